What follows belongs to an exercise in optimizing a design on an open flow for small area, a short achievable clock period and few clock cycles per item; a production flow would make more cautious choices.
At most, simulation tests tie the RTL to the original design; equivalence was not proved.
The runs stand in the order in which they began. Some may have run side by side, so a run need not build on the results above it, and the first need not be the original design.
Not every run is shown, and edits may drop behaviour that the tests do not exercise.
No functional check of the RTL was part of runs 2 to 8, 15 and 22.
Power and IR drop assume default switching activity.

### design/flow/constraint.sdc
create_clock -name core_clock -period 10.0 [get_ports {clk}]
set_input_delay 2.0000 -clock core_clock [delete_from_list [all_inputs] [get_ports {clk}]]
set_output_delay 2.0000 -clock core_clock [all_outputs]
set_load 0.01 [all_outputs]
### design/flow/design.v
module gost89_sbox(
  input      [63:0] sbox,
  input      [3:0]  in,
  output reg [3:0]  out
);
  always @(in or sbox)
    case (in)
      4'h0: out <= sbox[63:60];
      4'h1: out <= sbox[59:56];
      4'h2: out <= sbox[55:52];
      4'h3: out <= sbox[51:48];
      4'h4: out <= sbox[47:44];
      4'h5: out <= sbox[43:40];
      4'h6: out <= sbox[39:36];
      4'h7: out <= sbox[35:32];
      4'h8: out <= sbox[31:28];
      4'h9: out <= sbox[27:24];
      4'ha: out <= sbox[23:20];
      4'hb: out <= sbox[19:16];
      4'hc: out <= sbox[15:12];
      4'hd: out <= sbox[11:8];
      4'he: out <= sbox[7:4];
      4'hf: out <= sbox[3:0];
    endcase
endmodule
module gost89_round(
  input          clk,
  input  [511:0] sbox,
  input  [31:0]  key,
  input  [31:0]  n1,
  input  [31:0]  n2,
  output [31:0]  out1,
  output [31:0]  out2
);
  wire [31:0] tmp1, tmp2;
  assign tmp1 = n1 + key;
  gost89_sbox
    sbox1(sbox[511:448], tmp1[3:0],   tmp2[3:0]),
    sbox2(sbox[447:384], tmp1[7:4],   tmp2[7:4]),
    sbox3(sbox[383:320], tmp1[11:8],  tmp2[11:8]),
    sbox4(sbox[319:256], tmp1[15:12], tmp2[15:12]),
    sbox5(sbox[255:192], tmp1[19:16], tmp2[19:16]),
    sbox6(sbox[191:128], tmp1[23:20], tmp2[23:20]),
    sbox7(sbox[127:64],  tmp1[27:24], tmp2[27:24]),
    sbox8(sbox[63 :0],   tmp1[31:28], tmp2[31:28]);
  assign out1[10:0]  = tmp2[31:21] ^ n2[10:0];
  assign out1[31:11] = tmp2[20:0]  ^ n2[31:11];
  assign out2 = n1;
endmodule
module gost89_ofb_encrypt(
  input              clk,
  input              reset,
  input              load_data,
  input              load_IV,
  input      [255:0] key,
  input      [63:0]  in,
  input      [63:0]  IV,
  output     [63:0]  out,
  output reg         busy
);
  reg  [5:0]  round_num;
  reg  [31:0] n1, n2, round_key;
  reg  [63:0] fb;
  wire [31:0] out1, out2;
  wire  [511:0] sbox;
  assign sbox = 512'h4a92d80e6b1c7f53eb4c6dfa23810759581da342efc7609b7da1089fe46cb2536c715fd84a9e03b24ba0721d36859cfedb413f590ae7682c1fd057a4923e6b8c;
  gost89_round
    rnd(clk, sbox, round_key, n1, n2, out1, out2);
  always @(posedge clk) begin
    if (load_data) begin
      busy <= 1;
      round_num <= 0;
      if (load_IV) begin
        n1 <= IV[63:32];
        n2 <= IV[31:0];
      end
      else begin
        n1 <= fb[63:32];
        n2 <= fb[31:0];
      end
    end
    if (reset && !load_data) begin
      busy <= 0;
      round_num <= 32;
    end
    if (!reset && !load_data) begin
      if (round_num < 32)
        round_num <= round_num + 1;
      if (round_num > 0 && round_num < 32) begin
        n1 <= out1;
        n2 <= out2;
      end
      if (round_num == 32) begin
        fb[63:32] <= out2;
        fb[31:0]  <= out1;
        busy <= 0;
      end
    end
  end
  assign out = fb ^ in;
  always @(posedge clk)
    case (round_num)
      0:  round_key <= key[255:224];
      1:  round_key <= key[223:192];
      2:  round_key <= key[191:160];
      3:  round_key <= key[159:128];
      4:  round_key <= key[127:96];
      5:  round_key <= key[95:64];
      6:  round_key <= key[63:32];
      7:  round_key <= key[31:0];
      8:  round_key <= key[255:224];
      9:  round_key <= key[223:192];
      10: round_key <= key[191:160];
      11: round_key <= key[159:128];
      12: round_key <= key[127:96];
      13: round_key <= key[95:64];
      14: round_key <= key[63:32];
      15: round_key <= key[31:0];
      16: round_key <= key[255:224];
      17: round_key <= key[223:192];
      18: round_key <= key[191:160];
      19: round_key <= key[159:128];
      20: round_key <= key[127:96];
      21: round_key <= key[95:64];
      22: round_key <= key[63:32];
      23: round_key <= key[31:0];
      24: round_key <= key[31:0];
      25: round_key <= key[63:32];
      26: round_key <= key[95:64];
      27: round_key <= key[127:96];
      28: round_key <= key[159:128];
      29: round_key <= key[191:160];
      30: round_key <= key[223:192];
      31: round_key <= key[255:224];
    endcase
endmodule
### design/flow/config.mk
export PLATFORM = sky130hd
export DESIGN_NAME = gost89_ofb_encrypt
export DESIGN_NICKNAME = gost89_ofb_encrypt
export VERILOG_FILES = /design/flow/design.v
export SDC_FILE = /design/flow/constraint.sdc
export NUM_CORES = 4
export LEC_CHECK = 0
export CAP_MARGIN = 20
export CORE_AREA = 10 10 370 370
export DIE_AREA = 0 0 380 380
export SLEW_MARGIN = 20
### design/flow/run.sh
#!/bin/bash
# synth_recipe.tcl (not shown) runs the flow's synth.tcl, then flattens the netlist and writes it again
# the make line also repeats each setting of config.mk as NAME=value (left out here)
make -C /OpenROAD-flow-scripts/flow DESIGN_CONFIG=/design/flow/config.mk WORK_HOME=/design/flow/orfs CLKGATE_MAP_FILE= SYNTH_SCRIPT=/design/flow/synth_recipe.tcl finish
==> results of run 1 <==
## final cells by class
class	instances	area (um^2)	area share
Antenna cell	4	10.0	0.000521
Clock buffer	20	478	0.0249
Clock inverter	12	145	0.00756
Inverter	23	86.3	0.00450
Multi-Input combinational cell	1041	7350	0.383
Sequential cell	167	4300	0.224
Tap cell	1742	2180	0.114
Timing Repair Buffer	467	4640	0.242
## per-stage QoR
step	std cells	hold WS [ps]
3_5_place_dp	3440	485
3_3_place_gp	3439	481
5_1_grt	3475	530
4_1_cts	3472	504
2_1_floorplan	1316	453
6_report	3476	510
## placed cells by master (no fill, tap or decap), types with 8 or more instances in the layout
cell type | Yosys | final
xor2_1 | 89 | 89
nor3_1 | 15 | 14
nor2_1 | 94 | 86
a21oi_1 | 53 | 53
and3_1 | 10 | 10
mux2i_1 | 73 | 73
a31oi_1 | 41 | 41
dfxtp_1 | 71 | 71
o22ai_1 | 8 | 8
a22oi_1 | 10 | 10
nand2_1 | 128 | 127
buf_4 | 0 | 16
inv_1 | 23 | 23
a211oi_1 | 34 | 34
a21o_1 | 39 | 39
xnor2_1 | 45 | 45
nor2_4 | 0 | 8
nand4_1 | 11 | 11
ha_1 | 35 | 35
a22o_1 | 33 | 33
clkbuf_16 | 0 | 18
a222oi_1 | 32 | 32
nand3_1 | 19 | 19
a221oi_1 | 33 | 33
o21ai_0 | 102 | 102
clkdlybuf4s50_1 | 0 | 450
edfxtp_1 | 96 | 96
## final timing paths
kind | from | cells after the start | end
worst max-delay path | in[33] | 3 | out[33]
worst min-delay path | busy | 1 | busy
worst max register to register | n1[0] | 13 | n1[28]
worst min register to register | busy | 1 | busy
## cells by family (layout without fill, tap and decap cells)
group / after synthesis / in the layout / synth area share
multiplexers: 74 / 74 / 0.0617
XOR/XNOR: 136 / 136 / 0.100
flip-flops: 167 / 167 / 0.358
adder cells (fa/ha/maj): 36 / 36 / 0.0381
other: 0 / 4 / 0
buffers and inverters: 108 / 522 / 0.0366
AO/OA/AOI/OAI: 464 / 464 / 0.278
AND/OR/NAND/NOR: 331 / 331 / 0.127
## power by group through the flow
| stage | registers [mW] | logic (mW) | clock network, mW |
|---|---|---|---|
| floorplan | 0.951 | 1.28 | 0 |
| global placement | 1.02 | 1.98 | 0 |
| detailed placement | 1.02 | 2.00 | 0 |
| CTS | 1.01 | 2.01 | 0.716 |
| global route | 1.01 | 2.19 | 0.743 |
| finish | 1.00 | 1.99 | 0.698 |
## worst register-to-register path: cells and delay by family, from the launching register on
| kind | cells | cell delay (ps) |
|---|---|---|
| AND/OR/NAND/NOR | 3 | 340 |
| adder cells (fa/ha/maj) | 2 | 670 |
| flip-flops | 1 | 540 |
| buffers and inverters | 1 | 70 |
| XOR/XNOR | 1 | 200 |
| AO/OA/AOI/OAI | 6 | 2200 |
## state kept, by name (all words and copies together) (netlist names)
| name | cells |
|---|---|
| round_num | 6 |
| round_key | 32 |
| n2 | 32 |
| n1 | 32 |
| fb | 64 |
| busy | 1 |
## layer usage
metal  part of all wire  GRT usage  up-vias
li1                   -          -     5865
met1               0.44      0.109     5828
met2               0.47      0.140      485
met3              0.066     0.0208       49
met4              0.018     0.0205       12
met5             0.0011          0        -
==> metrics.md, run 1 <==
| Metric | Value |
|---|---|
| Effective utilization at floorplan | 0.0931 |
| Ys Warns | 2 |
| Clock Latency Late Sink | 470 ps |
| GPL Wtd Cong | 0.895 |
| Int Power | 2.08 mW |
| Relative slew slack | 0.260 |
| Total power | 3.69 mW |
| Family with the most delay on the worst path | buffers and inverters |
| IO Pins | 453 |
| P_sw | 1.60 mW |
| Fill cells | 14.6k |
| Final Hold Viols | 0 |
| Slew Limit Fails | 0 |
| Endpoint class of the critical path | primary output |
| RSZ-0062 raised after global routing | false |
| Grt ovf | 0 |
| FMAX | 180 MHz |
| Min Tclk post-route | 5570 ps |
| DRC violations left | 0 |
| Synth Area per Inst | 9.14 um^2 |
| Min-delay worst type | register to register |
| Antenna-violating nets left | 0 |
| Max clock buf depth | 2 |
| Drt wl/cell | 18.5 um |
| Initial DRC count | 931 |
| Post-synth top cells | nand2_1 (128), o21ai_0 (102), edfxtp_1 (96) |
| Crit-path cells | clkdlybuf4s50_1 > xor2_1 > clkdlybuf4s50_1 |
| Height of the die | 380 um |
| Antenna violations before repair | 20 |
| First-pass DRT Iterations | 8 |
| CTS root buf | clkbuf_16 |
| Util after Layout | 0.149 |
| Clock slew at reported path FFs | 80 ps |
| Vias | 12.2k |
| Setup TNS | 0 ps |
| TritonCTS clock tree | yes |
| GRT Overall Usage | 0.0845 |
| # H-tree levels | 4 |
| Post-DP HPWL | 53.6 mm |
| Max-cap viol count | 0 |
| Post-synth top flop | edfxtp_1 |
| Post-Syn Instances | 1316 |
| Num rows | 132 |
| Total core area | 129000 um^2 |
| P per Cell Area | 192 nW/um^2 |
| PnR worst setup slack | 4430 ps |
| Vias in the first global route | 11.9k |
| Post-cts resize count | 0 |
| #FFs+latches synth | 167 |
| Port-buffer cells | 452 |
| Clock Power Share | 0.189 |
| Place WS | 4200 ps |
| Cell taking the most area after synthesis | edfxtp_1 |
| Maximum vdd ir drop | 0.0926 mV |
| Critical-path top delay cell | clkdlybuf4s50_1 |
| Most frequent CP cell | clkdlybuf4s50_1 |
| Crit path max fanout | 1 |
| Fin crit share | 0.557 |
| Reg2reg setup slack | 5910 ps |
| Area growth from synthesis to layout | 59.7% |
| Final #Nets | 2141 |
| Post-DP Area | 18600 um^2 |
| Global-route wire length before repair | 88.5 mm |
| Static leakage | 6.53 nW |
| Crit Path Class | input pin to primary output |
| Final WL | 64.3 mm |
| EDFF count, synth | 96 |
| Main area contributors after synthesis | edfxtp_1 (24%), dfxtp_1 (12%), xor2_1 (6.5%) |
| Sequential area share after synthesis | 0.358 |
| Sequential Power Share | 0.271 |
| Final setup vio count | 0 |
| Critical path's largest stage delay | 620 ps |
| CP bufs+invs | 2 |
| Required time of the critical path | 8000 ps |
| Slew @ Worst Pin | 1110 ps |
| Comb power frac | 0.539 |
| Post-CTS Setup Bufs | 0 |
| CTS Sinks | 167 |
| Die ar. | 144000 um^2 |
| Critical path startpoint category | input pin |
| Distinct cells, synth | 83 |
| Asr flop ratio synth | 0 |
| Pin count of the biggest net entering global routing | 89 |
| Arrival time worst endpoint | 3570 ps |
| Clock Skew | 18.1 ps |
| Post-synth top area share | 0.240 |
| Most common cell in the netlist | nand2_1 |
| TritonCTS Buffers | 17 |
| Switching share of power | 0.435 |
| Status | timing/DRC/antenna clean |
| Mapped Area | 12000 um^2 |
| Share of layout cells above drive strength 1 | 0.0514 |
| Hold Buf Count CTS | 0 |
| Via-per-instance ratio | 3.52 |
| Die W | 380 um |
| Design Area, Final | 19200 um^2 |
| Mapped Nets | 1740 |
Testbench counts, summed over its fixed seeds: cycles 34,816, items 1,024.
==> run 2, diff against run 1 <==
==> design/flow/design.v (replaced) <==
module gost89_sbox #(parameter integer I = 0) (
  input      [3:0] in,
  output     [3:0] out
);
  localparam [511:0] SBOX = 512'h4a92d80e6b1c7f53eb4c6dfa23810759581da342efc7609b7da1089fe46cb2536c715fd84a9e03b24ba0721d36859cfedb413f590ae7682c1fd057a4923e6b8c;
  localparam [63:0]  ROW  = SBOX[511-64*I -: 64];
  assign out = ROW[63 - 4*in -: 4];
endmodule
module gost89_round(
  input  [31:0] key,
  input  [31:0] n1,
  input  [31:0] n2,
  output [31:0] out1,
  output [31:0] out2
);
  wire [31:0] sum = n1 + key;
  wire [31:0] s;
  genvar i;
  generate
    for (i = 0; i < 8; i = i + 1) begin : g_sb
      gost89_sbox #(.I(i)) sb(.in(sum[4*i +: 4]), .out(s[4*i +: 4]));
    end
  endgenerate
  assign out1 = {s[20:0], s[31:21]} ^ n2;
  assign out2 = n1;
endmodule
module gost89_ofb_encrypt(
  input              clk,
  input              reset,
  input              load_data,
  input              load_IV,
  input      [255:0] key,
  input      [63:0]  in,
  input      [63:0]  IV,
  output     [63:0]  out,
  output reg         busy
);
  localparam integer K  = 2;             
  localparam integer NC = 32 / K;        
  localparam integer CW = (NC > 1) ? $clog2(NC) : 1;
  reg  [31:0]   a, b;
  reg  [CW-1:0] cnt;
  localparam integer RK = (K > 1) ? 1 : 1;  
  reg  [32*RK-1:0] rk;             
  function [2:0] kidx(input [4:0] r);
    kidx = r[2:0] ^ {3{r[4] & r[3]}};
  endfunction
  function [31:0] ksel(input [255:0] k, input [2:0] i);
    ksel = k[255 - 32*i -: 32];
  endfunction
  wire [31:0] n1 [0:K];
  wire [31:0] n2 [0:K];
  assign n1[0] = a;
  assign n2[0] = b;
  genvar j;
  generate
    for (j = 0; j < K; j = j + 1) begin : g_rnd
      wire [4:0]  r  = cnt * K + j;
      wire [31:0] kj = (j < RK) ? rk[32*j +: 32] : ksel(key, kidx(r));
      gost89_round rnd(.key(kj), .n1(n1[j]), .n2(n2[j]),
                       .out1(n1[j+1]), .out2(n2[j+1]));
    end
  endgenerate
  wire [CW-1:0] cnt_n = load_data ? {CW{1'b0}} : cnt + 1'b1;
  wire [4:0]    r_n   = cnt_n * K;
  integer i;
  always @(posedge clk) begin
    if (load_data) begin
      busy <= 1'b1;
      if (load_IV) begin
        a <= IV[63:32];
        b <= IV[31:0];
      end else begin
        a <= b;
        b <= a;
      end
    end else if (reset) begin
      busy <= 1'b0;
    end else if (busy) begin
      a <= n1[K];
      b <= n2[K];
      if (cnt == NC - 1)
        busy <= 1'b0;
    end
    if (load_data || busy) begin
      cnt <= cnt_n;
      for (i = 0; i < RK; i = i + 1)
        rk[32*i +: 32] <= ksel(key, kidx(r_n + i));
    end
  end
  assign out = {b, a} ^ in;
endmodule
--- a/design/flow/config.mk
+++ b/design/flow/config.mk
@@ -7,5 +7,6 @@
 export LEC_CHECK = 0
 export CAP_MARGIN = 20
-export CORE_AREA = 10 10 370 370
-export DIE_AREA = 0 0 380 380
+export CORE_MARGIN = 2
+export CORE_UTILIZATION = 50
+export SETUP_SLACK_MARGIN = 4
 export SLEW_MARGIN = 20
==> run 2 against run 1 <==
Compared with the run above: critical endpoint is now a[8]; fmax down 25%; core utilization up 63 points; wire length up 28%; sequential share of layout area down 12 points; critical path depth up 31; largest cell class unchanged.
==> metrics.md, run 2 <==
| Metric | Value |
|---|---|
| Status | timing/DRC/antenna clean (unchanged) |
| Pin count of the biggest net entering global routing | 82 (was 89) |
| Port-buffer cells | 452 (unchanged) |
| CTS root buf | clkbuf_16 (unchanged) |
| Die W | 195 um (was 380 um) |
| Multi-input gate area | 17000 um^2 (was 7350 um^2) |
| Place WS | 1590 ps (was 4200 ps) |
| Grt ovf | 0 (unchanged) |
| Most frequent CP cell | buf_6 (was clkdlybuf4s50_1) |
| Clock Latency Late Sink | 390 ps (was 470 ps) |
| R2r startpoint | a[0] (was n1[0]) |
| Reg2reg setup slack | 2600 ps (was 5910 ps) |
| Vias in the first global route | 21.2k (was 11.9k) |
| Worst Setup EP | a[8] (was out[33]) |
| Antenna violations before repair | 15 (was 20) |
| Max clock buf depth | 2 (unchanged) |
| Effective utilization at floorplan | 0.510 (was 0.0931) |
| Cell taking the most area after synthesis | edfxtp_1 (unchanged) |
| CTS Sinks | 101 (was 167) |
| Crit path max fanout | 5 (was 1) |
| Commonest non-fill, non-tap cells in the layout | nand2_1 (554), clkdlybuf4s50_1 (450), buf_4 (203) (was clkdlybuf4s50_1 (450), nand2_1 (127), o21ai_0 (102)) |
| Final Hold Viols | 0 (unchanged) |
| Relative slew slack | 0.224 (was 0.260) |
| Distinct cells, synth | 95 (was 83) |
| Fill cells | 2511 (was 14.6k) |
| Num rows | 69 (was 132) |
| Die ar. | 37900 um^2 (was 144000 um^2) |
| Global-route wire length before repair | 121 mm (was 88.5 mm) |
| Share of layout cells above drive strength 1 | 0.214 (was 0.0514) |
| TritonCTS Buffers | 9 (was 17) |
| Crit path launch | a[0] (was in[33]) |
| Most common cell in the netlist | nand2_1 (unchanged) |
| Clock slew at reported path FFs | 100 ps (was 80 ps) |
| Arrival time worst endpoint | 7500 ps (was 3570 ps) |
| Synth Area per Inst | 7.24 um^2 (was 9.14 um^2) |
| Number of instances in the placed design | 3303 (was 3440) |
| Slew @ Worst Pin | 1150 ps (was 1110 ps) |
| Vias | 22.5k (was 12.2k) |
| Area growth from synthesis to layout | 52.6% (was 59.7%) |
| Main combinational cell family by area after synthesis | compound AO/OA/AOI/OAI gates (unchanged) |
| Family with the most delay on the worst path | compound AO/OA/AOI/OAI gates (was buffers and inverters) |
| PnR worst setup slack | 2600 ps (was 4430 ps) |
| XOR/XNOR Fraction of Synth Area | 0.114 (was 0.100) |
| Max-cap viol count | 0 (unchanged) |
| Required time of the critical path | 10100 ps (was 8000 ps) |
| Antenna-violating nets left | 0 (unchanged) |
| GRT Overall Usage | 0.407 (was 0.0845) |
| Post-synth top area share | 0.165 (was 0.240) |
| Mapped Area | 18200 um^2 (was 12000 um^2) |
| Total core area | 35700 um^2 (was 129000 um^2) |
| Mux share of post-synthesis cell area | 0.0908 (was 0.0617) |
| EDFF count, synth | 100 (was 96) |
| Critical-path top delay cell | edfxtp_1 (was clkdlybuf4s50_1) |
| RSZ-0062 raised after global routing | true (was false) |
| Clock Skew | 24.7 ps (was 18.1 ps) |
| Ys Warns | 1 (was 2) |
| IO Pins | 453 (unchanged) |
| TritonCTS clock tree | yes (unchanged) |
| Post-DP HPWL | 59.9 mm (was 53.6 mm) |
| Sequential area share after synthesis | 0.166 (was 0.358) |
| Commonest non-fill, non-tap cell in the layout | nand2_1 (was clkdlybuf4s50_1) |
| Post-Syn Instances | 2511 (was 1316) |
| DRC violations left | 0 (unchanged) |
| Height of the die | 195 um (was 380 um) |
| Endpoint class of the critical path | register (was primary output) |
| Slew Limit Fails | 0 (unchanged) |
| Final #Nets | 3605 (was 2141) |
| Asr flop ratio synth | 0 (unchanged) |
| CP bufs+invs | 5 (was 2) |
| Initial DRC count | 2365 (was 931) |
| Levels on crit path | 34 (was 3) |
| Mapped Nets | 3045 (was 1740) |
| Via-per-instance ratio | 6.34 (was 3.52) |
| Simple-gate share of the synthesized area | 0.222 (was 0.127) |
| Post-synth top cells | nand2_1 (566), a21oi_1 (225), o21ai_0 (219) (was nand2_1 (128), o21ai_0 (102), edfxtp_1 (96)) |
| Crit Path Class | register to register (was input pin to primary output) |
| Fin crit share | 0.740 (was 0.557) |
| Biggest regs | a x32, b x32, rk x32 |
| Final setup vio count | 0 (unchanged) |
| Critical path startpoint category | register (was input pin) |
| Drt wl/cell | 23.3 um (was 18.5 um) |
| # H-tree levels | 3 (was 4) |
| First-pass DRT Iterations | 8 (unchanged) |
| Min Tclk post-route | 7400 ps (was 5570 ps) |
| FMAX | 135 MHz (was 180 MHz) |
| FF/Latch Area | 3020 um^2 (was 4300 um^2) |
| #FFs+latches synth | 101 (was 167) |
| Synthesized-area fraction occupied by adder cells | 0.104 (was 0.0381) |
| Final WL | 82.6 mm (was 64.3 mm) |
| Main area contributors after synthesis | edfxtp_1 (17%), nand2_1 (12%), ha_1 (9.9%) (was edfxtp_1 (24%), dfxtp_1 (12%), xor2_1 (6.5%)) |
| Critical path's largest stage delay | 470 ps (was 620 ps) |
| Compound-Gate Fraction of Synth Area | 0.256 (was 0.278) |
| Final non-filler cell total | 3550 (was 3476) |
| Min-delay worst type | register to register (unchanged) |
| R2r endpoint | a[8] (was n1[28]) |
| Post-synth top flop | edfxtp_1 (unchanged) |
| Length in cells of the worst reg-to-reg path | 34 (was 13) |
| Setup TNS | 0 ps (unchanged) |
| GPL Wtd Cong | 0.993 (was 0.895) |
[run 2: cells by family (layout without fill, tap and decap cells)]
group,Yosys count,in the layout
xor+xnor,228,228
buf+inv,218,783
compound gates,759,759
mux,122,122
other cells,0,13
fa+ha+maj,150,150
flops,101,101
simple gates,933,933
[run 2: how the worst min path moves through the flow]
stage                     startpoint      to  slack [ps]  cells after the start
final                          b[11]   a[11]         770                      2
after floorplan               cnt[3]  cnt[3]         590                      2
after global routing           b[11]   a[11]         780                      2
after CTS                      b[11]   a[11]         760                      2
after detailed placement      cnt[3]  cnt[3]         690                      2
after global placement        cnt[3]  cnt[3]         670                      2
[run 2: layout make-up]
class	count	share of cell area
Tap cell	461	0.0208
Sequential cell	101	0.109
Multi-Input combinational cell	2192	0.611
Antenna cell	13	0.00117
Inverter	74	0.0109
Clock inverter	6	0.00185
Timing Repair Buffer	693	0.237
Clock buffer	10	0.00825
[run 2: timing repair]
item                       4_1_cts  5_1_grt
pin swaps                      127       90
resized for setup              314      101
setup endpoints to repair       32       32
setup buffers                  170       48
hold buffers                     0        0
[run 2: worst register-to-register path: cells and delay by family, from the launching register on]
family	cells	cell delay, ps
multiplexers	1	80
flip-flops	1	470
AND/OR/NAND/NOR	3	290
adder cells (fa/ha/maj)	4	1040
AO/OA/AOI/OAI	15	3280
XOR/XNOR	6	1300
buffers and inverters	5	660
[run 2: through the flow]
step	area [um^2]	utilization	hold slack, ps
6_report	27700	0.778	769
5_1_grt	27700	0.778	785
4_1_cts	26800	0.752	762
3_5_place_dp	23400	0.657	687
2_1_floorplan	18700	-	588
3_3_place_gp	23400	0.657	670
[run 2: per-layer routing]
layer,track usage,vias to the layer above,part of all wire
met4,0.221,2,0.058
li1,-,10200,-
met5,0,-,0.00012
met1,0.485,10500,0.36
met2,0.692,1517,0.48
met3,0.0786,322,0.10
Power of run 2 is not shown: default switching activity piles up to over one toggle a cycle in this logic, so the estimate is an artifact.
==> run 3, diff against run 2 <==
--- a/design/flow/design.v
+++ b/design/flow/design.v
@@ -36,5 +36,5 @@
   output reg         busy
 );
-  localparam integer K  = 2;             
+  localparam integer K  = 1;             
   localparam integer NC = 32 / K;        
   localparam integer CW = (NC > 1) ? $clog2(NC) : 1;
--- a/design/flow/config.mk
+++ b/design/flow/config.mk
@@ -9,4 +9,4 @@
 export CORE_MARGIN = 2
 export CORE_UTILIZATION = 50
-export SETUP_SLACK_MARGIN = 4
+export SETUP_SLACK_MARGIN = 5
 export SLEW_MARGIN = 20
==> run 3 against run 2 <==
Compared with the run above: still clean on timing, DRC and antenna; synthesized cell count decreased by 44%; flip-flop and latch count rose by 1; critical path depth shrank 31; wire length shrank 39%; fmax rose by 48%; clock skew shrank 5.6 ps; worst hold slack lost 170 ps; first-iteration DRC count fell by 37%; synthesized area fell by 31%; critical path type is now input pin to primary output.
==> metrics.md, run 3 <==
| Metric | Value |
|---|---|
| FMAX | 200 MHz (was 135 MHz) |
| Main area contributors after synthesis | edfxtp_1 (24%), mux2_2 (7.1%), ha_1 (7.1%) (was edfxtp_1 (17%), nand2_1 (12%), ha_1 (9.9%)) |
| DRC violations left | 0 (unchanged) |
| Post-Syn Instances | 1405 (was 2511) |
| Mapped Area | 12500 um^2 (was 18200 um^2) |
| Post-synth top flop | edfxtp_1 (unchanged) |
| Antenna-violating nets left | 0 (unchanged) |
| Final WL | 50.4 mm (was 82.6 mm) |
| Critical-path top delay cell | clkdlybuf4s50_1 (was edfxtp_1) |
| Final #Nets | 2249 (was 3605) |
| Sequential area share after synthesis | 0.245 (was 0.166) |
| Fin crit share | 0.500 (was 0.740) |
| Status | timing/DRC/antenna clean (unchanged) |
| Endpoint class of the critical path | primary output (was register) |
| EDFF count, synth | 101 (was 100) |
| #FFs+latches synth | 102 (was 101) |
| Area growth from synthesis to layout | 40.4% (was 52.6%) |
| CP bufs+invs | 2 (was 5) |
| Post-synth top area share | 0.243 (was 0.165) |
| Effective utilization at floorplan | 0.511 (was 0.510) |
| Vias | 13.2k (was 22.5k) |
| Clock Latency Late Sink | 380 ps (was 390 ps) |
| Ys Warns | 1 (unchanged) |
| Cell taking the most area after synthesis | edfxtp_1 (unchanged) |
| Hold Buf Count CTS | 0 (unchanged) |
| Grt ovf | 0 (unchanged) |
| Commonest non-fill, non-tap cell in the layout | clkdlybuf4s50_1 (was nand2_1) |
| Slew @ Worst Pin | 996 ps (was 1150 ps) |
| Setup TNS | 0 ps (unchanged) |
| # H-tree levels | 3 (unchanged) |
| Slew Limit Fails | 0 (unchanged) |
| Min-delay worst type | register to register (unchanged) |
| Family with the most delay on the worst path | buffers and inverters (was compound AO/OA/AOI/OAI gates) |
| Crit-path cells | clkdlybuf4s50_1 > xor2_2 > clkbuf_2 |
| CTS Sinks | 102 (was 101) |
| CTS root buf | clkbuf_16 (unchanged) |
| Final non-filler cell total | 2133 (was 3550) |
| Pin count of the biggest net entering global routing | 65 (was 82) |
| Min Tclk post-route | 5000 ps (was 7400 ps) |
| Final Hold Viols | 0 (unchanged) |
| First-pass DRT Iterations | 6 (was 8) |
| Relative slew slack | 0.332 (was 0.224) |
| TritonCTS clock tree | yes (unchanged) |
| GRT Overall Usage | 0.368 (was 0.407) |
| Total core area | 24400 um^2 (was 35700 um^2) |
| Initial DRC count | 1484 (was 2365) |
| Commonest non-fill, non-tap cells in the layout | clkdlybuf4s50_1 (386), nand2_1 (137), o21ai_0 (128) (was nand2_1 (554), clkdlybuf4s50_1 (450), buf_4 (203)) |
| Synth Area per Inst | 8.87 um^2 (was 7.24 um^2) |
| Asr flop ratio synth | 0 (unchanged) |
| Drt wl/cell | 23.6 um (was 23.3 um) |
| Distinct cells, synth | 99 (was 95) |
| Required time of the critical path | 8000 ps (was 10100 ps) |
| Num rows | 57 (was 69) |
| Max clock buf depth | 2 (unchanged) |
| Fill cells | 1933 (was 2511) |
| Critical path's largest stage delay | 590 ps (was 470 ps) |
| Vias in the first global route | 12.4k (was 21.2k) |
| Die ar. | 26200 um^2 (was 37900 um^2) |
| TritonCTS Buffers | 9 (unchanged) |
| Mapped Nets | 1865 (was 3045) |
| Most common cell in the netlist | nand2_1 (unchanged) |
| Number of instances in the placed design | 2100 (was 3303) |
| RSZ-0062 raised after global routing | true (unchanged) |
| Crit path max fanout | 1 (was 5) |
| Clock slew at reported path FFs | 90 ps (was 100 ps) |
| Final setup vio count | 0 (unchanged) |
| Critical path startpoint category | input pin (was register) |
| GPL Wtd Cong | 0.959 (was 0.993) |
| Max-cap viol count | 0 (unchanged) |
| Post-DP HPWL | 39.8 mm (was 59.9 mm) |
| Share of layout cells above drive strength 1 | 0.118 (was 0.214) |
| Arrival time worst endpoint | 3000 ps (was 7500 ps) |
| Global-route wire length before repair | 73.3 mm (was 121 mm) |
| Post-synth top cells | nand2_1 (140), o21ai_0 (128), a21oi_1 (106) (was nand2_1 (566), a21oi_1 (225), o21ai_0 (219)) |
| Biggest regs | a x32, b x32, rk x32 (unchanged) |
| Crit Path Class | input pin to primary output (was register to register) |
| Antenna violations before repair | 13 (was 15) |
| Via-per-instance ratio | 6.20 (was 6.34) |
| IO Pins | 453 (unchanged) |
| Height of the die | 162 um (was 195 um) |
| Clock Skew | 19.1 ps (was 24.7 ps) |
| Port-buffer cells | 452 (unchanged) |
| Die W | 162 um (was 195 um) |
run 3: changes by cell type after synthesis, moves of 27 or more:
cell	delta
o211ai_1	-27
a31oi_1	-33
nand2_1	-426
xnor2_1	-57
nor2_1	-84
ha_1	-73
and3_1	-36
xor2_1	-41
a21oi_1	-119
o21ai_0	-91
mux2i_1	-49
clkbuf_1	-71
mux2_2	+66
run 3: kinds of logic after synthesis:
family	synth area share
compound gates	0.230
xor+xnor	0.0946
fa+ha+maj	0.0737
buf+inv	0.0476
flops	0.245
mux	0.153
simple gates	0.156
run 3: path summary, 6_finish.rpt:
| check | start | endpoint | slack [ps] | depth (start not counted) |
|---|---|---|---|---|
| worst max-delay path | in[38] | out[38] | 5000 | 3 |
| worst min-delay path | busy | busy | 600 | 2 |
| worst max register to register | a[0] | a[5] | 5250 | 17 |
| worst min register to register | busy | busy | 600 | 2 |
run 3: final cells by class:
type	count	area [um^2]	area share
sequential	102	3050	0.175
inverter	52	195	0.0112
clock inverter	7	75.1	0.00429
timing repair buffer	464	4550	0.260
tap	324	405	0.0232
clock buffer	9	225	0.0129
multi-input combinational	1160	8950	0.512
antenna	15	37.5	0.00215
run 3: worst reg2reg max path, cell delays in order, from the launching register on:
cell and delay (ps):
edfxtp_1 490, ha_1 290, fa_1 470, a211oi_2 360, o21ai_2 180, a21oi_4 270
o22ai_2 140, o211a_1 330, inv_2 180, ha_2 320, clkinv_1 270, nand2_1 200
o21ai_0 110, o22ai_1 130, mux2i_1 110, a211oi_1 370, and3_1 210, o31ai_1 60
run 3: through the flow:
| step | utilization | setup WS [ps] | cell area [um^2] | hold WS [ps] |
|---|---|---|---|---|
| 6_report | 0.717 | 5000 | 17500 | 600 |
| 5_1_grt | 0.717 | 4950 | 17500 | 643 |
| 4_1_cts | 0.713 | 4830 | 17400 | 598 |
| 3_5_place_dp | 0.701 | 4190 | 17100 | 585 |
| 3_3_place_gp | 0.701 | 4340 | 17100 | 570 |
| 2_1_floorplan | - | 5100 | 12500 | 524 |
run 3: timing repair:
item / in CTS / in global routing
resized for setup: 81 / 25
setup endpoints to repair: 98 / 45
buffers inserted: 1 / 1
pin swaps: 1 / 1
run 3: routing by layer:
layer  global-route usage  up-vias  part of all wire
li1                     -     6097                 -
met1                0.478     6342              0.39
met2                0.610      711              0.48
met3               0.0654       79             0.091
met4                0.146        0             0.031
met5                    0        -                 0
Power of run 3 is not shown: the default activity estimate is doubtful for this run.
==> run 4, diff against run 3 <==
--- a/design/flow/design.v
+++ b/design/flow/design.v
@@ -36,11 +36,7 @@
   output reg         busy
 );
-  localparam integer K  = 1;             
-  localparam integer NC = 32 / K;        
-  localparam integer CW = (NC > 1) ? $clog2(NC) : 1;
-  reg  [31:0]   a, b;
-  reg  [CW-1:0] cnt;
-  localparam integer RK = (K > 1) ? 1 : 1;  
-  reg  [32*RK-1:0] rk;             
+  reg  [31:0] a, b;      
+  reg  [31:0] rk;        
+  reg  [4:0]  cnt;       
   function [2:0] kidx(input [4:0] r);
     kidx = r[2:0] ^ {3{r[4] & r[3]}};
@@ -49,20 +45,7 @@
     ksel = k[255 - 32*i -: 32];
   endfunction
-  wire [31:0] n1 [0:K];
-  wire [31:0] n2 [0:K];
-  assign n1[0] = a;
-  assign n2[0] = b;
-  genvar j;
-  generate
-    for (j = 0; j < K; j = j + 1) begin : g_rnd
-      wire [4:0]  r  = cnt * K + j;
-      wire [31:0] kj = (j < RK) ? rk[32*j +: 32] : ksel(key, kidx(r));
-      gost89_round rnd(.key(kj), .n1(n1[j]), .n2(n2[j]),
-                       .out1(n1[j+1]), .out2(n2[j+1]));
-    end
-  endgenerate
-  wire [CW-1:0] cnt_n = load_data ? {CW{1'b0}} : cnt + 1'b1;
-  wire [4:0]    r_n   = cnt_n * K;
-  integer i;
+  wire [31:0] ra, rb;
+  gost89_round rnd(.key(rk), .n1(a), .n2(b), .out1(ra), .out2(rb));
+  wire [4:0] cnt_inc = cnt + 5'd1;
   always @(posedge clk) begin
     if (load_data) begin
@@ -78,14 +61,11 @@
       busy <= 1'b0;
     end else if (busy) begin
-      a <= n1[K];
-      b <= n2[K];
-      if (cnt == NC - 1)
+      a <= ra;
+      b <= rb;
+      if (cnt == 5'd31)
         busy <= 1'b0;
     end
-    if (load_data || busy) begin
-      cnt <= cnt_n;
-      for (i = 0; i < RK; i = i + 1)
-        rk[32*i +: 32] <= ksel(key, kidx(r_n + i));
-    end
+    cnt <= load_data ? 5'd0 : cnt_inc;
+    rk  <= load_data ? key[255:224] : ksel(key, kidx(cnt_inc));
   end
   assign out = {b, a} ^ in;
==> run 4 against run 3 <==
Compared with the run above: clock skew is 6.5 ps lower; critical endpoint is now out[50]; still clean; first-iteration DRC count is 36% lower; wire length is 11% lower; fmax is 0.12% lower; synthesized cell count is 0.64% higher; core utilization is 0.18 points higher; clock-buffer cell count is 2 higher; setup slack worse by 6.1 ps; worst hold slack worse by 26 ps; via count is 2.5% lower; non-clock buffer count stayed put; flip-flop and latch count stayed put.
==> metrics.md, run 4 <==
| Metric | Value |
|---|---|
| Required time of the critical path | 8000 ps (about the same) |
| Hold Buf Count CTS | 0 (unchanged) |
| Asr flop ratio synth | 0 (unchanged) |
| #FFs+latches synth | 102 (unchanged) |
| Fill cells | 1867 (was 1933) |
| Length in cells of the worst reg-to-reg path | 16 (was 17) |
| # H-tree levels | 3 (unchanged) |
| Commonest non-fill, non-tap cells in the layout | clkdlybuf4s50_1 (386), nand2_1 (169), a21oi_1 (117) (was clkdlybuf4s50_1 (386), nand2_1 (137), o21ai_0 (128)) |
| FF/Latch Area | 2680 um^2 (was 3050 um^2) |
| Drt wl/cell | 21.2 um (was 23.6 um) |
| GRT Overall Usage | 0.347 (was 0.368) |
| Distinct cells, synth | 92 (was 99) |
| Biggest regs | a x32, b x32, rk x32 (unchanged) |
| Beginning of the worst hold path | busy (unchanged) |
| Die W | 158 um (was 162 um) |
| Final setup vio count | 0 (unchanged) |
| DRC violations left | 0 (unchanged) |
| Most common cell in the netlist | nand2_1 (unchanged) |
| Area growth from synthesis to layout | 41.8% (was 40.4%) |
| Min-delay worst type | register to register (unchanged) |
| WHS Endpoint | busy (unchanged) |
| Sequential area share after synthesis | 0.227 (was 0.245) |
| Max-cap viol count | 0 (unchanged) |
| IO Pins | 453 (unchanged) |
| Reg2reg setup slack | 5250 ps (about the same) |
| FMAX | 200 MHz (about the same) |
| Commonest non-fill, non-tap cell in the layout | clkdlybuf4s50_1 (unchanged) |
| EDFF count, synth | 64 (was 101) |
| Slew Limit Fails | 0 (unchanged) |
| Share of layout cells above drive strength 1 | 0.0889 (was 0.118) |
| Global-route wire length before repair | 66.2 mm (was 73.3 mm) |
| Clock Latency Late Sink | 370 ps (was 380 ps) |
| Multi-input gate area | 8710 um^2 (was 8950 um^2) |
| Via-per-instance ratio | 6.06 (was 6.20) |
| Mapped Nets | 1873 (was 1865) |
| R2r endpoint | a[6] (was a[5]) |
| Initial DRC count | 953 (was 1484) |
| Endpoint class of the critical path | primary output (unchanged) |
| Vias in the first global route | 12.0k (was 12.4k) |
| Crit path max fanout | 1 (unchanged) |
| Status | timing/DRC/antenna clean (unchanged) |
| Post-synth top cells | nand2_1 (172), a21oi_1 (117), nor2_1 (103) (was nand2_1 (140), o21ai_0 (128), a21oi_1 (106)) |
| Effective utilization at floorplan | 0.507 (was 0.511) |
| Post-Syn Instances | 1414 (was 1405) |
| Post-synth top area share | 0.162 (was 0.243) |
| TritonCTS clock tree | yes (unchanged) |
| Relative slew slack | 0.270 (was 0.332) |
| Main area contributors after synthesis | edfxtp_1 (16%), ha_1 (7.4%), xor2_1 (6.7%) (was edfxtp_1 (24%), mux2_2 (7.1%), ha_1 (7.1%)) |
| Final Hold Viols | 0 (unchanged) |
| Hold Path Stages | 2 (unchanged) |
| Crit Path Class | input pin to primary output (unchanged) |
| CTS root buf | clkbuf_16 (unchanged) |
| Pin count of the biggest net entering global routing | 66 (was 65) |
| Total core area | 23300 um^2 (was 24400 um^2) |
| Vias | 12.9k (was 13.2k) |
| Slew @ Worst Pin | 1090 ps (was 996 ps) |
| Post-DP HPWL | 36.2 mm (was 39.8 mm) |
| Height of the die | 158 um (was 162 um) |
| Final #Nets | 2254 (was 2249) |
| Num rows | 56 (was 57) |
| RSZ-0062 raised after global routing | false (was true) |
| Arrival time worst endpoint | 3000 ps (about the same) |
| Port-buffer cells | 452 (unchanged) |
| Design Area, Final | 16800 um^2 (was 17500 um^2) |
| Grt ovf | 0 (unchanged) |
| Clock Skew | 12.6 ps (was 19.1 ps) |
| GPL Wtd Cong | 0.969 (was 0.959) |
| Cell taking the most area after synthesis | edfxtp_1 (unchanged) |
| Post-synth top flop | edfxtp_1 (unchanged) |
| Die ar. | 24900 um^2 (was 26200 um^2) |
| Crit path launch | in[50] (was in[38]) |
| Antenna violations before repair | 8 (was 13) |
| Max clock buf depth | 2 (unchanged) |
| Fin crit share | 0.500 (about the same) |
| Clock slew at reported path FFs | 80 ps (was 90 ps) |
| Setup TNS | 0 ps (unchanged) |
| TritonCTS Buffers | 9 (unchanged) |
| Final WL | 45.1 mm (was 50.4 mm) |
| Synth Area per Inst | 8.36 um^2 (was 8.87 um^2) |
| Mapped Area | 11800 um^2 (was 12500 um^2) |
| Post-DP Area | 16500 um^2 (was 17100 um^2) |
| CTS Sinks | 102 (unchanged) |
| Antenna-violating nets left | 0 (unchanged) |
| First-pass DRT Iterations | 5 (was 6) |
| Ys Warns | 1 (unchanged) |
| Min Tclk post-route | 5000 ps (about the same) |
| Critical path startpoint category | input pin (unchanged) |
| R2r startpoint | a[0] (unchanged) |
==> run 4: cell count changes after synthesis, moves of 10 or more <==
cell and change:
nor2_1 +48, inv_1 -17, o21ai_0 -37, a221oi_1 +33
nand3_1 -16, a21oi_1 +11, edfxtp_1 -37, nand2_1 +32
xnor2_1 +10, a31oi_1 +34, nor3b_1 -31, mux2_2 -34
dfxtp_1 +37
==> run 4: worst max-delay path, stage by stage <==
cell,delay [ps]
clkdlybuf4s50_1,510
xor2_1,150
dlygate4sd2_1,340
==> run 4: final cells by class <==
cell class                 count  area share
multi-input combinational   1184       0.519
antenna                        8     0.00119
tap                          319      0.0238
clock inverter                 5     0.00380
timing repair buffer         464       0.269
sequential                   102       0.160
clock buffer                  11      0.0151
inverter                      34     0.00761
==> run 4: logic make-up after synthesis <==
family / count (synthesis) / share of synthesized area
compound gates: 458 / 0.260
xor+xnor: 142 / 0.109
fa+ha+maj: 72 / 0.0766
buf+inv: 128 / 0.0447
flops: 102 / 0.227
mux: 98 / 0.122
simple gates: 414 / 0.161
==> run 4: what timing repair did <==
item / 4_1_cts / 5_1_grt
endpoints found under the setup margin: 64 / 15
setup buffers: 0 / 0
resized for setup: 66 / 14
gates cloned: 0 / 0
==> run 4: layer usage <==
layer | vias to the layer above | wire length, um | global-route usage
met1 | 6091 | 17200 | 0.430
met2 | 641 | 22000 | 0.593
li1 | 6070 | - | -
met3 | 88 | 4600 | 0.0884
met4 | 4 | 1280 | 0.106
met5 | - | 33 | 0
==> run 4: worst max-delay path by stage <==
stage                         end  slack, ps  cells after the start
after floorplan              a[6]       5610                     17
after detailed placement  out[16]       4620                      3
final                     out[50]       5000                      3
after CTS                 out[16]       4960                      3
after global routing      out[54]       5000                      3
after global placement    out[16]       4550                      3
==> run 4: per-stage QoR <==
stage	setup WS [ps]	instances	util	hold WS, ps
2_1_floorplan	5610	1414	-	521
3_3_place_gp	4550	2103	0.707	532
3_5_place_dp	4620	2103	0.707	564
4_1_cts	4960	2119	0.717	575
5_1_grt	5000	2121	0.718	582
6_report	5000	2127	0.719	574
Power of run 4 is not shown: the default activity estimate is doubtful for this run.
==> run 5, diff against run 4 <==
==> design/flow/flow/run.sh (new file) <==
#!/bin/bash
# Standard ORFS layout (standard.sh), with the port buffers that
# buffer_ports inserts on every input and output made the smallest buffer
# (sky130_fd_sc_hd__buf_1) instead of ORFS's default choice; the resizer
# may still upsize any of them where timing needs it.
cp standard.sh standard.sh.log
export BUFFER_PORTS_ARGS="-buffer_cell sky130_fd_sc_hd__buf_1"
bash standard.sh > standard.log 2>&1
rc=$?
exit $rc
==> design/flow/standard.sh (new file) <==
#!/bin/bash
# synth_recipe.tcl (not shown) runs the flow's synth.tcl, then flattens the netlist and writes it again
# the make line also repeats each setting of config.mk as NAME=value (left out here)
make -C /OpenROAD-flow-scripts/flow DESIGN_CONFIG=/design/flow/config.mk WORK_HOME=/design/flow/orfs CLKGATE_MAP_FILE= SYNTH_SCRIPT=/design/flow/synth_recipe.tcl "${@:-finish}"
removed: design/flow/run.sh
==> run 5 against run 4 <==
Compared with the run above: sequential share of layout area is 3.2 points higher; non-clock buffer count stayed put; die area stayed put; flip-flop and latch count stayed put; worst hold slack worse by 20 ps; clock skew is 4.1 ps higher; fmax is 5.8% higher.
==> metrics.md, run 5 <==
| Metric | Value |
|---|---|
| Commonest non-fill, non-tap cells in the layout | buf_1 (450), nand2_1 (169), a21oi_1 (117) (was clkdlybuf4s50_1 (386), nand2_1 (169), a21oi_1 (117)) |
| Final non-filler cell total | 2123 (was 2127) |
| Asr flop ratio synth | 0 (unchanged) |
| Relative slew slack | 0.262 (was 0.270) |
| Clock Latency Late Sink | 370 ps (about the same) |
| Min Tclk post-route | 4730 ps (was 5000 ps) |
| Setup TNS | 0 ps (unchanged) |
| TritonCTS Buffers | 9 (unchanged) |
| Crit path max fanout | 12 (was 1) |
| IO Pins | 453 (unchanged) |
| Pin count of the biggest net entering global routing | 66 (unchanged) |
| Post-synth top cells | nand2_1 (172), a21oi_1 (117), nor2_1 (103) (unchanged) |
| Clock slew at reported path FFs | 80 ps (about the same) |
| Mapped Area | 11800 um^2 (unchanged) |
| Endpoint class of the critical path | register (was primary output) |
| Synth Area per Inst | 8.36 um^2 (unchanged) |
| Final #Nets | 2254 (unchanged) |
| Post-cts resize count | 0 (was 66) |
| Final Hold Viols | 0 (unchanged) |
| Height of the die | 158 um (unchanged) |
| Number of instances in the placed design | 2103 (unchanged) |
| Final setup vio count | 0 (unchanged) |
| Mapped Nets | 1873 (unchanged) |
| Share of layout cells above drive strength 1 | 0.0850 (was 0.0889) |
| Crit Path Class | register to register (was input pin to primary output) |
| Hold WS | 555 ps (was 574 ps) |
| Num rows | 56 (unchanged) |
| Hold Path Stages | 2 (unchanged) |
| Reg2reg setup slack | 5270 ps (was 5250 ps) |
| Final WL | 43.1 mm (was 45.1 mm) |
| Initial DRC count | 1036 (was 953) |
| Area growth from synthesis to layout | 18.2% (was 41.8%) |
| Grt ovf | 0 (unchanged) |
| Vias in the first global route | 11.1k (was 12.0k) |
| Port-buffer cells | 452 (unchanged) |
| EDFF count, synth | 64 (unchanged) |
| Fin crit share | 0.473 (was 0.500) |
| Distinct cells, synth | 92 (unchanged) |
| DRC violations left | 0 (unchanged) |
| Min-delay worst type | register to register (unchanged) |
| Die W | 158 um (unchanged) |
| Post-synth top area share | 0.162 (unchanged) |
| Sequential area share after synthesis | 0.227 (unchanged) |
| Main area contributors after synthesis | edfxtp_1 (16%), ha_1 (7.4%), xor2_1 (6.7%) (unchanged) |
| GPL Wtd Cong | 0.960 (was 0.969) |
| FMAX | 211 MHz (was 200 MHz) |
| Post-Syn Instances | 1414 (unchanged) |
| Total core area | 23300 um^2 (unchanged) |
| Hold Buf Count CTS | 0 (unchanged) |
| # H-tree levels | 3 (unchanged) |
| WHS Endpoint | busy (unchanged) |
| Vias | 12.7k (was 12.9k) |
| Beginning of the worst hold path | busy (unchanged) |
| R2r startpoint | a[0] (unchanged) |
| Antenna violations before repair | 10 (was 8) |
| Max clock buf depth | 2 (unchanged) |
| RSZ-0062 raised after global routing | false (unchanged) |
| First-pass DRT Iterations | 5 (unchanged) |
| Arrival time worst endpoint | 4830 ps (was 3000 ps) |
| Length in cells of the worst reg-to-reg path | 17 (was 16) |
| TritonCTS clock tree | yes (unchanged) |
| Clock Skew | 16.7 ps (was 12.6 ps) |
| Via-per-instance ratio | 5.97 (was 6.06) |
| Post-CTS Setup Bufs | 0 (unchanged) |
| Critical path startpoint category | register (was input pin) |
| Cell taking the most area after synthesis | edfxtp_1 (unchanged) |
| #FFs+latches synth | 102 (unchanged) |
| Ys Warns | 1 (unchanged) |
| CTS root buf | clkbuf_16 (unchanged) |
| CTS Sinks | 102 (unchanged) |
| Post-synth top flop | edfxtp_1 (unchanged) |
| Effective utilization at floorplan | 0.507 (unchanged) |
| Drt wl/cell | 20.3 um (was 21.2 um) |
| Max-cap viol count | 0 (unchanged) |
| Antenna-violating nets left | 0 (unchanged) |
| Commonest non-fill, non-tap cell in the layout | buf_1 (was clkdlybuf4s50_1) |
| R2r endpoint | a[6] (unchanged) |
| Die ar. | 24900 um^2 (unchanged) |
| Most common cell in the netlist | nand2_1 (unchanged) |
| Biggest regs | a x32, b x32, rk x32 (unchanged) |
| Global-route wire length before repair | 62.0 mm (was 66.2 mm) |
| Slew @ Worst Pin | 1100 ps (was 1090 ps) |
| Status | timing/DRC/antenna clean (unchanged) |
| Slew Limit Fails | 0 (unchanged) |
| Post-DP HPWL | 34.8 mm (was 36.2 mm) |
| Required time of the critical path | 10100 ps (was 8000 ps) |
| GRT Overall Usage | 0.329 (was 0.347) |
[run 5: cell types whose count changed in the layout (fill, tap and decap cells not counted), moves of 2 or more]
cell,before,now
buf_1,0,450
clkbuf_2,3,1
clkdlybuf4s15_1,2,0
clkdlybuf4s50_1,386,0
diode_2,8,4
dlygate4sd2_1,59,0
ha_1,67,69
ha_2,3,1
inv_6,0,3
inv_8,2,0
xor2_1,87,89
xor2_2,5,3
[run 5: stage by stage]
step            util  instance area, um^2  worst slack [ps]
2_1_floorplan      -                11800              5610
3_3_place_gp   0.586                13700              5350
3_5_place_dp   0.586                13700              5230
4_1_cts        0.598                14000              5220
5_1_grt        0.599                14000              5010
6_report       0.599                14000              5270
[run 5: worst max path at each step]
stage               startpoint    to  slack (ps)  depth (start not counted)
CTS                       a[0]  a[6]        5220                         17
global route              a[0]  a[6]        5010                         17
global placement          a[0]  a[6]        5350                         17
finish                    a[0]  a[6]        5270                         17
floorplan                 a[0]  a[6]        5610                         17
detailed placement        a[0]  a[6]        5230                         17
[run 5: cell families (layout without fill, tap and decap cells)]
| kind of cell | count (synthesis) | in the layout | synth area share |
|---|---|---|---|
| muxes | 98 | 98 | 0.122 |
| AOI/OAI and AO/OA | 458 | 458 | 0.260 |
| xor gates and xnor gates | 142 | 142 | 0.109 |
| and+or+nand+nor | 414 | 414 | 0.161 |
| other | 0 | 4 | 0 |
| buffers and inverters | 128 | 514 | 0.0447 |
| DFF | 102 | 102 | 0.227 |
| adders and majority gates | 72 | 72 | 0.0766 |
[run 5: metal layers]
metal	up-vias	wire (um)	global-route usage
li1	6071	-	-
met1	5830	18200	0.447
met2	666	19800	0.521
met3	91	3680	0.0665
met4	10	1320	0.112
met5	-	61	0
[run 5: critical path, stage by stage, from the launching register on]
cell and delay, ps:
edfxtp_1 460, ha_1 280, fa_1 440, a21o_1 230, a311o_1 450, nand4_2 160
a211oi_1 120, o21ba_1 240, o21ai_2 250, and2_1 370, inv_1 130, ha_2 280
inv_1 170, a21oi_1 90, mux2i_1 140, nand4_1 130, a2111oi_1 440, nor3b_2 90
[run 5: final cells by class]
class                      instances  area (um^2)
sequential                       102         2680
tap                              319          399
clock inverter                     5         37.5
inverter                          34          128
timing repair buffer             464         1790
multi-input combinational       1184         8690
antenna                            4         10.0
fill                            2208         9350
clock buffer                      11          246
Power of run 5 is not shown: the default activity estimate is doubtful for this run.
==> run 6, diff against run 5 <==
==> design/flow/flow/run.sh (replaced) <==
#!/bin/bash
# The standard ORFS layout (standard.sh) with two changes:
#  - the port buffers that buffer_ports puts on every input and output are the
#    smallest buffer (sky130_fd_sc_hd__buf_1) instead of ORFS's default choice;
#    the resizer may still upsize any of them where timing needs it;
#  - synthesis skips the extraction of full/half adder cells (extract_fa), so
#    ABC maps all of the combinational logic itself.
# Each tool's full output goes to standard.log (ORFS keeps per-step logs too).
export BUFFER_PORTS_ARGS="-buffer_cell sky130_fd_sc_hd__buf_1"
export ADDER_MAP_FILE=
bash standard.sh SETUP_SLACK_MARGIN=5.6 finish > standard.log 2>&1
==> run 6 against run 5 <==
Compared with the run above: still clean; flip-flop and latch count stayed put; first-iteration DRC count fell by 20%; clock skew is 3.6 ps lower; via count fell by 18%; synthesized cell count down 20%; design area decreased by 11%; worst hold slack got worse by 52 ps; cell count decreased by 15%.
==> metrics.md, run 6 <==
| Metric | Value |
|---|---|
| GRT Overall Usage | 0.333 (was 0.329) |
| Maximum vdd ir drop | 0.150 mV |
| Arrival time worst endpoint | 2470 ps (was 4830 ps) |
| Die W | 145 um (was 158 um) |
| Vias | 10.3k (was 12.7k) |
| Max-cap viol count | 0 (unchanged) |
| Mapped Area | 9970 um^2 (was 11800 um^2) |
| Post-DP Area | 11800 um^2 (was 13700 um^2) |
| Ys Warns | 1 (unchanged) |
| Crit Path Class | input pin to primary output (was register to register) |
| Mapped Nets | 1522 (was 1873) |
| Crit path max fanout | 1 (was 12) |
| Distinct cells, synth | 70 (was 92) |
| Compound-Gate Fraction of Synth Area | 0.188 (was 0.260) |
| Hold WS | 503 ps (was 555 ps) |
| Height of the die | 145 um (was 158 um) |
| EDFF count, synth | 64 (unchanged) |
| Crit-path cells | buf_8 > xor2_4 > buf_6 (was ha_1 > fa_1 > a21o_1 > a311o_1 > nand4_2 > a211oi_1 > o21ba_1 > o21ai_2 > and2_1 > inv_1 > ha_2 > inv_1 > a21oi_1 > mux2i_1 > nand4_1 > a2111oi_1 > nor3b_2) |
| Synthesized-area fraction occupied by adder cells | 0.0122 (was 0.0766) |
| Final #Nets | 1910 (was 2254) |
| # H-tree levels | 3 (unchanged) |
| TritonCTS clock tree | yes (unchanged) |
| DRC violations left | 0 (unchanged) |
| Clock slew at reported path FFs | 70 ps (was 80 ps) |
| Num rows | 51 (was 56) |
| Post-CTS Setup Bufs | 0 (unchanged) |
| Critical path startpoint category | input pin (was register) |
| Hold Buf Count CTS | 0 (unchanged) |
| Post-synth top area share | 0.193 (was 0.162) |
| Antenna-violating nets left | 0 (unchanged) |
| TritonCTS Buffers | 9 (unchanged) |
| Slew Limit Fails | 0 (unchanged) |
| Total power | 4.03 mW |
| Cell taking the most area after synthesis | edfxtp_1 (unchanged) |
| Main area contributors after synthesis | edfxtp_1 (19%), xor2_1 (8.6%), mux2i_1 (8.5%) (was edfxtp_1 (16%), ha_1 (7.4%), xor2_1 (6.7%)) |
| Setup TNS | 0 ps (unchanged) |
| Commonest non-fill, non-tap cell in the layout | buf_1 (unchanged) |
| Crit path launch | in[50] (was a[0]) |
| GPL Wtd Cong | 1.00 (was 0.960) |
| Critical-path top delay cell | xor2_4 (was edfxtp_1) |
| Grt ovf | 0 (unchanged) |
| FMAX | 224 MHz (was 211 MHz) |
| Slew @ Worst Pin | 1010 ps (was 1100 ps) |
| Post-synth top cells | nand2_1 (115), o21ai_0 (106), xor2_1 (98) (was nand2_1 (172), a21oi_1 (117), nor2_1 (103)) |
| Min Tclk post-route | 4470 ps (was 4730 ps) |
| Die ar. | 21100 um^2 (was 24900 um^2) |
| Commonest non-fill, non-tap cells in the layout | buf_1 (374), nand2_1 (114), o21ai_0 (105) (was buf_1 (450), nand2_1 (169), a21oi_1 (117)) |
| Levels on crit path | 3 (was 17) |
| Biggest regs | a x32, b x32, rk x32 (unchanged) |
| CP bufs+invs | 2 (unchanged) |
| R2r endpoint | a[10] (was a[6]) |
| Initial DRC count | 827 (was 1036) |
| XOR/XNOR Fraction of Synth Area | 0.155 (was 0.109) |
| Main combinational cell family by area after synthesis | multiplexers (was compound AO/OA/AOI/OAI gates) |
| Simple-gate share of the synthesized area | 0.131 (was 0.161) |
| Effective utilization at floorplan | 0.511 (was 0.507) |
| Static leakage | 4.65 nW |
| First-pass DRT Iterations | 6 (was 5) |
| Final setup vio count | 0 (unchanged) |
| Asr flop ratio synth | 0 (unchanged) |
| Area growth from synthesis to layout | 24.2% (was 18.2%) |
| Global-route wire length before repair | 54.6 mm (was 62.0 mm) |
| Relative slew slack | 0.328 (was 0.262) |
| Pin count of the biggest net entering global routing | 84 (was 66) |
| Post-Syn Instances | 1134 (was 1414) |
| Max clock buf depth | 2 (unchanged) |
| Clock Latency Late Sink | 360 ps (was 370 ps) |
| Required time of the critical path | 8000 ps (was 10100 ps) |
| Most common cell in the netlist | nand2_1 (unchanged) |
| Family with the most delay on the worst path | buffers and inverters (was compound AO/OA/AOI/OAI gates) |
| Drt wl/cell | 20.4 um (was 20.3 um) |
| Final WL | 36.6 mm (was 43.1 mm) |
| #FFs+latches synth | 102 (unchanged) |
| Synth Area per Inst | 8.79 um^2 (was 8.36 um^2) |
| Mux share of post-synthesis cell area | 0.206 (was 0.122) |
| Fill cells | 1803 (was 2208) |
| Reg2reg setup slack | 5950 ps (was 5270 ps) |
| IO Pins | 453 (unchanged) |
| Length in cells of the worst reg-to-reg path | 12 (was 17) |
| Sequential area share after synthesis | 0.269 (was 0.227) |
| CTS Sinks | 102 (unchanged) |
| P per Cell Area | 325 nW/um^2 |
| Critical path's largest stage delay | 220 ps (was 460 ps) |
| Design Area, Final | 12400 um^2 (was 14000 um^2) |
| Vias in the first global route | 9361 (was 11.1k) |
| Min-delay worst type | register to register (unchanged) |
| RSZ-0062 raised after global routing | true (was false) |
| Fin crit share | 0.447 (was 0.473) |
| Status | timing/DRC/antenna clean (unchanged) |
| Endpoint class of the critical path | primary output (was register) |
| CTS root buf | clkbuf_16 (unchanged) |
| Post-synth top flop | edfxtp_1 (unchanged) |
| Post-DP HPWL | 29.6 mm (was 34.8 mm) |
| Total core area | 19500 um^2 (was 23300 um^2) |
| Clock Skew | 13.1 ps (was 16.7 ps) |
| Worst Setup EP | out[50] (was a[6]) |
| Port-buffer cells | 452 (unchanged) |
| Antenna violations before repair | 4 (was 10) |
| Share of layout cells above drive strength 1 | 0.140 (was 0.0850) |
| Via-per-instance ratio | 5.75 (was 5.97) |
| Final Hold Viols | 0 (unchanged) |
| R2r startpoint | a[17] (was a[0]) |
==> run 6: timing repair <==
item                                    in CTS  in global routing
cloned                                       0                  0
resized for setup                           50                 88
endpoints found under the hold margin        0                  0
pin swaps                                    1                  0
endpoints found under the setup margin      26                 56
==> run 6: per-stage QoR <==
step           worst slack (ps)  instances   util
3_3_place_gp               5300       1776  0.603
4_1_cts                    5520       1792  0.625
2_1_floorplan              5780       1134      -
6_report                   5530       1797  0.634
5_1_grt                    5530       1792  0.634
3_5_place_dp               5310       1776  0.603
==> run 6: final cells by class <==
class / instances / area, um^2 / area share
Multi-Input combinational cell: 935 / 7060 / 0.570
Clock buffer: 12 / 250 / 0.0202
Inverter: 13 / 48.8 / 0.00394
Clock inverter: 4 / 31.3 / 0.00253
Antenna cell: 5 / 12.5 / 0.00101
Sequential cell: 102 / 2680 / 0.217
Timing Repair Buffer: 461 / 1970 / 0.159
Tap cell: 265 / 332 / 0.0268
==> run 6: per-layer routing <==
layer | routed length, um | track usage
met4 | 452 | 0.0598
met2 | 16900 | 0.530
met3 | 2950 | 0.0531
met1 | 16300 | 0.483
met5 | 13 | 0
==> run 6: how the worst min path moves through the flow <==
| stage | from | endpoint | slack [ps] | cells after the start |
|---|---|---|---|---|
| final | cnt[0] | cnt[0] | 500 | 1 |
| after global routing | cnt[0] | cnt[0] | 570 | 1 |
| after CTS | cnt[0] | cnt[0] | 500 | 1 |
| after detailed placement | cnt[0] | cnt[0] | 480 | 1 |
| after global placement | cnt[0] | cnt[0] | 480 | 1 |
| after floorplan | cnt[0] | cnt[0] | 450 | 1 |
==> run 6: kinds of logic after synthesis <==
logic type	count (synthesis)
mux	160
compound gates	301
fa+ha+maj	12
flops	102
simple gates	288
xor+xnor	174
buf+inv	97
==> run 6: where the power goes <==
group          leakage (nW)  total, mW  switching (mW)  internal [mW]
registers             0.962      0.956           0.304          0.652
logic                  3.56       2.73            1.53           1.20
clock network         0.137      0.347           0.167          0.180
total                  4.65       4.03            2.00           2.03
==> run 7, diff against run 6 <==
--- a/design/flow/flow/run.sh
+++ b/design/flow/flow/run.sh
@@ -9,3 +9,3 @@
 export BUFFER_PORTS_ARGS="-buffer_cell sky130_fd_sc_hd__buf_1"
 export ADDER_MAP_FILE=
-bash standard.sh SETUP_SLACK_MARGIN=5.6 finish > standard.log 2>&1
+bash standard.sh "$@" > standard.log 2>&1
==> run 7 against run 6 <==
Compared with the run above: first-iteration DRC count is 5.9% lower; non-clock buffer count stayed put; critical path type unchanged; clock-buffer cell count stayed put; highest routed layer unchanged; synthesized cell count stayed put; largest cell class unchanged; still clean.
==> metrics.md, run 7 <==
| Metric | Value |
|---|---|
| Final Hold Viols | 0 (unchanged) |
| Fin crit share | 0.470 (was 0.447) |
| Switching share of power | 0.501 (was 0.496) |
| Final WL | 36.3 mm (was 36.6 mm) |
| Effective utilization at floorplan | 0.511 (unchanged) |
| PnR worst setup slack | 5300 ps (was 5530 ps) |
| Cell taking the most area after synthesis | edfxtp_1 (unchanged) |
| First-pass DRT Iterations | 6 (unchanged) |
| Area growth from synthesis to layout | 21.0% (was 24.2%) |
| Min Tclk post-route | 4700 ps (was 4470 ps) |
| Arrival time worst endpoint | 2700 ps (was 2470 ps) |
| IO Pins | 453 (unchanged) |
| Max clock buf depth | 2 (unchanged) |
| CTS Sinks | 102 (unchanged) |
| Crit path max fanout | 1 (unchanged) |
| Antenna-violating nets left | 0 (unchanged) |
| Mapped Area | 9970 um^2 (unchanged) |
| GPL Wtd Cong | 1.00 (unchanged) |
| Slew Limit Fails | 0 (unchanged) |
| Fill cells | 1847 (was 1803) |
| Endpoint class of the critical path | primary output (unchanged) |
| GR peak layer | met2 (unchanged) |
| Distinct cells, synth | 70 (unchanged) |
| Sequential Power Share | 0.240 (was 0.237) |
| Post-DP HPWL | 29.6 mm (unchanged) |
| GRT Overall Usage | 0.331 (was 0.333) |
| Pin count of the biggest net entering global routing | 84 (unchanged) |
| Clock Skew | 12.7 ps (was 13.1 ps) |
| Biggest regs | a x32, b x32, rk x32 (unchanged) |
| Maximum vdd ir drop | 0.152 mV (was 0.150 mV) |
| Antenna violations before repair | 4 (unchanged) |
| Design Area, Final | 12100 um^2 (was 12400 um^2) |
| Post-synth top cells | nand2_1 (115), o21ai_0 (106), xor2_1 (98) (unchanged) |
| #FFs+latches synth | 102 (unchanged) |
| Final #Nets | 1910 (unchanged) |
| Commonest non-fill, non-tap cell in the layout | buf_1 (unchanged) |
| Main area contributors after synthesis | edfxtp_1 (19%), xor2_1 (8.6%), mux2i_1 (8.5%) (unchanged) |
| Relative slew slack | 0.336 (was 0.328) |
| Asr flop ratio synth | 0 (unchanged) |
| Die ar. | 21100 um^2 (unchanged) |
| Commonest non-fill, non-tap cells in the layout | buf_1 (450), nand2_1 (114), o21ai_0 (105) (was buf_1 (374), nand2_1 (114), o21ai_0 (105)) |
| M3 GR Usage | 0.0541 (was 0.0531) |
| Post-CTS Setup Bufs | 0 (unchanged) |
| Required time of the critical path | 8000 ps (about the same) |
| Mapped Nets | 1522 (unchanged) |
| Final setup vio count | 0 (unchanged) |
| Int Power | 1.97 mW (was 2.03 mW) |
| Min-delay worst type | register to register (unchanged) |
| Vias | 10.3k (about the same) |
| P per Cell Area | 327 nW/um^2 (was 325 nW/um^2) |
| Clock Latency Late Sink | 360 ps (about the same) |
| Critical path startpoint category | input pin (unchanged) |
| Crit Path Class | input pin to primary output (unchanged) |
| FMAX | 213 MHz (was 224 MHz) |
| Die W | 145 um (unchanged) |
| Via-per-instance ratio | 5.74 (was 5.75) |
| Num rows | 51 (unchanged) |
| Met2 Use GR | 0.525 (was 0.530) |
| Met1 GRT Util | 0.481 (was 0.483) |
| Initial DRC count | 778 (was 827) |
| Clock slew at reported path FFs | 70 ps (about the same) |
| Ys Warns | 1 (unchanged) |
| Max-cap viol count | 0 (unchanged) |
| TritonCTS clock tree | yes (unchanged) |
| Grt ovf | 0 (unchanged) |
| Clock Power Share | 0.088 (was 0.086) |
| Post-Syn Instances | 1134 (unchanged) |
| RSZ-0062 raised after global routing | false (was true) |
| Drt wl/cell | 20.2 um (was 20.4 um) |
| CTS root buf | clkbuf_16 (unchanged) |
| Post-synth top area share | 0.193 (unchanged) |
| Sequential area share after synthesis | 0.269 (unchanged) |
| P_sw | 1.98 mW (was 2.00 mW) |
| Place WS | 5310 ps (unchanged) |
| Slew @ Worst Pin | 989 ps (was 1010 ps) |
| Hold Buf Count CTS | 0 (unchanged) |
| Status | timing/DRC/antenna clean (unchanged) |
| Vias in the first global route | 9334 (was 9361) |
| EDFF count, synth | 64 (unchanged) |
| Port-buffer cells | 452 (unchanged) |
| Static leakage | 4.38 nW (was 4.65 nW) |
| Post-cts resize count | 0 (was 50) |
| Global-route wire length before repair | 54.4 mm (was 54.6 mm) |
| Util after Layout | 0.618 (was 0.634) |
| Synth Area per Inst | 8.79 um^2 (unchanged) |
| Height of the die | 145 um (unchanged) |
| DRC violations left | 0 (unchanged) |
| Hold WS | 494 ps (was 503 ps) |
| Setup TNS | 0 ps (unchanged) |
| # H-tree levels | 3 (unchanged) |
| Post-DP Area | 11800 um^2 (unchanged) |
| Comb power frac | 0.672 (was 0.677) |
| Share of layout cells above drive strength 1 | 0.0845 (was 0.140) |
| Post-synth top flop | edfxtp_1 (unchanged) |
| Most common cell in the netlist | nand2_1 (unchanged) |
| Total core area | 19500 um^2 (unchanged) |
| TritonCTS Buffers | 9 (unchanged) |
## run 7: cell types whose count changed in the layout (fill, tap and decap cells not counted), moves of 6 or more
cell | before | now
buf_1 | 374 | 450
buf_2 | 50 | 1
buf_6 | 11 | 0
clkbuf_2 | 13 | 1
xor2_1 | 92 | 98
## run 7: stage by stage
step	power (mW)	std cells
finish	3.95	1796
global route	4.27	1792
CTS	3.93	1792
detailed placement	3.57	1776
global placement	3.53	1776
floorplan	2.95	1134
## run 7: power by group through the flow
stage               Sequential [mW]  Combinational, mW  Clock [mW]
finish                        0.948               2.66       0.347
global route                  0.973               2.93       0.361
CTS                           0.942               2.64       0.348
detailed placement            0.950               2.62           0
global placement              0.948               2.58           0
floorplan                     0.724               2.23           0
## run 7: routing by layer
metal  up-vias  wire, um
li1       4938         -
met1      4851     16100
met2       478     16700
met3        36      3000
met4         2       484
met5         -        13
## run 7: logic make-up (layout without fill, tap and decap cells)
group / after synthesis / count (layout) / synth area share
muxes: 160 / 160 / 0.206
adders and majority gates: 12 / 12 / 0.0122
and+or+nand+nor: 288 / 288 / 0.131
AOI/OAI and AO/OA: 301 / 301 / 0.188
buffers and inverters: 97 / 490 / 0.0390
other: 0 / 4 / 0
xor gates and xnor gates: 174 / 174 / 0.155
DFF: 102 / 102 / 0.269
## run 7: final timing paths
path | startpoint | slack (ps) | to | depth (start not counted)
worst max-delay path | in[17] | 5300 | out[17] | 3
worst min-delay path | cnt[0] | 490 | cnt[0] | 1
worst max register to register | a[0] | 5780 | a[5] | 12
worst min register to register | cnt[0] | 490 | cnt[0] | 1
## run 7: final cells by class
cell class / count / area [um^2] / area share
multi-input combinational: 935 / 6950 / 0.576
clock inverter: 4 / 31.3 / 0.00259
inverter: 13 / 48.8 / 0.00404
sequential: 102 / 2680 / 0.222
timing repair buffer: 461 / 1770 / 0.146
antenna: 4 / 10.0 / 0.000829
tap: 265 / 332 / 0.0275
clock buffer: 12 / 250 / 0.0207
## run 7: worst max-delay path, stage by stage
cell and delay (ps):
buf_1 120, xor2_1 380, buf_1 200
==> run 8, diff against run 7 <==
--- a/design/flow/design.v
+++ b/design/flow/design.v
@@ -48,22 +48,15 @@
   gost89_round rnd(.key(rk), .n1(a), .n2(b), .out1(ra), .out2(rb));
   wire [4:0] cnt_inc = cnt + 5'd1;
+  wire        ld_iv = load_data & load_IV;
+  wire [31:0] fm    = load_data ? 32'd0 : (ra ^ b);
   always @(posedge clk) begin
-    if (load_data) begin
+    if (load_data || busy) begin
+      a <= ld_iv ? IV[63:32] : (b ^ fm);
+      b <= ld_iv ? IV[31:0]  : a;
+    end
+    if (load_data)
       busy <= 1'b1;
-      if (load_IV) begin
-        a <= IV[63:32];
-        b <= IV[31:0];
-      end else begin
-        a <= b;
-        b <= a;
-      end
-    end else if (reset) begin
+    else if (reset || cnt == 5'd31)
       busy <= 1'b0;
-    end else if (busy) begin
-      a <= ra;
-      b <= rb;
-      if (cnt == 5'd31)
-        busy <= 1'b0;
-    end
     cnt <= load_data ? 5'd0 : cnt_inc;
     rk  <= load_data ? key[255:224] : ksel(key, kidx(cnt_inc));
--- a/design/flow/flow/run.sh
+++ b/design/flow/flow/run.sh
@@ -9,3 +9,3 @@
 export BUFFER_PORTS_ARGS="-buffer_cell sky130_fd_sc_hd__buf_1"
 export ADDER_MAP_FILE=
-bash standard.sh "$@" > standard.log 2>&1
+bash standard.sh SETUP_SLACK_MARGIN=5.6 finish > standard.log 2>&1
==> run 8 against run 7 <==
Compared with the run above: first-iteration DRC count shrank 1.9%; core utilization grew 1.9 points; setup slack gained 240 ps; still clean; largest cell class unchanged; sequential share of layout area grew 0.074 points.
==> metrics.md, run 8 <==
| Metric | Value |
|---|---|
| Area growth from synthesis to layout | 24.0% (was 21.0%) |
| Slew @ Worst Pin | 1030 ps (was 989 ps) |
| Antenna violations before repair | 3 (was 4) |
| Comb power frac | 0.656 (was 0.672) |
| RSZ-0062 raised after global routing | true (was false) |
| Int Power | 1.92 mW (was 1.97 mW) |
| GRT Overall Usage | 0.331 (about the same) |
| Commonest non-fill, non-tap cells in the layout | buf_1 (380), nand2_1 (273), o21ai_0 (111) (was buf_1 (450), nand2_1 (114), o21ai_0 (105)) |
| Vias in the first global route | 9564 (was 9334) |
| Sequential Power Share | 0.242 (was 0.240) |
| Cell taking the most area after synthesis | edfxtp_1 (unchanged) |
| Post-CTS Setup Bufs | 0 (unchanged) |
| Most common cell in the netlist | nand2_1 (unchanged) |
| Total core area | 18900 um^2 (was 19500 um^2) |
| Ys Warns | 1 (unchanged) |
| Crit Path Class | input pin to primary output (unchanged) |
| TritonCTS Buffers | 9 (unchanged) |
| Min-delay worst type | register to register (unchanged) |
| Min Tclk post-route | 4460 ps (was 4700 ps) |
| Required time of the critical path | 8000 ps (about the same) |
| Total power | 3.85 mW (was 3.95 mW) |
| #FFs+latches synth | 102 (unchanged) |
| GPL Wtd Cong | 0.927 (was 1.00) |
| Asr flop ratio synth | 0 (unchanged) |
| Critical path's largest stage delay | 190 ps (was 380 ps) |
| Final Hold Viols | 0 (unchanged) |
| Grt ovf | 0 (unchanged) |
| Clock slew at reported path FFs | 70 ps (about the same) |
| Biggest regs | a x32, b x32, rk x32 (unchanged) |
| Static leakage | 4.61 nW (was 4.38 nW) |
| Max clock buf depth | 2 (unchanged) |
| Share of layout cells above drive strength 1 | 0.0871 (was 0.0845) |
| Family with the most delay on the worst path | buffers and inverters (was XOR/XNOR gates) |
| Clock Latency Late Sink | 370 ps (was 360 ps) |
| Die W | 143 um (was 145 um) |
| Via-per-instance ratio | 5.62 (was 5.74) |
| Mapped Area | 9700 um^2 (was 9970 um^2) |
| Port-buffer cells | 452 (unchanged) |
| Status | timing/DRC/antenna clean (unchanged) |
| Sequential area share after synthesis | 0.277 (was 0.269) |
| Arrival time worst endpoint | 2460 ps (was 2700 ps) |
| Crit path max fanout | 1 (unchanged) |
| FMAX | 224 MHz (was 213 MHz) |
| Post-DP HPWL | 28.2 mm (was 29.6 mm) |
| Drt wl/cell | 18.5 um (was 20.2 um) |
| P per Cell Area | 320 nW/um^2 (was 327 nW/um^2) |
| CP bufs+invs | 2 (unchanged) |
| Switching share of power | 0.502 (was 0.501) |
| IO Pins | 453 (unchanged) |
| Initial DRC count | 763 (was 778) |
| Place WS | 5280 ps (was 5310 ps) |
| Die ar. | 20500 um^2 (was 21100 um^2) |
| Crit-path cells | buf_8 > xor2_2 > buf_2 (was buf_1 > xor2_1 > buf_1) |
| Effective utilization at floorplan | 0.514 (was 0.511) |
| Setup TNS | 0 ps (unchanged) |
| Fin crit share | 0.446 (was 0.470) |
| Post-synth top cells | nand2_1 (274), o21ai_0 (112), xor2_1 (103) (was nand2_1 (115), o21ai_0 (106), xor2_1 (98)) |
| Relative slew slack | 0.311 (was 0.336) |
| Mapped Nets | 1679 (was 1522) |
| Critical path startpoint category | input pin (unchanged) |
| CTS root buf | clkbuf_16 (unchanged) |
| Global-route wire length before repair | 52.3 mm (was 54.4 mm) |
| Final setup vio count | 0 (unchanged) |
| Maximum vdd ir drop | 0.152 mV (about the same) |
| First-pass DRT Iterations | 6 (unchanged) |
| TritonCTS clock tree | yes (unchanged) |
| Vias | 10.8k (was 10.3k) |
| Final #Nets | 2047 (was 1910) |
| Multi-input gate area | 6670 um^2 (was 6950 um^2) |
| Num rows | 50 (was 51) |
| CTS Sinks | 102 (unchanged) |
| Height of the die | 143 um (was 145 um) |
| Max-cap viol count | 0 (unchanged) |
| Slew Limit Fails | 0 (unchanged) |
| FF/Latch Area | 2680 um^2 (unchanged) |
| Endpoint class of the critical path | primary output (unchanged) |
| EDFF count, synth | 64 (unchanged) |
| Main area contributors after synthesis | edfxtp_1 (20%), nand2_1 (11%), xor2_1 (9.3%) (was edfxtp_1 (19%), xor2_1 (8.6%), mux2i_1 (8.5%)) |
| Antenna-violating nets left | 0 (unchanged) |
| Commonest non-fill, non-tap cell in the layout | buf_1 (unchanged) |
| Pin count of the biggest net entering global routing | 99 (was 84) |
| Critical-path top delay cell | xor2_2 (was xor2_1) |
| Clock Power Share | 0.102 (was 0.088) |
| Post-Syn Instances | 1291 (was 1134) |
| Final WL | 35.7 mm (was 36.3 mm) |
| Post-synth top flop | edfxtp_1 (unchanged) |
| Clock Skew | 8.70 ps (was 12.7 ps) |
| # H-tree levels | 3 (unchanged) |
| Post-synth top area share | 0.198 (was 0.193) |
| Synth Area per Inst | 7.51 um^2 (was 8.79 um^2) |
| PnR worst setup slack | 5540 ps (was 5300 ps) |
| P_sw | 1.93 mW (was 1.98 mW) |
| DRC violations left | 0 (unchanged) |
| Distinct cells, synth | 76 (was 70) |
| Fill cells | 1830 (was 1847) |
## run 8: final timing paths
path | startpoint | to | slack (ps) | cells after the start
setup / recovery | in[13] | out[13] | 5540 | 3
hold / removal | busy | busy | 490 | 2
setup reg to reg | a[13] | a[2] | 5790 | 11
hold reg to reg | busy | busy | 490 | 2
## run 8: area by class of cell
class	count	share of cell area
flip-flops and latches	102	0.223
clock inverters	7	0.00801
multi-input cells	1072	0.555
clock buffers	9	0.0187
repair buffers	460	0.163
well taps	260	0.0270
diodes	2	0.000416
inverters	14	0.00468
## run 8: layer usage
layer	GRT usage	part of all wire	vias up
met3	0.0427	0.075	46
li1	-	-	5311
met2	0.548	0.47	505
met4	0.101	0.021	2
met1	0.454	0.43	4959
met5	0	0.00031	-
## run 8: timing repair
action	in CTS	in global routing
endpoints found under the setup margin	13	71
gates cloned	0	0
resized for setup	39	94
endpoints found under the hold margin	0	0
hold buffers	0	0
pin swaps	0	0
## run 8: metrics by stage
stage / hold slack (ps) / util / area [um^2] / cells
3_5_place_dp: 489 / 0.604 / 11400 / 1907
3_3_place_gp: 489 / 0.604 / 11400 / 1907
5_1_grt: 514 / 0.637 / 12000 / 1926
6_report: 493 / 0.637 / 12000 / 1926
4_1_cts: 497 / 0.627 / 11800 / 1923
2_1_floorplan: 453 / - / 9700 / 1291
## run 8: worst reg2reg max path, cell delays in order (launching register included)
cell,delay (ps)
edfxtp_1,590
a31oi_1,350
nor2_1,110
maj3_2,320
maj3_2,320
a22o_1,250
or3_4,390
maj3_2,360
xnor2_2,170
o311ai_1,600
o21ai_1,130
a221o_1,370
## run 8: power by group through the flow
| stage | Clock, mW | Sequential (mW) | Combinational [mW] |
|---|---|---|---|
| 2_1_floorplan | 0 | 0.723 | 1.99 |
| 3_3_place_gp | 0 | 0.929 | 2.38 |
| 3_5_place_dp | 0 | 0.929 | 2.42 |
| 4_1_cts | 0.389 | 0.924 | 2.45 |
| 5_1_grt | 0.406 | 0.952 | 2.78 |
| 6_report | 0.391 | 0.931 | 2.53 |
## run 8: cells by family after synthesis
group           share of synthesized area
buf+inv                            0.0476
fa+ha+maj                          0.0213
mux                                0.0427
xor+xnor                            0.145
simple gates                        0.216
flops                               0.277
compound gates                      0.251
==> run 9, diff against run 8 <==
--- a/design/flow/design.v
+++ b/design/flow/design.v
@@ -50,4 +50,12 @@
   wire        ld_iv = load_data & load_IV;
   wire [31:0] fm    = load_data ? 32'd0 : (ra ^ b);
+  wire [2:0] ki = load_data ? 3'd0 : kidx(cnt_inc);
+  reg  [31:0] kmux;
+  integer i;
+  always @* begin
+    kmux = 32'd0;
+    for (i = 0; i < 8; i = i + 1)
+      kmux = kmux | (ksel(key, i) & {32{ki == i}});
+  end
   always @(posedge clk) begin
     if (load_data || busy) begin
@@ -60,5 +68,5 @@
       busy <= 1'b0;
     cnt <= load_data ? 5'd0 : cnt_inc;
-    rk  <= load_data ? key[255:224] : ksel(key, kidx(cnt_inc));
+    rk  <= kmux;
   end
   assign out = {b, a} ^ in;
==> run 9 against run 8 <==
Compared with the run above: combinational power is essentially flat; fmax grew 0.16%; register-to-register slack is essentially flat; clock power shrank 7.2%; critical path type unchanged; wire length grew 13%; largest power group unchanged; non-clock buffer count grew 14; clock-buffer cell count is the same; flip-flop and latch count is the same.
==> metrics.md, run 9 <==
| Metric | Value |
|---|---|
| Final #Nets | 1874 (was 2047) |
| Distinct cells, synth | 66 (was 76) |
| P per Cell Area | 340 nW/um^2 (was 320 nW/um^2) |
| Final Hold Viols | 0 (unchanged) |
| TritonCTS Buffers | 9 (unchanged) |
| Port-buffer cells | 452 (unchanged) |
| CP bufs+invs | 2 (unchanged) |
| R2r startpoint | a[4] (was a[13]) |
| Drt wl/cell | 23.2 um (was 18.5 um) |
| Initial DRC count | 1334 (was 763) |
| IO Pins | 453 (unchanged) |
| Slew @ Worst Pin | 1070 ps (was 1030 ps) |
| Crit path launch | in[58] (was in[13]) |
| GRT Overall Usage | 0.414 (was 0.331) |
| Pin count of the biggest net entering global routing | 65 (was 99) |
| Sequential area share after synthesis | 0.303 (was 0.277) |
| Place WS | 5450 ps (was 5280 ps) |
| Min Tclk post-route | 4460 ps (about the same) |
| Crit Path Class | input pin to primary output (unchanged) |
| Critical-path top delay cell | xor2_1 (was xor2_2) |
| Arrival time worst endpoint | 2460 ps (about the same) |
| Die W | 137 um (was 143 um) |
| Area growth from synthesis to layout | 28.4% (was 24.0%) |
| Die ar. | 18800 um^2 (was 20500 um^2) |
| CTS Sinks | 102 (unchanged) |
| Slew Limit Fails | 0 (unchanged) |
| Fin crit share | 0.446 (about the same) |
| Clock Latency Late Sink | 370 ps (about the same) |
| Vias | 10.5k (was 10.8k) |
| Share of layout cells above drive strength 1 | 0.113 (was 0.0871) |
| Synth Area per Inst | 8.12 um^2 (was 7.51 um^2) |
| Design Area, Final | 11400 um^2 (was 12000 um^2) |
| Maximum vdd ir drop | 0.163 mV (was 0.152 mV) |
| PnR worst setup slack | 5540 ps (about the same) |
| Required time of the critical path | 8000 ps (about the same) |
| Clock slew at reported path FFs | 60 ps (was 70 ps) |
| Post-synth top flop | edfxtp_1 (unchanged) |
| Post-DP Area | 10600 um^2 (was 11400 um^2) |
| Post-Syn Instances | 1089 (was 1291) |
| Setup TNS | 0 ps (unchanged) |
| # H-tree levels | 3 (unchanged) |
| Antenna violations before repair | 24 (was 3) |
| Crit path max fanout | 1 (unchanged) |
| Asr flop ratio synth | 0 (unchanged) |
| Critical path's largest stage delay | 200 ps (was 190 ps) |
| Global-route wire length before repair | 56.4 mm (was 52.3 mm) |
| Max clock buf depth | 2 (unchanged) |
| GPL Wtd Cong | 1.01 (was 0.927) |
| First-pass DRT Iterations | 7 (was 6) |
| Fill cells | 1565 (was 1830) |
| Main area contributors after synthesis | edfxtp_1 (22%), xor2_1 (9.7%), dfxtp_1 (8.6%) (was edfxtp_1 (20%), nand2_1 (11%), xor2_1 (9.3%)) |
| Min-delay worst type | register to register (unchanged) |
| Biggest regs | a x32, b x32, rk x32 (unchanged) |
| Endpoint class of the critical path | primary output (unchanged) |
| DRC violations left | 0 (unchanged) |
| Max-cap viol count | 0 (unchanged) |
| Crit-path cells | buf_1 > xor2_1 > buf_2 (was buf_8 > xor2_2 > buf_2) |
| Commonest non-fill, non-tap cell in the layout | buf_1 (unchanged) |
| Mapped Area | 8840 um^2 (was 9700 um^2) |
| Via-per-instance ratio | 6.06 (was 5.62) |
| Vias in the first global route | 9348 (was 9564) |
| TritonCTS clock tree | yes (unchanged) |
| Post-synth top cells | nand2_1 (154), xor2_1 (98), clkbuf_1 (79) (was nand2_1 (274), o21ai_0 (112), xor2_1 (103)) |
| Final non-filler cell total | 1741 (was 1926) |
| Family with the most delay on the worst path | buffers and inverters (unchanged) |
| Total power | 3.86 mW (was 3.85 mW) |
| Ys Warns | 1 (unchanged) |
| Most common cell in the netlist | nand2_1 (unchanged) |
| #FFs+latches synth | 102 (unchanged) |
| FMAX | 224 MHz (about the same) |
| Mapped Nets | 1477 (was 1679) |
| Critical path startpoint category | input pin (unchanged) |
| Final WL | 40.4 mm (was 35.7 mm) |
| RSZ-0062 raised after global routing | true (unchanged) |
| EDFF count, synth | 64 (unchanged) |
| CTS root buf | clkbuf_16 (unchanged) |
| Final setup vio count | 0 (unchanged) |
| Post-synth top area share | 0.217 (was 0.198) |
| Num rows | 48 (was 50) |
| Status | timing/DRC/antenna clean (unchanged) |
| Post-DP HPWL | 32.4 mm (was 28.2 mm) |
| Clock Skew | 13.1 ps (was 8.70 ps) |
| Static leakage | 4.38 nW (was 4.61 nW) |
| Total core area | 17300 um^2 (was 18900 um^2) |
| Height of the die | 137 um (was 143 um) |
| Antenna-violating nets left | 0 (unchanged) |
| Effective utilization at floorplan | 0.511 (was 0.514) |
| Cell taking the most area after synthesis | edfxtp_1 (unchanged) |
| Number of instances in the placed design | 1691 (was 1907) |
| Relative slew slack | 0.284 (was 0.311) |
| Grt ovf | 0 (unchanged) |
| Beginning of the worst hold path | cnt[4] (was busy) |
| Commonest non-fill, non-tap cells in the layout | buf_1 (371), nand2_1 (154), xor2_1 (92) (was buf_1 (380), nand2_1 (273), o21ai_0 (111)) |
==> run 9: cell types whose count changed in the layout (fill, tap and decap cells not counted), sizes merged, moves of 21 or more <==
| cell | before | now |
|---|---|---|
| a21oi | 81 | 59 |
| diode | 2 | 25 |
| mux2i | 38 | 12 |
| nand2 | 274 | 154 |
| a22o | 5 | 33 |
| nand3 | 24 | 45 |
| a221oi | 2 | 36 |
| a311oi | 36 | 2 |
| and2 | 44 | 12 |
| a22oi | 4 | 38 |
| a211oi | 42 | 12 |
| o21ai | 117 | 67 |
==> run 9: cells by family (layout without fill, tap and decap cells) <==
family	Yosys count	in the layout	share of synthesized area
flops	102	102	0.303
simple gates	346	346	0.175
xor+xnor	151	151	0.152
compound gates	345	345	0.280
mux	19	19	0.0225
other cells	0	25	0
buf+inv	108	510	0.0471
fa+ha+maj	18	18	0.0211
==> run 9: tightest hold or removal path: stages (launching register included) <==
cell and delay (ps):
dfxtp_1 320, inv_1 90, xnor2_1 80, nor2_1 70
==> run 9: per-layer routing <==
metal | global-route usage | share of wire
met5 | 0 | 0.00027
met4 | 0.304 | 0.071
met3 | 0.0696 | 0.10
met2 | 0.630 | 0.45
met1 | 0.527 | 0.38
==> run 9: path summary, 6_finish.rpt <==
check	to	slack, ps	cells past startpoint
hold / removal	cnt[4]	580	3
setup / recovery	out[58]	5540	3
setup reg to reg	a[31]	5800	14
hold reg to reg	cnt[4]	580	3
==> run 9: through the flow <==
stage	hold slack, ps	utilization
after CTS	582	0.636
after global routing	638	0.656
final	585	0.656
after floorplan	514	-
after detailed placement	559	0.613
after global placement	546	0.613
==> run 9: power breakdown <==
part / switching, mW / total [mW] / internal [mW]
sequential: 0.283 / 0.931 / 0.648
combinational: 1.48 / 2.56 / 1.08
clock: 0.171 / 0.363 / 0.192
total: 1.93 / 3.86 / 1.92
==> run 9: layout make-up <==
cell class                      instances  area (um^2)  share of cell area
Antenna cell                           25         62.6             0.00551
Clock buffer                            9          225              0.0198
Clock inverter                          7         65.1             0.00573
Inverter                               20         75.1             0.00661
Multi-Input combinational cell        879         5880               0.518
Sequential cell                       102         2680               0.236
Tap cell                              225          282              0.0248
Timing Repair Buffer                  474         2080               0.183
==> run 9: what timing repair did <==
action                                  CTS  global route
setup buffers                             0             9
endpoints found under the setup margin   24            70
pin swaps                                 1             0
endpoints found under the hold margin     0             0
gates resized for setup                  37           104
hold buffers                              0             0
cloned                                    0             0
Testbench counts for the RTL of run 9, summed over its fixed seeds: cycles 33,792, items 1,024.
==> run 10, diff against run 9 <==
--- a/design/flow/flow/run.sh
+++ b/design/flow/flow/run.sh
@@ -9,3 +9,3 @@
 export BUFFER_PORTS_ARGS="-buffer_cell sky130_fd_sc_hd__buf_1"
 export ADDER_MAP_FILE=
-bash standard.sh SETUP_SLACK_MARGIN=5.6 finish > standard.log 2>&1
+bash standard.sh SETUP_SLACK_MARGIN=5.7 finish > standard.log 2>&1
--- a/design/flow/config.mk
+++ b/design/flow/config.mk
@@ -8,5 +8,6 @@
 export CAP_MARGIN = 20
 export CORE_MARGIN = 2
-export CORE_UTILIZATION = 50
+export CORE_UTILIZATION = 60
+export CTS_BUF_LIST = sky130_fd_sc_hd__clkbuf_8
 export SETUP_SLACK_MARGIN = 5
 export SLEW_MARGIN = 20
==> run 10 against run 9 <==
Compared with the run above: synthesized area stayed put; synthesized cell count stayed put; the run now fails in 3_2_place_iop.
==> metrics.md, run 10 <==
| Metric | Value |
|---|---|
| Status | aborted with a tool error (was timing/DRC/antenna clean) |
| Exit stage | 3_2_place_iop |
| Tool error | [ERROR PPL-0024] Number of IO pins (453) exceeds maximum number of available positions (444). Increase the die perimeter from 501.62um to 616.08um. |
| #FFs+latches synth | 102 (unchanged) |
| Synth Area per Inst | 8.12 um^2 (unchanged) |
| Post-synth top cells | nand2_1 (154), xor2_1 (98), clkbuf_1 (79) (unchanged) |
| Ys Warns | 1 (unchanged) |
| EDFF count, synth | 64 (unchanged) |
| Height of the die | 125 um (was 137 um) |
| Main area contributors after synthesis | edfxtp_1 (22%), xor2_1 (9.7%), dfxtp_1 (8.6%) (unchanged) |
| Asr flop ratio synth | 0 (unchanged) |
| Mapped Area | 8840 um^2 (unchanged) |
| Distinct cells, synth | 66 (unchanged) |
| Post-synth top area share | 0.217 (unchanged) |
| Post-Syn Instances | 1089 (unchanged) |
| Most common cell in the netlist | nand2_1 (unchanged) |
| Post-synth top flop | edfxtp_1 (unchanged) |
| Effective utilization at floorplan | 0.611 (was 0.511) |
| Num rows | 44 (was 48) |
| Mapped Nets | 1477 (unchanged) |
| Cell taking the most area after synthesis | edfxtp_1 (unchanged) |
| Sequential area share after synthesis | 0.303 (unchanged) |
| Die W | 125 um (was 137 um) |
## run 10: cell families after synthesis
group                      Yosys count  synth area share
and+or+nand+nor                    346             0.175
AOI/OAI and AO/OA                  345             0.280
xor gates and xnor gates           151             0.152
buffers and inverters              108            0.0471
DFF                                102             0.303
muxes                               19            0.0225
adders and majority gates           18            0.0211
==> run 11, diff against run 10 <==
--- a/design/flow/config.mk
+++ b/design/flow/config.mk
@@ -8,5 +8,5 @@
 export CAP_MARGIN = 20
 export CORE_MARGIN = 2
-export CORE_UTILIZATION = 60
+export CORE_UTILIZATION = 50
 export CTS_BUF_LIST = sky130_fd_sc_hd__clkbuf_8
 export SETUP_SLACK_MARGIN = 5
==> run 11 against run 10 <==
Compared with the run above: the run now finishes clean; synthesized cell count stayed put; synthesized area is the same.
==> metrics.md, run 11 <==
| Metric | Value |
|---|---|
| Status | timing/DRC/antenna clean (was aborted with a tool error) |
| Clock Latency Late Sink | 400 ps |
| Height of the die | 137 um (was 125 um) |
| Antenna violations before repair | 25 |
| Final #Nets | 1877 |
| Post-synth top flop | edfxtp_1 (unchanged) |
| GR peak layer | met2 |
| Antenna-violating nets left | 0 |
| Final Hold Viols | 0 |
| Drt wl/cell | 23.2 um |
| Mapped Area | 8840 um^2 (unchanged) |
| #FFs+latches synth | 102 (unchanged) |
| Biggest regs | a x32, b x32, rk x32 |
| Met2 Use GR | 0.622 |
| Global-route wire length before repair | 56.2 mm |
| Main area contributors after synthesis | edfxtp_1 (22%), xor2_1 (9.7%), dfxtp_1 (8.6%) (unchanged) |
| Post-Syn Instances | 1089 (unchanged) |
| Mapped Nets | 1477 (unchanged) |
| Required time of the critical path | 8000 ps |
| Crit path max fanout | 1 |
| Post-synth top area share | 0.217 (unchanged) |
| Vias in the first global route | 9350 |
| Post-DP HPWL | 32.4 mm |
| Via-per-instance ratio | 6.05 |
| Port-buffer cells | 452 |
| Asr flop ratio synth | 0 (unchanged) |
| FMAX | 224 MHz |
| Slew @ Worst Pin | 1070 ps |
| Num rows | 48 (was 44) |
| GPL Wtd Cong | 1.01 |
| Commonest non-fill, non-tap cell in the layout | buf_1 |
| Distinct cells, synth | 66 (unchanged) |
| Clock slew at reported path FFs | 90 ps |
| Total power | 3.78 mW |
| P per Cell Area | 335 nW/um^2 |
| Post-synth top cells | nand2_1 (154), xor2_1 (98), clkbuf_1 (79) (unchanged) |
| Pin count of the biggest net entering global routing | 65 |
| Die ar. | 18800 um^2 |
| Most common cell in the netlist | nand2_1 (unchanged) |
| Min-delay worst type | register to register |
| Arrival time worst endpoint | 2470 ps |
| EDFF count, synth | 64 (unchanged) |
| Commonest non-fill, non-tap cells in the layout | buf_1 (371), nand2_1 (154), xor2_1 (91) |
| Die W | 137 um (was 125 um) |
| Setup TNS | 0 ps |
| Final WL | 40.5 mm |
| Total core area | 17300 um^2 |
| Post-DP Area | 10600 um^2 |
| Share of layout cells above drive strength 1 | 0.116 |
| First-pass DRT Iterations | 8 |
| Cell taking the most area after synthesis | edfxtp_1 (unchanged) |
| Design Area, Final | 11300 um^2 |
| Endpoint class of the critical path | primary output |
| Critical path startpoint category | input pin |
| # H-tree levels | 3 |
| CTS Sinks | 102 |
| Vias | 10.5k |
| Min Tclk post-route | 4470 ps |
| Area growth from synthesis to layout | 27.7% |
| DRC violations left | 0 |
| Initial DRC count | 1304 |
| Met1 GRT Util | 0.525 |
| Crit Path Class | input pin to primary output |
| Maximum vdd ir drop | 0.162 mV |
| Fin crit share | 0.447 |
| Ys Warns | 1 (unchanged) |
| Hold Buf Count CTS | 0 |
| Relative slew slack | 0.289 |
| Effective utilization at floorplan | 0.511 (was 0.611) |
| Sequential area share after synthesis | 0.303 (unchanged) |
| IO Pins | 453 |
| CTS root buf | clkbuf_8 |
| TritonCTS Buffers | 9 |
| Clock Skew | 22.5 ps |
| TritonCTS clock tree | yes |
| Static leakage | 4.35 nW |
| Grt ovf | 0 |
| Max clock buf depth | 2 |
| RSZ-0062 raised after global routing | true |
| M3 GR Usage | 0.0711 |
| Synth Area per Inst | 8.12 um^2 (unchanged) |
| Slew Limit Fails | 0 |
| GRT Overall Usage | 0.412 |
| Final setup vio count | 0 |
| Max-cap viol count | 0 |
-- run 11: cell counts after synthesis --
No cell type changed its count.
-- run 11: what timing repair did --
action	CTS	global route
setup endpoints to repair	67	75
pin swaps	6	0
resized for setup	74	47
gates cloned	0	0
buffers inserted	0	12
-- run 11: cells by family after synthesis --
| logic type | share of synthesized area |
|---|---|
| flip-flops | 0.303 |
| buffers and inverters | 0.0471 |
| AND/OR/NAND/NOR | 0.175 |
| XOR/XNOR | 0.152 |
| AO/OA/AOI/OAI | 0.280 |
| adder cells (fa/ha/maj) | 0.0211 |
| multiplexers | 0.0225 |
-- run 11: report_power, final --
group,switching [mW],leakage (nW),internal (mW)
logic,1.48,3.27,1.10
registers,0.284,0.989,0.647
clock network,0.160,0.0881,0.114
total,1.92,4.35,1.86
-- run 11: final cells by class --
type                       instances  area (um^2)
fill                            1583         6000
multi-input combinational        879         5900
sequential                       102         2680
timing repair buffer             477         2100
tap                              225          282
clock buffer                       9          124
inverter                          20         75.1
clock inverter                     7         65.1
antenna                           25         62.6
-- run 11: final timing paths --
kind / slack (ps) / endpoint / from / depth (start not counted)
max: 5530 / out[25] / in[25] / 3
min: 590 / cnt[3] / cnt[3] / 2
max reg2reg: 5790 / a[8] / a[4] / 14
min reg2reg: 590 / cnt[3] / cnt[3] / 2
-- run 11: critical path, cell delays in order --
cell,delay (ps)
buf_1,90
xor2_1,210
buf_2,170
-- run 11: per-stage QoR --
stage	util	hold slack [ps]	std cells	setup WS [ps]
2_1_floorplan	-	514	1089	5780
3_3_place_gp	0.613	546	1691	5460
3_5_place_dp	0.613	559	1691	5450
4_1_cts	0.633	580	1707	5550
5_1_grt	0.653	630	1741	5510
6_report	0.653	590	1744	5530
-- run 11: layer usage --
metal | vias up | routed length [um]
li1 | 4840 | -
met1 | 4894 | 15500
met2 | 703 | 18300
met3 | 111 | 3770
met4 | 0 | 2810
met5 | - | 0
==> run 12, diff against run 11 <==
==> design/flow/flow/run.sh (replaced) <==
#!/bin/bash
# The standard ORFS layout (standard.sh) with three changes:
#  - the port buffers that buffer_ports puts on every input and output are the
#    smallest buffer (sky130_fd_sc_hd__buf_1) instead of ORFS's default choice;
#    the resizer may still upsize any of them where timing needs it;
#  - synthesis skips the extraction of full/half adder cells (extract_fa), so
#    ABC maps all of the combinational logic itself, and ABC uses the mapping
#    script flow/abc_speed.script (a copy of ORFS's scripts folder with only
#    that file replaced);
#  - the resizer aims at a setup slack of 5.6 ns.
# standard.sh's output (every tool's) goes to standard.log; ORFS keeps per-step logs too.
set -e
rm -rf orfs_scripts
cp -r "$FLOW_HOME/scripts" orfs_scripts
cp flow/abc_speed.script orfs_scripts/abc_speed.script
export SCRIPTS_DIR="$PWD/orfs_scripts"
export BUFFER_PORTS_ARGS="-buffer_cell sky130_fd_sc_hd__buf_1"
export ADDER_MAP_FILE=
bash standard.sh SETUP_SLACK_MARGIN=5.6 finish > standard.log 2>&1
==> design/flow/flow/abc_speed.script (new file) <==
strash
dch -f
amap
topo
stime -c
buffer -c
upsize -c
dnsize -c
--- a/design/flow/config.mk
+++ b/design/flow/config.mk
@@ -9,5 +9,4 @@
 export CORE_MARGIN = 2
 export CORE_UTILIZATION = 50
-export CTS_BUF_LIST = sky130_fd_sc_hd__clkbuf_8
 export SETUP_SLACK_MARGIN = 5
 export SLEW_MARGIN = 20
==> run 12 against run 11 <==
Compared with the run above: fmax fell by 0.97%; combinational power fell by 6%; wire length up 7.4%; die area shrank 6.4%; synthesized area is 6.6% lower; sequential share of layout area decreased by 0.73 points; global-route usage increased by 3.5 points; non-clock buffer count up 4; clock-buffer cell count stayed put; critical path depth increased by 1; critical path type unchanged; highest routed layer is now met5.
==> metrics.md, run 12 <==
| Metric | Value |
|---|---|
| R2r endpoint | a[31] (was a[8]) |
| Commonest non-fill, non-tap cell in the layout | buf_1 (unchanged) |
| TritonCTS Buffers | 9 (unchanged) |
| Min Tclk post-route | 4510 ps (was 4470 ps) |
| Relative slew slack | 0.316 (was 0.289) |
| Distinct cells, synth | 57 (was 66) |
| Hold Buf Count CTS | 0 (unchanged) |
| Commonest non-fill, non-tap cells in the layout | buf_1 (336), nor2_1 (139), nand2_1 (119) (was buf_1 (371), nand2_1 (154), xor2_1 (91)) |
| First-pass DRT Iterations | 12 (was 8) |
| Slew @ Worst Pin | 1030 ps (was 1070 ps) |
| Final setup vio count | 0 (unchanged) |
| Reg2reg setup slack | 5790 ps (about the same) |
| FMAX | 222 MHz (was 224 MHz) |
| GPL Wtd Cong | 1.07 (was 1.01) |
| IO Pins | 453 (unchanged) |
| TritonCTS clock tree | yes (unchanged) |
| #FFs+latches synth | 102 (unchanged) |
| EDFF count, synth | 64 (unchanged) |
| RSZ-0062 raised after global routing | true (unchanged) |
| Crit-path cells | clkbuf_2 > nor2_1 > a21oi_1 > buf_2 (was buf_1 > xor2_1 > buf_2) |
| Number of instances in the placed design | 1730 (was 1691) |
| Antenna-violating nets left | 0 (unchanged) |
| Height of the die | 133 um (was 137 um) |
| Setup TNS | 0 ps (unchanged) |
| Endpoint class of the critical path | primary output (unchanged) |
| Pin count of the biggest net entering global routing | 73 (was 65) |
| DRC violations left | 0 (unchanged) |
| Via-per-instance ratio | 6.61 (was 6.05) |
| Port-buffer cells | 452 (unchanged) |
| Vias | 11.7k (was 10.5k) |
| Final Hold Viols | 0 (unchanged) |
| Die W | 133 um (was 137 um) |
| R2r startpoint | a[3] (was a[4]) |
| Post-synth top flop | edfxtp_1 (unchanged) |
| Min-delay worst type | register to register (unchanged) |
| Max clock buf depth | 2 (unchanged) |
| Slew Limit Fails | 0 (unchanged) |
| Global-route wire length before repair | 59.4 mm (was 56.2 mm) |
| Area growth from synthesis to layout | 41.1% (was 27.7%) |
| Critical path startpoint category | input pin (unchanged) |
| Post-synth top area share | 0.233 (was 0.217) |
| Critical-path top delay cell | a21oi_1 (was xor2_1) |
| Clock Latency Late Sink | 370 ps (was 400 ps) |
| Antenna violations before repair | 17 (was 25) |
| # H-tree levels | 3 (unchanged) |
| Effective utilization at floorplan | 0.516 (was 0.511) |
| Critical path's largest stage delay | 180 ps (was 210 ps) |
| Crit path max fanout | 2 (was 1) |
| Asr flop ratio synth | 0 (unchanged) |
| Total core area | 16000 um^2 (was 17300 um^2) |
| Beginning of the worst hold path | cnt[0] (was cnt[3]) |
| Num rows | 46 (was 48) |
| Final #Nets | 1930 (was 1877) |
| Post-Syn Instances | 1092 (was 1089) |
| Drt wl/cell | 24.5 um (was 23.2 um) |
| Mapped Nets | 1480 (was 1477) |
| Final non-filler cell total | 1770 (was 1744) |
| Multi-input gate area | 5660 um^2 (was 5900 um^2) |
| Static leakage | 4.26 nW (was 4.35 nW) |
| Cell taking the most area after synthesis | edfxtp_1 (unchanged) |
| Status | timing/DRC/antenna clean (unchanged) |
| Clock Skew | 18.0 ps (was 22.5 ps) |
| CTS Sinks | 102 (unchanged) |
| P per Cell Area | 315 nW/um^2 (was 335 nW/um^2) |
| CTS root buf | clkbuf_16 (was clkbuf_8) |
| GRT Overall Usage | 0.448 (was 0.412) |
| Fin crit share | 0.451 (was 0.447) |
| Final WL | 43.4 mm (was 40.5 mm) |
| Die ar. | 17600 um^2 (was 18800 um^2) |
| Hold Path Stages | 1 (was 2) |
| CP bufs+invs | 2 (unchanged) |
| Fill cells | 1253 (was 1583) |
| Post-synth top cells | nor2_1 (179), nand2_1 (121), a21oi_1 (104) (was nand2_1 (154), xor2_1 (98), clkbuf_1 (79)) |
| Ys Warns | 1 (unchanged) |
| Arrival time worst endpoint | 2510 ps (was 2470 ps) |
| Clock slew at reported path FFs | 70 ps (was 90 ps) |
| Main area contributors after synthesis | edfxtp_1 (23%), dfxtp_1 (9.2%), nor2_1 (8.1%) (was edfxtp_1 (22%), xor2_1 (9.7%), dfxtp_1 (8.6%)) |
| WHS Endpoint | cnt[0] (was cnt[3]) |
| Required time of the critical path | 8000 ps (about the same) |
| FF/Latch Area | 2680 um^2 (unchanged) |
| Family with the most delay on the worst path | buffers and inverters (unchanged) |
| Length in cells of the worst reg-to-reg path | 15 (was 14) |
| Share of layout cells above drive strength 1 | 0.197 (was 0.116) |
| Crit Path Class | input pin to primary output (unchanged) |
| Maximum vdd ir drop | 0.161 mV (was 0.162 mV) |
| Initial DRC count | 1830 (was 1304) |
| Synth Area per Inst | 7.56 um^2 (was 8.12 um^2) |
| Vias in the first global route | 10.0k (was 9350) |
| Grt ovf | 0 (unchanged) |
| Sequential area share after synthesis | 0.325 (was 0.303) |
| Max-cap viol count | 0 (unchanged) |
| Mapped Area | 8260 um^2 (was 8840 um^2) |
| Post-DP HPWL | 33.4 mm (was 32.4 mm) |
| Most common cell in the netlist | nor2_1 (was nand2_1) |
| Biggest regs | a x32, b x32, rk x32 (unchanged) |
==> run 12: cell types whose count changed after synthesis, sizes merged, moves of 24 or more <==
| cell | before | now |
|---|---|---|
| a21oi | 59 | 107 |
| a22o | 33 | 0 |
| a222oi | 18 | 63 |
| xor2 | 98 | 0 |
| o22a | 3 | 54 |
| nand3 | 45 | 21 |
| xnor2 | 53 | 10 |
| nand2 | 154 | 123 |
| nand4 | 4 | 32 |
| clkbuf | 80 | 41 |
| a221oi | 36 | 6 |
| inv | 20 | 76 |
| nor2 | 75 | 185 |
| o21ai | 67 | 94 |
==> run 12: kinds of logic (layout without fill, tap and decap cells) <==
| family | count (synthesis) | after routing | synth area share |
|---|---|---|---|
| AO/OA/AOI/OAI | 444 | 444 | 0.388 |
| AND/OR/NAND/NOR | 418 | 418 | 0.223 |
| buffers and inverters | 118 | 573 | 0.0536 |
| flip-flops | 102 | 102 | 0.325 |
| XOR/XNOR | 10 | 10 | 0.0106 |
| other | 0 | 7 | 0 |
==> run 12: report_power, final <==
part	internal, mW	switching [mW]
combinational	0.934	1.49
clock	0.173	0.182
sequential	0.645	0.247
total	1.75	1.92
==> run 12: worst max path at each step <==
stage	startpoint	end	slack, ps	cells after the start
global placement	load_data	rk[26]	4720	11
detailed placement	load_data	rk[13]	4570	9
CTS	in[52]	out[52]	5490	4
global route	in[35]	out[35]	5470	4
floorplan	in[11]	out[11]	5770	2
finish	in[35]	out[35]	5490	4
==> run 12: layout make-up <==
cell class,instances,share of cell area
multi-input cells,872,0.486
well taps,216,0.0232
inverters,76,0.0245
clock inverters,7,0.00505
flip-flops and latches,102,0.230
repair buffers,481,0.211
diodes,7,0.00150
clock buffers,9,0.0193
==> run 12: what timing repair did <==
item | CTS | global route
pin swaps | 30 | 19
setup endpoints to repair | 94 | 89
buffers inserted | 6 | 11
gates resized for setup | 126 | 199
endpoints found under the hold margin | 0 | 0
==> run 12: metrics by stage <==
step / worst slack, ps / hold slack, ps / instance area, um^2 / utilization / total power [mW]
finish: 5490 / 482 / 11700 / 0.728 / 3.67
global route: 5470 / 513 / 11600 / 0.727 / 3.90
CTS: 5490 / 474 / 10900 / 0.680 / 3.42
detailed placement: 4570 / 455 / 10200 / 0.638 / 3.00
global placement: 4720 / 460 / 10200 / 0.638 / 2.95
floorplan: 5770 / 419 / 8260 / - / 2.40
==> run 12: layer usage <==
metal,GRT usage,vias to the layer above,share of wire
met4,0.172,16,0.051
li1,-,5143,-
met1,0.580,5284,0.35
met5,0,-,0.0024
met3,0.182,209,0.16
met2,0.667,1039,0.43
==> run 13, diff against run 12 <==
==> design/flow/flow/abc_speed.script (replaced) <==
strash
dch -f
amap
==> run 13 against run 12 <==
Compared with the run above: largest cell class unchanged; sequential share of layout area shrank 0.074 points; non-clock buffer count increased by 9; register-to-register slack lost 320 ps; die area down 4.0%; synthesized cell count shrank 3.8%; synthesized area down 4.1%; design area grew 0.32%; cell count increased by 0.28%.
==> metrics.md, run 13 <==
| Metric | Value |
|---|---|
| Antenna-violating nets left | 0 (unchanged) |
| Clock slew at reported path FFs | 60 ps (was 70 ps) |
| Commonest non-fill, non-tap cells in the layout | buf_1 (341), nor2_1 (145), nand2_1 (120) (was buf_1 (336), nor2_1 (139), nand2_1 (119)) |
| Effective utilization at floorplan | 0.517 (was 0.516) |
| Fin crit share | 0.455 (was 0.451) |
| Max-cap viol count | 0 (unchanged) |
| GRT Overall Usage | 0.450 (was 0.448) |
| First-pass DRT Iterations | 13 (was 12) |
| RSZ-0062 raised after global routing | true (unchanged) |
| Final WL | 43.3 mm (was 43.4 mm) |
| DRC violations left | 0 (unchanged) |
| Critical path startpoint category | input pin (unchanged) |
| Ys Warns | 1 (unchanged) |
| Final setup vio count | 0 (unchanged) |
| Post-DP HPWL | 31.6 mm (was 33.4 mm) |
| XOR/XNOR Fraction of Synth Area | 0.0111 (was 0.0106) |
| GPL Wtd Cong | 1.01 (was 1.07) |
| Synth Area per Inst | 7.54 um^2 (was 7.56 um^2) |
| Compound-Gate Fraction of Synth Area | 0.389 (was 0.388) |
| EDFF count, synth | 64 (unchanged) |
| Post-Syn Instances | 1050 (was 1092) |
| #FFs+latches synth | 102 (unchanged) |
| Cell taking the most area after synthesis | edfxtp_1 (unchanged) |
| Final Hold Viols | 0 (unchanged) |
| Main area contributors after synthesis | edfxtp_1 (24%), dfxtp_1 (9.6%), nor2_1 (8.8%) (was edfxtp_1 (23%), dfxtp_1 (9.2%), nor2_1 (8.1%)) |
| Status | timing/DRC/antenna clean (unchanged) |
| Arrival time worst endpoint | 2550 ps (was 2510 ps) |
| Grt ovf | 0 (unchanged) |
| Vias | 11.9k (was 11.7k) |
| Antenna violations before repair | 12 (was 17) |
| Synthesized-area fraction occupied by adder cells | 0 (unchanged) |
| Most common cell in the netlist | nor2_1 (unchanged) |
| Sequential area share after synthesis | 0.339 (was 0.325) |
| Util after Layout | 0.763 (was 0.728) |
| Slew @ Worst Pin | 1010 ps (was 1030 ps) |
| Setup TNS | 0 ps (unchanged) |
| Area growth from synthesis to layout | 47.7% (was 41.1%) |
| # H-tree levels | 3 (unchanged) |
| Max clock buf depth | 2 (unchanged) |
| CTS Sinks | 102 (unchanged) |
| P per Cell Area | 326 nW/um^2 (was 315 nW/um^2) |
| Vias in the first global route | 10.0k (about the same) |
| Mapped Area | 7920 um^2 (was 8260 um^2) |
| Die ar. | 16900 um^2 (was 17600 um^2) |
| Main combinational cell family by area after synthesis | compound AO/OA/AOI/OAI gates (unchanged) |
| Hold Buf Count CTS | 0 (unchanged) |
| Simple-gate share of the synthesized area | 0.225 (was 0.223) |
| Post-synth top flop | edfxtp_1 (unchanged) |
| Min-delay worst type | register to register (unchanged) |
| Port-buffer cells | 452 (unchanged) |
| Pin count of the biggest net entering global routing | 74 (was 73) |
| Crit Path Class | input pin to primary output (unchanged) |
| Share of layout cells above drive strength 1 | 0.185 (was 0.197) |
| Biggest regs | a x32, b x32, rk x32 (unchanged) |
| Drt wl/cell | 24.4 um (was 24.5 um) |
| CTS root buf | clkbuf_16 (unchanged) |
| Initial DRC count | 2121 (was 1830) |
| Static leakage | 4.04 nW (was 4.26 nW) |
| FMAX | 220 MHz (was 222 MHz) |
| Place WS | 4870 ps (was 4570 ps) |
| Endpoint class of the critical path | primary output (unchanged) |
| IO Pins | 453 (unchanged) |
| Final #Nets | 1939 (was 1930) |
| Via-per-instance ratio | 6.73 (was 6.61) |
| Total core area | 15300 um^2 (was 16000 um^2) |
| Clock Skew | 19.5 ps (was 18.0 ps) |
| Mapped Nets | 1438 (was 1480) |
| Crit path max fanout | 2 (unchanged) |
| Num rows | 45 (was 46) |
| Post-synth top cells | nor2_1 (185), nand2_1 (123), a21oi_1 (107) (was nor2_1 (179), nand2_1 (121), a21oi_1 (104)) |
| Mux share of post-synthesis cell area | 0 (unchanged) |
| Height of the die | 130 um (was 133 um) |
| Commonest non-fill, non-tap cell in the layout | buf_1 (unchanged) |
| Min Tclk post-route | 4550 ps (was 4510 ps) |
| PnR worst setup slack | 5450 ps (was 5490 ps) |
| Design Area, Final | 11700 um^2 (about the same) |
| Maximum vdd ir drop | 0.151 mV (was 0.161 mV) |
| TritonCTS clock tree | yes (unchanged) |
| Slew Limit Fails | 0 (unchanged) |
| Die W | 130 um (was 133 um) |
| Distinct cells, synth | 40 (was 57) |
| Required time of the critical path | 8000 ps (about the same) |
| Hold WS | 460 ps (was 482 ps) |
| Relative slew slack | 0.317 (was 0.316) |
| Asr flop ratio synth | 0 (unchanged) |
| TritonCTS Buffers | 9 (unchanged) |
| Post-DP Area | 10100 um^2 (was 10200 um^2) |
| Clock Latency Late Sink | 380 ps (was 370 ps) |
| Global-route wire length before repair | 56.2 mm (was 59.4 mm) |
| Post-synth top area share | 0.243 (was 0.233) |
[run 13: changes by cell type after synthesis, moves of 8 or more]
cell	before	now
clkbuf_1	41	0
clkinv_1	0	76
inv_1	68	0
inv_2	8	0
o21ai_0	58	94
o21ai_1	28	0
or2_0	0	11
or2_2	10	0
[run 13: area by class of cell]
class	count	area, um^2
Tap cell	211	264
Clock inverter	5	58.8
Timing Repair Buffer	490	2530
Sequential cell	102	2680
Clock buffer	11	243
Antenna cell	8	20.0
Inverter	76	292
Fill cell	1155	3630
Multi-Input combinational cell	872	5600
[run 13: kinds of logic after synthesis]
| family | after synthesis |
|---|---|
| compound gates | 444 |
| simple gates | 418 |
| flops | 102 |
| buf+inv | 76 |
| xor+xnor | 10 |
[run 13: power by group]
part | internal, mW | switching, mW
clock | 0.202 | 0.175
sequential | 0.645 | 0.253
combinational | 0.950 | 1.59
[run 13: stage by stage]
stage | instances | power (mW)
2_1_floorplan | 1050 | 2.29
4_1_cts | 1746 | 3.38
3_5_place_dp | 1725 | 2.89
3_3_place_gp | 1725 | 2.83
6_report | 1775 | 3.81
5_1_grt | 1769 | 4.04
[run 13: worst max-delay path: stages]
cell	delay [ps]
buf_1	130
nor2_1	80
a21oi_1	170
buf_2	170
[run 13: final timing paths]
| check | startpoint | endpoint | slack, ps | cells past startpoint |
|---|---|---|---|---|
| min reg2reg | cnt[0] | cnt[0] | 460 | 1 |
| max | in[55] | out[55] | 5450 | 4 |
| max reg2reg | a[1] | a[29] | 5470 | 22 |
| min | cnt[0] | cnt[0] | 460 | 1 |
[run 13: routing by layer]
layer	vias to the layer above	global-route usage	share of wire
met2	1116	0.695	0.45
met4	12	0.175	0.049
met1	5420	0.594	0.35
met3	234	0.138	0.15
met5	-	0	0.0020
li1	5158	-	-
[run 13: repair_timing]
action,CTS,global route
resized for setup,148,221
endpoints found under the setup margin,76,142
setup buffers,5,21
pin swaps,23,33
==> run 14, diff against run 13 <==
==> design/flow/flow/run.sh (replaced) <==
#!/bin/bash
# The standard ORFS layout (standard.sh) with these changes:
#  - the port buffers that buffer_ports puts on every input and output are the
#    smallest buffer (sky130_fd_sc_hd__buf_1) instead of ORFS's default choice;
#    the resizer may still upsize any of them where timing needs it;
#  - synthesis skips the extraction of full/half adder cells (extract_fa), so
#    ABC maps all of the combinational logic itself;
#  - the pin placer keeps each in[i] next to out[i] (out = KS ^ in is a
#    combinational port-to-port path);
#  - the resizer aims at a setup slack of 5.8 ns.
# standard.sh's output (every tool's) goes to standard.log; ORFS keeps per-step logs too.
args=""
for i in $(seq 0 63); do args="$args -group_pins {in[$i] out[$i]}"; done
export PLACE_PINS_ARGS="$args"
export BUFFER_PORTS_ARGS="-buffer_cell sky130_fd_sc_hd__buf_1"
export ADDER_MAP_FILE=
bash standard.sh SETUP_SLACK_MARGIN=5.8 finish > standard.log 2>&1
removed: design/flow/flow/abc_speed.script
==> run 14 against run 13 <==
Compared with the run above: design area increased by 5.8%; non-clock buffer count decreased by 3; sequential power increased by 7.2%; synthesized area increased by 12%; wire length increased by 2.3%; highest routed layer unchanged.
==> metrics.md, run 14 <==
| Metric | Value |
|---|---|
| Endpoint class of the critical path | primary output (unchanged) |
| Commonest non-fill, non-tap cells in the layout | buf_1 (323), nand2_1 (153), nor2_1 (74) (was buf_1 (341), nor2_1 (145), nand2_1 (120)) |
| P per Cell Area | 327 nW/um^2 (was 326 nW/um^2) |
| Area growth from synthesis to layout | 39.8% (was 47.7%) |
| Required time of the critical path | 8000 ps (about the same) |
| WHS Endpoint | cnt[3] (was cnt[0]) |
| P_sw | 2.01 mW (was 2.02 mW) |
| Distinct cells, synth | 66 (was 40) |
| Levels on crit path | 3 (was 4) |
| First-pass DRT Iterations | 8 (was 13) |
| Ys Warns | 1 (unchanged) |
| R2r endpoint | a[28] (was a[29]) |
| Clock Latency Late Sink | 360 ps (was 380 ps) |
| Final setup vio count | 0 (unchanged) |
| Crit-path cells | buf_8 > xor2_2 > buf_2 (was buf_1 > nor2_1 > a21oi_1 > buf_2) |
| Simple-gate share of the synthesized area | 0.175 (was 0.225) |
| Post-synth top flop | edfxtp_1 (unchanged) |
| EDFF count, synth | 64 (unchanged) |
| Main area contributors after synthesis | edfxtp_1 (22%), xor2_1 (9.7%), dfxtp_1 (8.6%) (was edfxtp_1 (24%), dfxtp_1 (9.6%), nor2_1 (8.8%)) |
| Synth Area per Inst | 8.12 um^2 (was 7.54 um^2) |
| Final Hold Viols | 0 (unchanged) |
| Hold Buf Count CTS | 0 (unchanged) |
| Pin count of the biggest net entering global routing | 65 (was 74) |
| Hold Path Stages | 2 (was 1) |
| Antenna-violating nets left | 0 (unchanged) |
| Mux share of post-synthesis cell area | 0.0225 (was 0) |
| Comb power frac | 0.676 (was 0.666) |
| Family with the most delay on the worst path | buffers and inverters (unchanged) |
| Clock Power Share | 0.086 (was 0.099) |
| Die ar. | 18800 um^2 (was 16900 um^2) |
| Grt ovf | 0 (unchanged) |
| Final #Nets | 1887 (was 1939) |
| Status | timing/DRC/antenna clean (unchanged) |
| Sequential Power Share | 0.238 (was 0.235) |
| Relative slew slack | 0.274 (was 0.317) |
| RSZ-0062 raised after global routing | true (unchanged) |
| Post-synth top cells | nand2_1 (154), xor2_1 (98), clkbuf_1 (79) (was nor2_1 (185), nand2_1 (123), a21oi_1 (107)) |
| Arrival time worst endpoint | 2430 ps (was 2550 ps) |
| Synthesized-area fraction occupied by adder cells | 0.0211 (was 0) |
| FMAX | 226 MHz (was 220 MHz) |
| Crit Path Class | input pin to primary output (unchanged) |
| CP bufs+invs | 2 (unchanged) |
| Max clock buf depth | 2 (unchanged) |
| Post-Syn Instances | 1089 (was 1050) |
| Global-route wire length before repair | 60.1 mm (was 56.2 mm) |
| Post-synth top area share | 0.217 (was 0.243) |
| Critical path's largest stage delay | 170 ps (about the same) |
| Compound-Gate Fraction of Synth Area | 0.280 (was 0.389) |
| Sequential area share after synthesis | 0.303 (was 0.339) |
| Antenna violations before repair | 40 (was 12) |
| Cell taking the most area after synthesis | edfxtp_1 (unchanged) |
| Slew @ Worst Pin | 1080 ps (was 1010 ps) |
| # H-tree levels | 3 (unchanged) |
| Length in cells of the worst reg-to-reg path | 13 (was 22) |
| Effective utilization at floorplan | 0.511 (was 0.517) |
| Vias in the first global route | 9676 (was 10.0k) |
| Post-DP HPWL | 34.8 mm (was 31.6 mm) |
| Via-per-instance ratio | 6.15 (was 6.73) |
| Static leakage | 4.78 nW (was 4.04 nW) |
| TritonCTS Buffers | 9 (unchanged) |
| Final WL | 44.3 mm (was 43.3 mm) |
| Crit path launch | in[8] (was in[55]) |
| Main combinational cell family by area after synthesis | compound AO/OA/AOI/OAI gates (unchanged) |
| CTS Sinks | 102 (unchanged) |
| Setup TNS | 0 ps (unchanged) |
| Min-delay worst type | register to register (unchanged) |
| Biggest regs | a x32, b x32, rk x32 (unchanged) |
| Reg2reg setup slack | 5840 ps (was 5470 ps) |
| GRT Overall Usage | 0.448 (was 0.450) |
| Total power | 4.04 mW (was 3.81 mW) |
| DRC violations left | 0 (unchanged) |
| Maximum vdd ir drop | 0.206 mV (was 0.151 mV) |
| #FFs+latches synth | 102 (unchanged) |
| Total core area | 17300 um^2 (was 15300 um^2) |
| GPL Wtd Cong | 0.985 (was 1.01) |
| Critical path startpoint category | input pin (unchanged) |
| Mapped Nets | 1477 (was 1438) |
| Clock slew at reported path FFs | 70 ps (was 60 ps) |
| CTS root buf | clkbuf_16 (unchanged) |
| Crit path max fanout | 1 (was 2) |
| Most common cell in the netlist | nand2_1 (was nor2_1) |
| Vias | 10.9k (was 11.9k) |
| Height of the die | 137 um (was 130 um) |
| Multi-input gate area | 6420 um^2 (was 5600 um^2) |
| Switching share of power | 0.498 (was 0.529) |
| FF/Latch Area | 2680 um^2 (unchanged) |
| Mapped Area | 8840 um^2 (was 7920 um^2) |
| Commonest non-fill, non-tap cell in the layout | buf_1 (unchanged) |
| Fin crit share | 0.443 (was 0.455) |
| R2r startpoint | a[12] (was a[1]) |
| Asr flop ratio synth | 0 (unchanged) |
| IO Pins | 453 (unchanged) |
| TritonCTS clock tree | yes (unchanged) |
| Drt wl/cell | 25.0 um (was 24.4 um) |
| Beginning of the worst hold path | cnt[3] (was cnt[0]) |
| Min Tclk post-route | 4430 ps (was 4550 ps) |
| Num rows | 48 (was 45) |
| Hold WS | 579 ps (was 460 ps) |
| Die W | 137 um (was 130 um) |
| Max-cap viol count | 0 (unchanged) |
| Critical-path top delay cell | xor2_2 (was a21oi_1) |
| Initial DRC count | 1272 (was 2121) |
| Share of layout cells above drive strength 1 | 0.202 (was 0.185) |
| Clock Skew | 14.4 ps (was 19.5 ps) |
| Slew Limit Fails | 0 (unchanged) |
| XOR/XNOR Fraction of Synth Area | 0.152 (was 0.0111) |
| Fill cells | 1442 (was 1155) |
| Int Power | 2.03 mW (was 1.80 mW) |
| Port-buffer cells | 452 (unchanged) |
## run 14: cell count changes in the layout (fill, tap and decap cells not counted), moves of 32 or more
cell,previous run,this run
a22o_1,0,33
clkinv_1,64,0
diode_2,8,40
o22a_1,54,3
xnor2_1,10,48
a222oi_1,63,18
xor2_2,0,68
nand2_1,120,153
nor2_1,145,74
## run 14: stage by stage
stage	utilization	area [um^2]	cells	worst slack, ps
5_1_grt	0.713	12300	1757	5570
6_report	0.715	12400	1769	5570
4_1_cts	0.693	12000	1711	5550
3_3_place_gp	0.641	11100	1689	5210
2_1_floorplan	-	9320	1089	5820
3_5_place_dp	0.641	11100	1689	5170
## run 14: metal layers
layer,GRT usage,wire [um],up-vias,share of wire
met2,0.688,20800,847,0.47
met4,0.361,3240,6,0.073
met5,0,28,-,0.00063
met3,0.112,5110,162,0.12
li1,-,-,4832,-
met1,0.530,15100,5026,0.34
## run 14: worst max-delay path by stage
stage	to	slack, ps
floorplan	out[0]	5820
global placement	rk[18]	5210
detailed placement	rk[18]	5170
CTS	out[8]	5550
global route	out[8]	5570
finish	out[8]	5570
## run 14: cells by family (layout without fill, tap and decap cells)
family,Yosys count,in the layout
other,0,40
multiplexers,19,19
flip-flops,102,102
adder cells (fa/ha/maj),18,18
AND/OR/NAND/NOR,346,346
buffers and inverters,108,523
XOR/XNOR,151,151
AO/OA/AOI/OAI,345,345
## run 14: power groups by stage
stage	combinational [mW]	clock, mW	sequential, mW
after floorplan	1.99	0	0.739
after global placement	2.32	0	0.978
after detailed placement	2.37	0	0.979
after CTS	2.50	0.344	0.966
after global routing	2.96	0.359	0.975
final	2.73	0.347	0.963
## run 14: cell type report
cell class,instances,area share
timing repair buffer,487,0.205
clock buffer,10,0.0185
antenna,40,0.00810
sequential,102,0.217
clock inverter,6,0.00364
tap,225,0.0228
multi-input combinational,879,0.519
inverter,20,0.00607
## run 14: worst register-to-register path: cells and delay by family (launching register included)
family | cells | cell delay [ps]
adder cells (fa/ha/maj) | 5 | 1730
AO/OA/AOI/OAI | 5 | 740
AND/OR/NAND/NOR | 2 | 660
flip-flops | 1 | 510
XOR/XNOR | 1 | 250
## run 14: timing repair
item / in CTS / in global routing
resized for setup: 197 / 24
pin swaps: 49 / 8
setup endpoints to repair: 76 / 81
setup buffers: 6 / 18
==> run 15, diff against run 14 <==
--- a/design/flow/design.v
+++ b/design/flow/design.v
@@ -14,5 +14,6 @@
   output [31:0] out2
 );
-  wire [31:0] sum = n1 + key;
+  wire [31:0] sum;
+  gost89_add32 add(.a(n1), .b(key), .s(sum));
   wire [31:0] s;
   genvar i;
@@ -24,4 +25,36 @@
   assign out1 = {s[20:0], s[31:21]} ^ n2;
   assign out2 = n1;
+endmodule
+module gost89_add32(input [31:0] a, input [31:0] b, output [31:0] s);
+  wire [31:0] g = a & b, p = a ^ b;
+  wire [7:0] G, P;
+  genvar j;
+  generate for (j = 0; j < 8; j = j + 1) begin : grp
+    wire [3:0] gg = g[4*j +: 4], pp = p[4*j +: 4];
+    assign G[j] = gg[3] | (pp[3] & gg[2]) | (pp[3] & pp[2] & gg[1]) | (pp[3] & pp[2] & pp[1] & gg[0]);
+    assign P[j] = &pp;
+  end endgenerate
+  wire [7:0] G1, P1, G2, P2, G3;
+  generate for (j = 0; j < 8; j = j + 1) begin : l1
+    if (j >= 1) begin assign G1[j] = G[j] | (P[j] & G[j-1]); assign P1[j] = P[j] & P[j-1]; end
+    else begin assign G1[j] = G[j]; assign P1[j] = P[j]; end
+  end endgenerate
+  generate for (j = 0; j < 8; j = j + 1) begin : l2
+    if (j >= 2) begin assign G2[j] = G1[j] | (P1[j] & G1[j-2]); assign P2[j] = P1[j] & P1[j-2]; end
+    else begin assign G2[j] = G1[j]; assign P2[j] = P1[j]; end
+  end endgenerate
+  generate for (j = 0; j < 8; j = j + 1) begin : l3
+    if (j >= 4) begin assign G3[j] = G2[j] | (P2[j] & G2[j-4]); end
+    else begin assign G3[j] = G2[j]; end
+  end endgenerate
+  wire [7:0] C = {G3[6:0], 1'b0};
+  generate for (j = 0; j < 8; j = j + 1) begin : nib
+    wire [3:0] gg = g[4*j +: 4], pp = p[4*j +: 4];
+    wire c0 = C[j];
+    wire c1 = gg[0] | (pp[0] & c0);
+    wire c2 = gg[1] | (pp[1] & gg[0]) | (pp[1] & pp[0] & c0);
+    wire c3 = gg[2] | (pp[2] & gg[1]) | (pp[2] & pp[1] & gg[0]) | (pp[2] & pp[1] & pp[0] & c0);
+    assign s[4*j +: 4] = pp ^ {c3, c2, c1, c0};
+  end endgenerate
 endmodule
 module gost89_ofb_encrypt(
--- a/design/flow/flow/run.sh
+++ b/design/flow/flow/run.sh
@@ -8,5 +8,5 @@
 #  - the pin placer keeps each in[i] next to out[i] (out = KS ^ in is a
 #    combinational port-to-port path);
-#  - the resizer aims at a setup slack of 5.8 ns.
+#  - the resizer aims at a setup slack of 5.6 ns.
 # standard.sh's output (every tool's) goes to standard.log; ORFS keeps per-step logs too.
 args=""
@@ -15,3 +15,3 @@
 export BUFFER_PORTS_ARGS="-buffer_cell sky130_fd_sc_hd__buf_1"
 export ADDER_MAP_FILE=
-bash standard.sh SETUP_SLACK_MARGIN=5.8 finish > standard.log 2>&1
+bash standard.sh SETUP_SLACK_MARGIN=5.6 finish > standard.log 2>&1
==> run 15 against run 14 <==
Compared with the run above: core utilization fell by 8.0 points; combinational power rose by 6%; fmax barely moved; design area rose by 0.52%; global-route usage fell by 7.2 points.
==> metrics.md, run 15 <==
| Metric | Value |
|---|---|
| DRC violations left | 0 (unchanged) |
| Antenna violations before repair | 11 (was 40) |
| Arrival time worst endpoint | 2430 ps (about the same) |
| # H-tree levels | 3 (unchanged) |
| Die W | 146 um (was 137 um) |
| Max clock buf depth | 2 (unchanged) |
| GPL Wtd Cong | 0.956 (was 0.985) |
| Endpoint class of the critical path | primary output (unchanged) |
| Grt ovf | 0 (unchanged) |
| TritonCTS Buffers | 9 (unchanged) |
| Global-route wire length before repair | 61.9 mm (was 60.1 mm) |
| Synth Area per Inst | 7.89 um^2 (was 8.12 um^2) |
| Share of layout cells above drive strength 1 | 0.0948 (was 0.202) |
| Mapped Nets | 1661 (was 1477) |
| Die ar. | 21200 um^2 (was 18800 um^2) |
| Ys Warns | 1 (unchanged) |
| Min-delay worst type | register to register (unchanged) |
| Fin crit share | 0.443 (about the same) |
| Initial DRC count | 1449 (was 1272) |
| Crit-path cells | buf_1 > xor2_1 > clkbuf_2 (was buf_8 > xor2_2 > buf_2) |
| Post-synth top area share | 0.191 (was 0.217) |
| Pin count of the biggest net entering global routing | 65 (unchanged) |
| Commonest non-fill, non-tap cells in the layout | buf_1 (388), nand2_1 (162), xor2_1 (100) (was buf_1 (323), nand2_1 (153), nor2_1 (74)) |
| Family with the most delay on the worst path | buffers and inverters (unchanged) |
| Met2 Use GR | 0.577 (was 0.688) |
| #FFs+latches synth | 102 (unchanged) |
| Required time of the critical path | 8000 ps (about the same) |
| First-pass DRT Iterations | 6 (was 8) |
| Met1 GRT Util | 0.541 (was 0.530) |
| Clock Skew | 9.74 ps (was 14.4 ps) |
| EDFF count, synth | 64 (unchanged) |
| CP bufs+invs | 2 (unchanged) |
| Asr flop ratio synth | 0 (unchanged) |
| Post-synth top flop | edfxtp_1 (unchanged) |
| Area growth from synthesis to layout | 23.7% (was 39.8%) |
| Status | timing/DRC/antenna clean (unchanged) |
| Total power | 4.19 mW (was 4.04 mW) |
| CTS root buf | clkbuf_16 (unchanged) |
| Height of the die | 146 um (was 137 um) |
| Final Hold Viols | 0 (unchanged) |
| Relative slew slack | 0.354 (was 0.274) |
| Drt wl/cell | 21.9 um (was 25.0 um) |
| Total core area | 19600 um^2 (was 17300 um^2) |
| M3 GR Usage | 0.0762 (was 0.112) |
| IO Pins | 453 (unchanged) |
| FMAX | 226 MHz (about the same) |
| Setup TNS | 0 ps (unchanged) |
| Static leakage | 4.61 nW (was 4.78 nW) |
| RSZ-0062 raised after global routing | true (unchanged) |
| Commonest non-fill, non-tap cell in the layout | buf_1 (unchanged) |
| Post-Syn Instances | 1273 (was 1089) |
| Max-cap viol count | 0 (unchanged) |
| Effective utilization at floorplan | 0.513 (was 0.511) |
| Sequential area share after synthesis | 0.267 (was 0.303) |
| Crit path launch | in[16] (was in[8]) |
| Mapped Area | 10000 um^2 (was 8840 um^2) |
| Num rows | 51 (was 48) |
| Slew @ Worst Pin | 962 ps (was 1080 ps) |
| Fill cells | 1808 (was 1442) |
| Critical path startpoint category | input pin (unchanged) |
| Place WS | 5210 ps (was 5170 ps) |
| Clock Latency Late Sink | 360 ps (about the same) |
| Antenna-violating nets left | 0 (unchanged) |
| Critical-path top delay cell | xor2_1 (was xor2_2) |
| GRT Overall Usage | 0.376 (was 0.448) |
| Via-per-instance ratio | 6.20 (was 6.15) |
| Final setup vio count | 0 (unchanged) |
| Maximum vdd ir drop | 0.160 mV (was 0.206 mV) |
| Slew Limit Fails | 0 (unchanged) |
| Post-DP HPWL | 33.5 mm (was 34.8 mm) |
| Crit Path Class | input pin to primary output (unchanged) |
| Critical path's largest stage delay | 170 ps (about the same) |
| Post-synth top cells | nand2_1 (162), xor2_1 (102), clkbuf_1 (85) (was nand2_1 (154), xor2_1 (98), clkbuf_1 (79)) |
| Crit path max fanout | 1 (unchanged) |
| Final #Nets | 2049 (was 1887) |
| Cell taking the most area after synthesis | edfxtp_1 (unchanged) |
| CTS Sinks | 102 (unchanged) |
| Min Tclk post-route | 4430 ps (about the same) |
| TritonCTS clock tree | yes (unchanged) |
| Clock slew at reported path FFs | 70 ps (about the same) |
| Port-buffer cells | 452 (unchanged) |
| R2r startpoint | a[12] (unchanged) |
| Biggest regs | a x32, b x32, rk x32 (unchanged) |
| Distinct cells, synth | 75 (was 66) |
| Beginning of the worst hold path | cnt[4] (was cnt[3]) |
| Most common cell in the netlist | nand2_1 (unchanged) |
| GR peak layer | met2 (unchanged) |
| Main area contributors after synthesis | edfxtp_1 (19%), xor2_1 (8.9%), dfxtp_1 (7.6%) (was edfxtp_1 (22%), xor2_1 (9.7%), dfxtp_1 (8.6%)) |
| P per Cell Area | 337 nW/um^2 (was 327 nW/um^2) |
| Final WL | 42.4 mm (was 44.3 mm) |
| PnR worst setup slack | 5570 ps (about the same) |
| Vias | 12.0k (was 10.9k) |
| Vias in the first global route | 10.6k (was 9676) |
[run 15: changes by cell type in the layout (fill, tap and decap cells not counted), moves of 12 or more]
cell,before,now
a22oi_1,38,71
nor3_1,6,25
buf_6,62,6
a222oi_1,18,0
buf_2,64,37
o211ai_1,4,19
nand2b_1,2,14
diode_2,40,9
xor2_1,29,100
clkbuf_2,1,23
nand3_1,45,60
mux2i_1,12,25
xor2_2,68,1
buf_1,323,388
[run 15: what timing repair did]
action | 4_1_cts | 5_1_grt
pin swaps | 1 | 1
endpoints found under the setup margin | 20 | 71
hold buffers | 0 | 0
setup buffers | 1 | 8
gates resized for setup | 14 | 100
gates cloned | 0 | 1
[run 15: tightest hold or removal path: stages, from the launching register on]
cell and delay, ps:
dfxtp_1 320, inv_1 80, xnor2_1 70, nor2_1 80
[run 15: worst paths after layout]
path,end,slack [ps],cells past startpoint
max reg2reg,a[1],5750,12
max,out[16],5570,3
min reg2reg,cnt[4],590,3
min,cnt[4],590,3
[run 15: final cells by class]
type                    count  area [um^2]  share of cell area
diodes                      9         22.5             0.00181
clock buffers              10          239              0.0192
flip-flops and latches    102         2680               0.216
multi-input cells        1057         7070               0.569
well taps                 265          332              0.0267
repair buffers            477         2000               0.161
clock inverters             6         35.0             0.00282
inverters                  14         52.6             0.00423
[run 15: cell families after synthesis]
group,count (synthesis),share of synthesized area
muxes,36,0.0372
adders and majority gates,11,0.0110
xor gates and xnor gates,161,0.140
DFF,102,0.267
AOI/OAI and AO/OA,396,0.283
and+or+nand+nor,452,0.215
buffers and inverters,115,0.0463
[run 15: metal layers]
layer	wire, um	vias up
met1	17600	5621
met5	51	-
met4	920	8
li1	-	5583
met3	4920	73
met2	19000	736
[run 15: power breakdown]
part           internal, mW  total [mW]  leakage (nW)  switching (mW)
clock network         0.175       0.342         0.136           0.167
registers             0.650       0.945         0.987           0.295
logic                  1.20        2.90          3.49            1.70
[run 15: metrics by stage]
step / cell area [um^2] / utilization / hold WS (ps) / cells
after floorplan: 10000 / - / 514 / 1273
after global placement: 11800 / 0.604 / 553 / 1905
after detailed placement: 11800 / 0.604 / 565 / 1905
after CTS: 12100 / 0.619 / 580 / 1922
after global routing: 12400 / 0.633 / 640 / 1932
final: 12400 / 0.634 / 591 / 1940
==> run 16, diff against run 15 <==
--- a/design/flow/design.v
+++ b/design/flow/design.v
@@ -14,6 +14,5 @@
   output [31:0] out2
 );
-  wire [31:0] sum;
-  gost89_add32 add(.a(n1), .b(key), .s(sum));
+  wire [31:0] sum = n1 + key;
   wire [31:0] s;
   genvar i;
@@ -25,36 +24,4 @@
   assign out1 = {s[20:0], s[31:21]} ^ n2;
   assign out2 = n1;
-endmodule
-module gost89_add32(input [31:0] a, input [31:0] b, output [31:0] s);
-  wire [31:0] g = a & b, p = a ^ b;
-  wire [7:0] G, P;
-  genvar j;
-  generate for (j = 0; j < 8; j = j + 1) begin : grp
-    wire [3:0] gg = g[4*j +: 4], pp = p[4*j +: 4];
-    assign G[j] = gg[3] | (pp[3] & gg[2]) | (pp[3] & pp[2] & gg[1]) | (pp[3] & pp[2] & pp[1] & gg[0]);
-    assign P[j] = &pp;
-  end endgenerate
-  wire [7:0] G1, P1, G2, P2, G3;
-  generate for (j = 0; j < 8; j = j + 1) begin : l1
-    if (j >= 1) begin assign G1[j] = G[j] | (P[j] & G[j-1]); assign P1[j] = P[j] & P[j-1]; end
-    else begin assign G1[j] = G[j]; assign P1[j] = P[j]; end
-  end endgenerate
-  generate for (j = 0; j < 8; j = j + 1) begin : l2
-    if (j >= 2) begin assign G2[j] = G1[j] | (P1[j] & G1[j-2]); assign P2[j] = P1[j] & P1[j-2]; end
-    else begin assign G2[j] = G1[j]; assign P2[j] = P1[j]; end
-  end endgenerate
-  generate for (j = 0; j < 8; j = j + 1) begin : l3
-    if (j >= 4) begin assign G3[j] = G2[j] | (P2[j] & G2[j-4]); end
-    else begin assign G3[j] = G2[j]; end
-  end endgenerate
-  wire [7:0] C = {G3[6:0], 1'b0};
-  generate for (j = 0; j < 8; j = j + 1) begin : nib
-    wire [3:0] gg = g[4*j +: 4], pp = p[4*j +: 4];
-    wire c0 = C[j];
-    wire c1 = gg[0] | (pp[0] & c0);
-    wire c2 = gg[1] | (pp[1] & gg[0]) | (pp[1] & pp[0] & c0);
-    wire c3 = gg[2] | (pp[2] & gg[1]) | (pp[2] & pp[1] & gg[0]) | (pp[2] & pp[1] & pp[0] & c0);
-    assign s[4*j +: 4] = pp ^ {c3, c2, c1, c0};
-  end endgenerate
 endmodule
 module gost89_ofb_encrypt(
==> run 16 against run 15 <==
Compared with the run above: sequential share of layout area grew 2.4 points; die area shrank 12%; via count shrank 13%; non-clock buffer count shrank 16; first-iteration DRC count shrank 27%; synthesized area shrank 12%; synthesized cell count shrank 14%; critical path depth is the same.
==> metrics.md, run 16 <==
| Metric | Value |
|---|---|
| Main area contributors after synthesis | edfxtp_1 (22%), xor2_1 (9.7%), dfxtp_1 (8.6%) (was edfxtp_1 (19%), xor2_1 (8.9%), dfxtp_1 (7.6%)) |
| Post-CTS Setup Bufs | 0 (was 1) |
| CTS root buf | clkbuf_16 (unchanged) |
| Main combinational cell family by area after synthesis | compound AO/OA/AOI/OAI gates (unchanged) |
| Antenna violations before repair | 30 (was 11) |
| Arrival time worst endpoint | 2430 ps (about the same) |
| Die ar. | 18800 um^2 (was 21200 um^2) |
| Antenna-violating nets left | 0 (unchanged) |
| RSZ-0062 raised after global routing | true (unchanged) |
| Final setup vio count | 0 (unchanged) |
| Num rows | 48 (was 51) |
| Final Hold Viols | 0 (unchanged) |
| Grt ovf | 0 (unchanged) |
| Number of instances in the placed design | 1687 (was 1905) |
| DRC violations left | 0 (unchanged) |
| Biggest regs | a x32, b x32, rk x32 (unchanged) |
| Critical-path top delay cell | xor2_1 (unchanged) |
| Post-synth top flop | edfxtp_1 (unchanged) |
| Commonest non-fill, non-tap cells in the layout | buf_1 (376), nand2_1 (153), xor2_1 (96) (was buf_1 (388), nand2_1 (162), xor2_1 (100)) |
| Post-synth top area share | 0.217 (was 0.191) |
| Effective utilization at floorplan | 0.511 (was 0.513) |
| GRT Overall Usage | 0.419 (was 0.376) |
| Min-delay worst type | register to register (unchanged) |
| Synth Area per Inst | 8.12 um^2 (was 7.89 um^2) |
| Initial DRC count | 1065 (was 1449) |
| Most common cell in the netlist | nand2_1 (unchanged) |
| Crit path max fanout | 1 (unchanged) |
| CTS Sinks | 102 (unchanged) |
| FMAX | 225 MHz (was 226 MHz) |
| Distinct cells, synth | 66 (was 75) |
| Critical path startpoint category | input pin (unchanged) |
| Design Area, Final | 11200 um^2 (was 12400 um^2) |
| GPL Wtd Cong | 0.969 (was 0.956) |
| R2r startpoint | a[2] (was a[12]) |
| Vias | 10.5k (was 12.0k) |
| Clock Skew | 11.7 ps (was 9.74 ps) |
| Mapped Nets | 1477 (was 1661) |
| Post-Syn Instances | 1089 (was 1273) |
| PnR worst setup slack | 5570 ps (about the same) |
| Crit path launch | in[26] (was in[16]) |
| Final non-filler cell total | 1736 (was 1940) |
| Static leakage | 4.28 nW (was 4.61 nW) |
| Commonest non-fill, non-tap cell in the layout | buf_1 (unchanged) |
| CP bufs+invs | 2 (unchanged) |
| Simple-gate share of the synthesized area | 0.175 (was 0.215) |
| Crit-path cells | buf_1 > xor2_1 > clkbuf_2 (unchanged) |
| Hold Buf Count CTS | 0 (unchanged) |
| Die W | 137 um (was 146 um) |
| Area growth from synthesis to layout | 26.2% (was 23.7%) |
| First-pass DRT Iterations | 7 (was 6) |
| TritonCTS clock tree | yes (unchanged) |
| Via-per-instance ratio | 6.04 (was 6.20) |
| Mux share of post-synthesis cell area | 0.0225 (was 0.0372) |
| Clock slew at reported path FFs | 60 ps (was 70 ps) |
| Setup TNS | 0 ps (unchanged) |
| Global-route wire length before repair | 56.6 mm (was 61.9 mm) |
| Place WS | 5450 ps (was 5210 ps) |
| Slew @ Worst Pin | 1060 ps (was 962 ps) |
| Height of the die | 137 um (was 146 um) |
| Clock Latency Late Sink | 370 ps (was 360 ps) |
| P per Cell Area | 335 nW/um^2 (was 337 nW/um^2) |
| Max-cap viol count | 0 (unchanged) |
| Mapped Area | 8840 um^2 (was 10000 um^2) |
| Port-buffer cells | 452 (unchanged) |
| Cell taking the most area after synthesis | edfxtp_1 (unchanged) |
| Post-DP Area | 10600 um^2 (was 11800 um^2) |
| Endpoint class of the critical path | primary output (unchanged) |
| Critical path's largest stage delay | 170 ps (about the same) |
| Status | timing/DRC/antenna clean (unchanged) |
| Compound-Gate Fraction of Synth Area | 0.280 (was 0.283) |
| # H-tree levels | 3 (unchanged) |
| Post-cts resize count | 6 (was 14) |
| Share of layout cells above drive strength 1 | 0.0968 (was 0.0948) |
| Synthesized-area fraction occupied by adder cells | 0.0211 (was 0.0110) |
| Asr flop ratio synth | 0 (unchanged) |
| Pin count of the biggest net entering global routing | 65 (unchanged) |
| Post-DP HPWL | 32.9 mm (was 33.5 mm) |
| Final WL | 40.7 mm (was 42.4 mm) |
| Family with the most delay on the worst path | buffers and inverters (unchanged) |
| Fill cells | 1616 (was 1808) |
| Required time of the critical path | 8000 ps (about the same) |
| XOR/XNOR Fraction of Synth Area | 0.152 (was 0.140) |
| #FFs+latches synth | 102 (unchanged) |
| TritonCTS Buffers | 9 (unchanged) |
| Drt wl/cell | 23.5 um (was 21.9 um) |
| Relative slew slack | 0.287 (was 0.354) |
| Ys Warns | 1 (unchanged) |
| Beginning of the worst hold path | cnt[3] (was cnt[4]) |
| Vias in the first global route | 9261 (was 10.6k) |
| Final #Nets | 1861 (was 2049) |
| Maximum vdd ir drop | 0.166 mV (was 0.160 mV) |
| Crit Path Class | input pin to primary output (unchanged) |
| Sequential area share after synthesis | 0.303 (was 0.267) |
| Util after Layout | 0.645 (was 0.634) |
| Slew Limit Fails | 0 (unchanged) |
| Min Tclk post-route | 4430 ps (about the same) |
| Fin crit share | 0.443 (about the same) |
| IO Pins | 453 (unchanged) |
| EDFF count, synth | 64 (unchanged) |
| Total core area | 17300 um^2 (was 19600 um^2) |
| Post-synth top cells | nand2_1 (154), xor2_1 (98), clkbuf_1 (79) (was nand2_1 (162), xor2_1 (102), clkbuf_1 (85)) |
| Max clock buf depth | 2 (unchanged) |
-- run 16: changes by cell type after synthesis, moves of 7 or more --
cell       change
a2111oi_0      -7
o211ai_1      -15
or3_1         -11
a222oi_1      +18
xnor2_1        -7
a22oi_1       -33
mux2i_1       -13
nor3_1        -18
nand2_1        -8
nand3_1       -15
nand2b_1      -12
-- run 16: kinds of logic after synthesis --
family | count (synthesis)
and+or+nand+nor | 346
AOI/OAI and AO/OA | 345
xor gates and xnor gates | 151
buffers and inverters | 108
DFF | 102
muxes | 19
adders and majority gates | 18
-- run 16: power by group --
group | internal (mW) | switching, mW | total [mW]
Sequential | 0.649 | 0.298 | 0.947
Clock | 0.192 | 0.165 | 0.357
Combinational | 1.04 | 1.39 | 2.43
Total | 1.88 | 1.86 | 3.74
-- run 16: final cells by class --
cell class / count / area (um^2) / share of cell area
multi-input cells: 879 / 5830 / 0.522
flip-flops and latches: 102 / 2680 / 0.240
repair buffers: 461 / 1930 / 0.173
well taps: 225 / 282 / 0.0252
clock buffers: 11 / 233 / 0.0208
diodes: 33 / 82.6 / 0.00740
inverters: 20 / 75.1 / 0.00672
clock inverters: 5 / 50.0 / 0.00448
-- run 16: per-layer routing --
| metal | vias up | GRT usage | part of all wire | routed length [um] |
|---|---|---|---|---|
| met1 | 4917 | 0.479 | 0.37 | 15000 |
| li1 | 4835 | - | - | - |
| met2 | 630 | 0.655 | 0.48 | 19400 |
| met5 | - | 0 | 0.00029 | 12 |
| met4 | 2 | 0.313 | 0.059 | 2420 |
| met3 | 105 | 0.130 | 0.094 | 3840 |
-- run 16: path summary, 6_finish.rpt --
kind,to,slack [ps],depth (start not counted)
setup / recovery,out[26],5570,3
hold / removal,cnt[3],580,2
setup reg to reg,a[10],5780,13
hold reg to reg,cnt[3],580,2
-- run 16: worst reg2reg max path: cells and delay by family, from the launching register on --
| family | cells | cell delay [ps] |
|---|---|---|
| AO/OA/AOI/OAI | 8 | 2150 |
| flip-flops | 1 | 520 |
| XOR/XNOR | 1 | 340 |
| AND/OR/NAND/NOR | 4 | 1070 |
-- run 16: stage by stage --
step                hold WS [ps]  total power, mW
detailed placement           557             3.27
finish                       578             3.74
global placement             543             3.22
global route                 618             4.01
CTS                          574             3.64
floorplan                    514             2.66
Testbench counts for the RTL of run 16, summed over its fixed seeds: cycles 33,792, items 1,024.
==> run 17, diff against run 16 <==
--- a/design/flow/flow/run.sh
+++ b/design/flow/flow/run.sh
@@ -8,5 +8,5 @@
 #  - the pin placer keeps each in[i] next to out[i] (out = KS ^ in is a
 #    combinational port-to-port path);
-#  - the resizer aims at a setup slack of 5.6 ns.
+#  - the resizer aims at a setup slack of 5.4 ns.
 # standard.sh's output (every tool's) goes to standard.log; ORFS keeps per-step logs too.
 args=""
@@ -15,3 +15,3 @@
 export BUFFER_PORTS_ARGS="-buffer_cell sky130_fd_sc_hd__buf_1"
 export ADDER_MAP_FILE=
-bash standard.sh SETUP_SLACK_MARGIN=5.6 finish > standard.log 2>&1
+bash standard.sh SETUP_SLACK_MARGIN=5.4 finish > standard.log 2>&1
--- a/design/flow/config.mk
+++ b/design/flow/config.mk
@@ -9,4 +9,5 @@
 export CORE_MARGIN = 2
 export CORE_UTILIZATION = 50
+export PLACE_DENSITY = 0.85
 export SETUP_SLACK_MARGIN = 5
 export SLEW_MARGIN = 20
==> run 17 against run 16 <==
Compared with the run above: via count rose by 0.61%; first-iteration DRC count rose by 19%; cell count shrank 1.4%; sequential share of layout area rose by 0.57 points; total power shrank 0.94%; wire length fell by 8.1%; critical path type unchanged.
==> metrics.md, run 17 <==
| Metric | Value |
|---|---|
| Status | timing/DRC/antenna clean (unchanged) |
| DRC violations left | 0 (unchanged) |
| Slew Limit Fails | 0 (unchanged) |
| Number of instances in the placed design | 1687 (unchanged) |
| Clock Skew | 11.0 ps (was 11.7 ps) |
| Post-synth top cells | nand2_1 (154), xor2_1 (98), clkbuf_1 (79) (unchanged) |
| PnR worst setup slack | 5560 ps (was 5570 ps) |
| EDFF count, synth | 64 (unchanged) |
| Static leakage | 4.04 nW (was 4.28 nW) |
| FF/Latch Area | 2680 um^2 (unchanged) |
| Vias in the first global route | 9258 (was 9261) |
| Drt wl/cell | 21.8 um (was 23.5 um) |
| Commonest non-fill, non-tap cells in the layout | buf_1 (451), nand2_1 (153), xor2_1 (98) (was buf_1 (376), nand2_1 (153), xor2_1 (96)) |
| Cell taking the most area after synthesis | edfxtp_1 (unchanged) |
| GRT Overall Usage | 0.382 (was 0.419) |
| Biggest regs | a x32, b x32, rk x32 (unchanged) |
| Hold WS | 590 ps (was 578 ps) |
| P per Cell Area | 340 nW/um^2 (was 335 nW/um^2) |
| Grt ovf | 0 (unchanged) |
| Crit path max fanout | 1 (unchanged) |
| Antenna violations before repair | 8 (was 30) |
| Sequential area share after synthesis | 0.303 (unchanged) |
| TritonCTS Buffers | 9 (unchanged) |
| Critical path startpoint category | input pin (unchanged) |
| # H-tree levels | 3 (unchanged) |
| Via-per-instance ratio | 6.16 (was 6.04) |
| Crit Path Class | input pin to primary output (unchanged) |
| Most common cell in the netlist | nand2_1 (unchanged) |
| CTS root buf | clkbuf_16 (unchanged) |
| Final non-filler cell total | 1712 (was 1736) |
| Asr flop ratio synth | 0 (unchanged) |
| Setup TNS | 0 ps (unchanged) |
| Min-delay worst type | register to register (unchanged) |
| First-pass DRT Iterations | 7 (unchanged) |
| #FFs+latches synth | 102 (unchanged) |
| Final WL | 37.4 mm (was 40.7 mm) |
| Post-synth top area share | 0.217 (unchanged) |
| Vias | 10.6k (was 10.5k) |
| Effective utilization at floorplan | 0.511 (unchanged) |
| Place WS | 5350 ps (was 5450 ps) |
| Commonest non-fill, non-tap cell in the layout | buf_1 (unchanged) |
| Endpoint class of the critical path | primary output (unchanged) |
| Die ar. | 18800 um^2 (unchanged) |
| Final Hold Viols | 0 (unchanged) |
| Total core area | 17300 um^2 (unchanged) |
| Clock Latency Late Sink | 370 ps (about the same) |
| FMAX | 225 MHz (about the same) |
| Main area contributors after synthesis | edfxtp_1 (22%), xor2_1 (9.7%), dfxtp_1 (8.6%) (unchanged) |
| Post-cts resize count | 0 (was 6) |
| Ys Warns | 1 (unchanged) |
| Distinct cells, synth | 66 (unchanged) |
| Area growth from synthesis to layout | 23.3% (was 26.2%) |
| TritonCTS clock tree | yes (unchanged) |
| Post-CTS Setup Bufs | 0 (unchanged) |
| Final #Nets | 1861 (unchanged) |
| Initial DRC count | 1264 (was 1065) |
| Multi-input gate area | 5790 um^2 (was 5830 um^2) |
| RSZ-0062 raised after global routing | false (was true) |
| Post-DP HPWL | 30.3 mm (was 32.9 mm) |
| Share of layout cells above drive strength 1 | 0.0460 (was 0.0968) |
| Fin crit share | 0.444 (was 0.443) |
| Arrival time worst endpoint | 2440 ps (was 2430 ps) |
| Slew @ Worst Pin | 1030 ps (was 1060 ps) |
| Pin count of the biggest net entering global routing | 62 (was 65) |
| Clock slew at reported path FFs | 70 ps (was 60 ps) |
| Post-synth top flop | edfxtp_1 (unchanged) |
| Height of the die | 137 um (unchanged) |
| Fill cells | 1582 (was 1616) |
| Max-cap viol count | 0 (unchanged) |
| Required time of the critical path | 8000 ps (about the same) |
| Util after Layout | 0.630 (was 0.645) |
| Hold Buf Count CTS | 0 (unchanged) |
| IO Pins | 453 (unchanged) |
| Antenna-violating nets left | 0 (unchanged) |
| Post-Syn Instances | 1089 (unchanged) |
| Global-route wire length before repair | 53.2 mm (was 56.6 mm) |
| Max clock buf depth | 2 (unchanged) |
| Mapped Area | 8840 um^2 (unchanged) |
| Mapped Nets | 1477 (unchanged) |
| Relative slew slack | 0.312 (was 0.287) |
| Final setup vio count | 0 (unchanged) |
| Num rows | 48 (unchanged) |
| CTS Sinks | 102 (unchanged) |
| Die W | 137 um (unchanged) |
| Synth Area per Inst | 8.12 um^2 (unchanged) |
| GPL Wtd Cong | 1.05 (was 0.969) |
| Maximum vdd ir drop | 0.159 mV (was 0.166 mV) |
| Port-buffer cells | 452 (unchanged) |
| Min Tclk post-route | 4440 ps (was 4430 ps) |
-- run 17: cells by family after synthesis --
family | after synthesis | share of synthesized area
xor gates and xnor gates | 151 | 0.152
and+or+nand+nor | 346 | 0.175
DFF | 102 | 0.303
buffers and inverters | 108 | 0.0471
muxes | 19 | 0.0225
AOI/OAI and AO/OA | 345 | 0.280
adders and majority gates | 18 | 0.0211
-- run 17: worst paths after layout --
| path | end | from | depth (start not counted) | slack (ps) |
|---|---|---|---|---|
| worst max-delay path | out[11] | in[11] | 3 | 5560 |
| worst min register to register | cnt[3] | cnt[3] | 2 | 590 |
| worst max register to register | a[8] | a[6] | 13 | 5580 |
| worst min-delay path | cnt[3] | cnt[3] | 2 | 590 |
-- run 17: worst max-delay path, cell delays in order --
cell and delay [ps]:
buf_1 90, xor2_1 170, buf_1 170
-- run 17: power breakdown --
part / switching [mW] / internal (mW)
Combinational: 1.42 / 0.997
Clock: 0.162 / 0.182
Sequential: 0.291 / 0.649
Total: 1.87 / 1.83
-- run 17: layer usage --
metal	track usage	up-vias	part of all wire
li1	-	4803	-
met1	0.512	4899	0.39
met2	0.590	740	0.45
met3	0.0996	105	0.13
met4	0.148	6	0.035
met5	0	-	0.0010
-- run 17: final cells by class --
class	instances	share of cell area
inverter	20	0.00688
clock inverter	5	0.00298
antenna	9	0.00207
clock buffer	11	0.0232
multi-input combinational	879	0.531
sequential	102	0.246
timing repair buffer	461	0.162
tap	225	0.0258
-- run 17: stage by stage --
stage          area [um^2]  total power, mW
5_1_grt              10900             3.97
3_5_place_dp         10600             3.29
4_1_cts              10900             3.64
6_report             10900             3.70
3_3_place_gp         10600             3.19
2_1_floorplan         8840             2.66
==> run 18, diff against run 17 <==
--- a/design/flow/flow/run.sh
+++ b/design/flow/flow/run.sh
@@ -8,5 +8,5 @@
 #  - the pin placer keeps each in[i] next to out[i] (out = KS ^ in is a
 #    combinational port-to-port path);
-#  - the resizer aims at a setup slack of 5.4 ns.
+#  - the resizer aims at a setup slack of 5.5 ns.
 # standard.sh's output (every tool's) goes to standard.log; ORFS keeps per-step logs too.
 args=""
@@ -15,3 +15,3 @@
 export BUFFER_PORTS_ARGS="-buffer_cell sky130_fd_sc_hd__buf_1"
 export ADDER_MAP_FILE=
-bash standard.sh SETUP_SLACK_MARGIN=5.4 finish > standard.log 2>&1
+bash standard.sh SETUP_SLACK_MARGIN=5.5 finish > standard.log 2>&1
--- a/design/flow/config.mk
+++ b/design/flow/config.mk
@@ -9,5 +9,7 @@
 export CORE_MARGIN = 2
 export CORE_UTILIZATION = 50
-export PLACE_DENSITY = 0.85
+export CTS_CLUSTER_DIAMETER = 60
+export CTS_CLUSTER_SIZE = 40
+export PLACE_DENSITY = 0.75
 export SETUP_SLACK_MARGIN = 5
 export SLEW_MARGIN = 20
==> run 18 against run 17 <==
Compared with the run above: sequential share of layout area decreased by 0.076 points; still clean on timing, DRC and antenna; largest power group unchanged; highest routed layer is now met4; critical path type unchanged; flip-flop and latch count unchanged; global-route usage increased by 2.0 points.
==> metrics.md, run 18 <==
| Metric | Value |
|---|---|
| R2r endpoint | a[8] (unchanged) |
| Max clock buf depth | 2 (unchanged) |
| Length in cells of the worst reg-to-reg path | 13 (unchanged) |
| Vias | 10.5k (was 10.6k) |
| Max-cap viol count | 0 (unchanged) |
| Effective utilization at floorplan | 0.511 (unchanged) |
| P per Cell Area | 339 nW/um^2 (was 340 nW/um^2) |
| Via-per-instance ratio | 6.09 (was 6.16) |
| Post-synth top cells | nand2_1 (154), xor2_1 (98), clkbuf_1 (79) (unchanged) |
| Cell taking the most area after synthesis | edfxtp_1 (unchanged) |
| GPL Wtd Cong | 1.00 (was 1.05) |
| Num rows | 48 (unchanged) |
| Mapped Area | 8840 um^2 (unchanged) |
| Drt wl/cell | 22.8 um (was 21.8 um) |
| Slew @ Worst Pin | 1010 ps (was 1030 ps) |
| Min-delay worst type | register to register (unchanged) |
| Clock Latency Late Sink | 360 ps (was 370 ps) |
| Slew Limit Fails | 0 (unchanged) |
| Hold Buf Count CTS | 0 (unchanged) |
| Crit Path Class | input pin to primary output (unchanged) |
| Mapped Nets | 1477 (unchanged) |
| R2r startpoint | a[6] (unchanged) |
| Final WL | 39.1 mm (was 37.4 mm) |
| Relative slew slack | 0.328 (was 0.312) |
| Clock slew at reported path FFs | 70 ps (about the same) |
| EDFF count, synth | 64 (unchanged) |
| GRT Overall Usage | 0.402 (was 0.382) |
| Design Area, Final | 10900 um^2 (about the same) |
| FF/Latch Area | 2680 um^2 (unchanged) |
| Hold Path Stages | 3 (was 2) |
| Post-DP Area | 10600 um^2 (about the same) |
| CTS Sinks | 102 (unchanged) |
| Ys Warns | 1 (unchanged) |
| Post-synth top flop | edfxtp_1 (unchanged) |
| Arrival time worst endpoint | 2430 ps (was 2440 ps) |
| Die ar. | 18800 um^2 (unchanged) |
| Status | timing/DRC/antenna clean (unchanged) |
| Final Hold Viols | 0 (unchanged) |
| Crit-path cells | buf_1 > xor2_1 > buf_1 (unchanged) |
| Reg2reg setup slack | 5630 ps (was 5580 ps) |
| Fill cells | 1639 (was 1582) |
| Post-DP HPWL | 31.8 mm (was 30.3 mm) |
| Fin crit share | 0.443 (was 0.444) |
| FMAX | 226 MHz (was 225 MHz) |
| Total core area | 17300 um^2 (unchanged) |
| Multi-input gate area | 5800 um^2 (was 5790 um^2) |
| Critical-path top delay cell | buf_1 (was xor2_1) |
| Levels on crit path | 3 (unchanged) |
| Critical path startpoint category | input pin (unchanged) |
| Final #Nets | 1862 (was 1861) |
| Maximum vdd ir drop | 0.156 mV (was 0.159 mV) |
| Height of the die | 137 um (unchanged) |
| Vias in the first global route | 9176 (was 9258) |
| Family with the most delay on the worst path | buffers and inverters (unchanged) |
| TritonCTS Buffers | 9 (unchanged) |
| Crit path max fanout | 1 (unchanged) |
| Most frequent CP cell | buf_1 (unchanged) |
| Pin count of the biggest net entering global routing | 65 (was 62) |
| Area growth from synthesis to layout | 23.7% (was 23.3%) |
| Synth Area per Inst | 8.12 um^2 (unchanged) |
| Total power | 3.71 mW (was 3.70 mW) |
| # H-tree levels | 3 (unchanged) |
| Static leakage | 4.05 nW (was 4.04 nW) |
| Global-route wire length before repair | 55.3 mm (was 53.2 mm) |
| Post-synth top area share | 0.217 (unchanged) |
| Port-buffer cells | 452 (unchanged) |
| Min Tclk post-route | 4430 ps (was 4440 ps) |
| Biggest regs | a x32, b x32, rk x32 (unchanged) |
| RSZ-0062 raised after global routing | true (was false) |
| IO Pins | 453 (unchanged) |
| Most common cell in the netlist | nand2_1 (unchanged) |
| Post-Syn Instances | 1089 (unchanged) |
| Main area contributors after synthesis | edfxtp_1 (22%), xor2_1 (9.7%), dfxtp_1 (8.6%) (unchanged) |
| DRC violations left | 0 (unchanged) |
| Commonest non-fill, non-tap cell in the layout | buf_1 (unchanged) |
| Initial DRC count | 1204 (was 1264) |
| Final setup vio count | 0 (unchanged) |
| Post-CTS Setup Bufs | 0 (unchanged) |
| CP bufs+invs | 2 (unchanged) |
| Setup TNS | 0 ps (unchanged) |
| Antenna violations before repair | 15 (was 8) |
| Grt ovf | 0 (unchanged) |
| CTS root buf | clkbuf_16 (unchanged) |
| Crit path launch | in[56] (was in[11]) |
| Distinct cells, synth | 66 (unchanged) |
| #FFs+latches synth | 102 (unchanged) |
| Endpoint class of the critical path | primary output (unchanged) |
| Die W | 137 um (unchanged) |
| Commonest non-fill, non-tap cells in the layout | buf_1 (450), nand2_1 (153), xor2_1 (96) (was buf_1 (451), nand2_1 (153), xor2_1 (98)) |
| First-pass DRT Iterations | 6 (was 7) |
| Antenna-violating nets left | 0 (unchanged) |
| Beginning of the worst hold path | cnt[4] (was cnt[3]) |
| Critical path's largest stage delay | 190 ps (was 170 ps) |
| Asr flop ratio synth | 0 (unchanged) |
| TritonCTS clock tree | yes (unchanged) |
| WHS Endpoint | cnt[4] (was cnt[3]) |
| Required time of the critical path | 8000 ps (about the same) |
| Share of layout cells above drive strength 1 | 0.0480 (was 0.0460) |
| Sequential area share after synthesis | 0.303 (unchanged) |
| Clock Skew | 12.6 ps (was 11.0 ps) |
run 18: cell types whose count changed in the layout (fill, tap and decap cells not counted), sizes merged:
cell,delta
diode,+5
clkinv,-1
clkbuf,+2
run 18: worst max path at each step:
stage	slack [ps]	end
4_1_cts	5560	out[21]
3_3_place_gp	5510	rk[5]
6_report	5570	out[56]
2_1_floorplan	5780	out[0]
3_5_place_dp	5440	rk[5]
5_1_grt	5470	a[10]
run 18: layer usage:
layer  track usage  share of wire
met1         0.518           0.38
met2         0.632           0.46
met4         0.194          0.044
met3        0.0981           0.11
met5             0              0
run 18: logic make-up after synthesis:
| family | synth area share |
|---|---|
| fa+ha+maj | 0.0211 |
| simple gates | 0.175 |
| xor+xnor | 0.152 |
| buf+inv | 0.0471 |
| flops | 0.303 |
| compound gates | 0.280 |
| mux | 0.0225 |
run 18: per-stage QoR:
stage	utilization	worst slack, ps	hold WS, ps	cells
2_1_floorplan	-	5780	514	1089
4_1_cts	0.629	5560	583	1704
5_1_grt	0.632	5470	655	1713
3_3_place_gp	0.612	5510	546	1688
6_report	0.632	5570	599	1718
3_5_place_dp	0.612	5440	563	1688
run 18: final cells by class:
type | instances | share of cell area
multi-input combinational | 879 | 0.530
clock inverter | 4 | 0.00286
inverter | 20 | 0.00686
timing repair buffer | 462 | 0.162
sequential | 102 | 0.245
clock buffer | 12 | 0.0234
tap | 225 | 0.0257
antenna | 14 | 0.00320
run 18: timing repair:
action | 4_1_cts | 5_1_grt
hold endpoints to repair | 0 | 0
endpoints found under the setup margin | 0 | 4
resized for setup | 0 | 4
run 18: power by group:
part	leakage (nW)	internal [mW]	switching, mW
clock	0.143	0.184	0.170
sequential	0.989	0.649	0.296
combinational	2.92	1.00	1.41
run 18: worst reg2reg max path, stage by stage, from the launching register on:
cell and delay, ps:
edfxtp_1 590, a221oi_1 330, a211oi_1 80, maj3_1 350, a221o_1 380, nand4_1 190
nand3b_1 130, a221o_1 410, o2111ai_1 140, a31oi_1 230, or2_2 400, a211oi_1 490
mux2_2 400, nor2_1 100
==> run 19, diff against run 18 <==
--- a/design/flow/config.mk
+++ b/design/flow/config.mk
@@ -9,7 +9,5 @@
 export CORE_MARGIN = 2
 export CORE_UTILIZATION = 50
-export CTS_CLUSTER_DIAMETER = 60
-export CTS_CLUSTER_SIZE = 40
-export PLACE_DENSITY = 0.75
+export PLACE_DENSITY = 0.68
 export SETUP_SLACK_MARGIN = 5
 export SLEW_MARGIN = 20
==> run 19 against run 18 <==
Compared with the run above: critical path type unchanged; synthesized cell count unchanged; design area up 0.51%; flip-flop and latch count unchanged; still clean on timing, DRC and antenna; highest routed layer is now met5; largest power group unchanged.
==> metrics.md, run 19 <==
| Metric | Value |
|---|---|
| Drt wl/cell | 23.5 um (was 22.8 um) |
| Met2 Wirelength | 19.0 mm (was 18.1 mm) |
| Place WS | 5360 ps (was 5440 ps) |
| Main area contributors after synthesis | edfxtp_1 (22%), xor2_1 (9.7%), dfxtp_1 (8.6%) (unchanged) |
| DRT met1 WL | 15.5 mm (was 14.8 mm) |
| Required time of the critical path | 8000 ps (about the same) |
| Antenna-violating nets left | 0 (unchanged) |
| Share of layout cells above drive strength 1 | 0.0499 (was 0.0480) |
| Min Tclk post-route | 4470 ps (was 4430 ps) |
| Critical path's largest stage delay | 190 ps (about the same) |
| PnR worst setup slack | 5530 ps (was 5570 ps) |
| TritonCTS Buffers | 9 (unchanged) |
| Synth Area per Inst | 8.12 um^2 (unchanged) |
| Slew @ Worst Pin | 1010 ps (about the same) |
| Sequential Power Share | 0.248 (was 0.255) |
| Critical-path top delay cell | xor2_1 (was buf_1) |
| Biggest regs | a x32, b x32, rk x32 (unchanged) |
| DRC violations left | 0 (unchanged) |
| Antenna violations before repair | 17 (was 15) |
| Post-DP HPWL | 32.8 mm (was 31.8 mm) |
| Ys Warns | 1 (unchanged) |
| Most frequent CP cell | buf_1 (unchanged) |
| Util after Layout | 0.636 (was 0.632) |
| Grt ovf | 0 (unchanged) |
| Sequential area share after synthesis | 0.303 (unchanged) |
| Final #Nets | 1866 (was 1862) |
| Maximum vdd ir drop | 0.179 mV (was 0.156 mV) |
| Slew Limit Fails | 0 (unchanged) |
| Hold WS | 581 ps (was 599 ps) |
| Mapped Nets | 1477 (unchanged) |
| Setup TNS | 0 ps (unchanged) |
| RSZ-0062 raised after global routing | false (was true) |
| P per Cell Area | 345 nW/um^2 (was 339 nW/um^2) |
| Crit-path cells | buf_1 > xor2_1 > buf_1 (unchanged) |
| GPL Wtd Cong | 1.01 (was 1.00) |
| Clock Power Share | 0.104 (was 0.095) |
| Static leakage | 4.09 nW (was 4.05 nW) |
| Commonest non-fill, non-tap cell in the layout | buf_1 (unchanged) |
| CTS root buf | clkbuf_16 (unchanged) |
| GRT Overall Usage | 0.415 (was 0.402) |
| Post-synth top flop | edfxtp_1 (unchanged) |
| Port-buffer cells | 452 (unchanged) |
| EDFF count, synth | 64 (unchanged) |
| Initial DRC count | 1197 (was 1204) |
| Final setup vio count | 0 (unchanged) |
| #FFs+latches synth | 102 (unchanged) |
| Crit path max fanout | 1 (unchanged) |
| Final Hold Viols | 0 (unchanged) |
| Most common cell in the netlist | nand2_1 (unchanged) |
| Asr flop ratio synth | 0 (unchanged) |
| Relative slew slack | 0.322 (was 0.328) |
| Switching share of power | 0.505 (was 0.506) |
| CTS Sinks | 102 (unchanged) |
| Area growth from synthesis to layout | 24.3% (was 23.7%) |
| Via-per-instance ratio | 6.11 (was 6.09) |
| Post-synth top cells | nand2_1 (154), xor2_1 (98), clkbuf_1 (79) (unchanged) |
| Post-Syn Instances | 1089 (unchanged) |
| Commonest non-fill, non-tap cells in the layout | buf_1 (451), nand2_1 (153), xor2_1 (98) (was buf_1 (450), nand2_1 (153), xor2_1 (96)) |
| Mapped Area | 8840 um^2 (unchanged) |
| Die W | 137 um (unchanged) |
| Effective utilization at floorplan | 0.511 (unchanged) |
| Top Layer Used | met5 (was met4) |
| Max clock buf depth | 2 (unchanged) |
| Fin crit share | 0.447 (was 0.443) |
| Total core area | 17300 um^2 (unchanged) |
| Crit Path Class | input pin to primary output (unchanged) |
| WL met3 | 4.44 mm (was 4.42 mm) |
| Pin count of the biggest net entering global routing | 65 (unchanged) |
| Vias in the first global route | 9128 (was 9176) |
| Vias | 10.5k (about the same) |
| Arrival time worst endpoint | 2470 ps (was 2430 ps) |
| Clock slew at reported path FFs | 70 ps (about the same) |
| # H-tree levels | 3 (unchanged) |
| Max-cap viol count | 0 (unchanged) |
| Comb power frac | 0.648 (was 0.650) |
| Min-delay worst type | register to register (unchanged) |
| Endpoint class of the critical path | primary output (unchanged) |
| Critical path startpoint category | input pin (unchanged) |
| First-pass DRT Iterations | 8 (was 6) |
| Cell taking the most area after synthesis | edfxtp_1 (unchanged) |
| Die ar. | 18800 um^2 (unchanged) |
| TritonCTS clock tree | yes (unchanged) |
| Distinct cells, synth | 66 (unchanged) |
| Clock Skew | 8.22 ps (was 12.6 ps) |
| FMAX | 224 MHz (was 226 MHz) |
| Fill cells | 1646 (was 1639) |
| P_sw | 1.92 mW (was 1.88 mW) |
| Status | timing/DRC/antenna clean (unchanged) |
| Num rows | 48 (unchanged) |
| IO Pins | 453 (unchanged) |
| Final WL | 40.5 mm (was 39.1 mm) |
| Int Power | 1.88 mW (was 1.83 mW) |
| Global-route wire length before repair | 56.3 mm (was 55.3 mm) |
| Post-synth top area share | 0.217 (unchanged) |
| Height of the die | 137 um (unchanged) |
| Clock Latency Late Sink | 370 ps (was 360 ps) |
## run 19: cell counts after synthesis
No cell type changed its count.
## run 19: per-layer routing
layer,vias to the layer above,GRT usage
met3,96,0.114
met4,6,0.194
met2,651,0.649
li1,4842,-
met1,4923,0.531
met5,-,0
## run 19: worst max-delay path: cells and delay by family
kind                   cells  cell delay, ps
buffers and inverters      2             280
XOR/XNOR                   1             190
## run 19: path summary, 6_finish.rpt
kind                            slack, ps  cells after the start  startpoint     end
worst min-delay path                  580                      2      cnt[3]  cnt[3]
worst max register to register       5710                     13        a[6]    a[8]
worst min register to register        580                      2      cnt[3]  cnt[3]
worst max-delay path                 5530                      3       in[8]  out[8]
## run 19: logic make-up (layout without fill, tap and decap cells)
group                    after synthesis  after routing  share of synthesized area
AO/OA/AOI/OAI                        345            345                      0.280
XOR/XNOR                             151            151                      0.152
adder cells (fa/ha/maj)               18             18                     0.0211
buffers and inverters                108            502                     0.0471
flip-flops                           102            102                      0.303
multiplexers                          19             19                     0.0225
other                                  0             14                          0
AND/OR/NAND/NOR                      346            346                      0.175
## run 19: power groups by stage
stage / Sequential, mW / Combinational (mW) / Clock [mW]
floorplan: 0.722 / 1.94 / 0
global placement: 0.939 / 2.33 / 0
detailed placement: 0.938 / 2.37 / 0
CTS: 0.931 / 2.38 / 0.388
global route: 0.959 / 2.70 / 0.404
finish: 0.942 / 2.46 / 0.393
## run 19: metrics by stage
step                      power, mW  instance area [um^2]  cells
after floorplan                2.66                  8840   1089
after global placement         3.26                 10600   1689
after detailed placement       3.31                 10600   1689
after CTS                      3.70                 10900   1705
after global routing           4.06                 11000   1718
final                          3.79                 11000   1722
## run 19: what timing repair did
action	in CTS	in global routing
setup buffers	0	2
gates resized for setup	0	3
endpoints found under the hold margin	0	0
setup endpoints to repair	0	4
hold buffers	0	0
## run 19: area by class of cell
class	instances	area, um^2	area share
multi-input combinational	879	5800	0.528
sequential	102	2680	0.244
timing repair buffer	466	1800	0.164
tap	225	282	0.0256
clock buffer	10	250	0.0228
inverter	20	75.1	0.00683
clock inverter	6	65.1	0.00592
antenna	14	35.0	0.00319
==> run 20, diff against run 19 <==
--- a/design/flow/config.mk
+++ b/design/flow/config.mk
@@ -9,5 +9,6 @@
 export CORE_MARGIN = 2
 export CORE_UTILIZATION = 50
-export PLACE_DENSITY = 0.68
+export GPL_ROUTABILITY_DRIVEN = 0
+export PLACE_DENSITY = 0.75
 export SETUP_SLACK_MARGIN = 5
 export SLEW_MARGIN = 20
==> run 20 against run 19 <==
Compared with the run above: still clean on timing, DRC and antenna; setup slack improved by 6.4 ps; global-route usage decreased by 1.7 points; synthesized cell count unchanged; sequential share of layout area increased by 0.16 points; fmax increased by 0.14%; critical path depth unchanged; non-clock buffer count decreased by 3; die area unchanged; largest cell class unchanged; largest power group unchanged.
==> metrics.md, run 20 <==
| Metric | Value |
|---|---|
| Vias in the first global route | 9178 (was 9128) |
| First-pass DRT Iterations | 8 (unchanged) |
| EDFF count, synth | 64 (unchanged) |
| Final setup vio count | 0 (unchanged) |
| Post-synth top cells | nand2_1 (154), xor2_1 (98), clkbuf_1 (79) (unchanged) |
| Crit Path Class | input pin to primary output (unchanged) |
| Critical path startpoint category | input pin (unchanged) |
| Critical-path top delay cell | xor2_1 (unchanged) |
| GRT Overall Usage | 0.398 (was 0.415) |
| Distinct cells, synth | 66 (unchanged) |
| Total core area | 17300 um^2 (unchanged) |
| Crit path launch | in[1] (was in[8]) |
| P per Cell Area | 339 nW/um^2 (was 345 nW/um^2) |
| Area growth from synthesis to layout | 23.5% (was 24.3%) |
| Crit-path cells | buf_1 > xor2_1 > buf_1 (unchanged) |
| Commonest non-fill, non-tap cell in the layout | buf_1 (unchanged) |
| Antenna-violating nets left | 0 (unchanged) |
| Clock Skew | 12.4 ps (was 8.22 ps) |
| Static leakage | 4.03 nW (was 4.09 nW) |
| Final #Nets | 1863 (was 1866) |
| Maximum vdd ir drop | 0.142 mV (was 0.179 mV) |
| CTS root buf | clkbuf_16 (unchanged) |
| Fin crit share | 0.447 (about the same) |
| Port-buffer cells | 452 (unchanged) |
| Post-DP HPWL | 31.5 mm (was 32.8 mm) |
| RSZ-0062 raised after global routing | true (was false) |
| Height of the die | 137 um (unchanged) |
| Main area contributors after synthesis | edfxtp_1 (22%), xor2_1 (9.7%), dfxtp_1 (8.6%) (unchanged) |
| Reg2reg setup slack | 5720 ps (was 5710 ps) |
| Final Hold Viols | 0 (unchanged) |
| Slew @ Worst Pin | 1030 ps (was 1010 ps) |
| Clock slew at reported path FFs | 60 ps (was 70 ps) |
| Family with the most delay on the worst path | buffers and inverters (unchanged) |
| TritonCTS clock tree | yes (unchanged) |
| Length in cells of the worst reg-to-reg path | 13 (unchanged) |
| Drt wl/cell | 22.7 um (was 23.5 um) |
| R2r endpoint | a[9] (was a[8]) |
| Mapped Area | 8840 um^2 (unchanged) |
| Asr flop ratio synth | 0 (unchanged) |
| R2r startpoint | a[6] (unchanged) |
| Global-route wire length before repair | 54.4 mm (was 56.3 mm) |
| Antenna violations before repair | 17 (unchanged) |
| Post-Syn Instances | 1089 (unchanged) |
| Grt ovf | 0 (unchanged) |
| Post-synth top flop | edfxtp_1 (unchanged) |
| DRC violations left | 0 (unchanged) |
| Final WL | 39.0 mm (was 40.5 mm) |
| Crit path max fanout | 1 (unchanged) |
| Pin count of the biggest net entering global routing | 65 (unchanged) |
| Most frequent CP cell | buf_1 (unchanged) |
| Die W | 137 um (unchanged) |
| Relative slew slack | 0.313 (was 0.322) |
| Effective utilization at floorplan | 0.511 (unchanged) |
| Required time of the critical path | 8000 ps (about the same) |
| Num rows | 48 (unchanged) |
| Most common cell in the netlist | nand2_1 (unchanged) |
| Worst Setup EP | out[1] (was out[8]) |
| Die ar. | 18800 um^2 (unchanged) |
| Endpoint class of the critical path | primary output (unchanged) |
| Synth Area per Inst | 8.12 um^2 (unchanged) |
| Ys Warns | 1 (unchanged) |
| Critical path's largest stage delay | 180 ps (was 190 ps) |
| Initial DRC count | 1267 (was 1197) |
| CTS Sinks | 102 (unchanged) |
| Status | timing/DRC/antenna clean (unchanged) |
| Post-synth top area share | 0.217 (unchanged) |
| Share of layout cells above drive strength 1 | 0.0466 (was 0.0499) |
| Levels on crit path | 3 (unchanged) |
| Biggest regs | a x32, b x32, rk x32 (unchanged) |
| CP bufs+invs | 2 (unchanged) |
| Max-cap viol count | 0 (unchanged) |
| Sequential area share after synthesis | 0.303 (unchanged) |
| Via-per-instance ratio | 6.10 (was 6.11) |
| #FFs+latches synth | 102 (unchanged) |
| Clock Latency Late Sink | 370 ps (about the same) |
| Mapped Nets | 1477 (unchanged) |
| Max clock buf depth | 2 (unchanged) |
| Commonest non-fill, non-tap cells in the layout | buf_1 (451), nand2_1 (153), xor2_1 (97) (was buf_1 (451), nand2_1 (153), xor2_1 (98)) |
| Vias | 10.5k (about the same) |
| Cell taking the most area after synthesis | edfxtp_1 (unchanged) |
| Min Tclk post-route | 4470 ps (about the same) |
| Slew Limit Fails | 0 (unchanged) |
| Min-delay worst type | register to register (unchanged) |
| # H-tree levels | 3 (unchanged) |
| IO Pins | 453 (unchanged) |
| Hold Buf Count CTS | 0 (unchanged) |
| TritonCTS Buffers | 9 (unchanged) |
| Total power | 3.70 mW (was 3.79 mW) |
| FMAX | 224 MHz (about the same) |
| Setup TNS | 0 ps (unchanged) |
| Arrival time worst endpoint | 2470 ps (about the same) |
-- run 20: cell types whose count changed in the layout (fill, tap and decap cells not counted), moves of 2 or more --
cell,change
buf_4,-3
clkinv_1,+2
diode_2,+2
xnor2_2,-2
xnor2_1,+2
clkinvlp_4,+2
inv_6,-2
-- run 20: repair_timing --
action	CTS	global route
setup buffers	0	2
resized for setup	0	3
setup endpoints to repair	0	4
endpoints found under the hold margin	0	0
-- run 20: worst min path at each step --
stage,start,to,slack [ps],cells after the start
after floorplan,cnt[3],cnt[3],510,2
after global placement,cnt[3],cnt[3],550,2
after detailed placement,cnt[3],cnt[3],560,2
after CTS,cnt[3],cnt[3],580,2
after global routing,cnt[3],cnt[3],600,2
final,cnt[3],cnt[3],600,2
-- run 20: metrics by stage --
step           setup WS (ps)  instance area [um^2]  instances   util  hold WS (ps)
2_1_floorplan           5780                  8840       1089      -           514
3_3_place_gp            5460                 10600       1687  0.612           547
3_5_place_dp            5380                 10600       1687  0.612           557
4_1_cts                 5560                 10900       1703  0.627           576
5_1_grt                 5500                 10900       1714  0.631           603
6_report                5530                 10900       1721  0.632           597
-- run 20: layout make-up --
type                    instances  area (um^2)
fillers                      1648         6370
multi-input cells             879         5800
flip-flops and latches        102         2680
repair buffers                463         1780
well taps                     225          282
clock buffers                   9          225
inverters                      20         75.1
clock inverters                 7         40.0
diodes                         16         40.0
-- run 20: kinds of logic after synthesis --
| group | share of synthesized area |
|---|---|
| AOI/OAI and AO/OA | 0.280 |
| DFF | 0.303 |
| and+or+nand+nor | 0.175 |
| xor gates and xnor gates | 0.152 |
| muxes | 0.0225 |
| buffers and inverters | 0.0471 |
| adders and majority gates | 0.0211 |
-- run 20: metal layers --
layer / wire length (um) / global-route usage / vias to the layer above / share of wire
li1: - / - / 4826 / -
met1: 14600 / 0.493 / 4885 / 0.37
met2: 18000 / 0.613 / 670 / 0.46
met3: 4730 / 0.136 / 101 / 0.12
met4: 1680 / 0.204 / 10 / 0.043
met5: 57 / 0 / - / 0.0015
-- run 20: tightest hold or removal path: cells and delay by family, from the launching register on --
family        cells  cell delay (ps)
flops             1              390
xor+xnor          1               90
simple gates      1               80
-- run 20: report_power, final --
part	internal, mW	switching [mW]
logic	1.01	1.42
clock network	0.167	0.164
registers	0.649	0.288
==> run 21, diff against run 20 <==
--- a/design/flow/config.mk
+++ b/design/flow/config.mk
@@ -9,5 +9,4 @@
 export CORE_MARGIN = 2
 export CORE_UTILIZATION = 50
-export GPL_ROUTABILITY_DRIVEN = 0
 export PLACE_DENSITY = 0.75
 export SETUP_SLACK_MARGIN = 5
==> run 21 against run 20 <==
Compared with the run above: clock skew about the same; critical path type unchanged; setup slack improved by 36 ps; combinational power barely moved; synthesized area is the same; highest routed layer is now met4; register-to-register slack got worse by 90 ps; clock power increased by 6.9%; die area stayed put.
==> metrics.md, run 21 <==
| Metric | Value |
|---|---|
| Status | timing/DRC/antenna clean (unchanged) |
| Place WS | 5440 ps (was 5380 ps) |
| Grt ovf | 0 (unchanged) |
| Maximum vdd ir drop | 0.156 mV (was 0.142 mV) |
| P per Cell Area | 339 nW/um^2 (about the same) |
| Asr flop ratio synth | 0 (unchanged) |
| TritonCTS Buffers | 9 (unchanged) |
| Fin crit share | 0.443 (was 0.447) |
| Most frequent CP cell | buf_1 (unchanged) |
| Die W | 137 um (unchanged) |
| Main area contributors after synthesis | edfxtp_1 (22%), xor2_1 (9.7%), dfxtp_1 (8.6%) (unchanged) |
| Final WL | 39.1 mm (was 39.0 mm) |
| Crit path launch | in[56] (was in[1]) |
| EDFF count, synth | 64 (unchanged) |
| FMAX | 226 MHz (was 224 MHz) |
| Post-Syn Instances | 1089 (unchanged) |
| Slew @ Worst Pin | 1010 ps (was 1030 ps) |
| Worst Setup EP | out[56] (was out[1]) |
| R2r endpoint | a[8] (was a[9]) |
| Arrival time worst endpoint | 2430 ps (was 2470 ps) |
| TritonCTS clock tree | yes (unchanged) |
| Critical path startpoint category | input pin (unchanged) |
| Pin count of the biggest net entering global routing | 65 (unchanged) |
| Effective utilization at floorplan | 0.511 (unchanged) |
| Final setup vio count | 0 (unchanged) |
| #FFs+latches synth | 102 (unchanged) |
| Critical-path top delay cell | buf_1 (was xor2_1) |
| PnR worst setup slack | 5570 ps (was 5530 ps) |
| Mapped Nets | 1477 (unchanged) |
| Endpoint class of the critical path | primary output (unchanged) |
| Reg2reg setup slack | 5630 ps (was 5720 ps) |
| Port-buffer cells | 452 (unchanged) |
| First-pass DRT Iterations | 6 (was 8) |
| Final #Nets | 1862 (was 1863) |
| Clock Skew | 12.6 ps (was 12.4 ps) |
| Drt wl/cell | 22.8 um (was 22.7 um) |
| Crit path max fanout | 1 (unchanged) |
| Die ar. | 18800 um^2 (unchanged) |
| CP bufs+invs | 2 (unchanged) |
| Antenna violations before repair | 15 (was 17) |
| Family with the most delay on the worst path | buffers and inverters (unchanged) |
| Levels on crit path | 3 (unchanged) |
| Via-per-instance ratio | 6.09 (was 6.10) |
| Slew Limit Fails | 0 (unchanged) |
| Post-synth top area share | 0.217 (unchanged) |
| Crit-path cells | buf_1 > xor2_1 > buf_1 (unchanged) |
| Vias in the first global route | 9176 (was 9178) |
| Static leakage | 4.05 nW (was 4.03 nW) |
| Global-route wire length before repair | 55.3 mm (was 54.4 mm) |
| Synth Area per Inst | 8.12 um^2 (unchanged) |
| Min-delay worst type | register to register (unchanged) |
| Num rows | 48 (unchanged) |
| Length in cells of the worst reg-to-reg path | 13 (unchanged) |
| R2r startpoint | a[6] (unchanged) |
| Biggest regs | a x32, b x32, rk x32 (unchanged) |
| Area growth from synthesis to layout | 23.7% (was 23.5%) |
| RSZ-0062 raised after global routing | true (unchanged) |
| Post-DP HPWL | 31.8 mm (was 31.5 mm) |
| Distinct cells, synth | 66 (unchanged) |
| Commonest non-fill, non-tap cell in the layout | buf_1 (unchanged) |
| Max clock buf depth | 2 (unchanged) |
| Commonest non-fill, non-tap cells in the layout | buf_1 (450), nand2_1 (153), xor2_1 (96) (was buf_1 (451), nand2_1 (153), xor2_1 (97)) |
| Max-cap viol count | 0 (unchanged) |
| Clock slew at reported path FFs | 70 ps (was 60 ps) |
| Final Hold Viols | 0 (unchanged) |
| Relative slew slack | 0.328 (was 0.313) |
| Most common cell in the netlist | nand2_1 (unchanged) |
| Antenna-violating nets left | 0 (unchanged) |
| Critical path's largest stage delay | 190 ps (was 180 ps) |
| Setup TNS | 0 ps (unchanged) |
| Sequential area share after synthesis | 0.303 (unchanged) |
| Min Tclk post-route | 4430 ps (was 4470 ps) |
| CTS Sinks | 102 (unchanged) |
| Share of layout cells above drive strength 1 | 0.0480 (was 0.0466) |
| Post-synth top flop | edfxtp_1 (unchanged) |
| Total core area | 17300 um^2 (unchanged) |
| IO Pins | 453 (unchanged) |
| DRC violations left | 0 (unchanged) |
| Clock Latency Late Sink | 360 ps (was 370 ps) |
| GPL Wtd Cong | 1.00 |
| Ys Warns | 1 (unchanged) |
| Required time of the critical path | 8000 ps (about the same) |
| Cell taking the most area after synthesis | edfxtp_1 (unchanged) |
| # H-tree levels | 3 (unchanged) |
| Initial DRC count | 1204 (was 1267) |
| GRT Overall Usage | 0.402 (was 0.398) |
| CTS root buf | clkbuf_16 (unchanged) |
| Vias | 10.5k (about the same) |
| Mapped Area | 8840 um^2 (unchanged) |
| Crit Path Class | input pin to primary output (unchanged) |
| Height of the die | 137 um (unchanged) |
| Post-synth top cells | nand2_1 (154), xor2_1 (98), clkbuf_1 (79) (unchanged) |
## run 21: cell counts after synthesis
No cell type changed its count.
## run 21: power breakdown
part	total [mW]	leakage (nW)	switching [mW]	internal (mW)
Clock	0.354	0.143	0.170	0.184
Sequential	0.945	0.989	0.296	0.649
Combinational	2.41	2.92	1.41	1.00
Total	3.71	4.05	1.88	1.83
## run 21: per-layer routing
metal / global-route usage / wire [um] / up-vias
met3: 0.0981 / 4420 / 102
met5: 0 / 0 / -
met2: 0.632 / 18100 / 649
met1: 0.518 / 14800 / 4892
met4: 0.194 / 1710 / 0
li1: - / - / 4827
## run 21: per-stage QoR
stage	power, mW	hold slack [ps]	util	std cells	area [um^2]
2_1_floorplan	2.66	514	-	1089	8840
3_3_place_gp	3.22	546	0.612	1688	10600
6_report	3.71	599	0.632	1718	10900
3_5_place_dp	3.28	563	0.612	1688	10600
5_1_grt	3.98	655	0.632	1713	10900
4_1_cts	3.65	583	0.629	1704	10900
## run 21: worst reg2reg max path, stage by stage, from the launching register on
cell and delay, ps:
edfxtp_1 590, a221oi_1 330, a211oi_1 80, maj3_1 350, a221o_1 380, nand4_1 190, nand3b_1 130, a221o_1 410
o2111ai_1 140, a31oi_1 230, or2_2 400, a211oi_1 490, mux2_2 400, nor2_1 100
## run 21: area by class of cell
| class | count | area (um^2) |
|---|---|---|
| Tap cell | 225 | 282 |
| Multi-Input combinational cell | 879 | 5800 |
| Sequential cell | 102 | 2680 |
| Timing Repair Buffer | 462 | 1770 |
| Fill cell | 1639 | 6360 |
| Clock buffer | 12 | 256 |
| Inverter | 20 | 75.1 |
| Clock inverter | 4 | 31.3 |
| Antenna cell | 14 | 35.0 |
## run 21: logic make-up (layout without fill, tap and decap cells)
logic type	Yosys count	in the layout	synth area share
AND/OR/NAND/NOR	346	346	0.175
AO/OA/AOI/OAI	345	345	0.280
XOR/XNOR	151	151	0.152
buffers and inverters	108	498	0.0471
flip-flops	102	102	0.303
multiplexers	19	19	0.0225
adder cells (fa/ha/maj)	18	18	0.0211
other	0	14	0
## run 21: worst min path at each step
stage                      start     end  slack [ps]  cells after the start
after global routing      cnt[0]  cnt[0]         650                      1
after global placement    cnt[0]  cnt[0]         550                      1
after floorplan           cnt[3]  cnt[3]         510                      2
final                     cnt[4]  cnt[4]         600                      3
after CTS                 cnt[0]  cnt[0]         580                      1
after detailed placement  cnt[0]  cnt[0]         560                      1
## run 21: what timing repair did
item                                    in CTS  in global routing
hold buffers                                 0                  0
setup buffers                                0                  0
gates resized for setup                      0                  4
endpoints found under the setup margin       0                  4
==> run 22, diff against run 21 <==
--- a/design/flow/design.v
+++ b/design/flow/design.v
@@ -67,5 +67,5 @@
     else if (reset || cnt == 5'd31)
       busy <= 1'b0;
-    cnt <= load_data ? 5'd0 : cnt_inc;
+    cnt <= (load_data || reset) ? 5'd0 : cnt_inc;
     rk  <= kmux;
   end
==> run 22 against run 21 <==
Compared with the run above: synthesized cell count is 5.1% higher; core utilization is 1.4 points lower; clock-buffer cell count is 2 lower; sequential power is 1% lower; critical path type unchanged; largest cell class unchanged.
==> metrics.md, run 22 <==
| Metric | Value |
|---|---|
| Status | timing/DRC/antenna clean (unchanged) |
| P per Cell Area | 324 nW/um^2 (was 339 nW/um^2) |
| Commonest non-fill, non-tap cell in the layout | buf_1 (unchanged) |
| Total power | 3.73 mW (was 3.71 mW) |
| Fill cells | 1754 (was 1639) |
| R2r startpoint | a[5] (was a[6]) |
| Vias | 11.0k (was 10.5k) |
| Synth Area per Inst | 8.25 um^2 (was 8.12 um^2) |
| WHS Endpoint | cnt[3] (was cnt[4]) |
| Crit path max fanout | 1 (unchanged) |
| Pin count of the biggest net entering global routing | 65 (unchanged) |
| Multi-input gate area | 6370 um^2 (was 5800 um^2) |
| Min-delay worst type | register to register (unchanged) |
| Total core area | 18600 um^2 (was 17300 um^2) |
| Final #Nets | 1915 (was 1862) |
| Antenna-violating nets left | 0 (unchanged) |
| Maximum vdd ir drop | 0.165 mV (was 0.156 mV) |
| Design Area, Final | 11500 um^2 (was 10900 um^2) |
| Post-synth top area share | 0.204 (was 0.217) |
| Cell taking the most area after synthesis | edfxtp_1 (unchanged) |
| Post-DP HPWL | 31.8 mm (about the same) |
| Ys Warns | 1 (unchanged) |
| # H-tree levels | 3 (unchanged) |
| Post-synth top flop | edfxtp_1 (unchanged) |
| Post-synth top cells | nand2_1 (159), xor2_1 (99), a22oi_1 (71), nor2_1 (71), clkbuf_1 (69) (was nand2_1 (154), xor2_1 (98), clkbuf_1 (79)) |
| Length in cells of the worst reg-to-reg path | 12 (was 13) |
| R2r endpoint | a[2] (was a[8]) |
| Mapped Nets | 1532 (was 1477) |
| Share of layout cells above drive strength 1 | 0.0601 (was 0.0480) |
| Beginning of the worst hold path | cnt[3] (was cnt[4]) |
| Hold Path Stages | 2 (was 3) |
| IO Pins | 453 (unchanged) |
| Static leakage | 4.15 nW (was 4.05 nW) |
| Final setup vio count | 0 (unchanged) |
| Post-CTS Setup Bufs | 0 (unchanged) |
| Clock slew at reported path FFs | 70 ps (about the same) |
| Area growth from synthesis to layout | 21.9% (was 23.7%) |
| Effective utilization at floorplan | 0.508 (was 0.511) |
| Setup TNS | 0 ps (unchanged) |
| Initial DRC count | 1063 (was 1204) |
| Critical path startpoint category | input pin (unchanged) |
| Num rows | 50 (was 48) |
| Final WL | 39.8 mm (was 39.1 mm) |
| Arrival time worst endpoint | 2460 ps (was 2430 ps) |
| Main area contributors after synthesis | edfxtp_1 (20%), xor2_1 (9.2%), dfxtp_1 (8.1%) (was edfxtp_1 (22%), xor2_1 (9.7%), dfxtp_1 (8.6%)) |
| Fin crit share | 0.446 (was 0.443) |
| Mapped Area | 9430 um^2 (was 8840 um^2) |
| Final Hold Viols | 0 (unchanged) |
| Slew @ Worst Pin | 1060 ps (was 1010 ps) |
| Hold Buf Count CTS | 0 (unchanged) |
| Most common cell in the netlist | nand2_1 (unchanged) |
| Slew Limit Fails | 0 (unchanged) |
| TritonCTS clock tree | yes (unchanged) |
| Vias in the first global route | 9726 (was 9176) |
| FMAX | 224 MHz (was 226 MHz) |
| Port-buffer cells | 452 (unchanged) |
| Reg2reg setup slack | 5700 ps (was 5630 ps) |
| Crit Path Class | input pin to primary output (unchanged) |
| #FFs+latches synth | 102 (unchanged) |
| First-pass DRT Iterations | 7 (was 6) |
| Sequential area share after synthesis | 0.284 (was 0.303) |
| Max clock buf depth | 2 (unchanged) |
| Die ar. | 20000 um^2 (was 18800 um^2) |
| RSZ-0062 raised after global routing | false (was true) |
| Endpoint class of the critical path | primary output (unchanged) |
| DRC violations left | 0 (unchanged) |
| CTS root buf | clkbuf_16 (unchanged) |
| Max-cap viol count | 0 (unchanged) |
| EDFF count, synth | 64 (unchanged) |
| Height of the die | 141 um (was 137 um) |
| Util after Layout | 0.619 (was 0.632) |
| Asr flop ratio synth | 0 (unchanged) |
| Clock Skew | 10.8 ps (was 12.6 ps) |
| FF/Latch Area | 2680 um^2 (unchanged) |
| Drt wl/cell | 22.5 um (was 22.8 um) |
| PnR worst setup slack | 5540 ps (was 5570 ps) |
| Required time of the critical path | 8000 ps (about the same) |
| CTS Sinks | 102 (unchanged) |
| Via-per-instance ratio | 6.23 (was 6.09) |
| Distinct cells, synth | 85 (was 66) |
| Min Tclk post-route | 4460 ps (was 4430 ps) |
| Global-route wire length before repair | 57.2 mm (was 55.3 mm) |
| Clock Latency Late Sink | 370 ps (was 360 ps) |
| Post-Syn Instances | 1144 (was 1089) |
| Relative slew slack | 0.295 (was 0.328) |
| TritonCTS Buffers | 9 (unchanged) |
| Place WS | 5360 ps (was 5440 ps) |
| GPL Wtd Cong | 0.982 (was 1.00) |
| GRT Overall Usage | 0.380 (was 0.402) |
| Die W | 141 um (was 137 um) |
| Biggest regs | a x32, b x32, rk x32 (unchanged) |
| Grt ovf | 0 (unchanged) |
| Post-DP Area | 11200 um^2 (was 10600 um^2) |
| Commonest non-fill, non-tap cells in the layout | buf_1 (449), nand2_1 (158), xor2_1 (98) (was buf_1 (450), nand2_1 (153), xor2_1 (96)) |
| Antenna violations before repair | 6 (was 15) |
## run 22: cell types whose count changed after synthesis, moves of 6 or more
cell,before,now
a22oi_1,38,71
nor3_1,12,30
a222oi_1,18,1
buf_2,2,14
o21ai_0,63,51
clkbuf_1,79,69
nand3_1,45,55
o211ai_1,4,13
a31oi_1,15,7
or2_2,10,2
o22ai_1,6,13
a21oi_1,59,53
maj3_1,13,7
## run 22: worst max path at each step
stage,from,to,slack (ps)
final,in[6],out[6],5540
after global routing,a[6],a[21],5480
after CTS,in[6],out[6],5500
after detailed placement,load_data,rk[28],5360
after global placement,load_data,rk[28],5370
after floorplan,load_data,a[0],5630
## run 22: layout make-up
class / count / share of cell area
repair buffers: 464 / 0.156
clock buffers: 10 / 0.0208
inverters: 17 / 0.00555
diodes: 3 / 0.000653
clock inverters: 6 / 0.00403
flip-flops and latches: 102 / 0.233
multi-input cells: 933 / 0.554
well taps: 234 / 0.0255
## run 22: cell families after synthesis
group | synth area share
AO/OA/AOI/OAI | 0.297
flip-flops | 0.284
adder cells (fa/ha/maj) | 0.0146
AND/OR/NAND/NOR | 0.187
XOR/XNOR | 0.149
multiplexers | 0.0212
buffers and inverters | 0.0476
## run 22: per-stage QoR
| step | hold slack, ps | instances |
|---|---|---|
| floorplan | 547 | 1144 |
| global placement | 575 | 1750 |
| detailed placement | 573 | 1750 |
| CTS | 593 | 1766 |
| global route | 644 | 1766 |
| finish | 603 | 1769 |
## run 22: power by group
group          total, mW  switching (mW)  leakage (nW)  internal (mW)
combinational       2.44            1.43          3.03           1.02
sequential         0.935           0.294         0.988          0.641
clock              0.350           0.173         0.135          0.177
## run 22: worst max-delay path, stage by stage
cell and delay (ps):
clkbuf_2 110, xor2_2 180, buf_2 170
## run 22: layer usage
| metal | global-route usage | share of wire | vias to the layer above |
|---|---|---|---|
| li1 | - | - | 5054 |
| met1 | 0.511 | 0.40 | 5145 |
| met2 | 0.596 | 0.45 | 728 |
| met3 | 0.0969 | 0.12 | 94 |
| met4 | 0.131 | 0.030 | 6 |
| met5 | 0 | 0.00098 | - |
## run 22: repair_timing
| item | CTS | global route |
|---|---|---|
| setup endpoints to repair | 0 | 10 |
| endpoints found under the hold margin | 0 | 0 |
| resized for setup | 0 | 6 |
==> run 23, diff against run 22 <==
--- a/design/flow/design.v
+++ b/design/flow/design.v
@@ -67,5 +67,5 @@
     else if (reset || cnt == 5'd31)
       busy <= 1'b0;
-    cnt <= (load_data || reset) ? 5'd0 : cnt_inc;
+    cnt <= (load_data || !busy) ? 5'd0 : cnt_inc;
     rk  <= kmux;
   end
==> run 23 against run 22 <==
Compared with the run above: combinational power about the same; first-iteration DRC count up 17%; clock power up 5%; largest cell class unchanged; wire length down 2.9%; sequential power up 1%; die area about the same; critical endpoint is now out[50]; global-route usage down 1.5 points; synthesized cell count unchanged; largest power group unchanged; cell count about the same; highest routed layer unchanged; setup slack better by 28 ps; fmax up 0.63%.
==> metrics.md, run 23 <==
| Metric | Value |
|---|---|
| Port-buffer cells | 452 (unchanged) |
| Post-synth top cells | nand2_1 (160), xor2_1 (99), nor2_1 (76) (was nand2_1 (159), xor2_1 (99), a22oi_1 (71), nor2_1 (71), clkbuf_1 (69)) |
| CTS Sinks | 102 (unchanged) |
| First-pass DRT Iterations | 5 (was 7) |
| Slew @ Worst Pin | 1060 ps (about the same) |
| Crit-path cells | buf_1 > xor2_1 > buf_1 (was clkbuf_2 > xor2_2 > buf_2) |
| P_sw | 1.90 mW (was 1.89 mW) |
| Share of layout cells above drive strength 1 | 0.0569 (was 0.0601) |
| TritonCTS clock tree | yes (unchanged) |
| GPL Wtd Cong | 1.00 (was 0.982) |
| PnR worst setup slack | 5570 ps (was 5540 ps) |
| Main area contributors after synthesis | edfxtp_1 (20%), xor2_1 (9.2%), dfxtp_1 (8.1%) (unchanged) |
| Crit path max fanout | 1 (unchanged) |
| Reg2reg setup slack | 5780 ps (was 5700 ps) |
| Via-per-instance ratio | 6.20 (was 6.23) |
| CTS root buf | clkbuf_16 (unchanged) |
| Fin crit share | 0.443 (was 0.446) |
| Biggest regs | a x32, b x32, rk x32 (unchanged) |
| Final Hold Viols | 0 (unchanged) |
| Simple-gate share of the synthesized area | 0.186 (was 0.187) |
| Final WL | 38.7 mm (was 39.8 mm) |
| R2r startpoint | a[5] (unchanged) |
| Most frequent CP cell | buf_1 |
| WHS Endpoint | cnt[3] (unchanged) |
| FMAX | 226 MHz (was 224 MHz) |
| Initial DRC count | 1244 (was 1063) |
| Post-DP HPWL | 30.8 mm (was 31.8 mm) |
| Effective utilization at floorplan | 0.508 (about the same) |
| Grt ovf | 0 (unchanged) |
| Global-route wire length before repair | 55.2 mm (was 57.2 mm) |
| Clock Skew | 12.0 ps (was 10.8 ps) |
| Max clock buf depth | 2 (unchanged) |
| Slew Limit Fails | 0 (unchanged) |
| Ys Warns | 1 (unchanged) |
| Antenna-violating nets left | 0 (unchanged) |
| Post-CTS Setup Bufs | 0 (unchanged) |
| Main combinational cell family by area after synthesis | compound AO/OA/AOI/OAI gates (unchanged) |
| #FFs+latches synth | 102 (unchanged) |
| Final #Nets | 1913 (was 1915) |
| Clock Power Share | 0.097 (was 0.094) |
| R2r endpoint | a[2] (unchanged) |
| Family with the most delay on the worst path | buffers and inverters (unchanged) |
| Die W | 141 um (about the same) |
| Sequential area share after synthesis | 0.284 (about the same) |
| Post-synth top flop | edfxtp_1 (unchanged) |
| XOR/XNOR Fraction of Synth Area | 0.149 (about the same) |
| Endpoint class of the critical path | primary output (unchanged) |
| Clock Latency Late Sink | 370 ps (about the same) |
| GRT Overall Usage | 0.365 (was 0.380) |
| Num rows | 50 (unchanged) |
| Compound-Gate Fraction of Synth Area | 0.297 (about the same) |
| Setup TNS | 0 ps (unchanged) |
| Total core area | 18600 um^2 (unchanged) |
| IO Pins | 453 (unchanged) |
| Commonest non-fill, non-tap cell in the layout | buf_1 (unchanged) |
| CP bufs+invs | 2 (unchanged) |
| Critical-path top delay cell | buf_1 (was xor2_2) |
| Required time of the critical path | 8000 ps (about the same) |
| Distinct cells, synth | 86 (was 85) |
| Length in cells of the worst reg-to-reg path | 12 (unchanged) |
| Cell taking the most area after synthesis | edfxtp_1 (unchanged) |
| Total power | 3.76 mW (was 3.73 mW) |
| Mapped Nets | 1532 (unchanged) |
| Int Power | 1.86 mW (was 1.84 mW) |
| Arrival time worst endpoint | 2430 ps (was 2460 ps) |
| Max-cap viol count | 0 (unchanged) |
| Drt wl/cell | 21.9 um (was 22.5 um) |
| # H-tree levels | 3 (unchanged) |
| Vias in the first global route | 9509 (was 9726) |
| Pin count of the biggest net entering global routing | 65 (unchanged) |
| Min Tclk post-route | 4430 ps (was 4460 ps) |
| EDFF count, synth | 64 (unchanged) |
| Static leakage | 4.15 nW (about the same) |
| Relative slew slack | 0.290 (was 0.295) |
| Design Area, Final | 11500 um^2 (about the same) |
| Status | timing/DRC/antenna clean (unchanged) |
| Comb power frac | 0.651 (was 0.655) |
| Asr flop ratio synth | 0 (unchanged) |
| Final setup vio count | 0 (unchanged) |
| Critical path startpoint category | input pin (unchanged) |
| Mux share of post-synthesis cell area | 0.0212 (about the same) |
| Critical path's largest stage delay | 180 ps (about the same) |
| Antenna violations before repair | 7 (was 6) |
| P per Cell Area | 327 nW/um^2 (was 324 nW/um^2) |
| Clock slew at reported path FFs | 80 ps (was 70 ps) |
| Area growth from synthesis to layout | 21.9% (about the same) |
| TritonCTS Buffers | 9 (unchanged) |
| Die ar. | 20000 um^2 (about the same) |
| Util after Layout | 0.619 (about the same) |
| Post-synth top area share | 0.204 (about the same) |
| Commonest non-fill, non-tap cells in the layout | buf_1 (451), nand2_1 (159), xor2_1 (98) (was buf_1 (449), nand2_1 (158), xor2_1 (98)) |
| Crit Path Class | input pin to primary output (unchanged) |
| Switching share of power | 0.505 (was 0.508) |
| Mapped Area | 9430 um^2 (about the same) |
| Most common cell in the netlist | nand2_1 (unchanged) |
| DRC violations left | 0 (unchanged) |
| Height of the die | 141 um (about the same) |
| Hold Path Stages | 2 (unchanged) |
| Place WS | 5400 ps (was 5360 ps) |
| Vias | 11.0k (about the same) |
| Min-delay worst type | register to register (unchanged) |
| Synth Area per Inst | 8.25 um^2 (about the same) |
| RSZ-0062 raised after global routing | false (unchanged) |
| Post-Syn Instances | 1144 (unchanged) |
| Synthesized-area fraction occupied by adder cells | 0.0146 (about the same) |
| Beginning of the worst hold path | cnt[3] (unchanged) |
| Post-DP Area | 11200 um^2 (about the same) |
| Maximum vdd ir drop | 0.133 mV (was 0.165 mV) |
| Sequential Power Share | 0.252 (was 0.251) |
run 23: cells by family (layout without fill, tap and decap cells):
family	count (synthesis)	in the layout
adders and majority gates	13	13
and+or+nand+nor	380	380
DFF	102	102
other	0	4
xor gates and xnor gates	155	155
buffers and inverters	108	494
muxes	19	19
AOI/OAI and AO/OA	367	367
run 23: layout make-up:
cell class | instances | area [um^2]
clock buffers | 10 | 250
fillers | 1693 | 7080
clock inverters | 6 | 50.0
inverters | 17 | 63.8
well taps | 234 | 293
flip-flops and latches | 102 | 2680
repair buffers | 461 | 1770
diodes | 4 | 10.0
multi-input cells | 934 | 6380
run 23: power by group through the flow:
stage	sequential, mW	combinational (mW)	clock, mW
3_3_place_gp	0.942	2.33	0
3_5_place_dp	0.944	2.39	0
5_1_grt	0.963	2.69	0.378
4_1_cts	0.936	2.41	0.361
6_report	0.948	2.45	0.366
2_1_floorplan	0.729	2.06	0
run 23: timing repair:
action,4_1_cts,5_1_grt
gates resized for setup,1,3
hold buffers,0,0
setup endpoints to repair,1,12
gates cloned,0,0
run 23: worst min-delay path, stage by stage (launching register included):
cell and delay, ps:
dfxtp_1 390, xor2_1 90, nor2_1 80
run 23: metrics by stage:
step                      std cells  hold slack, ps
after floorplan                1144             514
after global placement         1748             542
after detailed placement       1748             558
after CTS                      1764             577
after global routing           1764             643
final                          1768             585
run 23: worst max-delay path by stage:
stage                          from  endpoint  slack [ps]  cells past startpoint
final                        in[50]   out[50]        5570                      3
after global routing           a[5]     a[28]        5510                     12
after CTS                     in[8]    out[8]        5580                      3
after detailed placement  load_data    rk[28]        5400                      8
after global placement    load_data    rk[28]        5340                      8
after floorplan               in[0]    out[0]        5780                      1
run 23: per-layer routing:
layer | track usage | vias up | routed length [um]
met3 | 0.112 | 83 | 4640
met1 | 0.489 | 5141 | 15700
li1 | - | 5052 | -
met4 | 0.123 | 6 | 1110
met5 | 0 | - | 38
met2 | 0.563 | 683 | 17200
Testbench counts for the RTL of run 23, summed over its fixed seeds: cycles 33,792, items 1,024.
==> run 24, diff against run 23 <==
--- a/design/flow/design.v
+++ b/design/flow/design.v
@@ -67,5 +67,5 @@
     else if (reset || cnt == 5'd31)
       busy <= 1'b0;
-    cnt <= (load_data || !busy) ? 5'd0 : cnt_inc;
+    cnt <= load_data ? 5'd0 : cnt_inc;
     rk  <= kmux;
   end
--- a/design/flow/config.mk
+++ b/design/flow/config.mk
@@ -9,5 +9,5 @@
 export CORE_MARGIN = 2
 export CORE_UTILIZATION = 50
-export PLACE_DENSITY = 0.75
+export PLACE_DENSITY = 0.8
 export SETUP_SLACK_MARGIN = 5
 export SLEW_MARGIN = 20
==> run 24 against run 23 <==
Compared with the run above: still clean; synthesized area fell by 6.3%; non-clock buffer count rose by 1; design area fell by 4.6%; combinational power fell by 2%; total power fell by 1.2%; via count fell by 3.9%; critical path type unchanged; largest cell class unchanged; largest power group unchanged.
==> metrics.md, run 24 <==
| Metric | Value |
|---|---|
| CTS Sinks | 102 (unchanged) |
| Biggest regs | a x32, b x32, rk x32 (unchanged) |
| Post-synth top cells | nand2_1 (154), xor2_1 (98), clkbuf_1 (79) (was nand2_1 (160), xor2_1 (99), nor2_1 (76)) |
| Initial DRC count | 1439 (was 1244) |
| Antenna violations before repair | 21 (was 7) |
| Hold Buf Count CTS | 0 (unchanged) |
| Cell taking the most area after synthesis | edfxtp_1 (unchanged) |
| Maximum vdd ir drop | 0.165 mV (was 0.133 mV) |
| Pin count of the biggest net entering global routing | 62 (was 65) |
| Place WS | 5470 ps (was 5400 ps) |
| Final Hold Viols | 0 (unchanged) |
| Critical path startpoint category | input pin (unchanged) |
| Post-DP HPWL | 31.2 mm (was 30.8 mm) |
| P per Cell Area | 339 nW/um^2 (was 327 nW/um^2) |
| Clock Skew | 7.08 ps (was 12.0 ps) |
| Mapped Nets | 1477 (was 1532) |
| Min Tclk post-route | 4430 ps (about the same) |
| Die ar. | 18800 um^2 (was 20000 um^2) |
| Global-route wire length before repair | 53.1 mm (was 55.2 mm) |
| Relative slew slack | 0.269 (was 0.290) |
| Total core area | 17300 um^2 (was 18600 um^2) |
| Clock Latency Late Sink | 350 ps (was 370 ps) |
| Endpoint class of the critical path | primary output (unchanged) |
| Post-Syn Instances | 1089 (was 1144) |
| Drt wl/cell | 22.3 um (was 21.9 um) |
| Synth Area per Inst | 8.12 um^2 (was 8.25 um^2) |
| IO Pins | 453 (unchanged) |
| Port-buffer cells | 452 (unchanged) |
| Commonest non-fill, non-tap cells in the layout | buf_1 (449), nand2_1 (153), xor2_1 (97) (was buf_1 (451), nand2_1 (159), xor2_1 (98)) |
| Post-synth top flop | edfxtp_1 (unchanged) |
| Static leakage | 4.07 nW (was 4.15 nW) |
| Fin crit share | 0.443 (about the same) |
| TritonCTS Buffers | 9 (unchanged) |
| Slew Limit Fails | 0 (unchanged) |
| Ys Warns | 1 (unchanged) |
| CTS root buf | clkbuf_16 (unchanged) |
| Commonest non-fill, non-tap cell in the layout | buf_1 (unchanged) |
| Mapped Area | 8840 um^2 (was 9430 um^2) |
| Post-synth top area share | 0.217 (was 0.204) |
| Crit path max fanout | 1 (unchanged) |
| Final WL | 38.3 mm (was 38.7 mm) |
| Final non-filler cell total | 1719 (was 1768) |
| Share of layout cells above drive strength 1 | 0.0494 (was 0.0569) |
| Max clock buf depth | 2 (unchanged) |
| GRT Overall Usage | 0.388 (was 0.365) |
| DRC violations left | 0 (unchanged) |
| Final setup vio count | 0 (unchanged) |
| Required time of the critical path | 8000 ps (about the same) |
| Via-per-instance ratio | 6.13 (was 6.20) |
| PnR worst setup slack | 5570 ps (about the same) |
| GPL Wtd Cong | 0.996 (was 1.00) |
| Distinct cells, synth | 66 (was 86) |
| FMAX | 226 MHz (about the same) |
| Die W | 137 um (was 141 um) |
| Clock slew at reported path FFs | 70 ps (was 80 ps) |
| Slew @ Worst Pin | 1090 ps (was 1060 ps) |
| #FFs+latches synth | 102 (unchanged) |
| Arrival time worst endpoint | 2430 ps (about the same) |
| Max-cap viol count | 0 (unchanged) |
| First-pass DRT Iterations | 8 (was 5) |
| Height of the die | 137 um (was 141 um) |
| Asr flop ratio synth | 0 (unchanged) |
| Grt ovf | 0 (unchanged) |
| Effective utilization at floorplan | 0.511 (was 0.508) |
| Crit Path Class | input pin to primary output (unchanged) |
| Sequential area share after synthesis | 0.303 (was 0.284) |
| # H-tree levels | 3 (unchanged) |
| Antenna-violating nets left | 0 (unchanged) |
| TritonCTS clock tree | yes (unchanged) |
| Total power | 3.72 mW (was 3.76 mW) |
| Vias | 10.5k (was 11.0k) |
| Main area contributors after synthesis | edfxtp_1 (22%), xor2_1 (9.7%), dfxtp_1 (8.6%) (was edfxtp_1 (20%), xor2_1 (9.2%), dfxtp_1 (8.1%)) |
| Status | timing/DRC/antenna clean (unchanged) |
| Number of instances in the placed design | 1688 (was 1748) |
| Vias in the first global route | 9044 (was 9509) |
| Setup TNS | 0 ps (unchanged) |
| Final #Nets | 1862 (was 1913) |
| RSZ-0062 raised after global routing | false (unchanged) |
| Area growth from synthesis to layout | 24.0% (was 21.9%) |
| Min-delay worst type | register to register (unchanged) |
| Most common cell in the netlist | nand2_1 (unchanged) |
| EDFF count, synth | 64 (unchanged) |
| Num rows | 48 (was 50) |
## run 24: cell types whose count changed in the layout (fill, tap and decap cells not counted), sizes merged, moves of 11 or more
| cell | delta |
|---|---|
| o21ai | +13 |
| a222oi | +17 |
| nand3 | -12 |
| a22oi | -33 |
| diode | +11 |
| nor3 | -16 |
| o211ai | -11 |
## run 24: worst paths after layout
path                              from       to  slack (ps)  depth (start not counted)
worst min-delay path            cnt[4]   cnt[4]         590                          3
worst max-delay path            in[11]  out[11]        5570                          3
worst min register to register  cnt[4]   cnt[4]         590                          3
worst max register to register    a[6]     a[8]        5700                         13
## run 24: critical path, cell delays in order
cell and delay [ps]:
buf_1 100, xor2_1 160, buf_1 170
## run 24: cell families after synthesis
| family | count (synthesis) | share of synthesized area |
|---|---|---|
| AOI/OAI and AO/OA | 345 | 0.280 |
| xor gates and xnor gates | 151 | 0.152 |
| adders and majority gates | 18 | 0.0211 |
| buffers and inverters | 108 | 0.0471 |
| DFF | 102 | 0.303 |
| muxes | 19 | 0.0225 |
| and+or+nand+nor | 346 | 0.175 |
## run 24: per-layer routing
layer | vias to the layer above | global-route usage | wire [um]
met3 | 125 | 0.163 | 5230
met4 | 16 | 0.189 | 1900
met1 | 4832 | 0.466 | 13900
met2 | 739 | 0.597 | 17200
li1 | 4824 | - | -
met5 | - | 0 | 102
## run 24: repair_timing
action / CTS / global route
resized for setup: 0 / 6
endpoints found under the setup margin: 0 / 5
buffers inserted: 0 / 0
## run 24: final cells by class
type                       count  area [um^2]
fill                        1598         6330
multi-input combinational    879         5800
sequential                   102         2680
timing repair buffer         462         1780
clock buffer                  13          292
tap                          225          282
inverter                      20         75.1
antenna                       15         37.5
clock inverter                 3         21.3
## run 24: through the flow
stage	hold slack [ps]	area, um^2	util
final	588	11000	0.634
after global routing	627	10900	0.633
after CTS	575	10900	0.630
after detailed placement	547	10600	0.612
after global placement	547	10600	0.612
after floorplan	514	8840	-
## run 24: report_power, final
part / internal [mW] / total [mW] / switching [mW]
sequential: 0.649 / 0.940 / 0.291
clock: 0.206 / 0.373 / 0.167
combinational: 1.00 / 2.41 / 1.40
total: 1.86 / 3.72 / 1.86
Testbench counts for the RTL of run 24, summed over its fixed seeds: cycles 33,792, items 1,024.
==> run 25, diff against run 24 <==
--- a/design/flow/config.mk
+++ b/design/flow/config.mk
@@ -9,5 +9,6 @@
 export CORE_MARGIN = 2
 export CORE_UTILIZATION = 50
-export PLACE_DENSITY = 0.8
+export CTS_BUF_LIST = sky130_fd_sc_hd__clkbuf_8
+export PLACE_DENSITY = 0.75
 export SETUP_SLACK_MARGIN = 5
 export SLEW_MARGIN = 20
==> run 25 against run 24 <==
Compared with the run above: fmax is 0.29% lower; synthesized cell count did not move; synthesized area unchanged; total power decreased by 2.5%; clock skew up 11 ps; largest cell class unchanged; non-clock buffer count stayed put; critical path depth stayed put.
==> metrics.md, run 25 <==
| Metric | Value |
|---|---|
| Status | timing/DRC/antenna clean (unchanged) |
| Required time of the critical path | 8000 ps (about the same) |
| Met2 Wirelength | 17.9 mm (was 17.2 mm) |
| WHS Endpoint | cnt[3] (was cnt[4]) |
| Clock slew at reported path FFs | 100 ps (was 70 ps) |
| Die W | 137 um (unchanged) |
| DRT met1 WL | 14.9 mm (was 13.9 mm) |
| Drt wl/cell | 22.6 um (was 22.3 um) |
| Final setup vio count | 0 (unchanged) |
| Asr flop ratio synth | 0 (unchanged) |
| P per Cell Area | 334 nW/um^2 (was 339 nW/um^2) |
| FMAX | 225 MHz (was 226 MHz) |
| Clock Latency Late Sink | 400 ps (was 350 ps) |
| WL met3 | 4.35 mm (was 5.23 mm) |
| Place WS | 5440 ps (was 5470 ps) |
| Slew @ Worst Pin | 997 ps (was 1090 ps) |
| Effective utilization at floorplan | 0.511 (unchanged) |
| Pin count of the biggest net entering global routing | 65 (was 62) |
| Commonest non-fill, non-tap cells in the layout | buf_1 (450), nand2_1 (153), xor2_1 (96) (was buf_1 (449), nand2_1 (153), xor2_1 (97)) |
| Synth Area per Inst | 8.12 um^2 (unchanged) |
| Fill cells | 1660 (was 1598) |
| Antenna violations before repair | 14 (was 21) |
| Clock Skew | 17.8 ps (was 7.08 ps) |
| Num rows | 48 (unchanged) |
| Vias | 10.4k (was 10.5k) |
| Beginning of the worst hold path | cnt[3] (was cnt[4]) |
| Min Tclk post-route | 4440 ps (was 4430 ps) |
| Maximum vdd ir drop | 0.146 mV (was 0.165 mV) |
| Port-buffer cells | 452 (unchanged) |
| Clock Power Share | 0.073 (was 0.100) |
| First-pass DRT Iterations | 7 (was 8) |
| Commonest non-fill, non-tap cell in the layout | buf_1 (unchanged) |
| TritonCTS clock tree | yes (unchanged) |
| Final #Nets | 1862 (unchanged) |
| Antenna-violating nets left | 0 (unchanged) |
| Biggest regs | a x32, b x32, rk x32 (unchanged) |
| Main area contributors after synthesis | edfxtp_1 (22%), xor2_1 (9.7%), dfxtp_1 (8.6%) (unchanged) |
| Mapped Area | 8840 um^2 (unchanged) |
| Crit Path Class | input pin to primary output (unchanged) |
| Sequential area share after synthesis | 0.303 (unchanged) |
| Distinct cells, synth | 66 (unchanged) |
| Vias in the first global route | 9174 (was 9044) |
| Share of layout cells above drive strength 1 | 0.0487 (was 0.0494) |
| GRT Overall Usage | 0.401 (was 0.388) |
| #FFs+latches synth | 102 (unchanged) |
| IO Pins | 453 (unchanged) |
| Total power | 3.62 mW (was 3.72 mW) |
| Final Hold Viols | 0 (unchanged) |
| Max-cap viol count | 0 (unchanged) |
| Mapped Nets | 1477 (unchanged) |
| R2r endpoint | a[8] (unchanged) |
| Post-synth top area share | 0.217 (unchanged) |
| Setup TNS | 0 ps (unchanged) |
| Final WL | 38.9 mm (was 38.3 mm) |
| DRC violations left | 0 (unchanged) |
| PnR worst setup slack | 5560 ps (was 5570 ps) |
| Most common cell in the netlist | nand2_1 (unchanged) |
| Max clock buf depth | 2 (unchanged) |
| R2r startpoint | a[6] (unchanged) |
| Cell taking the most area after synthesis | edfxtp_1 (unchanged) |
| Int Power | 1.76 mW (was 1.86 mW) |
| EDFF count, synth | 64 (unchanged) |
| Sequential Power Share | 0.260 (was 0.253) |
| Endpoint class of the critical path | primary output (unchanged) |
| Relative slew slack | 0.335 (was 0.269) |
| Post-synth top flop | edfxtp_1 (unchanged) |
| Initial DRC count | 1114 (was 1439) |
| CTS Sinks | 102 (unchanged) |
| Hold WS | 606 ps (was 588 ps) |
| Die ar. | 18800 um^2 (unchanged) |
| Post-DP HPWL | 31.8 mm (was 31.2 mm) |
| Area growth from synthesis to layout | 22.7% (was 24.0%) |
| Critical path startpoint category | input pin (unchanged) |
| Crit path max fanout | 1 (unchanged) |
| Post-CTS Setup Bufs | 0 (unchanged) |
| Height of the die | 137 um (unchanged) |
| Ys Warns | 1 (unchanged) |
| Length in cells of the worst reg-to-reg path | 13 (unchanged) |
| Total core area | 17300 um^2 (unchanged) |
| TritonCTS Buffers | 9 (unchanged) |
| Post-Syn Instances | 1089 (unchanged) |
| Static leakage | 4.01 nW (was 4.07 nW) |
| # H-tree levels | 3 (unchanged) |
| Arrival time worst endpoint | 2440 ps (was 2430 ps) |
| Grt ovf | 0 (unchanged) |
| RSZ-0062 raised after global routing | true (was false) |
| Reg2reg setup slack | 5640 ps (was 5700 ps) |
| GPL Wtd Cong | 1.00 (was 0.996) |
| Switching share of power | 0.516 (was 0.501) |
| Global-route wire length before repair | 55.0 mm (was 53.1 mm) |
| Fin crit share | 0.444 (was 0.443) |
| Slew Limit Fails | 0 (unchanged) |
| Via-per-instance ratio | 6.06 (was 6.13) |
| Comb power frac | 0.667 (was 0.647) |
| Min-delay worst type | register to register (unchanged) |
| Hold Buf Count CTS | 0 (unchanged) |
| CTS root buf | clkbuf_8 (was clkbuf_16) |
| Hold Path Stages | 2 (was 3) |
| Post-synth top cells | nand2_1 (154), xor2_1 (98), clkbuf_1 (79) (unchanged) |
| Top Layer Used | met4 (was met5) |
| P_sw | 1.87 mW (was 1.86 mW) |
[run 25: cell count changes in the layout (fill, tap and decap cells not counted), sizes merged]
cell / delta
clkbuf: -2
clkinv: +2
diode: +1
[run 25: how the worst max path moves through the flow]
stage	from	endpoint	slack [ps]	cells past startpoint
finish	in[30]	out[30]	5560	3
global route	a[11]	a[10]	5460	13
CTS	in[21]	out[21]	5560	3
detailed placement	load_data	rk[5]	5440	8
global placement	load_data	rk[5]	5510	8
floorplan	in[0]	out[0]	5780	1
[run 25: through the flow]
step / utilization / cells / cell area, um^2
floorplan: - / 1089 / 8840
global placement: 0.612 / 1688 / 10600
detailed placement: 0.612 / 1688 / 10600
CTS: 0.623 / 1704 / 10800
global route: 0.626 / 1714 / 10800
finish: 0.627 / 1720 / 10800
[run 25: area by class of cell]
cell class	instances	area [um^2]	share of cell area
antenna	16	40.0	0.00369
clock buffer	11	151	0.0140
multi-input combinational	879	5810	0.535
timing repair buffer	462	1770	0.164
clock inverter	5	35.0	0.00323
sequential	102	2680	0.247
inverter	20	75.1	0.00692
tap	225	282	0.0259
[run 25: cells by family after synthesis]
| group | share of synthesized area |
|---|---|
| mux | 0.0225 |
| flops | 0.303 |
| xor+xnor | 0.152 |
| fa+ha+maj | 0.0211 |
| buf+inv | 0.0471 |
| compound gates | 0.280 |
| simple gates | 0.175 |
[run 25: routing by layer]
metal	global-route usage	vias up
li1	-	4816
met5	0	-
met3	0.105	105
met1	0.516	4857
met2	0.622	643
met4	0.196	0
[run 25: critical path, stage by stage]
cell    delay, ps
buf_1         100
xor2_1        150
buf_1         190
[run 25: power groups by stage]
stage	logic, mW	registers, mW	clock network (mW)
after CTS	2.36	0.931	0.261
after global routing	2.65	0.961	0.279
after detailed placement	2.35	0.938	0
after global placement	2.29	0.937	0
after floorplan	1.94	0.722	0
final	2.42	0.943	0.263
[run 25: what timing repair did]
item | 4_1_cts | 5_1_grt
resized for setup | 0 | 5
endpoints found under the setup margin | 0 | 5
endpoints found under the hold margin | 0 | 0
==> run 26, diff against run 25 <==
--- a/design/flow/config.mk
+++ b/design/flow/config.mk
@@ -10,4 +10,5 @@
 export CORE_UTILIZATION = 50
 export CTS_BUF_LIST = sky130_fd_sc_hd__clkbuf_8
+export GPL_TIMING_DRIVEN = 0
 export PLACE_DENSITY = 0.75
 export SETUP_SLACK_MARGIN = 5
==> run 26 against run 25 <==
Compared with the run above: highest routed layer is now met5; flip-flop and latch count stayed put; register-to-register slack gained 30 ps; critical path type is now input pin to register; synthesized area stayed put; still clean.
==> metrics.md, run 26 <==
| Metric | Value |
|---|---|
| Status | timing/DRC/antenna clean (unchanged) |
| Length in cells of the worst reg-to-reg path | 14 (was 13) |
| P per Cell Area | 338 nW/um^2 (was 334 nW/um^2) |
| Min-delay worst type | register to register (unchanged) |
| IO Pins | 453 (unchanged) |
| Clock Latency Late Sink | 400 ps (about the same) |
| Required time of the critical path | 10230 ps (was 8000 ps) |
| Area growth from synthesis to layout | 26.4% (was 22.7%) |
| Pin count of the biggest net entering global routing | 32 (was 65) |
| Vias in the first global route | 9625 (was 9174) |
| Commonest non-fill, non-tap cell in the layout | buf_1 (unchanged) |
| Drt wl/cell | 23.5 um (was 22.6 um) |
| Critical path startpoint category | input pin (unchanged) |
| Post-Syn Instances | 1089 (unchanged) |
| Vias | 11.0k (was 10.4k) |
| Final Hold Viols | 0 (unchanged) |
| Cell taking the most area after synthesis | edfxtp_1 (unchanged) |
| R2r startpoint | a[6] (unchanged) |
| Max clock buf depth | 2 (unchanged) |
| Total core area | 17300 um^2 (unchanged) |
| Post-synth top area share | 0.217 (unchanged) |
| Crit path launch | load_data (was in[30]) |
| R2r endpoint | a[9] (was a[8]) |
| Share of layout cells above drive strength 1 | 0.0404 (was 0.0487) |
| Asr flop ratio synth | 0 (unchanged) |
| Most common cell in the netlist | nand2_1 (unchanged) |
| Clock Skew | 26.3 ps (was 17.8 ps) |
| Biggest regs | a x32, b x32, rk x32 (unchanged) |
| Commonest non-fill, non-tap cells in the layout | buf_1 (456), nand2_1 (154), xor2_1 (97) (was buf_1 (450), nand2_1 (153), xor2_1 (96)) |
| FMAX | 222 MHz (was 225 MHz) |
| Maximum vdd ir drop | 0.169 mV (was 0.146 mV) |
| Num rows | 48 (unchanged) |
| First-pass DRT Iterations | 8 (was 7) |
| Int Power | 1.85 mW (was 1.76 mW) |
| Comb power frac | 0.713 (was 0.667) |
| DRC violations left | 0 (unchanged) |
| Effective utilization at floorplan | 0.511 (unchanged) |
| Ys Warns | 1 (unchanged) |
| Min Tclk post-route | 4500 ps (was 4440 ps) |
| Mapped Area | 8840 um^2 (unchanged) |
| Post-DP Area | 10800 um^2 (was 10600 um^2) |
| # H-tree levels | 3 (unchanged) |
| Die W | 137 um (unchanged) |
| Antenna-violating nets left | 0 (unchanged) |
| Fin crit share | 0.450 (was 0.444) |
| Relative slew slack | 0.352 (was 0.335) |
| Slew @ Worst Pin | 969 ps (was 997 ps) |
| CTS root buf | clkbuf_8 (unchanged) |
| Global-route wire length before repair | 58.8 mm (was 55.0 mm) |
| Main area contributors after synthesis | edfxtp_1 (22%), xor2_1 (9.7%), dfxtp_1 (8.6%) (unchanged) |
| Clock Power Share | 0.086 (was 0.073) |
| Static leakage | 4.12 nW (was 4.01 nW) |
| CTS Sinks | 102 (unchanged) |
| P_sw | 1.92 mW (was 1.87 mW) |
| Distinct cells, synth | 66 (unchanged) |
| GPL Wtd Cong | 1.02 (was 1.00) |
| Switching share of power | 0.510 (was 0.516) |
| Reg2reg setup slack | 5670 ps (was 5640 ps) |
| Crit path max fanout | 10 (was 1) |
| Util after Layout | 0.646 (was 0.627) |
| Antenna violations before repair | 17 (was 14) |
| Endpoint class of the critical path | register (was primary output) |
| EDFF count, synth | 64 (unchanged) |
| Slew Limit Fails | 0 (unchanged) |
| Post-DP HPWL | 35.2 mm (was 31.8 mm) |
| Via-per-instance ratio | 6.12 (was 6.06) |
| TritonCTS clock tree | yes (unchanged) |
| Max-cap viol count | 0 (unchanged) |
| Final WL | 42.4 mm (was 38.9 mm) |
| TritonCTS Buffers | 9 (unchanged) |
| Port-buffer cells | 452 (unchanged) |
| Sequential area share after synthesis | 0.303 (unchanged) |
| Clock slew at reported path FFs | 100 ps (about the same) |
| Mapped Nets | 1477 (unchanged) |
| Arrival time worst endpoint | 4720 ps (was 2440 ps) |
| Grt ovf | 0 (unchanged) |
| Height of the die | 137 um (unchanged) |
| Sequential Power Share | 0.202 (was 0.260) |
| Die ar. | 18800 um^2 (unchanged) |
| Design Area, Final | 11200 um^2 (was 10800 um^2) |
| Worst Setup EP | rk[12] (was out[30]) |
| #FFs+latches synth | 102 (unchanged) |
| Post-synth top flop | edfxtp_1 (unchanged) |
| Final #Nets | 1943 (was 1862) |
| GRT Overall Usage | 0.434 (was 0.401) |
| RSZ-0062 raised after global routing | true (unchanged) |
| Initial DRC count | 1339 (was 1114) |
| Crit Path Class | input pin to register (was input pin to primary output) |
| Setup TNS | 0 ps (unchanged) |
| Post-synth top cells | nand2_1 (154), xor2_1 (98), clkbuf_1 (79) (unchanged) |
| Final setup vio count | 0 (unchanged) |
| Hold Buf Count CTS | 0 (unchanged) |
| Synth Area per Inst | 8.12 um^2 (unchanged) |
run 26: per-layer routing:
metal	track usage	vias up	wire length, um
met1	0.551	5094	15700
li1	-	4988	-
met4	0.222	4	2320
met3	0.0930	122	5010
met2	0.693	823	19300
met5	0	-	23
run 26: area by class of cell:
type | instances | area (um^2)
flip-flops and latches | 102 | 2680
clock inverters | 7 | 115
well taps | 225 | 282
multi-input cells | 880 | 5790
repair buffers | 454 | 1730
clock buffers | 9 | 124
diodes | 17 | 42.5
fillers | 1650 | 6120
inverters | 20 | 75.1
plain buffers | 88 | 345
run 26: worst max-delay path, cell delays in order:
cell,delay [ps]
buf_1,230
inv_1,160
clkbuf_1,580
o21ai_1,340
clkbuf_1,380
a22o_1,290
a221oi_1,480
nand3_1,250
run 26: cells by family (layout without fill, tap and decap cells):
kind of cell    count (synthesis)  after routing  synth area share
compound gates                345            345             0.280
other cells                     0             17                 0
flops                         102            102             0.303
fa+ha+maj                      18             18            0.0211
mux                            19             19            0.0225
simple gates                  346            347             0.175
xor+xnor                      151            151             0.152
buf+inv                       108            578            0.0471
run 26: worst min path at each step:
stage / slack, ps / from / depth (start not counted) / to
2_1_floorplan: 510 / cnt[3] / 2 / cnt[3]
3_3_place_gp: 540 / cnt[3] / 2 / cnt[3]
3_5_place_dp: 550 / cnt[3] / 2 / cnt[3]
4_1_cts: 590 / cnt[4] / 3 / cnt[4]
5_1_grt: 630 / cnt[4] / 3 / cnt[4]
6_report: 580 / cnt[4] / 3 / cnt[4]
run 26: what timing repair did:
action | 4_1_cts | 5_1_grt
pin swaps | 1 | 1
buffers inserted | 0 | 1
cloned | 1 | 0
resized for setup | 1 | 11
endpoints found under the setup margin | 64 | 42
run 26: power groups by stage:
stage	combinational (mW)	sequential, mW	clock (mW)
finish	2.69	0.761	0.324
global route	2.91	0.773	0.335
CTS	2.59	0.757	0.321
detailed placement	2.57	0.766	0
global placement	2.53	0.764	0
floorplan	1.94	0.722	0
run 26: per-stage QoR:
stage / hold slack (ps) / setup slack, ps / power, mW / instances
after floorplan: 514 / 5780 / 2.66 / 1089
after global placement: 544 / 4240 / 3.29 / 1766
after detailed placement: 552 / 4820 / 3.34 / 1767
after CTS: 586 / 5550 / 3.67 / 1784
after global routing: 626 / 5480 / 4.02 / 1796
final: 583 / 5500 / 3.77 / 1802
==> run 27, diff against run 26 <==
--- a/design/flow/config.mk
+++ b/design/flow/config.mk
@@ -10,5 +10,5 @@
 export CORE_UTILIZATION = 50
 export CTS_BUF_LIST = sky130_fd_sc_hd__clkbuf_8
-export GPL_TIMING_DRIVEN = 0
+export MAX_ROUTING_LAYER = met4
 export PLACE_DENSITY = 0.75
 export SETUP_SLACK_MARGIN = 5
==> run 27 against run 26 <==
Compared with the run above: still clean; cell count decreased by 4.5%; setup slack improved by 78 ps; first-iteration DRC count increased by 0.15%; die area unchanged; clock power decreased by 18%; via count decreased by 4.2%; design area decreased by 2.8%; synthesized area unchanged; core utilization decreased by 1.8 points; clock-buffer cell count unchanged.
==> metrics.md, run 27 <==
| Metric | Value |
|---|---|
| Status | timing/DRC/antenna clean (unchanged) |
| # H-tree levels | 3 (unchanged) |
| Num rows | 48 (unchanged) |
| Slew Limit Fails | 0 (unchanged) |
| Mapped Nets | 1477 (unchanged) |
| Area growth from synthesis to layout | 22.9% (was 26.4%) |
| Number of instances in the placed design | 1688 (was 1767) |
| Sequential area share after synthesis | 0.303 (unchanged) |
| Worst Setup EP | out[9] (was rk[12]) |
| Height of the die | 137 um (unchanged) |
| P_sw | 1.90 mW (was 1.92 mW) |
| Int Power | 1.75 mW (was 1.85 mW) |
| GPL Wtd Cong | 0.987 (was 1.02) |
| Antenna violations before repair | 15 (was 17) |
| CTS Sinks | 102 (unchanged) |
| Via-per-instance ratio | 6.14 (was 6.12) |
| Cell taking the most area after synthesis | edfxtp_1 (unchanged) |
| Critical path startpoint category | input pin (unchanged) |
| TritonCTS Buffers | 9 (unchanged) |
| Post-synth top flop | edfxtp_1 (unchanged) |
| Maximum vdd ir drop | 0.146 mV (was 0.169 mV) |
| EDFF count, synth | 64 (unchanged) |
| Biggest regs | a x32, b x32, rk x32 (unchanged) |
| Mapped Area | 8840 um^2 (unchanged) |
| Max clock buf depth | 2 (unchanged) |
| Vias in the first global route | 9170 (was 9625) |
| Post-Syn Instances | 1089 (unchanged) |
| Die ar. | 18800 um^2 (unchanged) |
| Crit path launch | in[9] (was load_data) |
| Synth Area per Inst | 8.12 um^2 (unchanged) |
| Min-delay worst type | register to register (unchanged) |
| Fin crit share | 0.442 (was 0.450) |
| #FFs+latches synth | 102 (unchanged) |
| RSZ-0062 raised after global routing | false (was true) |
| Util after Layout | 0.628 (was 0.646) |
| Max-cap viol count | 0 (unchanged) |
| R2r startpoint | a[4] (was a[6]) |
| Static leakage | 4.01 nW (was 4.12 nW) |
| Min Tclk post-route | 4420 ps (was 4500 ps) |
| Place WS | 5560 ps (was 4820 ps) |
| Crit path max fanout | 1 (was 10) |
| Arrival time worst endpoint | 2420 ps (was 4720 ps) |
| Antenna-violating nets left | 0 (unchanged) |
| TritonCTS clock tree | yes (unchanged) |
| Slew @ Worst Pin | 1050 ps (was 969 ps) |
| Die W | 137 um (unchanged) |
| Final WL | 39.8 mm (was 42.4 mm) |
| Total core area | 17300 um^2 (unchanged) |
| P per Cell Area | 336 nW/um^2 (was 338 nW/um^2) |
| IO Pins | 453 (unchanged) |
| Drt wl/cell | 23.1 um (was 23.5 um) |
| Sequential Power Share | 0.257 (was 0.202) |
| GRT Overall Usage | 0.423 (was 0.434) |
| Commonest non-fill, non-tap cells in the layout | buf_1 (450), nand2_1 (153), xor2_1 (96) (was buf_1 (456), nand2_1 (154), xor2_1 (97)) |
| Setup TNS | 0 ps (unchanged) |
| Most common cell in the netlist | nand2_1 (unchanged) |
| Vias | 10.6k (was 11.0k) |
| Share of layout cells above drive strength 1 | 0.0520 (was 0.0404) |
| FMAX | 226 MHz (was 222 MHz) |
| Asr flop ratio synth | 0 (unchanged) |
| Post-synth top area share | 0.217 (unchanged) |
| DRC violations left | 0 (unchanged) |
| Distinct cells, synth | 66 (unchanged) |
| Length in cells of the worst reg-to-reg path | 13 (was 14) |
| Commonest non-fill, non-tap cell in the layout | buf_1 (unchanged) |
| Clock Latency Late Sink | 420 ps (was 400 ps) |
| Relative slew slack | 0.297 (was 0.352) |
| CTS root buf | clkbuf_8 (unchanged) |
| Ys Warns | 1 (unchanged) |
| Comb power frac | 0.670 (was 0.713) |
| First-pass DRT Iterations | 9 (was 8) |
| Final non-filler cell total | 1721 (was 1802) |
| Post-synth top cells | nand2_1 (154), xor2_1 (98), clkbuf_1 (79) (unchanged) |
| Required time of the critical path | 8000 ps (was 10230 ps) |
| Port-buffer cells | 452 (unchanged) |
| Crit Path Class | input pin to primary output (was input pin to register) |
| Final Hold Viols | 0 (unchanged) |
| PnR worst setup slack | 5580 ps (was 5500 ps) |
| Global-route wire length before repair | 56.3 mm (was 58.8 mm) |
| Main area contributors after synthesis | edfxtp_1 (22%), xor2_1 (9.7%), dfxtp_1 (8.6%) (unchanged) |
| Clock Skew | 24.3 ps (was 26.3 ps) |
| Reg2reg setup slack | 5620 ps (was 5670 ps) |
| Grt ovf | 0 (unchanged) |
| Initial DRC count | 1341 (was 1339) |
| Switching share of power | 0.520 (was 0.510) |
| Post-DP HPWL | 32.4 mm (was 35.2 mm) |
| R2r endpoint | a[8] (was a[9]) |
| Clock Power Share | 0.073 (was 0.086) |
| Final setup vio count | 0 (unchanged) |
| Final #Nets | 1865 (was 1943) |
| Pin count of the biggest net entering global routing | 65 (was 32) |
| Effective utilization at floorplan | 0.511 (unchanged) |
| Endpoint class of the critical path | primary output (was register) |
| Total power | 3.65 mW (was 3.77 mW) |
| Clock slew at reported path FFs | 110 ps (was 100 ps) |
## run 27: cell counts after synthesis
No cell type changed its count.
## run 27: cell families (layout without fill, tap and decap cells)
kind of cell | after synthesis | in the layout | share of synthesized area
simple gates | 346 | 346 | 0.175
compound gates | 345 | 345 | 0.280
xor+xnor | 151 | 151 | 0.152
buf+inv | 108 | 501 | 0.0471
flops | 102 | 102 | 0.303
mux | 19 | 19 | 0.0225
fa+ha+maj | 18 | 18 | 0.0211
other cells | 0 | 14 | 0
## run 27: layout make-up
type | instances | area [um^2]
diodes | 14 | 35.0
clock buffers | 9 | 124
clock inverters | 7 | 57.6
fillers | 1626 | 6430
inverters | 20 | 75.1
multi-input cells | 879 | 5810
flip-flops and latches | 102 | 2680
well taps | 225 | 282
repair buffers | 465 | 1800
## run 27: worst min-delay path by stage
stage            from     end  slack [ps]  depth (start not counted)
2_1_floorplan  cnt[3]  cnt[3]         510                          2
3_3_place_gp   cnt[3]  cnt[3]         540                          2
3_5_place_dp   cnt[0]  cnt[0]         560                          1
4_1_cts        cnt[0]  cnt[0]         580                          1
5_1_grt        cnt[0]  cnt[0]         610                          1
6_report       cnt[0]  cnt[0]         590                          1
## run 27: metal layers
| layer | vias up | wire [um] | global-route usage |
|---|---|---|---|
| li1 | 4819 | - | - |
| met1 | 4954 | 15400 | 0.540 |
| met2 | 719 | 18900 | 0.664 |
| met3 | 77 | 4220 | 0.0789 |
| met4 | 0 | 1290 | 0.165 |
| met5 | - | 0 | - |
## run 27: through the flow
stage	hold slack, ps	cell area (um^2)
after global placement	537	10600
after CTS	580	10800
after floorplan	514	8840
after global routing	610	10900
final	589	10900
after detailed placement	555	10600
## run 27: power groups by stage
stage | clock network, mW | logic (mW) | registers [mW]
floorplan | 0 | 1.94 | 0.722
global placement | 0 | 2.31 | 0.943
detailed placement | 0 | 2.36 | 0.942
CTS | 0.262 | 2.37 | 0.934
global route | 0.281 | 2.68 | 0.958
finish | 0.266 | 2.45 | 0.940
## run 27: repair_timing
action	in CTS	in global routing
endpoints found under the setup margin	0	5
hold buffers	0	0
setup buffers	0	3
resized for setup	0	6
## run 27: critical path: stages
cell	delay, ps
buf_1	90
xor2_1	160
buf_1	170

## port drivers added, routing unchanged
No port has a modelled driver above. Below, the same layouts with a new extraction and two added sets of constraints. Step 1 sets driving cells, clkbuf_16 on the clock port and buf_2 on the other inputs (assumed; they add their load-dependent delay and slew). Step 2 also shifts input and output timing later by t, the mid clock arrival at the registers, as if the neighbouring blocks saw the same clock. Slacks: ideal / step 1 / step 2; pairs: ideal / step 1.
| run | t (ns) | setup WS [ns] | worst register clock-pin slew, ns | pins driven straight from the clock port |
|---|---|---|---|---|
| run 1 | 0.514 | 4.433 / 4.400 / 4.400 | 0.08 / 0.08 | 1 |
| run 2 | 0.423 | 2.600 / 2.600 / 2.469 | 0.10 / 0.10 | 1 |
| run 3 | 0.415 | 5.003 / 4.911 / 4.869 | 0.09 / 0.09 | 1 |
| run 4 | 0.421 | 4.997 / 4.959 / 4.959 | 0.08 / 0.08 | 1 |
| run 5 | 0.418 | 5.269 / 5.269 / 5.269 | 0.08 / 0.08 | 1 |
| run 6 | 0.404 | 5.534 / 5.494 / 5.494 | 0.08 / 0.08 | 1 |
| run 7 | 0.404 | 5.298 / 5.276 / 5.276 | 0.08 / 0.08 | 1 |
| run 8 | 0.403 | 5.536 / 5.483 / 5.388 | 0.08 / 0.08 | 1 |
| run 9 | 0.404 | 5.543 / 5.469 / 5.467 | 0.08 / 0.08 | 1 |
| run 11 | 0.432 | 5.531 / 5.507 / 5.486 | 0.12 / 0.12 | 1 |
| run 12 | 0.413 | 5.487 / 5.464 / 5.403 | 0.09 / 0.09 | 1 |
| run 13 | 0.414 | 5.452 / 5.416 / 5.416 | 0.09 / 0.09 | 1 |
| run 14 | 0.403 | 5.574 / 5.524 / 5.408 | 0.08 / 0.08 | 1 |
| run 15 | 0.404 | 5.574 / 5.551 / 5.442 | 0.07 / 0.07 | 1 |
| run 16 | 0.414 | 5.565 / 5.538 / 5.519 | 0.08 / 0.08 | 1 |
| run 17 | 0.407 | 5.563 / 5.533 / 5.212 | 0.07 / 0.07 | 1 |
| run 18 | 0.403 | 5.570 / 5.543 / 5.315 | 0.08 / 0.08 | 1 |
| run 19 | 0.407 | 5.527 / 5.502 / 5.228 | 0.08 / 0.08 | 1 |
| run 20 | 0.407 | 5.533 / 5.509 / 5.321 | 0.08 / 0.08 | 1 |
| run 21 | 0.403 | 5.570 / 5.543 / 5.315 | 0.08 / 0.08 | 1 |
| run 22 | 0.412 | 5.542 / 5.507 / 5.291 | 0.08 / 0.08 | 1 |
| run 23 | 0.410 | 5.570 / 5.524 / 5.359 | 0.08 / 0.08 | 1 |
| run 24 | 0.396 | 5.572 / 5.550 / 5.375 | 0.07 / 0.07 | 1 |
| run 25 | 0.430 | 5.560 / 5.520 / 5.376 | 0.11 / 0.11 | 1 |
| run 26 | 0.431 | 5.500 / 5.469 / 5.038 | 0.12 / 0.12 | 1 |
| run 27 | 0.442 | 5.579 / 5.549 / 5.536 | 0.12 / 0.12 | 1 |
After both steps every run listed still meets setup and hold. For run 26, which loses most, drivers alone change the setup slack by -0.031 ns; drivers and shift together by -0.462 ns.
